This is an optimization exercise on Yosys and OpenROAD, whose aim is small area, a short achievable clock period and few clock cycles, not a production implementation.
Function was checked by simulation only, so behaviour that the tests miss may differ from the original.
Order is by start time. A run may have started before the one above it ended, and the first run may already hold edits.
Not every run is shown, and edits may drop behaviour that the tests do not exercise.
No activity file was given, so power comes from the tool's default toggle rates.

--- design/flow/run.sh ---
#!/bin/bash
# synth_recipe.tcl (not shown) runs the flow's synth.tcl, then flattens the netlist and writes it again
# the make line also repeats each setting of config.mk as NAME=value (left out here)
make -C /OpenROAD-flow-scripts/flow DESIGN_CONFIG=/design/flow/config.mk WORK_HOME=/design/flow/orfs CLKGATE_MAP_FILE= SYNTH_SCRIPT=/design/flow/synth_recipe.tcl finish
--- design/flow/config.mk ---
export PLATFORM = sky130hd
export DESIGN_NAME = LASER
export DESIGN_NICKNAME = LASER
export VERILOG_FILES = /design/flow/design.v
export SDC_FILE = /design/flow/constraint.sdc
export NUM_CORES = 4
export LEC_CHECK = 0
export CAP_MARGIN = 20
export CORE_MARGIN = 2
export CORE_UTILIZATION = 40
export SLEW_MARGIN = 20
--- design/flow/constraint.sdc ---
create_clock -name core_clock -period 8.0 [get_ports {CLK}]
set_input_delay 1.6000 -clock core_clock [delete_from_list [all_inputs] [get_ports {CLK}]]
set_output_delay 1.6000 -clock core_clock [all_outputs]
set_load 0.01 [all_outputs]
--- design/flow/design.v ---
module LASER (
input CLK,  
input RST,  
input [3:0] X,  
input [3:0] Y,  
output reg [3:0] C1X,  
output reg [3:0] C1Y,  
output reg [3:0] C2X,  
output reg [3:0] C2Y,  
output reg DONE);  
reg [3:0] mov_cir_x;
reg [3:0] mov_cir_y;
reg [3:0] ob_x [39:0];  
reg [3:0] ob_y [39:0];  
localparam INPUT = 3'd0,  
           SET_C2_UPDATE_C1 = 3'd1,  
           SET_C1_UPDATE_C2 = 3'd2,  
           OUTPUT = 3'd7; 
reg [2:0] state;
reg [5:0] cnt;
reg first_step;  
wire [3:0] coor_max_x;
wire [3:0] coor_max_y;
wire [3:0] coor_min_x;
assign coor_max_x = first_step ? 4'd15 : 4'd13;
assign coor_max_y = first_step ? 4'd15 : 4'd12;
assign coor_min_x = first_step ? 4'd0  : 4'd2;  
wire [3:0] cir_x, cir_y;
assign cir_x = mov_cir_x;
assign cir_y = mov_cir_y;
wire [5:0] idx0;
assign idx0 = {cnt[3:0], 2'b00};  
wire [5:0] idx1;
assign idx1 = {cnt[3:0], 2'b01};  
wire [5:0] idx2;
assign idx2 = {cnt[3:0], 2'b10};  
wire [5:0] idx3;
assign idx3 = {cnt[3:0], 2'b11};  
wire [3:0] abs_cir_minus_x0, abs_cir_minus_y0;  
wire [3:0] abs_cir_minus_x1, abs_cir_minus_y1;  
wire [3:0] abs_cir_minus_x2, abs_cir_minus_y2;  
wire [3:0] abs_cir_minus_x3, abs_cir_minus_y3;  
assign abs_cir_minus_x0 = (cir_x >= ob_x[idx0]) ? (cir_x - ob_x[idx0]) : (ob_x[idx0] - cir_x);
assign abs_cir_minus_y0 = (cir_y >= ob_y[idx0]) ? (cir_y - ob_y[idx0]) : (ob_y[idx0] - cir_y);
assign abs_cir_minus_x1 = (cir_x >= ob_x[idx1]) ? (cir_x - ob_x[idx1]) : (ob_x[idx1] - cir_x);
assign abs_cir_minus_y1 = (cir_y >= ob_y[idx1]) ? (cir_y - ob_y[idx1]) : (ob_y[idx1] - cir_y);
assign abs_cir_minus_x2 = (cir_x >= ob_x[idx2]) ? (cir_x - ob_x[idx2]) : (ob_x[idx2] - cir_x);
assign abs_cir_minus_y2 = (cir_y >= ob_y[idx2]) ? (cir_y - ob_y[idx2]) : (ob_y[idx2] - cir_y);
assign abs_cir_minus_x3 = (cir_x >= ob_x[idx3]) ? (cir_x - ob_x[idx3]) : (ob_x[idx3] - cir_x);
assign abs_cir_minus_y3 = (cir_y >= ob_y[idx3]) ? (cir_y - ob_y[idx3]) : (ob_y[idx3] - cir_y);
reg cir_cover0, cir_cover1, cir_cover2, cir_cover3;  
reg [39:0] current_every_cover ;  
reg [39:0] best_every_cover_C1 ;  
reg [39:0] best_every_cover_C2 ;  
wire is_c1_state, best_every_cover_idx0, best_every_cover_idx1, best_every_cover_idx2, best_every_cover_idx3;
assign is_c1_state = (state == SET_C2_UPDATE_C1);
assign best_every_cover_idx0 = is_c1_state ? best_every_cover_C2[idx0] : best_every_cover_C1[idx0];
assign best_every_cover_idx1 = is_c1_state ? best_every_cover_C2[idx1] : best_every_cover_C1[idx1];
assign best_every_cover_idx2 = is_c1_state ? best_every_cover_C2[idx2] : best_every_cover_C1[idx2];
assign best_every_cover_idx3 = is_c1_state ? best_every_cover_C2[idx3] : best_every_cover_C1[idx3];
wire cover_OR0, cover_OR1, cover_OR2, cover_OR3;
assign cover_OR0 = cir_cover0 | best_every_cover_idx0;
assign cover_OR1 = cir_cover1 | best_every_cover_idx1;
assign cover_OR2 = cir_cover2 | best_every_cover_idx2;
assign cover_OR3 = cir_cover3 | best_every_cover_idx3;
wire [1:0] sum_01, sum_23; 
wire [2:0] sum_cover;
assign sum_01 = cover_OR0 + cover_OR1;
assign sum_23 = cover_OR2 + cover_OR3;
assign sum_cover = sum_01 + sum_23;
reg [5:0] total_cover; 
reg [5:0] total_cover_current;  
wire is_better_or_eq;  
assign is_better_or_eq = (total_cover_current >= total_cover);
wire scan_done;
assign scan_done = (mov_cir_x == coor_max_x && mov_cir_y == coor_max_y);
wire x_end;
assign x_end = (mov_cir_x == coor_max_x);
reg [3:0] best_C1X, best_C1Y, best_C2X, best_C2Y;
always @(*) begin
    case (abs_cir_minus_x0)  
        0: cir_cover0 = (abs_cir_minus_y0 <= 5'd4);
        1, 2: cir_cover0 = (abs_cir_minus_y0 <= 5'd3);
        3: cir_cover0 = (abs_cir_minus_y0 <= 5'd2);
        4: cir_cover0 = (abs_cir_minus_y0 == 0);
        default: cir_cover0 = 0;
    endcase
    case (abs_cir_minus_x1) 
        0: cir_cover1 = (abs_cir_minus_y1 <= 5'd4);
        1, 2: cir_cover1 = (abs_cir_minus_y1 <= 5'd3);
        3: cir_cover1 = (abs_cir_minus_y1 <= 5'd2);
        4: cir_cover1 = (abs_cir_minus_y1 == 0);
        default: cir_cover1 = 0;
    endcase
    case (abs_cir_minus_x2) 
        0: cir_cover2 = (abs_cir_minus_y2 <= 5'd4);
        1, 2: cir_cover2 = (abs_cir_minus_y2 <= 5'd3);
        3: cir_cover2 = (abs_cir_minus_y2 <= 5'd2);
        4: cir_cover2 = (abs_cir_minus_y2 == 0);
        default: cir_cover2 = 0;
    endcase
    case (abs_cir_minus_x3) 
        0: cir_cover3 = (abs_cir_minus_y3 <= 5'd4);
        1, 2: cir_cover3 = (abs_cir_minus_y3 <= 5'd3);
        3: cir_cover3 = (abs_cir_minus_y3 <= 5'd2);
        4: cir_cover3 = (abs_cir_minus_y3 == 0);
        default: cir_cover3 = 0;
    endcase
end
always @(posedge CLK or posedge RST) begin
    if (RST) begin
        DONE <= 1'b0;
        C1X <= 1'b0;
        C1Y <= 1'b0;
        C2X <= 1'b0;
        C2Y <= 1'b0;
        cnt <= 0;
        first_step <= 1'b1;  
        mov_cir_x <= 0;
        mov_cir_y <= 0;
        best_C1X <= 4'd0; best_C1Y <= 4'd0;
        best_C2X <= 4'd0; best_C2Y <= 4'd0;
        current_every_cover <= 0;
        best_every_cover_C1 <= 0;
        best_every_cover_C2 <= 0;
        total_cover_current <= 0;
        total_cover <= 0;
        state <= INPUT;
    end else begin
        case (state)
            INPUT: begin  
                ob_x[cnt] <= X;
                ob_y[cnt] <= Y;
                cnt <= cnt + 1'd1;
                if (cnt == 6'd39) begin
                    cnt <= 0;
                    state <= SET_C2_UPDATE_C1;
                end
            end 
            SET_C2_UPDATE_C1: begin
                if (cnt == 6'd10) begin  
                    cnt <= 0;
                    total_cover_current <= 0;
                    if (scan_done) begin  
                        total_cover <= 0;
                        best_C1X <= C1X;
                        best_C1Y <= C1Y;
                        first_step <= 1'b0;
                        if (best_C1X == C1X && best_C1Y == C1Y) begin
                            state <= OUTPUT;
                        end else begin
                            state <= SET_C1_UPDATE_C2;
                            mov_cir_x <= 4'd2;  
                            mov_cir_y <= 4'd2;
                        end
                    end else begin
                        if (is_better_or_eq) begin 
                            total_cover <= total_cover_current;
                            best_every_cover_C1 <= current_every_cover;
                            C1X <= mov_cir_x;
                            C1Y <= mov_cir_y;
                        end
                        if (x_end) begin  
                            mov_cir_x <= coor_min_x;  
                            mov_cir_y <= mov_cir_y + 1'd1;
                        end else begin
                            mov_cir_x <= mov_cir_x + 1'd1;
                        end
                    end
                end else begin
                    current_every_cover[idx0] <= cir_cover0;
                    current_every_cover[idx1] <= cir_cover1;
                    current_every_cover[idx2] <= cir_cover2;
                    current_every_cover[idx3] <= cir_cover3;
                    total_cover_current <= total_cover_current + {3'b00, sum_cover};
                    cnt <= cnt + 1'd1;
                end
            end
            SET_C1_UPDATE_C2: begin
                if (cnt == 6'd10) begin  
                    cnt <= 0;
                    total_cover_current <= 0;
                    if (scan_done) begin  
                        total_cover <= 0;
                        best_C2X <= C2X;
                        best_C2Y <= C2Y;
                        if (best_C2X == C2X && best_C2Y == C2Y) begin
                            state <= OUTPUT;
                        end else begin
                            state <= SET_C2_UPDATE_C1;
                            mov_cir_x <= 4'd2;  
                            mov_cir_y <= 4'd2;
                        end
                    end else begin
                        if (is_better_or_eq) begin  
                            total_cover <= total_cover_current;
                            best_every_cover_C2 <= current_every_cover;
                            C2X <= mov_cir_x;
                            C2Y <= mov_cir_y;
                        end
                        if (x_end) begin  
                            mov_cir_x <= 4'd2;  
                            mov_cir_y <= mov_cir_y + 1'd1;
                        end else begin
                            mov_cir_x <= mov_cir_x + 1'd1;
                        end
                    end
                end else begin
                    current_every_cover[idx0] <= cir_cover0;
                    current_every_cover[idx1] <= cir_cover1;
                    current_every_cover[idx2] <= cir_cover2;
                    current_every_cover[idx3] <= cir_cover3;
                    total_cover_current <= total_cover_current + {3'b00, sum_cover}; 
                    cnt <= cnt + 1'd1;
                end
            end
            OUTPUT: begin
                if (DONE == 1'b1) begin
                    DONE <= 1'b0;
                    C1X <= 1'b0;
                    C1Y <= 1'b0;
                    C2X <= 1'b0;
                    C2Y <= 1'b0;
                    cnt <= 0;
                    first_step <= 1'b1;  
                    mov_cir_x <= 0;
                    mov_cir_y <= 0;
                    best_C1X <= 4'd0; best_C1Y <= 4'd0;
                    best_C2X <= 4'd0; best_C2Y <= 4'd0;
                    current_every_cover <= 0;
                    best_every_cover_C1 <= 0;
                    best_every_cover_C2 <= 0;
                    total_cover_current <= 0;
                    total_cover <= 0;
                    state <= INPUT;
                end else begin
                    DONE <= 1'b1;
                end
            end
            default: ;
        endcase
    end
end
endmodule
==> flow_summary.yaml, run 1 <==
critical_path:
  critPathLaunchType: "flop"
  worst-path-max-fanout: 18
  crit_path_start: "cnt[1]"
  worst_ep_arrival_time_ns: 8.00
  ff2ff_path_depth: 25
  endpoint_of_the_worst_register_to_register_path: "total_cover_current[5]"
  crit_path_end_kind: "flop"
  crit-reg2reg-launch: "cnt[1]"
  regToRegSetupSlack_ns: 0.50
  crit_path_end: "total_cover_current[5]"
  timing.setup.critical_path_class: "flop to flop"
  cp_data_required_time_ns: 8.51
timing:
  fin_worst_skew_ns: 0.0635
  worstMarginPinSlew_ns: 1.11
  maxSlewHeadroom_pct: 25.8
  final_min_period_over_clock_period_pct: 93.7
  rsz0062_at_grt: "false"
  final_hold_viol_count: 0
  finalSetupViolCount: 0
  setup_tns_ns: 0
  final-max-slew-violation-count: 0
  clock.fmax_ghz: 0.133
  fin_crit_ns: 7.50
place:
  place.port_buffers: 26
  hpwlAfterDp_um: 41800
  globalplace.congestion: 0.876
logic_synthesis:
  synth.avg_cell_area_um2: 13.0
  asyncSetResetFlopFracSynth_pct: 36.4
  post_synth_instance_area_um2: 23300
  synthDistinctLibCells: 86
  synth-edff-count: 320
  ys.warnings.count: 3
  seq_area_frac_synth_pct: 60.9
  synth_ff_type: "sky130_fd_sc_hd__edfxtp_1"
  synth-seq-cells: 503
  synthCells: 1793
floorplanning:
  dieWidth_um: 245
  dieArea_um2: 60200
  fp_rows: 88
  core_region_area_um2: 57600
  die_y_um: 245
  floorplan.initialDensity_pct: 40.5
  ioPinCount: 27
run:
  maxCapViolCount: 0
cts:
  h-tree-depth: 2
  path_clk_slew_ns: 0.06
  cts.repair.resized: 0
  cts.sinks: 503
  post-cts-setup-buffers: 0
  cts_max_path_buffers: 3
  cts_buffers: 52
  tritoncts: "yes"
  clockRootBuffer: "sky130_fd_sc_hd__clkbuf_16"
  clk-insertion-delay-late_ns: 0.64
  number_of_hold_repair_buffers_added_at_the_cts_stage: 0
global_routing:
  grt_antenna_before_repair: 0
  globalRoute.totalOverflow: 0
  grt_use_total_pct: 21.5
  first_global_vias: 15700
  grt_pass1_wl_um: 98400
  grt_start_max_net_pins: 105
min_path:
  hold_crit_class: "flop to flop"
routing:
  ant_nets: 0
  via_count: 15700
  detail_route.first_pass.iterations: 5
  drt-wirelength-per-cell_um: 24.6
  totalWireLength_um: 64200
  drt-vias-per-instance: 6.04
  count_of_unresolved_drc_violations_after_routing: 0
  dr.first_iter.drc_count: 1617
final_layout:
  post_route_cells_drive_above_1_share_pct: 10.4
  number_of_diodes_added_for_antenna_fixing: 0
  layout.nets: 1909
  fillerInstances: 5113
  areaGrowthSynthToFinish_pct: 12.0
power:
  p_leak_uw: 0.00979
  pwr_density_cell_nw_per_um2: 201
  max-vdd-ir-drop_mv: 0.163
  fin_total_pwr_uw: 5230
status:
  status: "complete, no violations"
-- worst max-delay path, stage by stage (launching register included) --
cell and delay (ns):
sky130_fd_sc_hd__dfrtp_1 0.68, sky130_fd_sc_hd__inv_2 0.24, sky130_fd_sc_hd__ha_1 0.37, sky130_fd_sc_hd__and2_1 0.51
sky130_fd_sc_hd__buf_4 0.33, sky130_fd_sc_hd__a22oi_1 0.15, sky130_fd_sc_hd__nand2_1 0.11, sky130_fd_sc_hd__a221oi_1 0.67
sky130_fd_sc_hd__a31oi_1 0.31, sky130_fd_sc_hd__ha_1 0.31, sky130_fd_sc_hd__fa_1 0.40, sky130_fd_sc_hd__a31oi_1 0.32
sky130_fd_sc_hd__o32ai_1 0.15, sky130_fd_sc_hd__xor2_1 0.18, sky130_fd_sc_hd__maj3_1 0.37, sky130_fd_sc_hd__a22oi_1 0.19
sky130_fd_sc_hd__buf_4 0.26, sky130_fd_sc_hd__nor3b_1 0.28, sky130_fd_sc_hd__fa_1 0.47, sky130_fd_sc_hd__inv_1 0.12
sky130_fd_sc_hd__fa_1 0.23, sky130_fd_sc_hd__a21oi_1 0.08, sky130_fd_sc_hd__nor2b_1 0.23, sky130_fd_sc_hd__a31oi_1 0.11
sky130_fd_sc_hd__o21ai_0 0.19, sky130_fd_sc_hd__o21ai_0 0.10
-- sequential cells by signal, indices dropped and copies added (netlist names), 3 cells and up --
signal	count
C1X	4
C1Y	4
C2X	4
C2Y	4
best_C1X	4
best_C1Y	4
best_C2X	4
best_C2Y	4
best_every_cover_C1	40
best_every_cover_C2	40
cnt	6
current_every_cover	40
mov_cir_x	4
mov_cir_y	4
ob_x	160
ob_y	160
state	3
total_cover	6
total_cover_current	6
-- stage by stage --
step	hold WS, ns	instance area [um^2]	setup WS, ns	cells	utilization [%]
4_1_cts	0.484	26100	0.604	2605	45.3
5_1_grt	0.518	26100	0.0229	2606	45.3
3_5_place_dp	0.485	24400	0.641	2508	42.3
6_report	0.476	26100	0.502	2606	45.3
3_3_place_gp	0.481	24300	0.802	2507	42.3
2_1_floorplan	0.463	23300	1.43	1793	-
-- cells in the final DEF (no fill, tap or decap), types with 6 or more instances in the layout --
| cell type | count |
|---|---|
| sky130_fd_sc_hd__nor2_1 | 69 |
| sky130_fd_sc_hd__o21ai_1 | 44 |
| sky130_fd_sc_hd__and3_1 | 11 |
| sky130_fd_sc_hd__fa_1 | 19 |
| sky130_fd_sc_hd__xnor2_1 | 7 |
| sky130_fd_sc_hd__a22o_1 | 18 |
| sky130_fd_sc_hd__a21oi_1 | 40 |
| sky130_fd_sc_hd__o31ai_1 | 10 |
| sky130_fd_sc_hd__o31ai_2 | 10 |
| sky130_fd_sc_hd__mux4_2 | 20 |
| sky130_fd_sc_hd__nor3_1 | 12 |
| sky130_fd_sc_hd__a32o_1 | 95 |
| sky130_fd_sc_hd__nand3_1 | 37 |
| sky130_fd_sc_hd__a221oi_1 | 45 |
| sky130_fd_sc_hd__o22ai_1 | 11 |
| sky130_fd_sc_hd__and2_1 | 15 |
| sky130_fd_sc_hd__dfrtp_1 | 181 |
| sky130_fd_sc_hd__clkinv_2 | 14 |
| sky130_fd_sc_hd__o32ai_1 | 7 |
| sky130_fd_sc_hd__nand2_1 | 161 |
| sky130_fd_sc_hd__mux2i_1 | 16 |
| sky130_fd_sc_hd__nor2b_1 | 15 |
| sky130_fd_sc_hd__edfxtp_1 | 320 |
| sky130_fd_sc_hd__a22oi_1 | 97 |
| sky130_fd_sc_hd__o21ai_0 | 70 |
| sky130_fd_sc_hd__inv_1 | 63 |
| sky130_fd_sc_hd__nand4_1 | 17 |
| sky130_fd_sc_hd__buf_4 | 40 |
| sky130_fd_sc_hd__clkinv_1 | 6 |
| sky130_fd_sc_hd__clkbuf_16 | 52 |
| sky130_fd_sc_hd__nand2b_1 | 9 |
| sky130_fd_sc_hd__a31oi_1 | 26 |
| sky130_fd_sc_hd__clkbuf_1 | 13 |
| sky130_fd_sc_hd__o211ai_1 | 13 |
| sky130_fd_sc_hd__clkdlybuf4s50_1 | 26 |
| sky130_fd_sc_hd__ha_1 | 82 |
| sky130_fd_sc_hd__a21o_1 | 6 |
| sky130_fd_sc_hd__xor2_1 | 21 |
-- cells in the mapped netlist, types with 6 or more instances --
cell type / instances / area (um^2)
sky130_fd_sc_hd__edfxtp_1: 320 / 9610
sky130_fd_sc_hd__dfrtp_1: 182 / 4550
sky130_fd_sc_hd__nand2_1: 162 / 608
sky130_fd_sc_hd__a22oi_1: 97 / 728
sky130_fd_sc_hd__a32o_1: 95 / 951
sky130_fd_sc_hd__ha_1: 82 / 1030
sky130_fd_sc_hd__o21ai_0: 70 / 350
sky130_fd_sc_hd__nor2_1: 69 / 259
sky130_fd_sc_hd__inv_1: 64 / 240
sky130_fd_sc_hd__clkbuf_1: 61 / 229
sky130_fd_sc_hd__buf_2: 53 / 265
sky130_fd_sc_hd__a221oi_1: 45 / 394
sky130_fd_sc_hd__o21ai_1: 44 / 220
sky130_fd_sc_hd__a21oi_1: 41 / 205
sky130_fd_sc_hd__nand3_1: 39 / 195
sky130_fd_sc_hd__a31oi_1: 26 / 163
sky130_fd_sc_hd__xor2_1: 21 / 184
sky130_fd_sc_hd__mux4_2: 20 / 450
sky130_fd_sc_hd__fa_1: 19 / 380
sky130_fd_sc_hd__a22o_1: 18 / 158
sky130_fd_sc_hd__nand4_1: 17 / 106
sky130_fd_sc_hd__mux2i_1: 16 / 160
sky130_fd_sc_hd__and2_1: 15 / 93.8
sky130_fd_sc_hd__nor2b_1: 15 / 93.8
sky130_fd_sc_hd__o211ai_1: 13 / 97.6
sky130_fd_sc_hd__and3_1: 12 / 75.1
sky130_fd_sc_hd__nor3_1: 12 / 60.1
sky130_fd_sc_hd__o22ai_1: 11 / 68.8
sky130_fd_sc_hd__o31ai_1: 10 / 75.1
sky130_fd_sc_hd__o31ai_2: 10 / 125
sky130_fd_sc_hd__nand2b_1: 9 / 56.3
sky130_fd_sc_hd__o32ai_1: 7 / 61.3
sky130_fd_sc_hd__xnor2_1: 7 / 61.3
sky130_fd_sc_hd__a21o_1: 6 / 45.0
-- per-layer routing --
layer | global-route usage (%) | up-vias | wire (um) | share of wire [%]
met2 | 35.0 | 596 | 30500 | 48
met1 | 29.5 | 8074 | 27500 | 43
met4 | 5.90 | 0 | 1490 | 2.3
met5 | 0 | - | 0 | 0
li1 | - | 6978 | - | -
met3 | 3.87 | 101 | 4630 | 7.2
-- how the worst min path moves through the flow --
stage	startpoint	endpoint	slack, ns	depth (start not counted)
after floorplan	first_step	first_step	0.46	2
after global placement	best_C1Y[2]	best_C1Y[2]	0.48	2
after detailed placement	first_step	first_step	0.49	2
after CTS	current_every_cover[29]	best_every_cover_C1[29]	0.48	1
after global routing	current_every_cover[29]	best_every_cover_C1[29]	0.52	1
final	current_every_cover[29]	best_every_cover_C1[29]	0.48	1
-- kinds of logic (layout without fill, tap and decap cells) --
family	Yosys count	in the layout	synth area share [%]
XOR/XNOR	28	28	1.05
multiplexers	41	41	2.86
buffers and inverters	185	233	3.36
flip-flops	503	503	60.9
AND/OR/NAND/NOR	387	387	7.92
AO/OA/AOI/OAI	544	544	17.7
adder cells (fa/ha/maj)	105	105	6.22
-- report_power, final --
group	internal, uW	switching, uW
combinational	6.99	46.2
clock	1360	1050
sequential	2770	0
-- layout make-up --
cell class | instances | area, um^2 | area share (%)
tap | 765 | 957 | 3.67
sequential | 503 | 14200 | 54.4
timing repair buffer | 71 | 652 | 2.50
inverter | 65 | 249 | 0.954
clock inverter | 30 | 320 | 1.23
clock buffer | 67 | 1380 | 5.28
multi-input combinational | 1105 | 8350 | 32.0
Testbench counts, summed over its fixed seeds: cycles 934,880.
==> run 2: changes to the inputs <==
==> design/flow/design.v (replaced) <==
module LASER (
input CLK,
input RST,
input [3:0] X,
input [3:0] Y,
output reg [3:0] C1X,
output reg [3:0] C1Y,
output reg [3:0] C2X,
output reg [3:0] C2Y,
output reg DONE);
localparam LAT = 3;        
localparam TREECUT = 0;
localparam NPC = LAT - 2 - TREECUT;  
localparam ST_LOAD = 3'd0, ST_SCAN = 3'd1, ST_WAIT = 3'd2, ST_MASK = 3'd3, ST_DONE = 3'd4;
reg [2:0] state;
reg load;
reg [5:0] cnt;
reg first;             
reg ph;                
reg iss_v, iss_sof, iss_mask;
reg [3:0] iss_y;
reg [15:0] oxsel;      
reg [159:0] pxs, pys;
reg [39:0] msk;
wire [39:0] mnew;
always @(posedge CLK) begin
    pxs <= {pxs[155:0], load ? X : pxs[159:156]};
    pys <= {pys[155:0], load ? Y : pys[159:156]};
    if (load)
        msk <= 40'd0;
    else if (iss_mask)
        msk <= {mnew[38:0], mnew[39]};
    else
        msk <= {msk[38:0], msk[39]};
end
function [15:0] tge;
    input [3:0] v;
    reg [3:0] gt, eq, tl;
    integer h, l;
    begin
        eq[0] = ~v[3] & ~v[2]; eq[1] = ~v[3] & v[2]; eq[2] = v[3] & ~v[2]; eq[3] = v[3] & v[2];
        gt[0] = 1'b0; gt[1] = eq[0]; gt[2] = ~v[3]; gt[3] = ~(v[3] & v[2]);
        tl[0] = ~v[1] & ~v[0]; tl[1] = ~v[1]; tl[2] = ~(v[1] & v[0]); tl[3] = 1'b1;
        for (h = 0; h < 4; h = h + 1)
            for (l = 0; l < 4; l = l + 1)
                tge[h*4+l] = gt[h] | (eq[h] & tl[l]);
    end
endfunction
wire [15:0] ecov [0:39];    
genvar gi;
generate for (gi = 0; gi < 40; gi = gi + 1) begin : pt
    wire [3:0] px = pxs[gi*4 +: 4];
    wire [3:0] py = pys[gi*4 +: 4];
    wire [4:0] d = {1'b0, iss_y} - {1'b0, py};
    reg [2:0] w;
    reg ok;
    always @(*) begin
        ok = 1'b1;
        case (d)
            5'd0:                          w = 3'd4;
            5'd1, 5'd2, 5'd31, 5'd30:      w = 3'd3;
            5'd3, 5'd29:                   w = 3'd2;
            5'd4, 5'd28:                   w = 3'd0;
            default: begin                 w = 3'd0; ok = 1'b0; end
        endcase
    end
    wire [4:0] ls = {1'b0, px} - {2'b0, w};
    wire [4:0] hs = {1'b0, px} + {2'b0, w};
    wire [3:0] lo = ls[4] ? 4'd0 : ls[3:0];
    wire [3:0] hi = hs[4] ? 4'd15 : hs[3:0];
    wire [15:0] cov = {16{ok}} & tge(lo) & ~(tge(hi) << 1);
    assign ecov[gi] = cov | {16{msk[gi]}};
    assign mnew[gi] = |(cov & oxsel);
end endgenerate
wire [5:0] ccnt [0:15];
reg  [95:0] ccnt_r;
genvar gk;
generate for (gk = 0; gk < 16; gk = gk + 1) begin : col
    wire [39:0] bits;
    genvar gj;
    for (gj = 0; gj < 40; gj = gj + 1) begin : b
        assign bits[gj] = ecov[gj][gk];
    end
    laser_pc40 pc (.CLK(CLK), .b(bits), .s(ccnt[gk]));
    always @(posedge CLK) ccnt_r[6*gk +: 6] <= ccnt[gk];
end endgenerate
wire [7:0] tag0 = {iss_v, iss_sof, iss_v & (iss_y == (first ? 4'd15 : 4'd12)), first, iss_y};
reg  [8*LAT-1:0] tagp;      
always @(posedge CLK or posedge RST) begin
    if (RST)
        tagp <= {(8*LAT){1'b0}};
    else
        tagp <= {tagp[8*LAT-9:0], tag0};
end
wire [7:0] tagc = tagp[8*(NPC+1)-1 -: 8];      
wire [15:0] cvalid = tagc[4] ? ~((tagc[3:0] == 4'd15) ? 16'h8000 : 16'h0000)
                             : (16'h3ffc & ~((tagc[3:0] == 4'd12) ? 16'h2000 : 16'h0000));
function [10:0] pick;
    input [10:0] a, b;
    pick = (b[10:4] >= a[10:4]) ? b : a;
endfunction
wire [10:0] n1 [0:7];
wire [10:0] n2 [0:3];
reg  [43:0] n2_r;
wire [10:0] n3 [0:1];
wire [10:0] n4;
genvar gn;
generate
    for (gn = 0; gn < 8; gn = gn + 1) begin : lv1
        wire [3:0] ia = 2*gn;
        wire [3:0] ib = 2*gn+1;
        assign n1[gn] = pick({cvalid[2*gn], ccnt_r[12*gn +: 6], ia},
                             {cvalid[2*gn+1], ccnt_r[12*gn+6 +: 6], ib});
    end
    for (gn = 0; gn < 4; gn = gn + 1) begin : lv2
        assign n2[gn] = pick(n1[2*gn], n1[2*gn+1]);
    end
    if (TREECUT) begin : tc
        always @(posedge CLK) begin
            n2_r <= {n2[3], n2[2], n2[1], n2[0]};
        end
        assign n3[0] = pick(n2_r[10:0], n2_r[21:11]);
        assign n3[1] = pick(n2_r[32:22], n2_r[43:33]);
    end else begin : ntc
        assign n3[0] = pick(n2[0], n2[1]);
        assign n3[1] = pick(n2[2], n2[3]);
    end
endgenerate
assign n4 = pick(n3[0], n3[1]);
reg [5:0] g_cnt;
reg [3:0] g_x;
always @(posedge CLK) begin
    g_cnt <= n4[9:4];
    g_x <= n4[3:0];
end
wire [7:0] tg = tagp[8*LAT-1 -: 8];
reg [5:0] b_cnt;
reg [3:0] b_x, b_y;
wire take = tg[6] | (g_cnt >= b_cnt);
wire [3:0] f_x = take ? g_x : b_x;
wire [3:0] f_y = take ? tg[3:0] : b_y;
wire scan_end = tg[7] & tg[5];
always @(posedge CLK) begin
    if (tg[7] & take) begin
        b_cnt <= g_cnt;
        b_x <= g_x;
        b_y <= tg[3:0];
    end
end
always @(posedge CLK or posedge RST) begin
    if (RST) begin
        state <= ST_LOAD;
        load <= 1'b1;
        cnt <= 6'd0;
        first <= 1'b1;
        ph <= 1'b0;
        iss_v <= 1'b0;
        iss_sof <= 1'b0;
        iss_mask <= 1'b0;
        iss_y <= 4'd0;
        oxsel <= 16'd0;
        DONE <= 1'b0;
        C1X <= 4'd0; C1Y <= 4'd0;
        C2X <= 4'd0; C2Y <= 4'd0;
    end else begin
        iss_sof <= 1'b0;
        iss_mask <= 1'b0;
        case (state)
            ST_LOAD: begin
                C2X <= 4'd0; C2Y <= 4'd0;
                cnt <= cnt + 6'd1;
                if (cnt == 6'd39) begin
                    load <= 1'b0;
                    first <= 1'b1;
                    ph <= 1'b0;
                    iss_v <= 1'b1;
                    iss_sof <= 1'b1;
                    iss_y <= 4'd0;
                    state <= ST_SCAN;
                end
            end
            ST_SCAN: begin
                if (iss_y == (first ? 4'd15 : 4'd12)) begin
                    iss_v <= 1'b0;
                    state <= ST_WAIT;
                end else begin
                    iss_y <= iss_y + 4'd1;
                end
            end
            ST_WAIT: begin
                if (scan_end) begin
                    if (first) begin
                        C1X <= f_x; C1Y <= f_y;
                    end else if (ph) begin
                        C2X <= f_x; C2Y <= f_y;
                    end else begin
                        C1X <= f_x; C1Y <= f_y;
                    end
                    if (first ? ({f_x, f_y} == 8'd0)
                              : (ph ? ({f_x, f_y} == {C2X, C2Y}) : ({f_x, f_y} == {C1X, C1Y}))) begin
                        DONE <= 1'b1;
                        state <= ST_DONE;
                    end else begin
                        iss_mask <= 1'b1;
                        iss_y <= f_y;
                        oxsel <= 16'd1 << f_x;
                        ph <= ~ph;
                        first <= 1'b0;
                        state <= ST_MASK;
                    end
                end
            end
            ST_MASK: begin
                iss_v <= 1'b1;
                iss_sof <= 1'b1;
                iss_y <= 4'd2;
                state <= ST_SCAN;
            end
            default: begin  
                DONE <= 1'b0;
                load <= 1'b1;
                cnt <= 6'd0;
                state <= ST_LOAD;
            end
        endcase
    end
end
endmodule
module laser_pc40 (input CLK, input [39:0] b, output [5:0] s);
  wire l1_c0_s0 = b[0] ^ b[1] ^ b[2];
  wire l1_c0_c0 = (b[0] & b[1]) | (b[0] & b[2]) | (b[1] & b[2]);
  wire l1_c0_s1 = b[3] ^ b[4] ^ b[5];
  wire l1_c0_c1 = (b[3] & b[4]) | (b[3] & b[5]) | (b[4] & b[5]);
  wire l1_c0_s2 = b[6] ^ b[7] ^ b[8];
  wire l1_c0_c2 = (b[6] & b[7]) | (b[6] & b[8]) | (b[7] & b[8]);
  wire l1_c0_s3 = b[9] ^ b[10] ^ b[11];
  wire l1_c0_c3 = (b[9] & b[10]) | (b[9] & b[11]) | (b[10] & b[11]);
  wire l1_c0_s4 = b[12] ^ b[13] ^ b[14];
  wire l1_c0_c4 = (b[12] & b[13]) | (b[12] & b[14]) | (b[13] & b[14]);
  wire l1_c0_s5 = b[15] ^ b[16] ^ b[17];
  wire l1_c0_c5 = (b[15] & b[16]) | (b[15] & b[17]) | (b[16] & b[17]);
  wire l1_c0_s6 = b[18] ^ b[19] ^ b[20];
  wire l1_c0_c6 = (b[18] & b[19]) | (b[18] & b[20]) | (b[19] & b[20]);
  wire l1_c0_s7 = b[21] ^ b[22] ^ b[23];
  wire l1_c0_c7 = (b[21] & b[22]) | (b[21] & b[23]) | (b[22] & b[23]);
  wire l1_c0_s8 = b[24] ^ b[25] ^ b[26];
  wire l1_c0_c8 = (b[24] & b[25]) | (b[24] & b[26]) | (b[25] & b[26]);
  wire l1_c0_s9 = b[27] ^ b[28] ^ b[29];
  wire l1_c0_c9 = (b[27] & b[28]) | (b[27] & b[29]) | (b[28] & b[29]);
  wire l1_c0_s10 = b[30] ^ b[31] ^ b[32];
  wire l1_c0_c10 = (b[30] & b[31]) | (b[30] & b[32]) | (b[31] & b[32]);
  wire l1_c0_s11 = b[33] ^ b[34] ^ b[35];
  wire l1_c0_c11 = (b[33] & b[34]) | (b[33] & b[35]) | (b[34] & b[35]);
  wire l1_c0_s12 = b[36] ^ b[37] ^ b[38];
  wire l1_c0_c12 = (b[36] & b[37]) | (b[36] & b[38]) | (b[37] & b[38]);
  wire l2_c0_s0 = l1_c0_s0 ^ l1_c0_s1 ^ l1_c0_s2;
  wire l2_c0_c0 = (l1_c0_s0 & l1_c0_s1) | (l1_c0_s0 & l1_c0_s2) | (l1_c0_s1 & l1_c0_s2);
  wire l2_c0_s1 = l1_c0_s3 ^ l1_c0_s4 ^ l1_c0_s5;
  wire l2_c0_c1 = (l1_c0_s3 & l1_c0_s4) | (l1_c0_s3 & l1_c0_s5) | (l1_c0_s4 & l1_c0_s5);
  wire l2_c0_s2 = l1_c0_s6 ^ l1_c0_s7 ^ l1_c0_s8;
  wire l2_c0_c2 = (l1_c0_s6 & l1_c0_s7) | (l1_c0_s6 & l1_c0_s8) | (l1_c0_s7 & l1_c0_s8);
  wire l2_c0_s3 = l1_c0_s9 ^ l1_c0_s10 ^ l1_c0_s11;
  wire l2_c0_c3 = (l1_c0_s9 & l1_c0_s10) | (l1_c0_s9 & l1_c0_s11) | (l1_c0_s10 & l1_c0_s11);
  wire l2_c1_s0 = l1_c0_c0 ^ l1_c0_c1 ^ l1_c0_c2;
  wire l2_c1_c0 = (l1_c0_c0 & l1_c0_c1) | (l1_c0_c0 & l1_c0_c2) | (l1_c0_c1 & l1_c0_c2);
  wire l2_c1_s1 = l1_c0_c3 ^ l1_c0_c4 ^ l1_c0_c5;
  wire l2_c1_c1 = (l1_c0_c3 & l1_c0_c4) | (l1_c0_c3 & l1_c0_c5) | (l1_c0_c4 & l1_c0_c5);
  wire l2_c1_s2 = l1_c0_c6 ^ l1_c0_c7 ^ l1_c0_c8;
  wire l2_c1_c2 = (l1_c0_c6 & l1_c0_c7) | (l1_c0_c6 & l1_c0_c8) | (l1_c0_c7 & l1_c0_c8);
  wire l2_c1_s3 = l1_c0_c9 ^ l1_c0_c10 ^ l1_c0_c11;
  wire l2_c1_c3 = (l1_c0_c9 & l1_c0_c10) | (l1_c0_c9 & l1_c0_c11) | (l1_c0_c10 & l1_c0_c11);
  wire l3_c0_s0 = l2_c0_s0 ^ l2_c0_s1 ^ l2_c0_s2;
  wire l3_c0_c0 = (l2_c0_s0 & l2_c0_s1) | (l2_c0_s0 & l2_c0_s2) | (l2_c0_s1 & l2_c0_s2);
  wire l3_c0_s1 = l2_c0_s3 ^ l1_c0_s12 ^ b[39];
  wire l3_c0_c1 = (l2_c0_s3 & l1_c0_s12) | (l2_c0_s3 & b[39]) | (l1_c0_s12 & b[39]);
  wire l3_c1_s0 = l2_c0_c0 ^ l2_c0_c1 ^ l2_c0_c2;
  wire l3_c1_c0 = (l2_c0_c0 & l2_c0_c1) | (l2_c0_c0 & l2_c0_c2) | (l2_c0_c1 & l2_c0_c2);
  wire l3_c1_s1 = l2_c0_c3 ^ l2_c1_s0 ^ l2_c1_s1;
  wire l3_c1_c1 = (l2_c0_c3 & l2_c1_s0) | (l2_c0_c3 & l2_c1_s1) | (l2_c1_s0 & l2_c1_s1);
  wire l3_c1_s2 = l2_c1_s2 ^ l2_c1_s3 ^ l1_c0_c12;
  wire l3_c1_c2 = (l2_c1_s2 & l2_c1_s3) | (l2_c1_s2 & l1_c0_c12) | (l2_c1_s3 & l1_c0_c12);
  wire l3_c2_s0 = l2_c1_c0 ^ l2_c1_c1 ^ l2_c1_c2;
  wire l3_c2_c0 = (l2_c1_c0 & l2_c1_c1) | (l2_c1_c0 & l2_c1_c2) | (l2_c1_c1 & l2_c1_c2);
  reg q3_l3_c0_s0; always @(posedge CLK) q3_l3_c0_s0 <= l3_c0_s0;
  reg q3_l3_c0_s1; always @(posedge CLK) q3_l3_c0_s1 <= l3_c0_s1;
  reg q3_l3_c0_c0; always @(posedge CLK) q3_l3_c0_c0 <= l3_c0_c0;
  reg q3_l3_c0_c1; always @(posedge CLK) q3_l3_c0_c1 <= l3_c0_c1;
  reg q3_l3_c1_s0; always @(posedge CLK) q3_l3_c1_s0 <= l3_c1_s0;
  reg q3_l3_c1_s1; always @(posedge CLK) q3_l3_c1_s1 <= l3_c1_s1;
  reg q3_l3_c1_s2; always @(posedge CLK) q3_l3_c1_s2 <= l3_c1_s2;
  reg q3_l3_c1_c0; always @(posedge CLK) q3_l3_c1_c0 <= l3_c1_c0;
  reg q3_l3_c1_c1; always @(posedge CLK) q3_l3_c1_c1 <= l3_c1_c1;
  reg q3_l3_c1_c2; always @(posedge CLK) q3_l3_c1_c2 <= l3_c1_c2;
  reg q3_l3_c2_s0; always @(posedge CLK) q3_l3_c2_s0 <= l3_c2_s0;
  reg q3_l2_c1_c3; always @(posedge CLK) q3_l2_c1_c3 <= l2_c1_c3;
  reg q3_l3_c2_c0; always @(posedge CLK) q3_l3_c2_c0 <= l3_c2_c0;
  wire l4_c1_s0 = q3_l3_c0_c0 ^ q3_l3_c0_c1 ^ q3_l3_c1_s0;
  wire l4_c1_c0 = (q3_l3_c0_c0 & q3_l3_c0_c1) | (q3_l3_c0_c0 & q3_l3_c1_s0) | (q3_l3_c0_c1 & q3_l3_c1_s0);
  wire l4_c2_s0 = q3_l3_c1_c0 ^ q3_l3_c1_c1 ^ q3_l3_c1_c2;
  wire l4_c2_c0 = (q3_l3_c1_c0 & q3_l3_c1_c1) | (q3_l3_c1_c0 & q3_l3_c1_c2) | (q3_l3_c1_c1 & q3_l3_c1_c2);
  wire l5_c1_s0 = l4_c1_s0 ^ q3_l3_c1_s1 ^ q3_l3_c1_s2;
  wire l5_c1_c0 = (l4_c1_s0 & q3_l3_c1_s1) | (l4_c1_s0 & q3_l3_c1_s2) | (q3_l3_c1_s1 & q3_l3_c1_s2);
  wire l5_c2_s0 = l4_c1_c0 ^ l4_c2_s0 ^ q3_l3_c2_s0;
  wire l5_c2_c0 = (l4_c1_c0 & l4_c2_s0) | (l4_c1_c0 & q3_l3_c2_s0) | (l4_c2_s0 & q3_l3_c2_s0);
  wire l6_c2_s0 = l5_c1_c0 ^ l5_c2_s0 ^ q3_l2_c1_c3;
  wire l6_c2_c0 = (l5_c1_c0 & l5_c2_s0) | (l5_c1_c0 & q3_l2_c1_c3) | (l5_c2_s0 & q3_l2_c1_c3);
  wire l6_c3_s0 = l5_c2_c0 ^ l4_c2_c0 ^ q3_l3_c2_c0;
  wire l6_c3_c0 = (l5_c2_c0 & l4_c2_c0) | (l5_c2_c0 & q3_l3_c2_c0) | (l4_c2_c0 & q3_l3_c2_c0);
  wire [5:0] ra = {1'b0, l6_c3_c0, l6_c2_c0, l6_c2_s0, l5_c1_s0, q3_l3_c0_s0};
  wire [5:0] rb = {1'b0, 1'b0, l6_c3_s0, 1'b0, 1'b0, q3_l3_c0_s1};
  assign s = ra + rb;
endmodule
==> run 2 against run 1 <==
  * Die area grew to 3.0 times the previous value
  * Worst hold slack worse by 0.15 ns
  * Register-to-register slack improved by 0.24 ns
  * Still clean
  * Non-clock buffer count rose by 48
  * Flip-flop and latch count increased by 260
  * Via count rose to 4.0 times the previous value
  * Critical endpoint is now col[6].pc.q3_l3_c0_s0
  * Final area rose to 3.0 times the previous value
  * Critical path depth did not move
  * Cell count rose to 4.1 times the previous value
  * First-iteration DRC count increased to 4.3 times the previous value
  * Largest cell class is now multi-input combinational cells
  * Area after synthesis increased to 3.1 times the previous value
  * Worst setup slack gained 0.24 ns
  * Highest routed layer is now met5
==> flow_summary.yaml, run 2 <==
logic_synthesis:
  synthDistinctLibCells: 89
  synth_largest_type_area_fraction_pct: 19.0
  post_synth_instance_area_um2: 71200
  seq_area_frac_synth_pct: 22.2
  synth-edff-count: 14
  synthCells: 8369
  synth_most_common_cell: "sky130_fd_sc_hd__inv_1"
  synth.avg_cell_area_um2: 8.50
  synth-seq-cells: 763
  ys_top_cells_by_count: "1153 x sky130_fd_sc_hd__inv_1, 769 x sky130_fd_sc_hd__nor2_1, 674 x sky130_fd_sc_hd__dfxtp_1, 648 x sky130_fd_sc_hd__fa_1, 581 x sky130_fd_sc_hd__ha_1"
  synth_ff_type: "sky130_fd_sc_hd__dfxtp_1"
  post_synth_main_area_contributors: "sky130_fd_sc_hd__dfxtp_1 19%, sky130_fd_sc_hd__fa_1 18%, sky130_fd_sc_hd__ha_1 10%"
  asyncSetResetFlopFracSynth_pct: 9.83
  yosys.area.top_type: "sky130_fd_sc_hd__dfxtp_1"
  ys.warnings.count: 2
timing:
  finalSetupViolCount: 0
  final-max-slew-violation-count: 0
  maxSlewHeadroom_pct: 24.2
  worstMarginPinSlew_ns: 1.14
  fin_crit_ns: 7.26
  fin_worst_skew_ns: 0.0476
  clock.fmax_ghz: 0.138
  final_min_period_over_clock_period_pct: 90.7
  final_hold_viol_count: 0
  setup_tns_ns: 0
  rsz0062_at_grt: "false"
critical_path:
  buffers_plus_inverters_on_the_worst_setup_path: 6
  slowest_stage: "sky130_fd_sc_hd__fa_1"
  cp_data_required_time_ns: 8.62
  worst-path-max-fanout: 12
  critPathLaunchType: "flop"
  crit_path_end_kind: "flop"
  crit_family: "adder cells"
  timing.critical_path.slowest_cell_delay_ns: 0.48
  timing.setup.critical_path_class: "flop to flop"
  worst_ep_arrival_time_ns: 7.88
final_layout:
  layout.nets: 9575
  regArea_um2: 15800
  fin_cells: 10800
  fillerInstances: 17500
  multi_input_area_um2: 50100
  most_frequent_cells_in_the_layout: "1149 x sky130_fd_sc_hd__inv_1, 769 x sky130_fd_sc_hd__nor2_1, 674 x sky130_fd_sc_hd__dfxtp_1"
  commonest_non_fill_non_tap_cell_in_the_layout: "sky130_fd_sc_hd__inv_1"
  post_route_cells_drive_above_1_share_pct: 6.70
  areaGrowthSynthToFinish_pct: 8.81
  biggestRegsByFlops: "pxs: 160 flops, pys: 160 flops, ccnt_r: 96 flops"
floorplanning:
  ioPinCount: 27
  core_region_area_um2: 176000
  die_y_um: 426
  dieWidth_um: 426
  floorplan.initialDensity_pct: 40.3
  fp_rows: 154
  dieArea_um2: 181000
min_path:
  hold_crit_class: "flop to flop"
routing:
  detail_route.first_pass.iterations: 8
  dr.first_iter.drc_count: 6932
  totalWireLength_um: 272000
  count_of_unresolved_drc_violations_after_routing: 0
  drt-wirelength-per-cell_um: 25.3
  ant_nets: 0
  via_count: 62400
  drt-vias-per-instance: 5.80
cts:
  h-tree-depth: 3
  cts_buffers: 94
  post-cts-setup-buffers: 0
  cts.sinks: 763
  path_clk_slew_ns: 0.06
  clockRootBuffer: "sky130_fd_sc_hd__clkbuf_16"
  clk-insertion-delay-late_ns: 0.75
  tritoncts: "yes"
  cts_max_path_buffers: 3
global_routing:
  grt_use_total_pct: 29.5
  globalRoute.totalOverflow: 0
  grt_start_max_net_pins: 76
  first_global_vias: 60000
  grt_pass1_wl_um: 396000
  grt_antenna_before_repair: 11
place:
  place.port_buffers: 26
  globalplace.congestion: 1.03
  hpwlAfterDp_um: 219000
  dp_cells: 10600
status:
  status: "complete, no violations"
run:
  maxCapViolCount: 0
-- run 2: worst reg2reg max path, cell delays in order, from the launching register on --
cell	delay [ns]
sky130_fd_sc_hd__dfrtp_1	0.47
sky130_fd_sc_hd__inv_2	0.33
sky130_fd_sc_hd__buf_4	0.38
sky130_fd_sc_hd__ha_1	0.23
sky130_fd_sc_hd__inv_1	0.05
sky130_fd_sc_hd__fa_1	0.39
sky130_fd_sc_hd__a21o_1	0.17
sky130_fd_sc_hd__a21oi_1	0.28
sky130_fd_sc_hd__nand2_1	0.09
sky130_fd_sc_hd__or3_1	0.39
sky130_fd_sc_hd__a21oi_1	0.44
sky130_fd_sc_hd__ha_1	0.34
sky130_fd_sc_hd__o21bai_1	0.25
sky130_fd_sc_hd__nor4_1	0.07
sky130_fd_sc_hd__a21oi_1	0.11
sky130_fd_sc_hd__o21ai_0	0.10
sky130_fd_sc_hd__buf_4	0.17
sky130_fd_sc_hd__a21oi_1	0.39
sky130_fd_sc_hd__nand2_1	0.26
sky130_fd_sc_hd__nor3_1	0.45
sky130_fd_sc_hd__or2_2	0.21
sky130_fd_sc_hd__fa_1	0.48
sky130_fd_sc_hd__inv_1	0.11
sky130_fd_sc_hd__fa_1	0.46
sky130_fd_sc_hd__inv_1	0.10
sky130_fd_sc_hd__fa_1	0.41
-- run 2: per-stage QoR --
stage | worst slack, ns | hold slack, ns | utilization [%] | area, um^2
2_1_floorplan | 0.897 | 0.329 | - | 71200
3_3_place_gp | 0.661 | 0.333 | 42.0 | 74200
3_5_place_dp | 0.614 | 0.336 | 42.0 | 74200
4_1_cts | 0.524 | 0.335 | 43.9 | 77400
5_1_grt | 0.133 | 0.348 | 43.9 | 77400
6_report | 0.742 | 0.331 | 43.9 | 77400
-- run 2: final cells by class --
type | count | share of cell area (%)
multi-input combinational | 6204 | 64.7
sequential | 763 | 20.4
inverter | 1154 | 5.59
tap | 2340 | 3.78
clock buffer | 133 | 3.49
timing repair buffer | 119 | 1.29
clock inverter | 42 | 0.685
antenna | 6 | 0.0194
-- run 2: layer usage --
layer	global-route usage (%)	part of all wire [%]	vias up	routed length (um)
met1	40.5	43	30300	117000
met4	14.6	5.6	6	15100
met2	44.5	43	2875	116000
met5	0	0.014	-	38
li1	-	-	28600	-
met3	5.20	8.8	605	23800
-- run 2: cells by family (layout without fill, tap and decap cells) --
kind of cell,count (synthesis),in the layout,synth area share (%)
and+or+nand+nor,2457,2457,17.0
AOI/OAI and AO/OA,2236,2236,21.3
buffers and inverters,1403,1448,7.41
adders and majority gates,1230,1230,28.5
DFF,763,763,22.2
xor gates and xnor gates,175,175,2.15
muxes,103,103,1.48
other,2,9,0.0106
-- run 2: final timing paths --
check / startpoint / to / slack [ns] / cells past startpoint
max: iss_y[0] / col[6].pc.q3_l3_c0_s0 / 0.74 / 25
min: pys[120] / pys[124] / 0.33 / 0
max reg2reg: iss_y[0] / col[6].pc.q3_l3_c0_s0 / 0.74 / 25
min reg2reg: pys[120] / pys[124] / 0.33 / 0
max in group asynchronous: RST / iss_y[1] / 5.83 / 3
min in group asynchronous: RST / C2X[1] / 1.46 / 3
-- run 2: what timing repair did --
action,CTS,global route
endpoints found under the setup margin,0,10
hold buffers,0,0
resized for setup,0,4
Testbench counts for the RTL of run 2, summed over its fixed seeds: cycles 13,432.
Power of run 2 is not shown: the default activity estimate is doubtful for this run.
==> run 3: changes to the inputs <==
--- a/design/flow/design.v
+++ b/design/flow/design.v
@@ -8,9 +8,9 @@
 output reg [3:0] C2X,
 output reg [3:0] C2Y,
 output reg DONE);
-localparam LAT = 3;        
-localparam TREECUT = 0;
-localparam NPC = LAT - 2 - TREECUT;  
+localparam NPC = 1;        
+localparam LAT = NPC + 4;      
+localparam TW = 9;             
 localparam ST_LOAD = 3'd0, ST_SCAN = 3'd1, ST_WAIT = 3'd2, ST_MASK = 3'd3, ST_DONE = 3'd4;
 reg [2:0] state;
 reg load;
@@ -20,15 +20,29 @@
 reg iss_v, iss_sof, iss_mask;
 reg [3:0] iss_y;
 reg [15:0] oxsel;      
+wire [TW-1:0] tag0 = {iss_mask, iss_v, iss_sof, iss_v & (iss_y == (first ? 4'd15 : 4'd12)), first, iss_y};
+reg  [TW*LAT-1:0] tagp;      
+always @(posedge CLK or posedge RST) begin
+    if (RST)
+        tagp <= {(TW*LAT){1'b0}};
+    else
+        tagp <= {tagp[TW*LAT-TW-1:0], tag0};
+end
+wire [TW-1:0] tag1 = tagp[TW*1-1 -: TW];               
+wire [TW-1:0] tagc = tagp[TW*(NPC+2)-1 -: TW];         
+wire [TW-1:0] tg   = tagp[TW*LAT-1 -: TW];             
 reg [159:0] pxs, pys;
-reg [39:0] msk;
+reg [39:0] msk;        
+reg [119:0] cls;       
 wire [39:0] mnew;
+wire [119:0] clsn;
 always @(posedge CLK) begin
     pxs <= {pxs[155:0], load ? X : pxs[159:156]};
     pys <= {pys[155:0], load ? Y : pys[159:156]};
+    cls <= {clsn[116:0], clsn[119:117]};
     if (load)
         msk <= 40'd0;
-    else if (iss_mask)
+    else if (tag1[8])
         msk <= {mnew[38:0], mnew[39]};
     else
         msk <= {msk[38:0], msk[39]};
@@ -52,18 +66,20 @@
     wire [3:0] px = pxs[gi*4 +: 4];
     wire [3:0] py = pys[gi*4 +: 4];
     wire [4:0] d = {1'b0, iss_y} - {1'b0, py};
-    reg [2:0] w;
-    reg ok;
+    reg [2:0] c;
     always @(*) begin
-        ok = 1'b1;
         case (d)
-            5'd0:                          w = 3'd4;
-            5'd1, 5'd2, 5'd31, 5'd30:      w = 3'd3;
-            5'd3, 5'd29:                   w = 3'd2;
-            5'd4, 5'd28:                   w = 3'd0;
-            default: begin                 w = 3'd0; ok = 1'b0; end
+            5'd0:                          c = 3'b111;
+            5'd1, 5'd2, 5'd31, 5'd30:      c = 3'b110;
+            5'd3, 5'd29:                   c = 3'b101;
+            5'd4, 5'd28:                   c = 3'b100;
+            default:                       c = 3'b000;
         endcase
     end
+    assign clsn[gi*3 +: 3] = c;
+    wire ok = cls[gi*3+2];
+    wire [1:0] wc = cls[gi*3 +: 2];
+    wire [2:0] w = (wc == 2'd0) ? 3'd0 : {1'b0, wc} + 3'd1;
     wire [4:0] ls = {1'b0, px} - {2'b0, w};
     wire [4:0] hs = {1'b0, px} + {2'b0, w};
     wire [3:0] lo = ls[4] ? 4'd0 : ls[3:0];
@@ -84,59 +100,77 @@
     laser_pc40 pc (.CLK(CLK), .b(bits), .s(ccnt[gk]));
     always @(posedge CLK) ccnt_r[6*gk +: 6] <= ccnt[gk];
 end endgenerate
-wire [7:0] tag0 = {iss_v, iss_sof, iss_v & (iss_y == (first ? 4'd15 : 4'd12)), first, iss_y};
-reg  [8*LAT-1:0] tagp;      
-always @(posedge CLK or posedge RST) begin
-    if (RST)
-        tagp <= {(8*LAT){1'b0}};
-    else
-        tagp <= {tagp[8*LAT-9:0], tag0};
-end
-wire [7:0] tagc = tagp[8*(NPC+1)-1 -: 8];      
 wire [15:0] cvalid = tagc[4] ? ~((tagc[3:0] == 4'd15) ? 16'h8000 : 16'h0000)
                              : (16'h3ffc & ~((tagc[3:0] == 4'd12) ? 16'h2000 : 16'h0000));
-function [10:0] pick;
-    input [10:0] a, b;
-    pick = (b[10:4] >= a[10:4]) ? b : a;
+function [15:0] colbit;
+    input [95:0] cc;
+    input [2:0] b;
+    integer k;
+    for (k = 0; k < 16; k = k + 1) colbit[k] = cc[6*k + b];
 endfunction
-wire [10:0] n1 [0:7];
-wire [10:0] n2 [0:3];
-reg  [43:0] n2_r;
-wire [10:0] n3 [0:1];
-wire [10:0] n4;
-genvar gn;
-generate
-    for (gn = 0; gn < 8; gn = gn + 1) begin : lv1
-        wire [3:0] ia = 2*gn;
-        wire [3:0] ib = 2*gn+1;
-        assign n1[gn] = pick({cvalid[2*gn], ccnt_r[12*gn +: 6], ia},
-                             {cvalid[2*gn+1], ccnt_r[12*gn+6 +: 6], ib});
-    end
-    for (gn = 0; gn < 4; gn = gn + 1) begin : lv2
-        assign n2[gn] = pick(n1[2*gn], n1[2*gn+1]);
-    end
-    if (TREECUT) begin : tc
-        always @(posedge CLK) begin
-            n2_r <= {n2[3], n2[2], n2[1], n2[0]};
-        end
-        assign n3[0] = pick(n2_r[10:0], n2_r[21:11]);
-        assign n3[1] = pick(n2_r[32:22], n2_r[43:33]);
-    end else begin : ntc
-        assign n3[0] = pick(n2[0], n2[1]);
-        assign n3[1] = pick(n2[2], n2[3]);
-    end
-endgenerate
-assign n4 = pick(n3[0], n3[1]);
+reg [15:0] e5, e4, e3;
+reg [2:0] mh;
+always @(*) begin
+    mh[2] = |(cvalid & colbit(ccnt_r, 5));
+    e5 = mh[2] ? (cvalid & colbit(ccnt_r, 5)) : cvalid;
+    mh[1] = |(e5 & colbit(ccnt_r, 4));
+    e4 = mh[1] ? (e5 & colbit(ccnt_r, 4)) : e5;
+    mh[0] = |(e4 & colbit(ccnt_r, 3));
+    e3 = mh[0] ? (e4 & colbit(ccnt_r, 3)) : e4;
+end
+reg [15:0] s3;
+reg [2:0] s3_mh;
+reg [47:0] s3_lo;      
+integer k3;
+always @(posedge CLK) begin
+    s3 <= e3;
+    s3_mh <= mh;
+    for (k3 = 0; k3 < 16; k3 = k3 + 1) s3_lo[3*k3 +: 3] <= ccnt_r[6*k3 +: 3];
+end
+function [15:0] lobit;
+    input [47:0] cc;
+    input [2:0] b;
+    integer k;
+    for (k = 0; k < 16; k = k + 1) lobit[k] = cc[3*k + b];
+endfunction
+reg [15:0] e2, e1, e0;
+reg [2:0] ml;
+always @(*) begin
+    ml[2] = |(s3 & lobit(s3_lo, 2));
+    e2 = ml[2] ? (s3 & lobit(s3_lo, 2)) : s3;
+    ml[1] = |(e2 & lobit(s3_lo, 1));
+    e1 = ml[1] ? (e2 & lobit(s3_lo, 1)) : e2;
+    ml[0] = |(e1 & lobit(s3_lo, 0));
+    e0 = ml[0] ? (e1 & lobit(s3_lo, 0)) : e1;
+end
+reg [3:0] pidx;
+integer kp;
+always @(*) begin
+    pidx = 4'd0;
+    for (kp = 0; kp < 16; kp = kp + 1) if (e0[kp]) pidx = kp;
+end
 reg [5:0] g_cnt;
 reg [3:0] g_x;
 always @(posedge CLK) begin
-    g_cnt <= n4[9:4];
-    g_x <= n4[3:0];
+    g_cnt <= {s3_mh, ml};
+    g_x <= pidx;
 end
-wire [7:0] tg = tagp[8*LAT-1 -: 8];
 reg [5:0] b_cnt;
 reg [3:0] b_x, b_y;
-wire take = tg[6] | (g_cnt >= b_cnt);
+function ge6;
+    input [5:0] a, b;
+    reg [5:0] gt, eq;
+    integer i;
+    reg r;
+    begin
+        gt = a & ~b;
+        eq = ~(a ^ b);
+        r = 1'b1;
+        for (i = 0; i < 6; i = i + 1) r = gt[i] | (eq[i] & r);
+        ge6 = r;
+    end
+endfunction
+wire take = tg[6] | ge6(g_cnt, b_cnt);
 wire [3:0] f_x = take ? g_x : b_x;
 wire [3:0] f_y = take ? tg[3:0] : b_y;
 wire scan_end = tg[7] & tg[5];
==> run 3 against run 2 <==
  * Area after synthesis grew 3.4%
  * Count of clock-buffer cells in the layout rose by 2
  * Maximum frequency is 49% higher
  * Flip-flop and latch count increased by 203
  * Critical endpoint unchanged
==> flow_summary.yaml, run 3 <==
cts:
  path_clk_slew_ns: 0.07
  cts_buffers: 108
  cts.repair.resized: 0
  post-cts-setup-buffers: 0
  clockRootBuffer: "sky130_fd_sc_hd__clkbuf_16"
  clk-insertion-delay-late_ns: 0.80
  h-tree-depth: 3
  number_of_hold_repair_buffers_added_at_the_cts_stage: 0
  tritoncts: "yes"
  cts.sinks: 966
  cts_max_path_buffers: 3
final_layout:
  layout.nets: 9718
  biggestRegsByFlops: "pxs: 160 flops, pys: 160 flops, cls: 120 flops"
  commonest_non_fill_non_tap_cell_in_the_layout: "sky130_fd_sc_hd__inv_1"
  most_frequent_cells_in_the_layout: "1265 x sky130_fd_sc_hd__inv_1, 861 x sky130_fd_sc_hd__dfxtp_1, 753 x sky130_fd_sc_hd__nor2_1"
  post_route_cells_drive_above_1_share_pct: 6.05
  areaGrowthSynthToFinish_pct: 9.21
logic_synthesis:
  post_synth_main_area_contributors: "sky130_fd_sc_hd__dfxtp_1 23%, sky130_fd_sc_hd__fa_1 18%, sky130_fd_sc_hd__ha_1 11%"
  yosys.area.top_type: "sky130_fd_sc_hd__dfxtp_1"
  seq_area_frac_synth_pct: 27.1
  synth_most_common_cell: "sky130_fd_sc_hd__inv_1"
  synth_largest_type_area_fraction_pct: 23.4
  post_synth_instance_area_um2: 73600
  synth_ff_type: "sky130_fd_sc_hd__dfxtp_1"
  synth.avg_cell_area_um2: 8.70
  ys_top_cells_by_count: "1270 x sky130_fd_sc_hd__inv_1, 861 x sky130_fd_sc_hd__dfxtp_1, 753 x sky130_fd_sc_hd__nor2_1, 655 x sky130_fd_sc_hd__ha_1, 648 x sky130_fd_sc_hd__fa_1"
  synthCells: 8456
  asyncSetResetFlopFracSynth_pct: 9.42
  synthDistinctLibCells: 82
  synth-edff-count: 14
  ys.warnings.count: 2
  synth-seq-cells: 966
timing:
  worstMarginPinSlew_ns: 1.13
  maxSlewHeadroom_pct: 24.4
  rsz0062_at_grt: "false"
  setup_tns_ns: 0
  final_min_period_over_clock_period_pct: 60.8
  fin_worst_skew_ns: 0.0618
  fin_crit_ns: 4.86
  finalSetupViolCount: 0
  final_hold_viol_count: 0
  clock.fmax_ghz: 0.206
  final-max-slew-violation-count: 0
global_routing:
  grt_antenna_before_repair: 16
  grt_pass1_wl_um: 387000
  first_global_vias: 60500
  globalRoute.totalOverflow: 0
  grt_use_total_pct: 27.7
  grt_start_max_net_pins: 52
floorplanning:
  fp_rows: 157
  die_y_um: 433
  dieArea_um2: 187000
  ioPinCount: 27
  dieWidth_um: 433
  core_region_area_um2: 183000
  floorplan.initialDensity_pct: 40.2
routing:
  totalWireLength_um: 262000
  drt-vias-per-instance: 5.59
  ant_nets: 0
  via_count: 61300
  count_of_unresolved_drc_violations_after_routing: 0
  detail_route.first_pass.iterations: 7
  dr.first_iter.drc_count: 6579
  drt-wirelength-per-cell_um: 23.8
critical_path:
  worst-path-max-fanout: 7
  crit_path_end_kind: "flop"
  slowest_stage: "sky130_fd_sc_hd__a41oi_1"
  crit_path_start: "cls[33]"
  cp_data_required_time_ns: 8.67
  worst_ep_arrival_time_ns: 5.53
  crit_chain: "inv_1, ha_1, ha_1, a21oi_1, nor2b_1, o21ai_0, inv_1, a41oi_1, nand2_1, a21oi_1, o221ai_1, nand2b_1, fa_1, inv_1, fa_1, inv_1, fa_1"
  timing.setup.critical_path_class: "flop to flop"
  crit_path_frequent_cell: "sky130_fd_sc_hd__inv_1"
  crit-reg2reg-launch: "cls[33]"
  timing.critical_path.slowest_cell_delay_ns: 0.51
  critPathLaunchType: "flop"
min_path:
  hold_path.startpoint: "ccnt_r[49]"
  hold_crit_class: "flop to flop"
place:
  place.port_buffers: 26
  hpwlAfterDp_um: 211000
  globalplace.congestion: 1.05
status:
  status: "complete, no violations"
run:
  maxCapViolCount: 0
run 3: cell types whose count changed after synthesis, sizes merged, moves of 71 or more:
cell / change
a21oi: -71
nand2: +130
o21ai: +77
nand3: +73
inv: +118
dfxtp: +187
nor2b: -119
ha: +74
run 3: worst paths after layout:
| check | end | slack, ns | cells after the start |
|---|---|---|---|
| min reg2reg | s3_lo[25] | 0.32 | 0 |
| min in group asynchronous | C1Y[3] | 1.19 | 2 |
| max | col[6].pc.q3_l3_c0_s0 | 3.14 | 17 |
| max in group asynchronous | oxsel[9] | 5.70 | 3 |
| max reg2reg | col[6].pc.q3_l3_c0_s0 | 3.14 | 17 |
| min | s3_lo[25] | 0.32 | 0 |
run 3: final cells by class:
| class | instances | area (um^2) |
|---|---|---|
| clock buffer | 135 | 2980 |
| sequential | 966 | 20000 |
| multi-input combinational | 5981 | 48000 |
| fill | 17700 | 103000 |
| clock inverter | 67 | 938 |
| timing repair buffer | 76 | 648 |
| inverter | 1272 | 4780 |
| tap | 2464 | 3080 |
| antenna | 8 | 20.0 |
run 3: cell families (layout without fill, tap and decap cells):
group / count (synthesis) / in the layout / synth area share (%)
buffers and inverters: 1509 / 1550 / 7.74
and+or+nand+nor: 2431 / 2431 / 15.7
muxes: 23 / 23 / 0.320
xor gates and xnor gates: 223 / 223 / 2.65
adders and majority gates: 1303 / 1303 / 28.8
AOI/OAI and AO/OA: 2001 / 2001 / 17.8
other: 0 / 8 / 0
DFF: 966 / 966 / 27.1
run 3: worst max-delay path: cells and delay by family, from the launching register on:
kind	cells	cell delay, ns
adders and majority gates	5	1.95
AOI/OAI and AO/OA	5	1.74
and+or+nand+nor	3	0.37
DFF	1	0.33
buffers and inverters	4	0.34
run 3: routing by layer:
layer,up-vias,GRT usage (%),wire length (um)
met4,8,14.7,16000
met3,650,6.34,24200
met1,29700,36.1,109000
met2,2793,42.5,112000
met5,-,0,44
li1,28200,-,-
run 3: per-stage QoR:
step | hold slack (ns) | area, um^2 | utilization, % | worst slack, ns | instances
3_5_place_dp | 0.312 | 76400 | 41.8 | 3.18 | 10800
5_1_grt | 0.331 | 80400 | 43.9 | 2.76 | 11000
4_1_cts | 0.319 | 80400 | 43.9 | 3.18 | 11000
6_report | 0.316 | 80400 | 43.9 | 3.14 | 11000
2_1_floorplan | 0.310 | 73600 | - | 3.41 | 8456
3_3_place_gp | 0.311 | 76400 | 41.8 | 3.26 | 10800
Testbench counts for the RTL of run 3, summed over its fixed seeds: cycles 14,472.
Power of run 3 is not shown: the default activity estimate is doubtful for this run.
==> run 4: changes to the inputs <==
--- a/design/flow/design.v
+++ b/design/flow/design.v
@@ -159,15 +159,17 @@
 reg [3:0] b_x, b_y;
 function ge6;
     input [5:0] a, b;
-    reg [5:0] gt, eq;
+    reg [5:0] g, e;
+    reg [2:0] gg, ee;
     integer i;
-    reg r;
     begin
-        gt = a & ~b;
-        eq = ~(a ^ b);
-        r = 1'b1;
-        for (i = 0; i < 6; i = i + 1) r = gt[i] | (eq[i] & r);
-        ge6 = r;
+        g = a & ~b;
+        e = ~(a ^ b);
+        for (i = 0; i < 3; i = i + 1) begin
+            gg[i] = g[2*i+1] | (e[2*i+1] & g[2*i]);
+            ee[i] = e[2*i+1] & e[2*i];
+        end
+        ge6 = gg[2] | (ee[2] & (gg[1] | (ee[1] & (gg[0] | ee[0]))));
     end
 endfunction
 wire take = tg[6] | ge6(g_cnt, b_cnt);
@@ -181,6 +183,11 @@
         b_y <= tg[3:0];
     end
 end
+wire [7:0] prev = first ? 8'd0 : (ph ? {C2X, C2Y} : {C1X, C1Y});
+wire stop_g = ({g_x, tg[3:0]} == prev);
+wire stop_b = ({b_x, b_y} == prev);
+wire stop = take ? stop_g : stop_b;
+wire [15:0] oxsel_n = take ? (16'd1 << g_x) : (16'd1 << b_x);
 always @(posedge CLK or posedge RST) begin
     if (RST) begin
         state <= ST_LOAD;
@@ -230,14 +237,13 @@
                     end else begin
                         C1X <= f_x; C1Y <= f_y;
                     end
-                    if (first ? ({f_x, f_y} == 8'd0)
-                              : (ph ? ({f_x, f_y} == {C2X, C2Y}) : ({f_x, f_y} == {C1X, C1Y}))) begin
+                    if (stop) begin
                         DONE <= 1'b1;
                         state <= ST_DONE;
                     end else begin
                         iss_mask <= 1'b1;
                         iss_y <= f_y;
-                        oxsel <= 16'd1 << f_x;
+                        oxsel <= oxsel_n;
                         ph <= ~ph;
                         first <= 1'b0;
                         state <= ST_MASK;
@@ -303,44 +309,50 @@
   wire l2_c1_c2 = (l1_c0_c6 & l1_c0_c7) | (l1_c0_c6 & l1_c0_c8) | (l1_c0_c7 & l1_c0_c8);
   wire l2_c1_s3 = l1_c0_c9 ^ l1_c0_c10 ^ l1_c0_c11;
   wire l2_c1_c3 = (l1_c0_c9 & l1_c0_c10) | (l1_c0_c9 & l1_c0_c11) | (l1_c0_c10 & l1_c0_c11);
-  wire l3_c0_s0 = l2_c0_s0 ^ l2_c0_s1 ^ l2_c0_s2;
-  wire l3_c0_c0 = (l2_c0_s0 & l2_c0_s1) | (l2_c0_s0 & l2_c0_s2) | (l2_c0_s1 & l2_c0_s2);
-  wire l3_c0_s1 = l2_c0_s3 ^ l1_c0_s12 ^ b[39];
-  wire l3_c0_c1 = (l2_c0_s3 & l1_c0_s12) | (l2_c0_s3 & b[39]) | (l1_c0_s12 & b[39]);
-  wire l3_c1_s0 = l2_c0_c0 ^ l2_c0_c1 ^ l2_c0_c2;
-  wire l3_c1_c0 = (l2_c0_c0 & l2_c0_c1) | (l2_c0_c0 & l2_c0_c2) | (l2_c0_c1 & l2_c0_c2);
-  wire l3_c1_s1 = l2_c0_c3 ^ l2_c1_s0 ^ l2_c1_s1;
-  wire l3_c1_c1 = (l2_c0_c3 & l2_c1_s0) | (l2_c0_c3 & l2_c1_s1) | (l2_c1_s0 & l2_c1_s1);
-  wire l3_c1_s2 = l2_c1_s2 ^ l2_c1_s3 ^ l1_c0_c12;
-  wire l3_c1_c2 = (l2_c1_s2 & l2_c1_s3) | (l2_c1_s2 & l1_c0_c12) | (l2_c1_s3 & l1_c0_c12);
-  wire l3_c2_s0 = l2_c1_c0 ^ l2_c1_c1 ^ l2_c1_c2;
-  wire l3_c2_c0 = (l2_c1_c0 & l2_c1_c1) | (l2_c1_c0 & l2_c1_c2) | (l2_c1_c1 & l2_c1_c2);
-  reg q3_l3_c0_s0; always @(posedge CLK) q3_l3_c0_s0 <= l3_c0_s0;
-  reg q3_l3_c0_s1; always @(posedge CLK) q3_l3_c0_s1 <= l3_c0_s1;
-  reg q3_l3_c0_c0; always @(posedge CLK) q3_l3_c0_c0 <= l3_c0_c0;
-  reg q3_l3_c0_c1; always @(posedge CLK) q3_l3_c0_c1 <= l3_c0_c1;
-  reg q3_l3_c1_s0; always @(posedge CLK) q3_l3_c1_s0 <= l3_c1_s0;
-  reg q3_l3_c1_s1; always @(posedge CLK) q3_l3_c1_s1 <= l3_c1_s1;
-  reg q3_l3_c1_s2; always @(posedge CLK) q3_l3_c1_s2 <= l3_c1_s2;
-  reg q3_l3_c1_c0; always @(posedge CLK) q3_l3_c1_c0 <= l3_c1_c0;
-  reg q3_l3_c1_c1; always @(posedge CLK) q3_l3_c1_c1 <= l3_c1_c1;
-  reg q3_l3_c1_c2; always @(posedge CLK) q3_l3_c1_c2 <= l3_c1_c2;
-  reg q3_l3_c2_s0; always @(posedge CLK) q3_l3_c2_s0 <= l3_c2_s0;
-  reg q3_l2_c1_c3; always @(posedge CLK) q3_l2_c1_c3 <= l2_c1_c3;
-  reg q3_l3_c2_c0; always @(posedge CLK) q3_l3_c2_c0 <= l3_c2_c0;
-  wire l4_c1_s0 = q3_l3_c0_c0 ^ q3_l3_c0_c1 ^ q3_l3_c1_s0;
-  wire l4_c1_c0 = (q3_l3_c0_c0 & q3_l3_c0_c1) | (q3_l3_c0_c0 & q3_l3_c1_s0) | (q3_l3_c0_c1 & q3_l3_c1_s0);
-  wire l4_c2_s0 = q3_l3_c1_c0 ^ q3_l3_c1_c1 ^ q3_l3_c1_c2;
-  wire l4_c2_c0 = (q3_l3_c1_c0 & q3_l3_c1_c1) | (q3_l3_c1_c0 & q3_l3_c1_c2) | (q3_l3_c1_c1 & q3_l3_c1_c2);
-  wire l5_c1_s0 = l4_c1_s0 ^ q3_l3_c1_s1 ^ q3_l3_c1_s2;
-  wire l5_c1_c0 = (l4_c1_s0 & q3_l3_c1_s1) | (l4_c1_s0 & q3_l3_c1_s2) | (q3_l3_c1_s1 & q3_l3_c1_s2);
-  wire l5_c2_s0 = l4_c1_c0 ^ l4_c2_s0 ^ q3_l3_c2_s0;
-  wire l5_c2_c0 = (l4_c1_c0 & l4_c2_s0) | (l4_c1_c0 & q3_l3_c2_s0) | (l4_c2_s0 & q3_l3_c2_s0);
-  wire l6_c2_s0 = l5_c1_c0 ^ l5_c2_s0 ^ q3_l2_c1_c3;
-  wire l6_c2_c0 = (l5_c1_c0 & l5_c2_s0) | (l5_c1_c0 & q3_l2_c1_c3) | (l5_c2_s0 & q3_l2_c1_c3);
-  wire l6_c3_s0 = l5_c2_c0 ^ l4_c2_c0 ^ q3_l3_c2_c0;
-  wire l6_c3_c0 = (l5_c2_c0 & l4_c2_c0) | (l5_c2_c0 & q3_l3_c2_c0) | (l4_c2_c0 & q3_l3_c2_c0);
-  wire [5:0] ra = {1'b0, l6_c3_c0, l6_c2_c0, l6_c2_s0, l5_c1_s0, q3_l3_c0_s0};
-  wire [5:0] rb = {1'b0, 1'b0, l6_c3_s0, 1'b0, 1'b0, q3_l3_c0_s1};
+  reg q2_l2_c0_s0; always @(posedge CLK) q2_l2_c0_s0 <= l2_c0_s0;
+  reg q2_l2_c0_s1; always @(posedge CLK) q2_l2_c0_s1 <= l2_c0_s1;
+  reg q2_l2_c0_s2; always @(posedge CLK) q2_l2_c0_s2 <= l2_c0_s2;
+  reg q2_l2_c0_s3; always @(posedge CLK) q2_l2_c0_s3 <= l2_c0_s3;
+  reg q2_l1_c0_s12; always @(posedge CLK) q2_l1_c0_s12 <= l1_c0_s12;
+  reg q2_b_39; always @(posedge CLK) q2_b_39 <= b[39];
+  reg q2_l2_c0_c0; always @(posedge CLK) q2_l2_c0_c0 <= l2_c0_c0;
+  reg q2_l2_c0_c1; always @(posedge CLK) q2_l2_c0_c1 <= l2_c0_c1;
+  reg q2_l2_c0_c2; always @(posedge CLK) q2_l2_c0_c2 <= l2_c0_c2;
+  reg q2_l2_c0_c3; always @(posedge CLK) q2_l2_c0_c3 <= l2_c0_c3;
+  reg q2_l2_c1_s0; always @(posedge CLK) q2_l2_c1_s0 <= l2_c1_s0;
+  reg q2_l2_c1_s1; always @(posedge CLK) q2_l2_c1_s1 <= l2_c1_s1;
+  reg q2_l2_c1_s2; always @(posedge CLK) q2_l2_c1_s2 <= l2_c1_s2;
+  reg q2_l2_c1_s3; always @(posedge CLK) q2_l2_c1_s3 <= l2_c1_s3;
+  reg q2_l1_c0_c12; always @(posedge CLK) q2_l1_c0_c12 <= l1_c0_c12;
+  reg q2_l2_c1_c0; always @(posedge CLK) q2_l2_c1_c0 <= l2_c1_c0;
+  reg q2_l2_c1_c1; always @(posedge CLK) q2_l2_c1_c1 <= l2_c1_c1;
+  reg q2_l2_c1_c2; always @(posedge CLK) q2_l2_c1_c2 <= l2_c1_c2;
+  reg q2_l2_c1_c3; always @(posedge CLK) q2_l2_c1_c3 <= l2_c1_c3;
+  wire l3_c0_s0 = q2_l2_c0_s0 ^ q2_l2_c0_s1 ^ q2_l2_c0_s2;
+  wire l3_c0_c0 = (q2_l2_c0_s0 & q2_l2_c0_s1) | (q2_l2_c0_s0 & q2_l2_c0_s2) | (q2_l2_c0_s1 & q2_l2_c0_s2);
+  wire l3_c0_s1 = q2_l2_c0_s3 ^ q2_l1_c0_s12 ^ q2_b_39;
+  wire l3_c0_c1 = (q2_l2_c0_s3 & q2_l1_c0_s12) | (q2_l2_c0_s3 & q2_b_39) | (q2_l1_c0_s12 & q2_b_39);
+  wire l3_c1_s0 = q2_l2_c0_c0 ^ q2_l2_c0_c1 ^ q2_l2_c0_c2;
+  wire l3_c1_c0 = (q2_l2_c0_c0 & q2_l2_c0_c1) | (q2_l2_c0_c0 & q2_l2_c0_c2) | (q2_l2_c0_c1 & q2_l2_c0_c2);
+  wire l3_c1_s1 = q2_l2_c0_c3 ^ q2_l2_c1_s0 ^ q2_l2_c1_s1;
+  wire l3_c1_c1 = (q2_l2_c0_c3 & q2_l2_c1_s0) | (q2_l2_c0_c3 & q2_l2_c1_s1) | (q2_l2_c1_s0 & q2_l2_c1_s1);
+  wire l3_c1_s2 = q2_l2_c1_s2 ^ q2_l2_c1_s3 ^ q2_l1_c0_c12;
+  wire l3_c1_c2 = (q2_l2_c1_s2 & q2_l2_c1_s3) | (q2_l2_c1_s2 & q2_l1_c0_c12) | (q2_l2_c1_s3 & q2_l1_c0_c12);
+  wire l3_c2_s0 = q2_l2_c1_c0 ^ q2_l2_c1_c1 ^ q2_l2_c1_c2;
+  wire l3_c2_c0 = (q2_l2_c1_c0 & q2_l2_c1_c1) | (q2_l2_c1_c0 & q2_l2_c1_c2) | (q2_l2_c1_c1 & q2_l2_c1_c2);
+  wire l4_c1_s0 = l3_c0_c0 ^ l3_c0_c1 ^ l3_c1_s0;
+  wire l4_c1_c0 = (l3_c0_c0 & l3_c0_c1) | (l3_c0_c0 & l3_c1_s0) | (l3_c0_c1 & l3_c1_s0);
+  wire l4_c2_s0 = l3_c1_c0 ^ l3_c1_c1 ^ l3_c1_c2;
+  wire l4_c2_c0 = (l3_c1_c0 & l3_c1_c1) | (l3_c1_c0 & l3_c1_c2) | (l3_c1_c1 & l3_c1_c2);
+  wire l5_c1_s0 = l4_c1_s0 ^ l3_c1_s1 ^ l3_c1_s2;
+  wire l5_c1_c0 = (l4_c1_s0 & l3_c1_s1) | (l4_c1_s0 & l3_c1_s2) | (l3_c1_s1 & l3_c1_s2);
+  wire l5_c2_s0 = l4_c1_c0 ^ l4_c2_s0 ^ l3_c2_s0;
+  wire l5_c2_c0 = (l4_c1_c0 & l4_c2_s0) | (l4_c1_c0 & l3_c2_s0) | (l4_c2_s0 & l3_c2_s0);
+  wire l6_c2_s0 = l5_c1_c0 ^ l5_c2_s0 ^ q2_l2_c1_c3;
+  wire l6_c2_c0 = (l5_c1_c0 & l5_c2_s0) | (l5_c1_c0 & q2_l2_c1_c3) | (l5_c2_s0 & q2_l2_c1_c3);
+  wire l6_c3_s0 = l5_c2_c0 ^ l4_c2_c0 ^ l3_c2_c0;
+  wire l6_c3_c0 = (l5_c2_c0 & l4_c2_c0) | (l5_c2_c0 & l3_c2_c0) | (l4_c2_c0 & l3_c2_c0);
+  wire [5:0] ra = {1'b0, l6_c3_c0, l6_c2_c0, l6_c2_s0, l5_c1_s0, l3_c0_s0};
+  wire [5:0] rb = {1'b0, 1'b0, l6_c3_s0, 1'b0, 1'b0, l3_c0_s1};
   assign s = ra + rb;
 endmodule
==> run 4 against run 3 <==
  * Still clean on timing, DRC and antenna
  * Register-to-register slack hardly changed
  * Via count up 0.13%
  * Area after synthesis grew 2.4%
  * Largest cell class unchanged
==> flow_summary.yaml, run 4 <==
status:
  status: "complete, no violations"
cts:
  number_of_hold_repair_buffers_added_at_the_cts_stage: 0
  post-cts-setup-buffers: 0
  cts.sinks: 1062
  cts.repair.resized: 0
  tritoncts: "yes"
  clk-insertion-delay-late_ns: 0.80
  h-tree-depth: 4
  cts_max_path_buffers: 3
  path_clk_slew_ns: 0.06
  cts_buffers: 130
  clockRootBuffer: "sky130_fd_sc_hd__clkbuf_16"
global_routing:
  globalRoute.totalOverflow: 0
  grt_antenna_before_repair: 20
  grt_start_max_net_pins: 56
  grt_use_total_pct: 28.0
  grt_pass1_wl_um: 396000
  first_global_vias: 59800
logic_synthesis:
  synthCells: 8440
  synth_largest_type_area_fraction_pct: 25.4
  ys_top_cells_by_count: "1134 x sky130_fd_sc_hd__inv_1, 957 x sky130_fd_sc_hd__dfxtp_1, 746 x sky130_fd_sc_hd__nor2_1, 656 x sky130_fd_sc_hd__ha_1, 648 x sky130_fd_sc_hd__fa_1"
  synth-seq-cells: 1062
  post_synth_main_area_contributors: "sky130_fd_sc_hd__dfxtp_1 25%, sky130_fd_sc_hd__fa_1 17%, sky130_fd_sc_hd__ha_1 11%"
  post_synth_instance_area_um2: 75400
  synth.avg_cell_area_um2: 8.93
  synth_most_common_cell: "sky130_fd_sc_hd__inv_1"
  synth-edff-count: 14
  asyncSetResetFlopFracSynth_pct: 8.57
  ys.warnings.count: 2
  synthDistinctLibCells: 89
  seq_area_frac_synth_pct: 29.0
  yosys.area.top_type: "sky130_fd_sc_hd__dfxtp_1"
  synth_ff_type: "sky130_fd_sc_hd__dfxtp_1"
final_layout:
  areaGrowthSynthToFinish_pct: 10.0
  layout.nets: 9738
  fillerInstances: 18100
  commonest_non_fill_non_tap_cell_in_the_layout: "sky130_fd_sc_hd__inv_1"
  post_route_cells_drive_above_1_share_pct: 6.98
  biggestRegsByFlops: "pxs: 160 flops, pys: 160 flops, cls: 120 flops"
  most_frequent_cells_in_the_layout: "1128 x sky130_fd_sc_hd__inv_1, 957 x sky130_fd_sc_hd__dfxtp_1, 746 x sky130_fd_sc_hd__nor2_1"
routing:
  detail_route.first_pass.iterations: 9
  totalWireLength_um: 273000
  drt-wirelength-per-cell_um: 24.8
  drt-vias-per-instance: 5.57
  dr.first_iter.drc_count: 6041
  via_count: 61400
  count_of_unresolved_drc_violations_after_routing: 0
  ant_nets: 0
floorplanning:
  ioPinCount: 27
  dieWidth_um: 438
  die_y_um: 438
  dieArea_um2: 192000
  fp_rows: 159
  core_region_area_um2: 187000
  floorplan.initialDensity_pct: 40.2
place:
  globalplace.congestion: 1.03
  hpwlAfterDp_um: 218000
  place.port_buffers: 26
  worst_setup_slack_after_placement_ns: 2.69
timing:
  maxSlewHeadroom_pct: 23.5
  clock.fmax_ghz: 0.206
  fin_crit_ns: 4.86
  fin_ws_ns: 3.14
  setup_tns_ns: 0
  final_min_period_over_clock_period_pct: 60.7
  final-max-slew-violation-count: 0
  fin_worst_skew_ns: 0.0483
  final_hold_viol_count: 0
  worstMarginPinSlew_ns: 1.15
  rsz0062_at_grt: "false"
  finalSetupViolCount: 0
critical_path:
  crit_path_end: "g_x[1]"
  ff2ff_path_depth: 15
  crit-reg2reg-launch: "s3[5]"
  cp_data_required_time_ns: 8.67
  endpoint_of_the_worst_register_to_register_path: "g_x[1]"
  crit_path_start: "s3[5]"
  timing.setup.critical_path_class: "flop to flop"
  critPathLaunchType: "flop"
  worst-path-max-fanout: 26
  crit_path_end_kind: "flop"
  worst_ep_arrival_time_ns: 5.53
  regToRegSetupSlack_ns: 3.14
min_path:
  hold_crit_class: "flop to flop"
run:
  maxCapViolCount: 0
==> run 4: area by class of cell <==
type	instances	area (um^2)	share of cell area [%]
antenna	4	10.0	0.0121
multi-input combinational	6011	48300	58.3
clock inverter	68	921	1.11
tap	2495	3120	3.76
timing repair buffer	80	691	0.833
inverter	1139	4280	5.16
sequential	1062	21900	26.4
clock buffer	167	3680	4.44
==> run 4: how the worst min path moves through the flow <==
stage                    start   endpoint  slack, ns  cells past startpoint
finish              ccnt_r[48]  s3_lo[24]       0.32                      0
global route        ccnt_r[90]  s3_lo[45]       0.33                      0
CTS                 ccnt_r[55]  s3_lo[28]       0.33                      0
detailed placement  ccnt_r[25]  s3_lo[13]       0.31                      0
global placement    ccnt_r[72]  s3_lo[36]       0.31                      0
floorplan             s3_mh[0]   g_cnt[3]       0.31                      0
==> run 4: layer usage <==
metal / GRT usage (%) / share of wire (%)
met1: 37.9 / 43
met2: 42.7 / 43
met3: 6.59 / 8.6
met4: 11.8 / 4.8
met5: 0 / 0.019
==> run 4: logic make-up after synthesis <==
group | Yosys count | share of synthesized area [%]
DFF | 1062 | 29.0
adders and majority gates | 1304 | 28.1
AOI/OAI and AO/OA | 1935 | 17.1
buffers and inverters | 1367 | 6.86
muxes | 20 | 0.271
and+or+nand+nor | 2530 | 16.1
xor gates and xnor gates | 222 | 2.58
==> run 4: per-stage QoR <==
step                hold slack (ns)  cells  cell area [um^2]  utilization (%)
floorplan                     0.310   8440             75400                -
global placement              0.311  10800             78300             41.8
detailed placement            0.312  10800             78300             41.8
CTS                           0.326  11000             82900             44.2
global route                  0.332  11000             82900             44.2
finish                        0.324  11000             82900             44.2
==> run 4: worst max-delay path: stages, from the launching register on <==
cell and delay (ns):
sky130_fd_sc_hd__dfxtp_1 0.33, sky130_fd_sc_hd__a22o_1 0.24, sky130_fd_sc_hd__a221oi_1 0.24, sky130_fd_sc_hd__and4_1 0.50, sky130_fd_sc_hd__buf_8 0.24, sky130_fd_sc_hd__o21ai_1 0.12, sky130_fd_sc_hd__o2111ai_2 0.23, sky130_fd_sc_hd__nor4_4 0.07
sky130_fd_sc_hd__buf_4 0.22, sky130_fd_sc_hd__o221a_1 0.27, sky130_fd_sc_hd__a2111o_1 0.45, sky130_fd_sc_hd__nor4b_4 0.85, sky130_fd_sc_hd__o221ai_1 0.40, sky130_fd_sc_hd__nand4b_1 0.23, sky130_fd_sc_hd__a211oi_1 0.07, sky130_fd_sc_hd__a211o_1 0.27
Testbench counts for the RTL of run 4, summed over its fixed seeds: cycles 14,472.
Power of run 4 is not shown: the default activity estimate is doubtful for this run.
==> run 5: changes to the inputs <==
--- a/design/flow/design.v
+++ b/design/flow/design.v
@@ -79,12 +79,22 @@
     assign clsn[gi*3 +: 3] = c;
     wire ok = cls[gi*3+2];
     wire [1:0] wc = cls[gi*3 +: 2];
-    wire [2:0] w = (wc == 2'd0) ? 3'd0 : {1'b0, wc} + 3'd1;
-    wire [4:0] ls = {1'b0, px} - {2'b0, w};
-    wire [4:0] hs = {1'b0, px} + {2'b0, w};
-    wire [3:0] lo = ls[4] ? 4'd0 : ls[3:0];
-    wire [3:0] hi = hs[4] ? 4'd15 : hs[3:0];
-    wire [15:0] cov = {16{ok}} & tge(lo) & ~(tge(hi) << 1);
+    wire [15:0] le = tge(px);                  
+    wire [23:0] lex = {8'hff, le};             
+    wire [23:0] gex = {~le[14:0], 9'h1ff};     
+    reg [15:0] cv;
+    integer k;
+    always @(*) begin
+        for (k = 0; k < 16; k = k + 1) begin
+            case (wc)
+                2'd0:    cv[k] = lex[k]   & gex[k+8];
+                2'd1:    cv[k] = lex[k+2] & gex[k+6];
+                2'd2:    cv[k] = lex[k+3] & gex[k+5];
+                default: cv[k] = lex[k+4] & gex[k+4];
+            endcase
+        end
+    end
+    wire [15:0] cov = cv & {16{ok}};
     assign ecov[gi] = cov | {16{msk[gi]}};
     assign mnew[gi] = |(cov & oxsel);
 end endgenerate
@@ -100,59 +110,61 @@
     laser_pc40 pc (.CLK(CLK), .b(bits), .s(ccnt[gk]));
     always @(posedge CLK) ccnt_r[6*gk +: 6] <= ccnt[gk];
 end endgenerate
-wire [15:0] cvalid = tagc[4] ? ~((tagc[3:0] == 4'd15) ? 16'h8000 : 16'h0000)
-                             : (16'h3ffc & ~((tagc[3:0] == 4'd12) ? 16'h2000 : 16'h0000));
-function [15:0] colbit;
+wire [TW-1:0] tagb = tagp[TW*(NPC+1)-1 -: TW];         
+reg  [15:0] cvalid;
+always @(posedge CLK)
+    cvalid <= tagb[4] ? ~((tagb[3:0] == 4'd15) ? 16'h8000 : 16'h0000)
+                      : (16'h3ffc & ~((tagb[3:0] == 4'd12) ? 16'h2000 : 16'h0000));
+function [17:0] elim2;      
+    input [15:0] s;
+    input [31:0] v;
+    reg [15:0] h3, h2, h1;
+    reg a3, a2, a1;
+    integer k;
+    begin
+        for (k = 0; k < 16; k = k + 1) begin
+            h3[k] = s[k] & v[2*k+1] & v[2*k];
+            h2[k] = s[k] & v[2*k+1] & ~v[2*k];
+            h1[k] = s[k] & ~v[2*k+1] & v[2*k];
+        end
+        a3 = |h3; a2 = |h2; a1 = |h1;
+        if (a3)      elim2 = {2'd3, h3};
+        else if (a2) elim2 = {2'd2, h2};
+        else if (a1) elim2 = {2'd1, h1};
+        else         elim2 = {2'd0, s};
+    end
+endfunction
+function [31:0] bits2;      
     input [95:0] cc;
     input [2:0] b;
     integer k;
-    for (k = 0; k < 16; k = k + 1) colbit[k] = cc[6*k + b];
+    for (k = 0; k < 16; k = k + 1) bits2[2*k +: 2] = cc[6*k + b +: 2];
 endfunction
-reg [15:0] e5, e4, e3;
-reg [2:0] mh;
-always @(*) begin
-    mh[2] = |(cvalid & colbit(ccnt_r, 5));
-    e5 = mh[2] ? (cvalid & colbit(ccnt_r, 5)) : cvalid;
-    mh[1] = |(e5 & colbit(ccnt_r, 4));
-    e4 = mh[1] ? (e5 & colbit(ccnt_r, 4)) : e5;
-    mh[0] = |(e4 & colbit(ccnt_r, 3));
-    e3 = mh[0] ? (e4 & colbit(ccnt_r, 3)) : e4;
-end
+wire [17:0] el5 = elim2(cvalid, bits2(ccnt_r, 4));
+wire [17:0] el3 = elim2(el5[15:0], bits2(ccnt_r, 2));
 reg [15:0] s3;
-reg [2:0] s3_mh;
-reg [47:0] s3_lo;      
-integer k3;
+reg [3:0] s3_mh;
+reg [31:0] s3_lo;      
 always @(posedge CLK) begin
-    s3 <= e3;
-    s3_mh <= mh;
-    for (k3 = 0; k3 < 16; k3 = k3 + 1) s3_lo[3*k3 +: 3] <= ccnt_r[6*k3 +: 3];
-end
-function [15:0] lobit;
-    input [47:0] cc;
-    input [2:0] b;
-    integer k;
-    for (k = 0; k < 16; k = k + 1) lobit[k] = cc[3*k + b];
-endfunction
-reg [15:0] e2, e1, e0;
-reg [2:0] ml;
-always @(*) begin
-    ml[2] = |(s3 & lobit(s3_lo, 2));
-    e2 = ml[2] ? (s3 & lobit(s3_lo, 2)) : s3;
-    ml[1] = |(e2 & lobit(s3_lo, 1));
-    e1 = ml[1] ? (e2 & lobit(s3_lo, 1)) : e2;
-    ml[0] = |(e1 & lobit(s3_lo, 0));
-    e0 = ml[0] ? (e1 & lobit(s3_lo, 0)) : e1;
-end
-reg [3:0] pidx;
-integer kp;
-always @(*) begin
-    pidx = 4'd0;
-    for (kp = 0; kp < 16; kp = kp + 1) if (e0[kp]) pidx = kp;
+    s3 <= el3[15:0];
+    s3_mh <= {el5[17:16], el3[17:16]};
+    s3_lo <= bits2(ccnt_r, 0);
 end
+wire [17:0] el1 = elim2(s3, s3_lo);
+wire [15:0] e0 = el1[15:0];
+wire [3:0] q4;
+assign q4[3] = |e0[15:8];
+wire [7:0] e0h = q4[3] ? e0[15:8] : e0[7:0];
+assign q4[2] = |e0h[7:4];
+wire [3:0] e0q = q4[2] ? e0h[7:4] : e0h[3:0];
+assign q4[1] = |e0q[3:2];
+wire [1:0] e0p = q4[1] ? e0q[3:2] : e0q[1:0];
+assign q4[0] = e0p[1];
+wire [3:0] pidx = q4;
 reg [5:0] g_cnt;
 reg [3:0] g_x;
 always @(posedge CLK) begin
-    g_cnt <= {s3_mh, ml};
+    g_cnt <= {s3_mh, el1[17:16]};
     g_x <= pidx;
 end
 reg [5:0] b_cnt;
--- a/design/flow/config.mk
+++ b/design/flow/config.mk
@@ -8,4 +8,5 @@
 export CAP_MARGIN = 20
 export CORE_MARGIN = 2
 export CORE_UTILIZATION = 40
+export SETUP_SLACK_MARGIN = 4.5
 export SLEW_MARGIN = 20
==> run 5 against run 4 <==
  * Cell count grew 10%
  * Die area grew 4.4%
  * Highest routed layer unchanged
  * Sequential share of layout area shrank 0.95 points
  * Critical endpoint is now ccnt_r[52]
==> flow_summary.yaml, run 5 <==
logic_synthesis:
  seq_area_frac_synth_pct: 27.4
  synth_largest_type_area_fraction_pct: 24.0
  post_synth_main_area_contributors: "sky130_fd_sc_hd__dfxtp_1 24%, sky130_fd_sc_hd__fa_1 14%, sky130_fd_sc_hd__o21ai_0 6.7%"
  post_synth_instance_area_um2: 78700
  synth.avg_cell_area_um2: 8.00
  synth-seq-cells: 1049
  asyncSetResetFlopFracSynth_pct: 8.58
  synthCells: 9837
  yosys.area.top_type: "sky130_fd_sc_hd__dfxtp_1"
  synth-edff-count: 14
  synth_most_common_cell: "sky130_fd_sc_hd__o21ai_0"
  synthDistinctLibCells: 101
  ys.warnings.count: 2
  synth_ff_type: "sky130_fd_sc_hd__dfxtp_1"
  ys_top_cells_by_count: "1050 x sky130_fd_sc_hd__o21ai_0, 1021 x sky130_fd_sc_hd__nand2_1, 945 x sky130_fd_sc_hd__dfxtp_1, 891 x sky130_fd_sc_hd__inv_1, 818 x sky130_fd_sc_hd__nor2_1"
floorplanning:
  dieWidth_um: 448
  fp_rows: 162
  floorplan.initialDensity_pct: 40.3
  core_region_area_um2: 195000
  dieArea_um2: 200000
  ioPinCount: 27
  die_y_um: 448
min_path:
  holdPathEnd: "s3_lo[4]"
  timing.hold.worst_path_depth: 0
  hold_crit_class: "flop to flop"
  hold_path.startpoint: "ccnt_r[12]"
final_layout:
  biggestRegsByFlops: "pxs: 160 flops, pys: 160 flops, cls: 120 flops"
  multi_input_area_um2: 51600
  areaGrowthSynthToFinish_pct: 8.35
  layout.nets: 10400
  regArea_um2: 21700
  post_route_cells_drive_above_1_share_pct: 8.11
  commonest_non_fill_non_tap_cell_in_the_layout: "sky130_fd_sc_hd__o21ai_0"
  fillerInstances: 19100
  most_frequent_cells_in_the_layout: "1047 x sky130_fd_sc_hd__o21ai_0, 1020 x sky130_fd_sc_hd__nand2_1, 899 x sky130_fd_sc_hd__dfxtp_1"
critical_path:
  cp_data_required_time_ns: 8.71
  critPathLaunchType: "flop"
  crit_chain: "fa_1, fa_1, inv_1, fa_1, fa_1, inv_1, ha_1, a31oi_1, xor2_1"
  ff2ff_path_depth: 9
  crit_path_frequent_cell: "sky130_fd_sc_hd__fa_1"
  crit_path_end_kind: "flop"
  slowest_stage: "sky130_fd_sc_hd__fa_1"
  regToRegSetupSlack_ns: 4.56
  worst_ep_arrival_time_ns: 4.16
  worst-path-max-fanout: 3
  timing.critical_path.slowest_cell_delay_ns: 0.57
  crit-reg2reg-launch: "col[8].pc.q2_l2_c1_s1"
  endpoint_of_the_worst_register_to_register_path: "ccnt_r[52]"
  timing.setup.critical_path_class: "flop to flop"
cts:
  cts_max_path_buffers: 3
  h-tree-depth: 3
  cts_buffers: 119
  clk-insertion-delay-late_ns: 0.81
  path_clk_slew_ns: 0.07
  clockRootBuffer: "sky130_fd_sc_hd__clkbuf_16"
  cts.sinks: 1049
  tritoncts: "yes"
  number_of_hold_repair_buffers_added_at_the_cts_stage: 0
run:
  maxCapViolCount: 0
routing:
  drt-vias-per-instance: 5.99
  ant_nets: 0
  dr.first_iter.drc_count: 10600
  count_of_unresolved_drc_violations_after_routing: 0
  drt-wirelength-per-cell_um: 24.9
  detail_route.first_pass.iterations: 10
  totalWireLength_um: 303000
  via_count: 73000
place:
  globalplace.congestion: 1.11
  place.port_buffers: 26
  hpwlAfterDp_um: 230000
global_routing:
  grt_use_total_pct: 29.4
  grt_pass1_wl_um: 443000
  grt_start_max_net_pins: 55
  globalRoute.totalOverflow: 0
  grt_antenna_before_repair: 15
  first_global_vias: 67000
timing:
  setup_tns_ns: 0
  fin_worst_skew_ns: 0.0645
  rsz0062_at_grt: "true"
  final-max-slew-violation-count: 0
  final_min_period_over_clock_period_pct: 43.0
  final_hold_viol_count: 0
  finalSetupViolCount: 0
  worstMarginPinSlew_ns: 1.25
  clock.fmax_ghz: 0.290
  maxSlewHeadroom_pct: 16.4
  fin_crit_ns: 3.44
status:
  status: "complete, no violations"
run 5: cell types whose count changed in the layout (fill, tap and decap cells not counted), moves of 59 or more:
cell and change:
sky130_fd_sc_hd__nand2_1 +378, sky130_fd_sc_hd__nor2_1 +72, sky130_fd_sc_hd__a22oi_1 +93, sky130_fd_sc_hd__fa_1 -80, sky130_fd_sc_hd__inv_1 -242, sky130_fd_sc_hd__o21ai_0 +642
sky130_fd_sc_hd__a21oi_1 +193, sky130_fd_sc_hd__nor2b_1 +117, sky130_fd_sc_hd__maj3_1 +59, sky130_fd_sc_hd__ha_1 -320, sky130_fd_sc_hd__xor2_1 -78, sky130_fd_sc_hd__a31oi_1 +98
run 5: metal layers:
layer | global-route usage [%] | part of all wire [%] | vias up
li1 | - | - | 33100
met1 | 40.6 | 42 | 34900
met2 | 43.0 | 42 | 4216
met3 | 6.18 | 10 | 723
met4 | 15.4 | 6.0 | 4
met5 | 0 | 0.011 | -
run 5: timing repair:
item / in CTS / in global routing
pin swaps: 9 / 25
setup endpoints to repair: 85 / 147
gates resized for setup: 44 / 103
cloned: 1 / 5
setup buffers: 29 / 28
run 5: cell families after synthesis:
group | share of synthesized area, %
flip-flops | 27.4
AND/OR/NAND/NOR | 17.7
buffers and inverters | 7.56
adder cells (fa/ha/maj) | 20.5
AO/OA/AOI/OAI | 24.8
multiplexers | 0.469
XOR/XNOR | 1.56
run 5: worst max path at each step:
stage / end / slack, ns / from / cells after the start
3_5_place_dp: ph / 3.68 / b_cnt[0] / 14
5_1_grt: s3[12] / 4.43 / ccnt_r[17] / 13
3_3_place_gp: ph / 3.67 / b_cnt[0] / 14
6_report: ccnt_r[52] / 4.56 / col[8].pc.q2_l2_c1_s1 / 9
4_1_cts: ph / 4.50 / b_cnt[0] / 14
2_1_floorplan: cls[100] / 4.64 / iss_y[1] / 8
run 5: critical path: cells and delay by family, from the launching register on:
family	cells	cell delay [ns]
adder cells (fa/ha/maj)	5	2.41
flip-flops	1	0.46
AO/OA/AOI/OAI	1	0.23
XOR/XNOR	1	0.18
buffers and inverters	2	0.10
run 5: metrics by stage:
| step | area (um^2) | std cells | setup slack, ns | utilization, % | hold WS [ns] |
|---|---|---|---|---|---|
| after global placement | 80200 | 11900 | 3.67 | 41.1 | 0.313 |
| after floorplan | 78700 | 9837 | 4.64 | - | 0.310 |
| after global routing | 85300 | 12200 | 4.43 | 43.7 | 0.330 |
| after detailed placement | 80200 | 11900 | 3.68 | 41.1 | 0.313 |
| final | 85300 | 12200 | 4.56 | 43.7 | 0.327 |
| after CTS | 84600 | 12100 | 4.50 | 43.4 | 0.328 |
run 5: cell type report:
class	count	share of cell area, %
clock inverters	76	0.898
inverters	915	4.04
clock buffers	149	3.86
repair buffers	136	1.36
flip-flops and latches	1049	25.4
well taps	2624	3.85
diodes	16	0.0469
multi-input cells	7216	60.5
Testbench counts for the RTL of run 5, summed over its fixed seeds: cycles 14,472.
Power of run 5 is not shown: the default activity estimate is doubtful for this run.
==> run 6: changes to the inputs <==
--- a/design/flow/design.v
+++ b/design/flow/design.v
@@ -35,6 +35,7 @@
 reg [39:0] msk;        
 reg [119:0] cls;       
 wire [39:0] mnew;
+wire [39:0] meff = tag1[8] ? mnew : msk;    
 wire [119:0] clsn;
 always @(posedge CLK) begin
     pxs <= {pxs[155:0], load ? X : pxs[159:156]};
@@ -42,10 +43,8 @@
     cls <= {clsn[116:0], clsn[119:117]};
     if (load)
         msk <= 40'd0;
-    else if (tag1[8])
-        msk <= {mnew[38:0], mnew[39]};
     else
-        msk <= {msk[38:0], msk[39]};
+        msk <= {meff[38:0], meff[39]};
 end
 function [15:0] tge;
     input [3:0] v;
@@ -76,7 +75,7 @@
             default:                       c = 3'b000;
         endcase
     end
-    assign clsn[gi*3 +: 3] = c;
+    assign clsn[gi*3 +: 3] = {c[2] & ~(meff[gi] & ~iss_mask), c[1:0]};
     wire ok = cls[gi*3+2];
     wire [1:0] wc = cls[gi*3 +: 2];
     wire [15:0] le = tge(px);                  
@@ -95,7 +94,7 @@
         end
     end
     wire [15:0] cov = cv & {16{ok}};
-    assign ecov[gi] = cov | {16{msk[gi]}};
+    assign ecov[gi] = cov;
     assign mnew[gi] = |(cov & oxsel);
 end endgenerate
 wire [5:0] ccnt [0:15];
@@ -321,50 +320,44 @@
   wire l2_c1_c2 = (l1_c0_c6 & l1_c0_c7) | (l1_c0_c6 & l1_c0_c8) | (l1_c0_c7 & l1_c0_c8);
   wire l2_c1_s3 = l1_c0_c9 ^ l1_c0_c10 ^ l1_c0_c11;
   wire l2_c1_c3 = (l1_c0_c9 & l1_c0_c10) | (l1_c0_c9 & l1_c0_c11) | (l1_c0_c10 & l1_c0_c11);
-  reg q2_l2_c0_s0; always @(posedge CLK) q2_l2_c0_s0 <= l2_c0_s0;
-  reg q2_l2_c0_s1; always @(posedge CLK) q2_l2_c0_s1 <= l2_c0_s1;
-  reg q2_l2_c0_s2; always @(posedge CLK) q2_l2_c0_s2 <= l2_c0_s2;
-  reg q2_l2_c0_s3; always @(posedge CLK) q2_l2_c0_s3 <= l2_c0_s3;
-  reg q2_l1_c0_s12; always @(posedge CLK) q2_l1_c0_s12 <= l1_c0_s12;
-  reg q2_b_39; always @(posedge CLK) q2_b_39 <= b[39];
-  reg q2_l2_c0_c0; always @(posedge CLK) q2_l2_c0_c0 <= l2_c0_c0;
-  reg q2_l2_c0_c1; always @(posedge CLK) q2_l2_c0_c1 <= l2_c0_c1;
-  reg q2_l2_c0_c2; always @(posedge CLK) q2_l2_c0_c2 <= l2_c0_c2;
-  reg q2_l2_c0_c3; always @(posedge CLK) q2_l2_c0_c3 <= l2_c0_c3;
-  reg q2_l2_c1_s0; always @(posedge CLK) q2_l2_c1_s0 <= l2_c1_s0;
-  reg q2_l2_c1_s1; always @(posedge CLK) q2_l2_c1_s1 <= l2_c1_s1;
-  reg q2_l2_c1_s2; always @(posedge CLK) q2_l2_c1_s2 <= l2_c1_s2;
-  reg q2_l2_c1_s3; always @(posedge CLK) q2_l2_c1_s3 <= l2_c1_s3;
-  reg q2_l1_c0_c12; always @(posedge CLK) q2_l1_c0_c12 <= l1_c0_c12;
-  reg q2_l2_c1_c0; always @(posedge CLK) q2_l2_c1_c0 <= l2_c1_c0;
-  reg q2_l2_c1_c1; always @(posedge CLK) q2_l2_c1_c1 <= l2_c1_c1;
-  reg q2_l2_c1_c2; always @(posedge CLK) q2_l2_c1_c2 <= l2_c1_c2;
-  reg q2_l2_c1_c3; always @(posedge CLK) q2_l2_c1_c3 <= l2_c1_c3;
-  wire l3_c0_s0 = q2_l2_c0_s0 ^ q2_l2_c0_s1 ^ q2_l2_c0_s2;
-  wire l3_c0_c0 = (q2_l2_c0_s0 & q2_l2_c0_s1) | (q2_l2_c0_s0 & q2_l2_c0_s2) | (q2_l2_c0_s1 & q2_l2_c0_s2);
-  wire l3_c0_s1 = q2_l2_c0_s3 ^ q2_l1_c0_s12 ^ q2_b_39;
-  wire l3_c0_c1 = (q2_l2_c0_s3 & q2_l1_c0_s12) | (q2_l2_c0_s3 & q2_b_39) | (q2_l1_c0_s12 & q2_b_39);
-  wire l3_c1_s0 = q2_l2_c0_c0 ^ q2_l2_c0_c1 ^ q2_l2_c0_c2;
-  wire l3_c1_c0 = (q2_l2_c0_c0 & q2_l2_c0_c1) | (q2_l2_c0_c0 & q2_l2_c0_c2) | (q2_l2_c0_c1 & q2_l2_c0_c2);
-  wire l3_c1_s1 = q2_l2_c0_c3 ^ q2_l2_c1_s0 ^ q2_l2_c1_s1;
-  wire l3_c1_c1 = (q2_l2_c0_c3 & q2_l2_c1_s0) | (q2_l2_c0_c3 & q2_l2_c1_s1) | (q2_l2_c1_s0 & q2_l2_c1_s1);
-  wire l3_c1_s2 = q2_l2_c1_s2 ^ q2_l2_c1_s3 ^ q2_l1_c0_c12;
-  wire l3_c1_c2 = (q2_l2_c1_s2 & q2_l2_c1_s3) | (q2_l2_c1_s2 & q2_l1_c0_c12) | (q2_l2_c1_s3 & q2_l1_c0_c12);
-  wire l3_c2_s0 = q2_l2_c1_c0 ^ q2_l2_c1_c1 ^ q2_l2_c1_c2;
-  wire l3_c2_c0 = (q2_l2_c1_c0 & q2_l2_c1_c1) | (q2_l2_c1_c0 & q2_l2_c1_c2) | (q2_l2_c1_c1 & q2_l2_c1_c2);
-  wire l4_c1_s0 = l3_c0_c0 ^ l3_c0_c1 ^ l3_c1_s0;
-  wire l4_c1_c0 = (l3_c0_c0 & l3_c0_c1) | (l3_c0_c0 & l3_c1_s0) | (l3_c0_c1 & l3_c1_s0);
-  wire l4_c2_s0 = l3_c1_c0 ^ l3_c1_c1 ^ l3_c1_c2;
-  wire l4_c2_c0 = (l3_c1_c0 & l3_c1_c1) | (l3_c1_c0 & l3_c1_c2) | (l3_c1_c1 & l3_c1_c2);
-  wire l5_c1_s0 = l4_c1_s0 ^ l3_c1_s1 ^ l3_c1_s2;
-  wire l5_c1_c0 = (l4_c1_s0 & l3_c1_s1) | (l4_c1_s0 & l3_c1_s2) | (l3_c1_s1 & l3_c1_s2);
-  wire l5_c2_s0 = l4_c1_c0 ^ l4_c2_s0 ^ l3_c2_s0;
-  wire l5_c2_c0 = (l4_c1_c0 & l4_c2_s0) | (l4_c1_c0 & l3_c2_s0) | (l4_c2_s0 & l3_c2_s0);
-  wire l6_c2_s0 = l5_c1_c0 ^ l5_c2_s0 ^ q2_l2_c1_c3;
-  wire l6_c2_c0 = (l5_c1_c0 & l5_c2_s0) | (l5_c1_c0 & q2_l2_c1_c3) | (l5_c2_s0 & q2_l2_c1_c3);
-  wire l6_c3_s0 = l5_c2_c0 ^ l4_c2_c0 ^ l3_c2_c0;
-  wire l6_c3_c0 = (l5_c2_c0 & l4_c2_c0) | (l5_c2_c0 & l3_c2_c0) | (l4_c2_c0 & l3_c2_c0);
-  wire [5:0] ra = {1'b0, l6_c3_c0, l6_c2_c0, l6_c2_s0, l5_c1_s0, l3_c0_s0};
-  wire [5:0] rb = {1'b0, 1'b0, l6_c3_s0, 1'b0, 1'b0, l3_c0_s1};
+  wire l3_c0_s0 = l2_c0_s0 ^ l2_c0_s1 ^ l2_c0_s2;
+  wire l3_c0_c0 = (l2_c0_s0 & l2_c0_s1) | (l2_c0_s0 & l2_c0_s2) | (l2_c0_s1 & l2_c0_s2);
+  wire l3_c0_s1 = l2_c0_s3 ^ l1_c0_s12 ^ b[39];
+  wire l3_c0_c1 = (l2_c0_s3 & l1_c0_s12) | (l2_c0_s3 & b[39]) | (l1_c0_s12 & b[39]);
+  wire l3_c1_s0 = l2_c0_c0 ^ l2_c0_c1 ^ l2_c0_c2;
+  wire l3_c1_c0 = (l2_c0_c0 & l2_c0_c1) | (l2_c0_c0 & l2_c0_c2) | (l2_c0_c1 & l2_c0_c2);
+  wire l3_c1_s1 = l2_c0_c3 ^ l2_c1_s0 ^ l2_c1_s1;
+  wire l3_c1_c1 = (l2_c0_c3 & l2_c1_s0) | (l2_c0_c3 & l2_c1_s1) | (l2_c1_s0 & l2_c1_s1);
+  wire l3_c1_s2 = l2_c1_s2 ^ l2_c1_s3 ^ l1_c0_c12;
+  wire l3_c1_c2 = (l2_c1_s2 & l2_c1_s3) | (l2_c1_s2 & l1_c0_c12) | (l2_c1_s3 & l1_c0_c12);
+  wire l3_c2_s0 = l2_c1_c0 ^ l2_c1_c1 ^ l2_c1_c2;
+  wire l3_c2_c0 = (l2_c1_c0 & l2_c1_c1) | (l2_c1_c0 & l2_c1_c2) | (l2_c1_c1 & l2_c1_c2);
+  reg q3_l3_c0_s0; always @(posedge CLK) q3_l3_c0_s0 <= l3_c0_s0;
+  reg q3_l3_c0_s1; always @(posedge CLK) q3_l3_c0_s1 <= l3_c0_s1;
+  reg q3_l3_c0_c0; always @(posedge CLK) q3_l3_c0_c0 <= l3_c0_c0;
+  reg q3_l3_c0_c1; always @(posedge CLK) q3_l3_c0_c1 <= l3_c0_c1;
+  reg q3_l3_c1_s0; always @(posedge CLK) q3_l3_c1_s0 <= l3_c1_s0;
+  reg q3_l3_c1_s1; always @(posedge CLK) q3_l3_c1_s1 <= l3_c1_s1;
+  reg q3_l3_c1_s2; always @(posedge CLK) q3_l3_c1_s2 <= l3_c1_s2;
+  reg q3_l3_c1_c0; always @(posedge CLK) q3_l3_c1_c0 <= l3_c1_c0;
+  reg q3_l3_c1_c1; always @(posedge CLK) q3_l3_c1_c1 <= l3_c1_c1;
+  reg q3_l3_c1_c2; always @(posedge CLK) q3_l3_c1_c2 <= l3_c1_c2;
+  reg q3_l3_c2_s0; always @(posedge CLK) q3_l3_c2_s0 <= l3_c2_s0;
+  reg q3_l2_c1_c3; always @(posedge CLK) q3_l2_c1_c3 <= l2_c1_c3;
+  reg q3_l3_c2_c0; always @(posedge CLK) q3_l3_c2_c0 <= l3_c2_c0;
+  wire l4_c1_s0 = q3_l3_c0_c0 ^ q3_l3_c0_c1 ^ q3_l3_c1_s0;
+  wire l4_c1_c0 = (q3_l3_c0_c0 & q3_l3_c0_c1) | (q3_l3_c0_c0 & q3_l3_c1_s0) | (q3_l3_c0_c1 & q3_l3_c1_s0);
+  wire l4_c2_s0 = q3_l3_c1_c0 ^ q3_l3_c1_c1 ^ q3_l3_c1_c2;
+  wire l4_c2_c0 = (q3_l3_c1_c0 & q3_l3_c1_c1) | (q3_l3_c1_c0 & q3_l3_c1_c2) | (q3_l3_c1_c1 & q3_l3_c1_c2);
+  wire l5_c1_s0 = l4_c1_s0 ^ q3_l3_c1_s1 ^ q3_l3_c1_s2;
+  wire l5_c1_c0 = (l4_c1_s0 & q3_l3_c1_s1) | (l4_c1_s0 & q3_l3_c1_s2) | (q3_l3_c1_s1 & q3_l3_c1_s2);
+  wire l5_c2_s0 = l4_c1_c0 ^ l4_c2_s0 ^ q3_l3_c2_s0;
+  wire l5_c2_c0 = (l4_c1_c0 & l4_c2_s0) | (l4_c1_c0 & q3_l3_c2_s0) | (l4_c2_s0 & q3_l3_c2_s0);
+  wire l6_c2_s0 = l5_c1_c0 ^ l5_c2_s0 ^ q3_l2_c1_c3;
+  wire l6_c2_c0 = (l5_c1_c0 & l5_c2_s0) | (l5_c1_c0 & q3_l2_c1_c3) | (l5_c2_s0 & q3_l2_c1_c3);
+  wire l6_c3_s0 = l5_c2_c0 ^ l4_c2_c0 ^ q3_l3_c2_c0;
+  wire l6_c3_c0 = (l5_c2_c0 & l4_c2_c0) | (l5_c2_c0 & q3_l3_c2_c0) | (l4_c2_c0 & q3_l3_c2_c0);
+  wire [5:0] ra = {1'b0, l6_c3_c0, l6_c2_c0, l6_c2_s0, l5_c1_s0, q3_l3_c0_s0};
+  wire [5:0] rb = {1'b0, 1'b0, l6_c3_s0, 1'b0, 1'b0, q3_l3_c0_s1};
   assign s = ra + rb;
 endmodule
==> run 6 against run 5 <==
  * Non-clock buffer count fell by 45
  * Flip-flop and latch count fell by 96
  * Die area fell by 6.0%
  * Worst hold slack got worse by 0.00088 ns
  * Critical path type unchanged
  * First-iteration DRC count fell by 11%
  * Area after synthesis fell by 6.1%
  * Wire length fell by 7.1%
  * Final area fell by 5.4%
  * Register-to-register slack got worse by 0.04 ns
  * Count of clock-buffer cells in the layout fell by 4
  * Utilization rose by 0.30 points
==> flow_summary.yaml, run 6 <==
global_routing:
  globalRoute.totalOverflow: 0
  grt_start_max_net_pins: 91
  grt_pass1_wl_um: 413000
  grt_use_total_pct: 29.1
  first_global_vias: 63100
  grt_antenna_before_repair: 18
routing:
  count_of_unresolved_drc_violations_after_routing: 0
  ant_nets: 0
  totalWireLength_um: 282000
  detail_route.first_pass.iterations: 10
  drt-vias-per-instance: 6.02
  dr.first_iter.drc_count: 9444
  drt-wirelength-per-cell_um: 25.0
  via_count: 68000
floorplanning:
  fp_rows: 157
  dieWidth_um: 434
  core_region_area_um2: 183000
  ioPinCount: 27
  die_y_um: 434
  dieArea_um2: 188000
  floorplan.initialDensity_pct: 40.3
cts:
  h-tree-depth: 3
  tritoncts: "yes"
  cts.sinks: 953
  path_clk_slew_ns: 0.06
  cts_buffers: 114
  clockRootBuffer: "sky130_fd_sc_hd__clkbuf_16"
  number_of_hold_repair_buffers_added_at_the_cts_stage: 0
  clk-insertion-delay-late_ns: 0.80
  cts_max_path_buffers: 3
place:
  place.port_buffers: 26
  globalplace.congestion: 1.05
  hpwlAfterDp_um: 215000
  worst_setup_slack_after_placement_ns: 3.73
  placed_cell_area_um2: 75200
critical_path:
  buffers_plus_inverters_on_the_worst_setup_path: 1
  crit_path_end_kind: "flop"
  cp_data_required_time_ns: 8.70
  worst-path-max-fanout: 22
  endpoint_of_the_worst_register_to_register_path: "cls[2]"
  crit_family: "compound AO/OA/AOI/OAI gates"
  slowest_stage: "sky130_fd_sc_hd__dfxtp_1"
  timing.critical_path.slowest_cell_delay_ns: 0.86
  crit-reg2reg-launch: "pxs[157]"
  ff2ff_path_depth: 9
  worst_ep_arrival_time_ns: 4.18
  timing.setup.critical_path_class: "flop to flop"
  crit_chain: "clkinvlp_4, nand2_1, nand2_1, o311a_1, o21a_1, a221oi_1, nand4_1, o22ai_1, o21a_1"
  regToRegSetupSlack_ns: 4.52
  critPathLaunchType: "flop"
timing:
  rsz0062_at_grt: "false"
  setup_tns_ns: 0
  fin_worst_skew_ns: 0.0494
  fin_ws_ns: 4.52
  worstMarginPinSlew_ns: 1.17
  clock.fmax_ghz: 0.287
  maxSlewHeadroom_pct: 22.1
  fin_crit_ns: 3.48
  final-max-slew-violation-count: 0
  final_min_period_over_clock_period_pct: 43.5
  finalSetupViolCount: 0
  final_hold_viol_count: 0
logic_synthesis:
  synth-edff-count: 14
  synth_largest_type_area_fraction_pct: 23.0
  synth.avg_cell_area_um2: 8.10
  synth_most_common_cell: "sky130_fd_sc_hd__inv_1"
  synth-seq-cells: 953
  synthDistinctLibCells: 98
  ys.warnings.count: 2
  asyncSetResetFlopFracSynth_pct: 9.44
  synthCells: 9128
  post_synth_instance_area_um2: 73900
  ys_top_cells_by_count: "964 x sky130_fd_sc_hd__inv_1, 858 x sky130_fd_sc_hd__o21ai_0, 849 x sky130_fd_sc_hd__dfxtp_1, 805 x sky130_fd_sc_hd__nand2_1, 719 x sky130_fd_sc_hd__nor2_1"
  seq_area_frac_synth_pct: 26.6
  post_synth_main_area_contributors: "sky130_fd_sc_hd__dfxtp_1 23%, sky130_fd_sc_hd__fa_1 15%, sky130_fd_sc_hd__ha_1 5.8%"
  yosys.area.top_type: "sky130_fd_sc_hd__dfxtp_1"
  synth_ff_type: "sky130_fd_sc_hd__dfxtp_1"
final_layout:
  areaGrowthSynthToFinish_pct: 9.17
  fin_area_um2: 80700
  layout.nets: 9634
  most_frequent_cells_in_the_layout: "961 x sky130_fd_sc_hd__inv_1, 844 x sky130_fd_sc_hd__o21ai_0, 804 x sky130_fd_sc_hd__nand2_1"
  commonest_non_fill_non_tap_cell_in_the_layout: "sky130_fd_sc_hd__inv_1"
  fillerInstances: 18100
  post_route_cells_drive_above_1_share_pct: 7.84
  biggestRegsByFlops: "pxs: 160 flops, pys: 160 flops, cls: 120 flops"
run:
  maxCapViolCount: 0
status:
  status: "complete, no violations"
min_path:
  holdPathEnd: "s3_lo[23]"
  hold_crit_class: "flop to flop"
  hold_path.startpoint: "ccnt_r[67]"
  timing.hold.worst_path_depth: 0
## run 6: changes by cell type after synthesis, sizes merged, moves of 89 or more
cell    change
nand2     -216
o21ai     -186
nand2b     -89
nor2      -101
or2       -195
dfxtp      -96
o22ai     +115
## run 6: cell families (layout without fill, tap and decap cells)
group           Yosys count  in the layout  synth area share (%)
compound gates         2872           2872                  24.6
simple gates           2512           2513                  15.9
buf+inv                1596           1285                  8.21
fa+ha+maj               992            992                  22.2
flops                   953            953                  26.6
xor+xnor                140            140                  1.66
mux                      63             63                 0.887
other cells               0              8                     0
## run 6: worst reg2reg max path: stages, from the launching register on
cell and delay [ns]:
sky130_fd_sc_hd__dfxtp_1 0.86, sky130_fd_sc_hd__clkinvlp_4 0.59, sky130_fd_sc_hd__nand2_1 0.30, sky130_fd_sc_hd__nand2_1 0.09
sky130_fd_sc_hd__o311a_1 0.16, sky130_fd_sc_hd__o21a_1 0.25, sky130_fd_sc_hd__a221oi_1 0.32, sky130_fd_sc_hd__nand4_1 0.11
sky130_fd_sc_hd__o22ai_1 0.53, sky130_fd_sc_hd__o21a_1 0.18
## run 6: repair_timing
item	4_1_cts	5_1_grt
buffers inserted	9	17
setup endpoints to repair	193	185
pin swaps	2	10
hold endpoints to repair	0	0
gates resized for setup	175	204
cloned	0	1
## run 6: per-stage QoR
step / instances / hold slack [ns] / utilization, %
after detailed placement: 11000 / 0.312 / 41.0
after global routing: 11300 / 0.330 / 44.0
after floorplan: 9128 / 0.310 / -
after global placement: 11000 / 0.310 / 41.0
final: 11300 / 0.326 / 44.0
after CTS: 11300 / 0.326 / 43.6
## run 6: worst max path at each step
stage | startpoint | end | slack (ns) | cells past startpoint
CTS | pxs[91] | col[11].pc.q3_l3_c0_s0 | 4.49 | 11
global placement | ccnt_r[94] | s3[8] | 3.76 | 9
global route | ccnt_r[35] | s3[5] | 4.49 | 13
floorplan | pxs[113] | col[8].pc.q3_l3_c0_s1 | 4.75 | 10
detailed placement | ccnt_r[59] | s3[3] | 3.73 | 9
finish | pxs[157] | cls[2] | 4.52 | 9
## run 6: final cells by class
cell class                      instances  area [um^2]  share of cell area, %
Tap cell                             2464         3080                   3.82
Clock inverter                         69         1090                   1.35
Timing Repair Buffer                   91          820                   1.02
Multi-Input combinational cell       6580        48700                   60.4
Antenna cell                            8         20.0                 0.0248
Clock buffer                          145         3190                   3.96
Inverter                              980         3730                   4.62
Sequential cell                       953        20100                   24.8
## run 6: metal layers
| layer | vias to the layer above | part of all wire (%) | routed length [um] | global-route usage [%] |
|---|---|---|---|---|
| met5 | - | 0.012 | 35 | 0 |
| met4 | 6 | 5.7 | 16000 | 14.0 |
| met3 | 790 | 10 | 28900 | 6.77 |
| met2 | 3777 | 43 | 120000 | 43.8 |
| met1 | 32600 | 41 | 116000 | 39.3 |
| li1 | 30800 | - | - | - |
Testbench counts for the RTL of run 6, summed over its fixed seeds: cycles 14,472.
Power of run 6 is not shown: the default activity estimate is doubtful for this run.
==> run 7: changes to the inputs <==
--- a/design/flow/design.v
+++ b/design/flow/design.v
@@ -320,44 +320,50 @@
   wire l2_c1_c2 = (l1_c0_c6 & l1_c0_c7) | (l1_c0_c6 & l1_c0_c8) | (l1_c0_c7 & l1_c0_c8);
   wire l2_c1_s3 = l1_c0_c9 ^ l1_c0_c10 ^ l1_c0_c11;
   wire l2_c1_c3 = (l1_c0_c9 & l1_c0_c10) | (l1_c0_c9 & l1_c0_c11) | (l1_c0_c10 & l1_c0_c11);
-  wire l3_c0_s0 = l2_c0_s0 ^ l2_c0_s1 ^ l2_c0_s2;
-  wire l3_c0_c0 = (l2_c0_s0 & l2_c0_s1) | (l2_c0_s0 & l2_c0_s2) | (l2_c0_s1 & l2_c0_s2);
-  wire l3_c0_s1 = l2_c0_s3 ^ l1_c0_s12 ^ b[39];
-  wire l3_c0_c1 = (l2_c0_s3 & l1_c0_s12) | (l2_c0_s3 & b[39]) | (l1_c0_s12 & b[39]);
-  wire l3_c1_s0 = l2_c0_c0 ^ l2_c0_c1 ^ l2_c0_c2;
-  wire l3_c1_c0 = (l2_c0_c0 & l2_c0_c1) | (l2_c0_c0 & l2_c0_c2) | (l2_c0_c1 & l2_c0_c2);
-  wire l3_c1_s1 = l2_c0_c3 ^ l2_c1_s0 ^ l2_c1_s1;
-  wire l3_c1_c1 = (l2_c0_c3 & l2_c1_s0) | (l2_c0_c3 & l2_c1_s1) | (l2_c1_s0 & l2_c1_s1);
-  wire l3_c1_s2 = l2_c1_s2 ^ l2_c1_s3 ^ l1_c0_c12;
-  wire l3_c1_c2 = (l2_c1_s2 & l2_c1_s3) | (l2_c1_s2 & l1_c0_c12) | (l2_c1_s3 & l1_c0_c12);
-  wire l3_c2_s0 = l2_c1_c0 ^ l2_c1_c1 ^ l2_c1_c2;
-  wire l3_c2_c0 = (l2_c1_c0 & l2_c1_c1) | (l2_c1_c0 & l2_c1_c2) | (l2_c1_c1 & l2_c1_c2);
-  reg q3_l3_c0_s0; always @(posedge CLK) q3_l3_c0_s0 <= l3_c0_s0;
-  reg q3_l3_c0_s1; always @(posedge CLK) q3_l3_c0_s1 <= l3_c0_s1;
-  reg q3_l3_c0_c0; always @(posedge CLK) q3_l3_c0_c0 <= l3_c0_c0;
-  reg q3_l3_c0_c1; always @(posedge CLK) q3_l3_c0_c1 <= l3_c0_c1;
-  reg q3_l3_c1_s0; always @(posedge CLK) q3_l3_c1_s0 <= l3_c1_s0;
-  reg q3_l3_c1_s1; always @(posedge CLK) q3_l3_c1_s1 <= l3_c1_s1;
-  reg q3_l3_c1_s2; always @(posedge CLK) q3_l3_c1_s2 <= l3_c1_s2;
-  reg q3_l3_c1_c0; always @(posedge CLK) q3_l3_c1_c0 <= l3_c1_c0;
-  reg q3_l3_c1_c1; always @(posedge CLK) q3_l3_c1_c1 <= l3_c1_c1;
-  reg q3_l3_c1_c2; always @(posedge CLK) q3_l3_c1_c2 <= l3_c1_c2;
-  reg q3_l3_c2_s0; always @(posedge CLK) q3_l3_c2_s0 <= l3_c2_s0;
-  reg q3_l2_c1_c3; always @(posedge CLK) q3_l2_c1_c3 <= l2_c1_c3;
-  reg q3_l3_c2_c0; always @(posedge CLK) q3_l3_c2_c0 <= l3_c2_c0;
-  wire l4_c1_s0 = q3_l3_c0_c0 ^ q3_l3_c0_c1 ^ q3_l3_c1_s0;
-  wire l4_c1_c0 = (q3_l3_c0_c0 & q3_l3_c0_c1) | (q3_l3_c0_c0 & q3_l3_c1_s0) | (q3_l3_c0_c1 & q3_l3_c1_s0);
-  wire l4_c2_s0 = q3_l3_c1_c0 ^ q3_l3_c1_c1 ^ q3_l3_c1_c2;
-  wire l4_c2_c0 = (q3_l3_c1_c0 & q3_l3_c1_c1) | (q3_l3_c1_c0 & q3_l3_c1_c2) | (q3_l3_c1_c1 & q3_l3_c1_c2);
-  wire l5_c1_s0 = l4_c1_s0 ^ q3_l3_c1_s1 ^ q3_l3_c1_s2;
-  wire l5_c1_c0 = (l4_c1_s0 & q3_l3_c1_s1) | (l4_c1_s0 & q3_l3_c1_s2) | (q3_l3_c1_s1 & q3_l3_c1_s2);
-  wire l5_c2_s0 = l4_c1_c0 ^ l4_c2_s0 ^ q3_l3_c2_s0;
-  wire l5_c2_c0 = (l4_c1_c0 & l4_c2_s0) | (l4_c1_c0 & q3_l3_c2_s0) | (l4_c2_s0 & q3_l3_c2_s0);
-  wire l6_c2_s0 = l5_c1_c0 ^ l5_c2_s0 ^ q3_l2_c1_c3;
-  wire l6_c2_c0 = (l5_c1_c0 & l5_c2_s0) | (l5_c1_c0 & q3_l2_c1_c3) | (l5_c2_s0 & q3_l2_c1_c3);
-  wire l6_c3_s0 = l5_c2_c0 ^ l4_c2_c0 ^ q3_l3_c2_c0;
-  wire l6_c3_c0 = (l5_c2_c0 & l4_c2_c0) | (l5_c2_c0 & q3_l3_c2_c0) | (l4_c2_c0 & q3_l3_c2_c0);
-  wire [5:0] ra = {1'b0, l6_c3_c0, l6_c2_c0, l6_c2_s0, l5_c1_s0, q3_l3_c0_s0};
-  wire [5:0] rb = {1'b0, 1'b0, l6_c3_s0, 1'b0, 1'b0, q3_l3_c0_s1};
+  reg q2_l2_c0_s0; always @(posedge CLK) q2_l2_c0_s0 <= l2_c0_s0;
+  reg q2_l2_c0_s1; always @(posedge CLK) q2_l2_c0_s1 <= l2_c0_s1;
+  reg q2_l2_c0_s2; always @(posedge CLK) q2_l2_c0_s2 <= l2_c0_s2;
+  reg q2_l2_c0_s3; always @(posedge CLK) q2_l2_c0_s3 <= l2_c0_s3;
+  reg q2_l1_c0_s12; always @(posedge CLK) q2_l1_c0_s12 <= l1_c0_s12;
+  reg q2_b_39; always @(posedge CLK) q2_b_39 <= b[39];
+  reg q2_l2_c0_c0; always @(posedge CLK) q2_l2_c0_c0 <= l2_c0_c0;
+  reg q2_l2_c0_c1; always @(posedge CLK) q2_l2_c0_c1 <= l2_c0_c1;
+  reg q2_l2_c0_c2; always @(posedge CLK) q2_l2_c0_c2 <= l2_c0_c2;
+  reg q2_l2_c0_c3; always @(posedge CLK) q2_l2_c0_c3 <= l2_c0_c3;
+  reg q2_l2_c1_s0; always @(posedge CLK) q2_l2_c1_s0 <= l2_c1_s0;
+  reg q2_l2_c1_s1; always @(posedge CLK) q2_l2_c1_s1 <= l2_c1_s1;
+  reg q2_l2_c1_s2; always @(posedge CLK) q2_l2_c1_s2 <= l2_c1_s2;
+  reg q2_l2_c1_s3; always @(posedge CLK) q2_l2_c1_s3 <= l2_c1_s3;
+  reg q2_l1_c0_c12; always @(posedge CLK) q2_l1_c0_c12 <= l1_c0_c12;
+  reg q2_l2_c1_c0; always @(posedge CLK) q2_l2_c1_c0 <= l2_c1_c0;
+  reg q2_l2_c1_c1; always @(posedge CLK) q2_l2_c1_c1 <= l2_c1_c1;
+  reg q2_l2_c1_c2; always @(posedge CLK) q2_l2_c1_c2 <= l2_c1_c2;
+  reg q2_l2_c1_c3; always @(posedge CLK) q2_l2_c1_c3 <= l2_c1_c3;
+  wire l3_c0_s0 = q2_l2_c0_s0 ^ q2_l2_c0_s1 ^ q2_l2_c0_s2;
+  wire l3_c0_c0 = (q2_l2_c0_s0 & q2_l2_c0_s1) | (q2_l2_c0_s0 & q2_l2_c0_s2) | (q2_l2_c0_s1 & q2_l2_c0_s2);
+  wire l3_c0_s1 = q2_l2_c0_s3 ^ q2_l1_c0_s12 ^ q2_b_39;
+  wire l3_c0_c1 = (q2_l2_c0_s3 & q2_l1_c0_s12) | (q2_l2_c0_s3 & q2_b_39) | (q2_l1_c0_s12 & q2_b_39);
+  wire l3_c1_s0 = q2_l2_c0_c0 ^ q2_l2_c0_c1 ^ q2_l2_c0_c2;
+  wire l3_c1_c0 = (q2_l2_c0_c0 & q2_l2_c0_c1) | (q2_l2_c0_c0 & q2_l2_c0_c2) | (q2_l2_c0_c1 & q2_l2_c0_c2);
+  wire l3_c1_s1 = q2_l2_c0_c3 ^ q2_l2_c1_s0 ^ q2_l2_c1_s1;
+  wire l3_c1_c1 = (q2_l2_c0_c3 & q2_l2_c1_s0) | (q2_l2_c0_c3 & q2_l2_c1_s1) | (q2_l2_c1_s0 & q2_l2_c1_s1);
+  wire l3_c1_s2 = q2_l2_c1_s2 ^ q2_l2_c1_s3 ^ q2_l1_c0_c12;
+  wire l3_c1_c2 = (q2_l2_c1_s2 & q2_l2_c1_s3) | (q2_l2_c1_s2 & q2_l1_c0_c12) | (q2_l2_c1_s3 & q2_l1_c0_c12);
+  wire l3_c2_s0 = q2_l2_c1_c0 ^ q2_l2_c1_c1 ^ q2_l2_c1_c2;
+  wire l3_c2_c0 = (q2_l2_c1_c0 & q2_l2_c1_c1) | (q2_l2_c1_c0 & q2_l2_c1_c2) | (q2_l2_c1_c1 & q2_l2_c1_c2);
+  wire l4_c1_s0 = l3_c0_c0 ^ l3_c0_c1 ^ l3_c1_s0;
+  wire l4_c1_c0 = (l3_c0_c0 & l3_c0_c1) | (l3_c0_c0 & l3_c1_s0) | (l3_c0_c1 & l3_c1_s0);
+  wire l4_c2_s0 = l3_c1_c0 ^ l3_c1_c1 ^ l3_c1_c2;
+  wire l4_c2_c0 = (l3_c1_c0 & l3_c1_c1) | (l3_c1_c0 & l3_c1_c2) | (l3_c1_c1 & l3_c1_c2);
+  wire l5_c1_s0 = l4_c1_s0 ^ l3_c1_s1 ^ l3_c1_s2;
+  wire l5_c1_c0 = (l4_c1_s0 & l3_c1_s1) | (l4_c1_s0 & l3_c1_s2) | (l3_c1_s1 & l3_c1_s2);
+  wire l5_c2_s0 = l4_c1_c0 ^ l4_c2_s0 ^ l3_c2_s0;
+  wire l5_c2_c0 = (l4_c1_c0 & l4_c2_s0) | (l4_c1_c0 & l3_c2_s0) | (l4_c2_s0 & l3_c2_s0);
+  wire l6_c2_s0 = l5_c1_c0 ^ l5_c2_s0 ^ q2_l2_c1_c3;
+  wire l6_c2_c0 = (l5_c1_c0 & l5_c2_s0) | (l5_c1_c0 & q2_l2_c1_c3) | (l5_c2_s0 & q2_l2_c1_c3);
+  wire l6_c3_s0 = l5_c2_c0 ^ l4_c2_c0 ^ l3_c2_c0;
+  wire l6_c3_c0 = (l5_c2_c0 & l4_c2_c0) | (l5_c2_c0 & l3_c2_c0) | (l4_c2_c0 & l3_c2_c0);
+  wire [5:0] ra = {1'b0, l6_c3_c0, l6_c2_c0, l6_c2_s0, l5_c1_s0, l3_c0_s0};
+  wire [5:0] rb = {1'b0, 1'b0, l6_c3_s0, 1'b0, 1'b0, l3_c0_s1};
   assign s = ra + rb;
 endmodule
==> run 7 against run 6 <==
  * Via count hardly changed
  * Sequential share of layout area increased by 1.7 points
  * Synthesized cell count down 0.64%
  * Worst hold slack worse by 0.019 ns
  * Final area increased by 1.2%
  * Clock skew increased by 0.0066 ns
  * Maximum frequency shrank 2.5%
  * Flip-flop and latch count up 96
  * Utilization about the same
  * Global-route usage rose by 0.44 points
  * Largest cell class unchanged
  * Highest routed layer unchanged
  * Count of clock-buffer cells in the layout rose by 13
  * Still clean
==> flow_summary.yaml, run 7 <==
critical_path:
  timing.setup.critical_path_class: "flop to flop"
  slowest_stage: "sky130_fd_sc_hd__or3_4"
  buffers_plus_inverters_on_the_worst_setup_path: 4
  worst_ep_arrival_time_ns: 4.28
  cp_data_required_time_ns: 8.71
  ff2ff_path_depth: 15
  crit-reg2reg-launch: "ccnt_r[47]"
  cp.depth: 15
  critPathLaunchType: "flop"
  crit_path_frequent_cell: "sky130_fd_sc_hd__buf_6"
  regToRegSetupSlack_ns: 4.43
  crit_chain: "a222oi_1, o21ai_1, or3_4, nor3b_4, buf_6, mux2i_4, nor2b_2, a2111oi_4, nand4_1, nor4_4, buf_4, buf_8, buf_6, o21ai_2, a21oi_1"
  crit_path_end_kind: "flop"
  worst-path-max-fanout: 7
  crit_family: "simple AND/OR/NAND/NOR gates"
  timing.critical_path.slowest_cell_delay_ns: 0.42
  endpoint_of_the_worst_register_to_register_path: "s3[13]"
timing:
  fin_crit_ns: 3.57
  final-max-slew-violation-count: 0
  maxSlewHeadroom_pct: 21.9
  finalSetupViolCount: 0
  setup_tns_ns: 0
  fin_worst_skew_ns: 0.0560
  clock.fmax_ghz: 0.280
  rsz0062_at_grt: "true"
  final_hold_viol_count: 0
  worstMarginPinSlew_ns: 1.16
  final_min_period_over_clock_period_pct: 44.7
global_routing:
  globalRoute.totalOverflow: 0
  grt_antenna_before_repair: 12
  grt_use_total_pct: 29.6
  grt_start_max_net_pins: 52
  first_global_vias: 62800
  grt_pass1_wl_um: 424000
routing:
  ant_nets: 0
  drt-vias-per-instance: 6.02
  count_of_unresolved_drc_violations_after_routing: 0
  dr.first_iter.drc_count: 9815
  via_count: 68000
  detail_route.first_pass.iterations: 8
  totalWireLength_um: 292000
  drt-wirelength-per-cell_um: 25.8
cts:
  clockRootBuffer: "sky130_fd_sc_hd__clkbuf_16"
  cts_buffers: 119
  path_clk_slew_ns: 0.06
  tritoncts: "yes"
  clk-insertion-delay-late_ns: 0.80
  h-tree-depth: 3
  cts_max_path_buffers: 3
  number_of_hold_repair_buffers_added_at_the_cts_stage: 0
  cts.sinks: 1049
min_path:
  hold_crit_class: "flop to flop"
  timing.hold.worst_path_depth: 0
  hold_path.startpoint: "pys[31]"
  holdPathEnd: "pys[35]"
logic_synthesis:
  synth.avg_cell_area_um2: 8.26
  synth-seq-cells: 1049
  ys_top_cells_by_count: "945 x sky130_fd_sc_hd__dfxtp_1, 935 x sky130_fd_sc_hd__o21ai_0, 864 x sky130_fd_sc_hd__inv_1, 859 x sky130_fd_sc_hd__nand2_1, 667 x sky130_fd_sc_hd__nor2_1"
  synthCells: 9070
  post_synth_instance_area_um2: 74900
  yosys.area.top_type: "sky130_fd_sc_hd__dfxtp_1"
  post_synth_main_area_contributors: "sky130_fd_sc_hd__dfxtp_1 25%, sky130_fd_sc_hd__fa_1 15%, sky130_fd_sc_hd__o21ai_0 6.2%"
  synth_most_common_cell: "sky130_fd_sc_hd__dfxtp_1"
  synth-edff-count: 14
  synth_ff_type: "sky130_fd_sc_hd__dfxtp_1"
  seq_area_frac_synth_pct: 28.8
  asyncSetResetFlopFracSynth_pct: 8.58
  synthDistinctLibCells: 86
  ys.warnings.count: 2
  synth_largest_type_area_fraction_pct: 25.2
place:
  globalplace.congestion: 1.06
  hpwlAfterDp_um: 225000
  place.port_buffers: 26
floorplanning:
  dieArea_um2: 191000
  die_y_um: 437
  fp_rows: 158
  core_region_area_um2: 186000
  ioPinCount: 27
  dieWidth_um: 437
  floorplan.initialDensity_pct: 40.3
status:
  status: "complete, no violations"
final_layout:
  areaGrowthSynthToFinish_pct: 9.01
  most_frequent_cells_in_the_layout: "932 x sky130_fd_sc_hd__o21ai_0, 920 x sky130_fd_sc_hd__dfxtp_1, 861 x sky130_fd_sc_hd__inv_1"
  biggestRegsByFlops: "pxs: 160 flops, pys: 160 flops, cls: 120 flops"
  fin_util_pct: 44.0
  commonest_non_fill_non_tap_cell_in_the_layout: "sky130_fd_sc_hd__o21ai_0"
  layout.nets: 9639
  post_route_cells_drive_above_1_share_pct: 5.96
run:
  maxCapViolCount: 0
-- run 7: cell types whose count changed after synthesis, sizes merged, moves of 42 or more --
cell | previous run | this run
a22oi | 229 | 187
o21ai | 865 | 944
dfxtp | 849 | 945
a211oi | 87 | 43
nand2 | 805 | 859
nor2 | 719 | 667
inv | 964 | 867
-- run 7: cell type report --
class                      instances  area, um^2
clock inverter                    62         773
sequential                      1049       21700
timing repair buffer             135        1170
tap                             2480        3100
fill                           18200      104000
inverter                         882        3330
multi-input combinational       6538       48300
antenna                            7        17.5
clock buffer                     158        3370
-- run 7: worst max-delay path by stage --
| stage | from | end | slack [ns] |
|---|---|---|---|
| 2_1_floorplan | b_cnt[0] | oxsel[0] | 4.51 |
| 3_3_place_gp | ccnt_r[47] | s3[4] | 3.39 |
| 3_5_place_dp | ccnt_r[47] | s3[4] | 3.49 |
| 4_1_cts | ccnt_r[23] | s3[4] | 4.45 |
| 5_1_grt | ccnt_r[47] | s3[13] | 4.28 |
| 6_report | ccnt_r[47] | s3[13] | 4.43 |
-- run 7: timing repair --
item,in CTS,in global routing
gates resized for setup,42,103
endpoints found under the setup margin,73,75
setup buffers,16,42
pin swaps,11,31
cloned,0,1
-- run 7: stage by stage --
stage                     hold WS [ns]  cell area, um^2  instances  setup slack, ns
final                            0.307            81700      11300             4.43
after global routing             0.304            81700      11300             4.28
after CTS                        0.302            80900      11300             4.45
after detailed placement         0.312            76400      11000             3.49
after global placement           0.315            76400      11000             3.39
after floorplan                  0.310            74900       9070             4.51
-- run 7: cell families after synthesis --
kind of cell,Yosys count,share of synthesized area [%]
adders and majority gates,1028,22.4
AOI/OAI and AO/OA,2788,23.1
and+or+nand+nor,2506,15.6
xor gates and xnor gates,140,1.64
buffers and inverters,1484,7.46
muxes,75,1.01
DFF,1049,28.8
-- run 7: layer usage --
| metal | vias up | share of wire [%] | global-route usage (%) |
|---|---|---|---|
| li1 | 30700 | - | - |
| met1 | 32800 | 42 | 41.1 |
| met2 | 3765 | 43 | 43.8 |
| met3 | 745 | 9.6 | 5.50 |
| met4 | 2 | 5.6 | 14.6 |
| met5 | - | 0.0045 | 0.126 |
Testbench counts for the RTL of run 7, summed over its fixed seeds: cycles 14,472.
Power of run 7 is not shown: the default activity estimate is doubtful for this run.
==> run 8: changes to the inputs <==
==> design/flow/design.v: back to that of run 6 <==
--- a/design/flow/config.mk
+++ b/design/flow/config.mk
@@ -8,5 +8,5 @@
 export CAP_MARGIN = 20
 export CORE_MARGIN = 2
 export CORE_UTILIZATION = 40
-export SETUP_SLACK_MARGIN = 4.5
+export SETUP_SLACK_MARGIN = 4.6
 export SLEW_MARGIN = 20
==> run 8 against run 7 <==
  * Area after synthesis shrank 1.3%
  * Worst setup slack gained 0.20 ns
  * Sequential share of layout area shrank 1.7 points
  * Via count grew 0.43%
  * Die area shrank 1.3%
  * Clock skew shrank 0.0024 ns
  * Non-clock buffer count shrank 16
  * Wire length shrank 3.0%
  * Critical endpoint is now col[9].pc.q3_l3_c0_s0
  * Highest routed layer unchanged
==> flow_summary.yaml, run 8 <==
status:
  status: "complete, no violations"
critical_path:
  worst_ep_arrival_time_ns: 4.05
  crit-reg2reg-launch: "cls[36]"
  ff2ff_path_depth: 7
  crit_path_end_kind: "flop"
  cp_data_required_time_ns: 8.68
  regToRegSetupSlack_ns: 4.63
  endpoint_of_the_worst_register_to_register_path: "col[9].pc.q3_l3_c0_s0"
  worst-path-max-fanout: 21
  critPathLaunchType: "flop"
  timing.setup.critical_path_class: "flop to flop"
final_layout:
  post_route_cells_drive_above_1_share_pct: 9.19
  biggestRegsByFlops: "pxs: 160 flops, pys: 160 flops, cls: 120 flops"
  areaGrowthSynthToFinish_pct: 10.0
  commonest_non_fill_non_tap_cell_in_the_layout: "sky130_fd_sc_hd__inv_1"
  most_frequent_cells_in_the_layout: "955 x sky130_fd_sc_hd__inv_1, 833 x sky130_fd_sc_hd__o21ai_0, 804 x sky130_fd_sc_hd__nand2_1"
  layout.nets: 9664
cts:
  tritoncts: "yes"
  clockRootBuffer: "sky130_fd_sc_hd__clkbuf_16"
  cts_buffers: 114
  cts_max_path_buffers: 3
  cts.sinks: 953
  clk-insertion-delay-late_ns: 0.81
  h-tree-depth: 3
  path_clk_slew_ns: 0.06
logic_synthesis:
  synth_largest_type_area_fraction_pct: 23.0
  synth_most_common_cell: "sky130_fd_sc_hd__inv_1"
  post_synth_main_area_contributors: "sky130_fd_sc_hd__dfxtp_1 23%, sky130_fd_sc_hd__fa_1 15%, sky130_fd_sc_hd__ha_1 5.8%"
  synth-edff-count: 14
  synth-seq-cells: 953
  synthCells: 9128
  ys_top_cells_by_count: "964 x sky130_fd_sc_hd__inv_1, 858 x sky130_fd_sc_hd__o21ai_0, 849 x sky130_fd_sc_hd__dfxtp_1, 805 x sky130_fd_sc_hd__nand2_1, 719 x sky130_fd_sc_hd__nor2_1"
  post_synth_instance_area_um2: 73900
  seq_area_frac_synth_pct: 26.6
  synth.avg_cell_area_um2: 8.10
  yosys.area.top_type: "sky130_fd_sc_hd__dfxtp_1"
  asyncSetResetFlopFracSynth_pct: 9.44
  synth_ff_type: "sky130_fd_sc_hd__dfxtp_1"
  ys.warnings.count: 2
  synthDistinctLibCells: 98
routing:
  drt-vias-per-instance: 6.03
  detail_route.first_pass.iterations: 10
  count_of_unresolved_drc_violations_after_routing: 0
  drt-wirelength-per-cell_um: 25.0
  ant_nets: 0
  dr.first_iter.drc_count: 9574
  totalWireLength_um: 283000
  via_count: 68300
min_path:
  holdPathEnd: "s3_lo[15]"
  hold_crit_class: "flop to flop"
  timing.hold.worst_path_depth: 0
  hold_path.startpoint: "ccnt_r[43]"
timing:
  clock.fmax_ghz: 0.296
  hold-worst-slack_ns: 0.325
  finalSetupViolCount: 0
  fin_crit_ns: 3.37
  final-max-slew-violation-count: 0
  fin_worst_skew_ns: 0.0536
  final_min_period_over_clock_period_pct: 42.2
  final_hold_viol_count: 0
  maxSlewHeadroom_pct: 22.3
  rsz0062_at_grt: "true"
  worstMarginPinSlew_ns: 1.17
  setup_tns_ns: 0
global_routing:
  met2_usage_pct: 43.9
  grt_antenna_before_repair: 17
  grt_busiest_layer: "met2"
  grt_util_met1_pct: 39.1
  grt_pass1_wl_um: 413000
  grt_start_max_net_pins: 91
  grt_use_total_pct: 29.2
  first_global_vias: 63300
  grt_use_met3_pct: 7.01
  globalRoute.totalOverflow: 0
run:
  maxCapViolCount: 0
floorplanning:
  floorplan.initialDensity_pct: 40.3
  dieArea_um2: 188000
  ioPinCount: 27
  fp_rows: 157
  core_region_area_um2: 183000
  dieWidth_um: 434
  die_y_um: 434
place:
  globalplace.congestion: 1.05
  hpwlAfterDp_um: 215000
  place.port_buffers: 26
-- run 8: cell types whose count changed after synthesis, sizes merged, moves of 26 or more --
| cell | delta |
|---|---|
| a211oi | +44 |
| o21ai | -79 |
| maj3 | -36 |
| a21oi | +26 |
| nor2b | +32 |
| nor2 | +52 |
| a22oi | +42 |
| mux2i | -27 |
| inv | +97 |
| nand2 | -54 |
| dfxtp | -96 |
-- run 8: timing repair --
action	in CTS	in global routing
pin swaps	5	20
hold buffers	0	0
gates resized for setup	272	252
endpoints found under the hold margin	0	0
setup buffers	15	39
setup endpoints to repair	239	189
gates cloned	1	2
-- run 8: how the worst max path moves through the flow --
stage	from	to	slack [ns]	depth (start not counted)
after global routing	cls[66]	col[8].pc.q3_l3_c0_s0	4.56	10
after detailed placement	ccnt_r[59]	s3[3]	3.73	9
after global placement	ccnt_r[94]	s3[8]	3.76	9
final	cls[36]	col[9].pc.q3_l3_c0_s0	4.63	7
after floorplan	pxs[113]	col[8].pc.q3_l3_c0_s1	4.75	10
after CTS	ccnt_r[10]	s3[3]	4.54	10
-- run 8: per-layer routing --
| layer | part of all wire [%] | routed length (um) | up-vias |
|---|---|---|---|
| met4 | 5.6 | 15900 | 4 |
| met3 | 10 | 28600 | 787 |
| met1 | 41 | 117000 | 32900 |
| li1 | - | - | 30900 |
| met2 | 43 | 122000 | 3776 |
| met5 | 0.0085 | 24 | - |
-- run 8: through the flow --
stage	setup slack [ns]	area [um^2]	cells	utilization, %
after floorplan	4.75	74000	9128	-
after global placement	3.76	75200	11000	41.0
after detailed placement	3.73	75200	11000	41.0
after CTS	4.54	80200	11300	43.7
after global routing	4.56	81300	11300	44.3
final	4.63	81400	11300	44.3
-- run 8: critical path: stages, from the launching register on --
cell and delay [ns]:
sky130_fd_sc_hd__dfxtp_2 0.54, sky130_fd_sc_hd__and2_1 0.27, sky130_fd_sc_hd__maj3_1 0.19, sky130_fd_sc_hd__a21oi_1 0.06, sky130_fd_sc_hd__a211oi_1 0.47, sky130_fd_sc_hd__fa_1 0.62, sky130_fd_sc_hd__fa_2 0.67, sky130_fd_sc_hd__fa_1 0.44
-- run 8: layout make-up --
type / count / area [um^2]
fillers: 18100 / 102000
clock inverters: 69 / 1090
well taps: 2464 / 3080
repair buffers: 119 / 996
inverters: 980 / 3730
diodes: 12 / 30.0
flip-flops and latches: 953 / 20200
clock buffers: 145 / 3190
multi-input cells: 6582 / 49100
-- run 8: cell families (layout without fill, tap and decap cells) --
logic type      after synthesis  count (layout)  share of synthesized area [%]
compound gates             2872            2872                           24.6
xor+xnor                    140             140                           1.66
fa+ha+maj                   992             992                           22.2
buf+inv                    1596            1313                           8.21
flops                       953             953                           26.6
mux                          63              63                          0.887
other cells                   0              12                              0
simple gates               2512            2515                           15.9
Testbench counts for the RTL of run 8, summed over its fixed seeds: cycles 14,472.
Power of run 8 is not shown: the default activity estimate is doubtful for this run.
==> run 9: changes to the inputs <==
--- a/design/flow/config.mk
+++ b/design/flow/config.mk
@@ -8,5 +8,5 @@
 export CAP_MARGIN = 20
 export CORE_MARGIN = 2
 export CORE_UTILIZATION = 40
-export SETUP_SLACK_MARGIN = 4.6
+export SETUP_SLACK_MARGIN = 4.4
 export SLEW_MARGIN = 20
==> run 9 against run 8 <==
  * Still clean
  * Clock skew fell by 0.0063 ns
  * Wire length fell by 0.67%
  * Non-clock buffer count fell by 41
  * Maximum frequency fell by 7.7%
  * Final area fell by 1.4%
  * First-iteration DRC count rose by 1.2%
==> flow_summary.yaml, run 9 <==
status:
  status: "complete, no violations"
logic_synthesis:
  yosys.area.top_type: "sky130_fd_sc_hd__dfxtp_1"
  ys.warnings.count: 2
  synth.avg_cell_area_um2: 8.10
  seq_area_frac_synth_pct: 26.6
  synth-edff-count: 14
  synth_ff_type: "sky130_fd_sc_hd__dfxtp_1"
  synthCells: 9128
  synth_largest_type_area_fraction_pct: 23.0
  asyncSetResetFlopFracSynth_pct: 9.44
  synthDistinctLibCells: 98
  post_synth_instance_area_um2: 73900
  post_synth_main_area_contributors: "sky130_fd_sc_hd__dfxtp_1 23%, sky130_fd_sc_hd__fa_1 15%, sky130_fd_sc_hd__ha_1 5.8%"
  synth-seq-cells: 953
  synth_most_common_cell: "sky130_fd_sc_hd__inv_1"
  ys_top_cells_by_count: "964 x sky130_fd_sc_hd__inv_1, 858 x sky130_fd_sc_hd__o21ai_0, 849 x sky130_fd_sc_hd__dfxtp_1, 805 x sky130_fd_sc_hd__nand2_1, 719 x sky130_fd_sc_hd__nor2_1"
final_layout:
  areaGrowthSynthToFinish_pct: 8.53
  layout.nets: 9620
  most_frequent_cells_in_the_layout: "961 x sky130_fd_sc_hd__inv_1, 850 x sky130_fd_sc_hd__o21ai_0, 805 x sky130_fd_sc_hd__nand2_1"
  fillerInstances: 18100
  biggestRegsByFlops: "pxs: 160 flops, pys: 160 flops, cls: 120 flops"
  multi_input_area_um2: 48500
  post_route_cells_drive_above_1_share_pct: 6.96
  commonest_non_fill_non_tap_cell_in_the_layout: "sky130_fd_sc_hd__inv_1"
  regArea_um2: 20000
timing:
  rsz0062_at_grt: "true"
  setup_tns_ns: 0
  fin_worst_skew_ns: 0.0473
  hold-worst-slack_ns: 0.324
  fin_crit_ns: 3.65
  fin_ws_ns: 4.35
  final-max-slew-violation-count: 0
  maxSlewHeadroom_pct: 23.5
  worstMarginPinSlew_ns: 1.15
  finalSetupViolCount: 0
  final_min_period_over_clock_period_pct: 45.7
  final_hold_viol_count: 0
  clock.fmax_ghz: 0.274
place:
  globalplace.congestion: 1.05
  place.port_buffers: 26
  worst_setup_slack_after_placement_ns: 3.73
  hpwlAfterDp_um: 215000
global_routing:
  grt_use_total_pct: 29.1
  globalRoute.totalOverflow: 0
  grt_start_max_net_pins: 91
  grt_pass1_wl_um: 412000
  grt_antenna_before_repair: 18
  first_global_vias: 63100
routing:
  count_of_unresolved_drc_violations_after_routing: 0
  ant_nets: 0
  totalWireLength_um: 281000
  via_count: 67900
  drt-vias-per-instance: 6.02
  dr.first_iter.drc_count: 9688
  detail_route.first_pass.iterations: 10
  drt-wirelength-per-cell_um: 24.9
critical_path:
  cp_data_required_time_ns: 8.64
  timing.setup.critical_path_class: "flop to flop"
  crit_chain: "inv_1, o22ai_1, nand2_1, a31oi_1, fa_1, fa_1, fa_1"
  timing.critical_path.slowest_cell_delay_ns: 0.76
  crit_family: "adder cells"
  buffers_plus_inverters_on_the_worst_setup_path: 1
  crit_path_frequent_cell: "sky130_fd_sc_hd__fa_1"
  critPathLaunchType: "flop"
  regToRegSetupSlack_ns: 4.35
  crit_path_end_kind: "flop"
  worst_ep_arrival_time_ns: 4.29
  slowest_stage: "sky130_fd_sc_hd__fa_1"
  worst-path-max-fanout: 18
floorplanning:
  die_y_um: 434
  core_region_area_um2: 183000
  floorplan.initialDensity_pct: 40.3
  dieWidth_um: 434
  fp_rows: 157
  ioPinCount: 27
  dieArea_um2: 188000
cts:
  clk-insertion-delay-late_ns: 0.81
  h-tree-depth: 3
  path_clk_slew_ns: 0.06
  tritoncts: "yes"
  cts_max_path_buffers: 3
  clockRootBuffer: "sky130_fd_sc_hd__clkbuf_16"
  number_of_hold_repair_buffers_added_at_the_cts_stage: 0
  cts.sinks: 953
  cts_buffers: 114
run:
  maxCapViolCount: 0
min_path:
  hold_crit_class: "flop to flop"
run 9: cell types whose count changed in the layout (fill, tap and decap cells not counted), moves of 9 or more:
cell | before | now
sky130_fd_sc_hd__a21oi_2 | 13 | 3
sky130_fd_sc_hd__dfxtp_1 | 631 | 666
sky130_fd_sc_hd__fa_1 | 550 | 560
sky130_fd_sc_hd__fa_2 | 10 | 0
sky130_fd_sc_hd__buf_4 | 86 | 50
sky130_fd_sc_hd__dfxtp_4 | 70 | 11
sky130_fd_sc_hd__nor2b_1 | 236 | 257
sky130_fd_sc_hd__o21ai_2 | 10 | 1
sky130_fd_sc_hd__a211oi_1 | 49 | 64
sky130_fd_sc_hd__o21ai_0 | 833 | 850
sky130_fd_sc_hd__a21oi_1 | 607 | 617
sky130_fd_sc_hd__dfxtp_2 | 148 | 172
sky130_fd_sc_hd__a211oi_2 | 38 | 23
sky130_fd_sc_hd__nor2b_2 | 21 | 1
run 9: logic make-up (layout without fill, tap and decap cells):
| family | Yosys count | count (layout) | share of synthesized area (%) |
|---|---|---|---|
| xor+xnor | 140 | 140 | 1.66 |
| fa+ha+maj | 992 | 992 | 22.2 |
| simple gates | 2512 | 2512 | 15.9 |
| mux | 63 | 63 | 0.887 |
| buf+inv | 1596 | 1272 | 8.21 |
| compound gates | 2872 | 2872 | 24.6 |
| other cells | 0 | 9 | 0 |
| flops | 953 | 953 | 26.6 |
run 9: worst paths after layout:
kind	start	endpoint	cells after the start
worst max register to register	cls[19]	col[13].pc.q3_l3_c0_s0	7
worst min-delay path	ccnt_r[84]	s3_lo[28]	0
worst min register to register	ccnt_r[84]	s3_lo[28]	0
min in group asynchronous	RST	C1Y[1]	3
max in group asynchronous	RST	iss_y[1]	3
worst max-delay path	cls[19]	col[13].pc.q3_l3_c0_s0	7
run 9: cell type report:
type	count	share of cell area [%]
flip-flops and latches	953	24.9
well taps	2464	3.84
clock inverters	69	1.35
multi-input cells	6579	60.5
repair buffers	78	0.831
inverters	980	4.64
diodes	9	0.0281
clock buffers	145	3.98
run 9: timing repair:
| item | 4_1_cts | 5_1_grt |
|---|---|---|
| endpoints found under the setup margin | 135 | 169 |
| hold endpoints to repair | 0 | 0 |
| resized for setup | 91 | 180 |
| buffers inserted | 9 | 4 |
| pin swaps | 2 | 2 |
run 9: per-layer routing:
| layer | GRT usage (%) | wire length, um |
|---|---|---|
| met2 | 43.7 | 120000 |
| met5 | 0 | 100 |
| met3 | 6.83 | 28100 |
| met1 | 39.2 | 117000 |
| met4 | 14.1 | 15900 |
run 9: stage by stage:
stage | utilization (%) | instances | area, um^2
after detailed placement | 41.0 | 11000 | 75200
after floorplan | - | 9128 | 74000
after CTS | 43.5 | 11300 | 79800
final | 43.7 | 11300 | 80300
after global placement | 41.0 | 11000 | 75200
after global routing | 43.7 | 11300 | 80200
Power of run 9 is not shown: the default activity estimate is doubtful for this run.
==> run 10: changes to the inputs <==
--- a/design/flow/config.mk
+++ b/design/flow/config.mk
@@ -8,5 +8,5 @@
 export CAP_MARGIN = 20
 export CORE_MARGIN = 2
 export CORE_UTILIZATION = 40
-export SETUP_SLACK_MARGIN = 4.4
+export SETUP_SLACK_MARGIN = 4.7
 export SLEW_MARGIN = 20
==> run 10 against run 9 <==
  * Flip-flop and latch count stayed put
  * Critical path depth stayed put
  * Utilization is 1.2 points higher
  * Cell count is 0.88% higher
  * First-iteration DRC count is 4.7% lower
  * Die area stayed put
  * Synthesized cell count stayed put
  * Register-to-register slack better by 0.35 ns
  * Wire length is 1.2% higher
  * Clock skew is 0.0028 ns higher
  * Area after synthesis stayed put
  * Critical path type unchanged
  * Highest routed layer unchanged
==> flow_summary.yaml, run 10 <==
status:
  status: "complete, no violations"
cts:
  tritoncts: "yes"
  path_clk_slew_ns: 0.06
  cts.sinks: 953
  clockRootBuffer: "sky130_fd_sc_hd__clkbuf_16"
  cts_buffers: 114
  clk-insertion-delay-late_ns: 0.80
  cts_max_path_buffers: 3
  h-tree-depth: 3
logic_synthesis:
  synth_ff_type: "sky130_fd_sc_hd__dfxtp_1"
  synth-edff-count: 14
  yosys.area.top_type: "sky130_fd_sc_hd__dfxtp_1"
  synthCells: 9128
  post_synth_instance_area_um2: 73900
  asyncSetResetFlopFracSynth_pct: 9.44
  synth_largest_type_area_fraction_pct: 23.0
  synthDistinctLibCells: 98
  ys.warnings.count: 2
  synth_most_common_cell: "sky130_fd_sc_hd__inv_1"
  ys_top_cells_by_count: "964 x sky130_fd_sc_hd__inv_1, 858 x sky130_fd_sc_hd__o21ai_0, 849 x sky130_fd_sc_hd__dfxtp_1, 805 x sky130_fd_sc_hd__nand2_1, 719 x sky130_fd_sc_hd__nor2_1"
  synth-seq-cells: 953
  post_synth_main_area_contributors: "sky130_fd_sc_hd__dfxtp_1 23%, sky130_fd_sc_hd__fa_1 15%, sky130_fd_sc_hd__ha_1 5.8%"
  seq_area_frac_synth_pct: 26.6
  synth.avg_cell_area_um2: 8.10
critical_path:
  worst_ep_arrival_time_ns: 3.97
  crit_family: "adder cells"
  worst-path-max-fanout: 18
  timing.critical_path.slowest_cell_delay_ns: 0.56
  crit_path_end_kind: "flop"
  critPathLaunchType: "flop"
  slowest_stage: "sky130_fd_sc_hd__fa_1"
  timing.setup.critical_path_class: "flop to flop"
  crit_chain: "inv_1, maj3_1, o21ai_0, o211a_1, fa_1, fa_1, fa_1"
  crit_path_frequent_cell: "sky130_fd_sc_hd__fa_1"
  cp_data_required_time_ns: 8.66
  buffers_plus_inverters_on_the_worst_setup_path: 1
  regToRegSetupSlack_ns: 4.70
timing:
  final-max-slew-violation-count: 0
  setup_tns_ns: 0
  final_hold_viol_count: 0
  worstMarginPinSlew_ns: 1.19
  fin_worst_skew_ns: 0.0501
  fin_ws_ns: 4.70
  fin_crit_ns: 3.30
  maxSlewHeadroom_pct: 20.7
  clock.fmax_ghz: 0.303
  finalSetupViolCount: 0
  final_min_period_over_clock_period_pct: 41.3
  rsz0062_at_grt: "true"
floorplanning:
  floorplan.initialDensity_pct: 40.3
  dieWidth_um: 434
  ioPinCount: 27
  fp_rows: 157
  core_region_area_um2: 183000
  dieArea_um2: 188000
  die_y_um: 434
place:
  worst_setup_slack_after_placement_ns: 3.73
  globalplace.congestion: 1.05
  place.port_buffers: 26
  hpwlAfterDp_um: 215000
final_layout:
  commonest_non_fill_non_tap_cell_in_the_layout: "sky130_fd_sc_hd__inv_1"
  areaGrowthSynthToFinish_pct: 11.6
  biggestRegsByFlops: "pxs: 160 flops, pys: 160 flops, cls: 120 flops"
  fin_util_pct: 45.0
  post_route_cells_drive_above_1_share_pct: 11.1
  most_frequent_cells_in_the_layout: "947 x sky130_fd_sc_hd__inv_1, 815 x sky130_fd_sc_hd__o21ai_0, 803 x sky130_fd_sc_hd__nand2_1"
  layout.nets: 9715
routing:
  drt-vias-per-instance: 6.05
  ant_nets: 0
  drt-wirelength-per-cell_um: 25.0
  detail_route.first_pass.iterations: 9
  count_of_unresolved_drc_violations_after_routing: 0
  dr.first_iter.drc_count: 9233
  via_count: 68800
  totalWireLength_um: 285000
global_routing:
  grt_antenna_before_repair: 14
  globalRoute.totalOverflow: 0
  grt_use_met3_pct: 7.10
  grt_use_total_pct: 29.2
  grt_start_max_net_pins: 91
  met2_usage_pct: 44.3
  grt_util_met1_pct: 39.1
  first_global_vias: 63500
  grt_pass1_wl_um: 414000
  grt_busiest_layer: "met2"
min_path:
  hold_crit_class: "flop to flop"
run:
  maxCapViolCount: 0
-- run 10: path summary, 6_finish.rpt --
path / startpoint / to / cells past startpoint
setup reg to reg: cls[19] / col[6].pc.q3_l3_c0_s0 / 7
setup / recovery: cls[19] / col[6].pc.q3_l3_c0_s0 / 7
max in group asynchronous: RST / iss_y[1] / 3
min in group asynchronous: RST / C1Y[3] / 3
hold reg to reg: ccnt_r[43] / s3_lo[15] / 0
hold / removal: ccnt_r[43] / s3_lo[15] / 0
-- run 10: what timing repair did --
action | 4_1_cts | 5_1_grt
endpoints found under the hold margin | 0 | 0
pin swaps | 16 | 38
resized for setup | 405 | 368
setup endpoints to repair | 299 | 203
setup buffers | 34 | 69
gates cloned | 0 | 5
hold buffers | 0 | 0
-- run 10: through the flow --
| stage | instance area [um^2] | hold slack [ns] | instances |
|---|---|---|---|
| 5_1_grt | 82500 | 0.330 | 11400 |
| 3_5_place_dp | 75200 | 0.312 | 11000 |
| 4_1_cts | 80700 | 0.326 | 11300 |
| 3_3_place_gp | 75200 | 0.310 | 11000 |
| 2_1_floorplan | 74000 | 0.310 | 9128 |
| 6_report | 82500 | 0.325 | 11400 |
-- run 10: worst reg2reg max path, cell delays in order, from the launching register on --
cell                      delay (ns)
sky130_fd_sc_hd__dfxtp_2        0.52
sky130_fd_sc_hd__inv_1          0.17
sky130_fd_sc_hd__maj3_1         0.36
sky130_fd_sc_hd__o21ai_0        0.26
sky130_fd_sc_hd__o211a_1        0.34
sky130_fd_sc_hd__fa_1           0.47
sky130_fd_sc_hd__fa_1           0.56
sky130_fd_sc_hd__fa_1           0.51
-- run 10: cells by family (layout without fill, tap and decap cells) --
family,count (synthesis),in the layout,share of synthesized area [%]
compound gates,2872,2872,24.6
xor+xnor,140,140,1.66
fa+ha+maj,992,992,22.2
buf+inv,1596,1366,8.21
flops,953,953,26.6
mux,63,63,0.887
other cells,0,13,0
simple gates,2512,2513,15.9
-- run 10: final cells by class --
type	count	area [um^2]
multi-input cells	6580	49500
flip-flops and latches	953	20300
diodes	13	32.5
repair buffers	171	1460
inverters	980	3750
fillers	18000	101000
clock buffers	145	3190
clock inverters	69	1090
well taps	2464	3080
repair inverters	1	5.00
-- run 10: routing by layer --
layer / routed length [um] / share of wire, % / vias to the layer above
met4: 16200 / 5.7 / 10
met1: 117000 / 41 / 33000
met2: 122000 / 43 / 3923
met3: 28900 / 10 / 845
li1: - / - / 31000
met5: 65 / 0.023 / -
Power of run 10 is not shown: the default activity estimate is doubtful for this run.

[what the ideal ports hide]
The results above use ideal ports. As a check the final layouts listed here were re-extracted and re-timed, cells and wires unchanged. Step 1 (the two cells are an assumption about what drives the block):
set clk [get_ports {CLK}]
set_driving_cell -lib_cell sky130_fd_sc_hd__clkbuf_16 $clk
set_driving_cell -lib_cell sky130_fd_sc_hd__buf_2 [delete_from_list [all_inputs] $clk]
Step 2 times the ports against the registers' clock, not the clock port: input delays grow and output delays shrink by t, the midpoint of the rising clock arrivals with the driver on. Slacks: no drivers / after step 1 / after step 2; pairs: no drivers / after step 1.
| run | t (ns) | slack for setup (ns) | worst setup path after step 2 | clock arrival spread, ns |
|---|---|---|---|---|
| run 1 | 0.662 | 0.502 / 0.502 / 0.502 | register to register | 0.072 / 0.072 |
| run 2 | 0.828 | 0.742 / 0.742 / 0.742 | register to register | 0.047 / 0.048 |
| run 3 | 0.851 | 3.138 / 3.138 / 3.138 | register to register | 0.066 / 0.066 |
| run 4 | 0.863 | 3.141 / 3.141 / 3.141 | register to register | 0.054 / 0.053 |
| run 5 | 0.870 | 4.557 / 4.474 / 4.557 | register to register | 0.068 / 0.068 |
| run 6 | 0.858 | 4.517 / 4.517 / 4.517 | register to register | 0.050 / 0.050 |
| run 7 | 0.852 | 4.427 / 4.427 / 4.427 | register to register | 0.056 / 0.056 |
| run 8 | 0.864 | 4.627 / 4.587 / 4.627 | register to register | 0.053 / 0.054 |
| run 9 | 0.865 | 4.347 / 4.347 / 4.347 | register to register | 0.049 / 0.049 |
| run 10 | 0.863 | 4.696 / 4.696 / 4.696 | register to register | 0.052 / 0.053 |
After both steps every run listed still meets setup and hold.
